What follows belongs to an exercise in optimizing a design on an open flow for small area; a production flow would make more cautious choices.
In this exercise RTL edits were held to simulation tests only and were not proved equivalent to the original.
Runs are listed by start time; runs that overlapped did not see each other's results, and the first one shown may already differ from the original design.
Some runs may be left out. An edit can pass the tests and still lose a function that they never use.
Power is estimated from default activity; no workload was simulated.

==> flow/design.v <==
`timescale 1ns / 1ps
module Multiply
  #(
    parameter Bit_width = 16  
  ) 
  (
        input [5:0] Enable,  
        input signed [Bit_width-1:0] data_0,
        input signed [Bit_width-1:0] data_1,
        input signed [Bit_width-1:0] data_2,
        input signed [Bit_width-1:0] data_3,
        input signed [Bit_width-1:0] data_4,
        input signed [Bit_width-1:0] weight_0,
        input signed [Bit_width-1:0] weight_1,
        input signed [Bit_width-1:0] weight_2,
        input signed [Bit_width-1:0] weight_3,
        input signed [Bit_width-1:0] weight_4,
        input signed [Bit_width-1:0] weight_5,
        output reg signed [Bit_width*2-1:0] mul_result_0,
        output reg signed [Bit_width*2-1:0] mul_result_1,
        output reg signed [Bit_width*2-1:0] mul_result_2,
        output reg signed [Bit_width*2-1:0] mul_result_3,
        output reg signed [Bit_width*2-1:0] mul_result_4,
        output reg signed [Bit_width*2-1:0] mul_result_5
  );
    always @ (*) begin
        mul_result_0 = Enable[5] ? { {8{weight_0[15]}}, weight_0, 8'h0} : 0;  
        mul_result_1 = Enable[4] ? data_0 * weight_1 : 0;
        mul_result_2 = Enable[3] ? data_1 * weight_2 : 0;
        mul_result_3 = Enable[2] ? data_2 * weight_3 : 0;
        mul_result_4 = Enable[1] ? data_3 * weight_4 : 0;
        mul_result_5 = Enable[0] ? data_4 * weight_5 : 0;
    end
endmodule
`timescale 1ns / 1ps
module Adder
    #(
        parameter Bit_width = 32  
    )(
        input [1:0] Adder_Ctrl,
        input signed [Bit_width-1:0] Mul_result_0,
        input signed [Bit_width-1:0] Mul_result_1,
        input signed [Bit_width-1:0] Mul_result_2,
        input signed [Bit_width-1:0] Mul_result_3,
        input signed [Bit_width-1:0] Mul_result_4,
        input signed [Bit_width-1:0] Mul_result_5,
        input signed [Bit_width-1:0] Additional_input,
        output reg [Bit_width-1:0] Out_sum
    );
    reg [Bit_width-1:0] Sum;
    reg [Bit_width-1:0] Div_sum;
    always @ (*) begin
        Sum = Mul_result_0 + Mul_result_1 + Mul_result_2 + Mul_result_3 + Mul_result_4 + Mul_result_5 + Additional_input;
        Div_sum = (Adder_Ctrl[1]) ? {{8{Sum[31]}}, Sum[31:8]} : Sum;
        Out_sum = (Adder_Ctrl[0]) ? (Div_sum[Bit_width-1]) ? 0 : Div_sum : Div_sum; 
    end 
endmodule
`timescale 1ns / 1ps
module Comparator
    #(
        parameter Bit_width = 32
    )
    (
        input signed [Bit_width - 1 : 0] Input_0,
        input signed [Bit_width - 1 : 0] Input_1,
        input signed [Bit_width - 1 : 0] Input_2,
        input signed [Bit_width - 1 : 0] Input_3,
        input signed [Bit_width - 1 : 0] Input_4,
        output reg signed [Bit_width - 1 : 0] Out_data
    );
    reg signed [Bit_width - 1 : 0] temp_0;
    reg signed [Bit_width - 1 : 0] temp_1;
    reg signed [Bit_width - 1 : 0] temp_2;
    always @ (*) begin
        temp_0 = (Input_0 > Input_1) ? Input_0 : Input_1;
        temp_1 = (Input_2 > Input_3) ? Input_2 : Input_3;
        temp_2 = (temp_0 > temp_1) ? temp_0 : temp_1;
        Out_data = (temp_2 > Input_4) ? temp_2 : Input_4;
    end
endmodule
`timescale 1ns / 1ps
module Comparator_2_into_1#(
    parameter Bit_width = 16
)(
    input Clk,
    input signed [Bit_width - 1 : 0] Data_in_A,
    input signed [Bit_width - 1 : 0] reference_data,
    input [1:0] Latch_reset,
    output signed [Bit_width - 1 : 0] Data_out
);
    wire Latch;
    wire Reset;
    assign Latch = Latch_reset[1];
    assign Reset = Latch_reset[0];
    reg signed [Bit_width - 1 : 0] internal_ref;
    always @ (posedge Clk) begin
        if (Latch) begin
            internal_ref <= reference_data;
        end else if (Reset) begin
            internal_ref <= 0;
        end else begin
            internal_ref <= internal_ref;
        end
    end
    assign Data_out = (Data_in_A > internal_ref) ? Data_in_A : internal_ref;
endmodule
`timescale 1ns / 1ps
module CONV1D_1st_RAM
    #(
        Bit_width = 16,
        RAM_Depth = 8
    )
    (
        input CLK,
        input Enable,
        input [4:0] Depth,
        output reg signed [Bit_width - 1 : 0] data_out_0,
        output reg signed [Bit_width - 1 : 0] data_out_1,
        output reg signed [Bit_width - 1 : 0] data_out_2,
        output reg signed [Bit_width - 1 : 0] data_out_3,
        output reg signed [Bit_width - 1 : 0] data_out_4,
        output reg signed [Bit_width - 1 : 0] data_out_5
    );
    function [15:0] f_RAM_0;
        input [8:0] a;
        begin
            case (a)
                9'd0: f_RAM_0 = 16'd22;
                9'd1: f_RAM_0 = 16'd20;
                9'd2: f_RAM_0 = 16'd80;
                9'd3: f_RAM_0 = 16'd45;
                9'd4: f_RAM_0 = 16'd22;
                9'd5: f_RAM_0 = 16'd13;
                9'd6: f_RAM_0 = -16'd14;
                9'd7: f_RAM_0 = 16'd6;
                default: f_RAM_0 = 16'd0;
            endcase
        end
    endfunction
    function [15:0] f_RAM_1;
        input [8:0] a;
        begin
            case (a)
                9'd0: f_RAM_1 = -16'd31;
                9'd1: f_RAM_1 = 16'd20;
                9'd2: f_RAM_1 = 16'd79;
                9'd3: f_RAM_1 = 16'd12;
                9'd4: f_RAM_1 = -16'd5;
                9'd5: f_RAM_1 = -16'd82;
                9'd6: f_RAM_1 = 16'd114;
                9'd7: f_RAM_1 = -16'd72;
                default: f_RAM_1 = 16'd0;
            endcase
        end
    endfunction
    function [15:0] f_RAM_2;
        input [8:0] a;
        begin
            case (a)
                9'd0: f_RAM_2 = -16'd1;
                9'd1: f_RAM_2 = -16'd10;
                9'd2: f_RAM_2 = 16'd43;
                9'd3: f_RAM_2 = -16'd21;
                9'd4: f_RAM_2 = -16'd40;
                9'd5: f_RAM_2 = 16'd89;
                9'd6: f_RAM_2 = 16'd65;
                9'd7: f_RAM_2 = -16'd44;
                default: f_RAM_2 = 16'd0;
            endcase
        end
    endfunction
    function [15:0] f_RAM_3;
        input [8:0] a;
        begin
            case (a)
                9'd0: f_RAM_3 = 16'd36;
                9'd1: f_RAM_3 = 16'd13;
                9'd2: f_RAM_3 = 16'd38;
                9'd3: f_RAM_3 = -16'd31;
                9'd4: f_RAM_3 = -16'd16;
                9'd5: f_RAM_3 = -16'd2;
                9'd6: f_RAM_3 = -16'd17;
                9'd7: f_RAM_3 = 16'd2;
                default: f_RAM_3 = 16'd0;
            endcase
        end
    endfunction
    function [15:0] f_RAM_4;
        input [8:0] a;
        begin
            case (a)
                9'd0: f_RAM_4 = 16'd62;
                9'd1: f_RAM_4 = -16'd72;
                9'd2: f_RAM_4 = 16'd41;
                9'd3: f_RAM_4 = 16'd40;
                9'd4: f_RAM_4 = -16'd15;
                9'd5: f_RAM_4 = -16'd15;
                9'd6: f_RAM_4 = -16'd86;
                9'd7: f_RAM_4 = 16'd27;
                default: f_RAM_4 = 16'd0;
            endcase
        end
    endfunction
    function [15:0] f_RAM_5;
        input [8:0] a;
        begin
            case (a)
                9'd0: f_RAM_5 = 16'd47;
                9'd1: f_RAM_5 = 16'd70;
                9'd2: f_RAM_5 = -16'd63;
                9'd3: f_RAM_5 = 16'd82;
                9'd4: f_RAM_5 = 16'd97;
                9'd5: f_RAM_5 = 16'd14;
                9'd6: f_RAM_5 = -16'd74;
                9'd7: f_RAM_5 = 16'd32;
                default: f_RAM_5 = 16'd0;
            endcase
        end
    endfunction
    always @ (negedge CLK) begin
        if (Enable) begin
            data_out_0 <= f_RAM_0(Depth);
            data_out_1 <= f_RAM_1(Depth);
            data_out_2 <= f_RAM_2(Depth);
            data_out_3 <= f_RAM_3(Depth);
            data_out_4 <= f_RAM_4(Depth);
            data_out_5 <= f_RAM_5(Depth);
        end else begin
            data_out_0 <= 0;
            data_out_1 <= 0;
            data_out_2 <= 0;
            data_out_3 <= 0;
            data_out_4 <= 0;
            data_out_5 <= 0;
        end
    end
endmodule
`timescale 1ns / 1ps
module CONV1D_2nd_RAM
    #(
        Bit_width = 16,
        RAM_Depth = 128
    )
    (
        input CLK,
        input Enable,
        input [4:0] Depth,
        input [3:0] Width,
        output reg signed [Bit_width - 1 : 0] data_out_0,
        output reg signed [Bit_width - 1 : 0] data_out_1,
        output reg signed [Bit_width - 1 : 0] data_out_2,
        output reg signed [Bit_width - 1 : 0] data_out_3
    );
    wire [6:0] ADDR = (Width << 4) + Depth;
    function [15:0] f_RAM_0;
        input [8:0] a;
        begin
            case (a)
                9'd0: f_RAM_0 = -16'd19;
                9'd1: f_RAM_0 = 16'd48;
                9'd2: f_RAM_0 = 16'd8;
                9'd3: f_RAM_0 = 16'd13;
                9'd4: f_RAM_0 = 16'd2;
                9'd5: f_RAM_0 = 16'd10;
                9'd6: f_RAM_0 = -16'd6;
                9'd7: f_RAM_0 = 16'd2;
                9'd8: f_RAM_0 = -16'd48;
                9'd9: f_RAM_0 = 16'd34;
                9'd10: f_RAM_0 = 16'd5;
                9'd11: f_RAM_0 = 16'd14;
                9'd12: f_RAM_0 = 16'd20;
                9'd13: f_RAM_0 = 16'd20;
                9'd14: f_RAM_0 = 16'd9;
                9'd15: f_RAM_0 = 16'd38;
                9'd16: f_RAM_0 = -16'd19;
                9'd17: f_RAM_0 = 16'd48;
                9'd18: f_RAM_0 = 16'd8;
                9'd19: f_RAM_0 = 16'd13;
                9'd20: f_RAM_0 = 16'd2;
                9'd21: f_RAM_0 = 16'd10;
                9'd22: f_RAM_0 = -16'd6;
                9'd23: f_RAM_0 = 16'd2;
                9'd24: f_RAM_0 = -16'd48;
                9'd25: f_RAM_0 = 16'd34;
                9'd26: f_RAM_0 = 16'd5;
                9'd27: f_RAM_0 = 16'd14;
                9'd28: f_RAM_0 = 16'd20;
                9'd29: f_RAM_0 = 16'd20;
                9'd30: f_RAM_0 = 16'd9;
                9'd31: f_RAM_0 = 16'd38;
                9'd32: f_RAM_0 = -16'd19;
                9'd33: f_RAM_0 = 16'd48;
                9'd34: f_RAM_0 = 16'd8;
                9'd35: f_RAM_0 = 16'd13;
                9'd36: f_RAM_0 = 16'd2;
                9'd37: f_RAM_0 = 16'd10;
                9'd38: f_RAM_0 = -16'd6;
                9'd39: f_RAM_0 = 16'd2;
                9'd40: f_RAM_0 = -16'd48;
                9'd41: f_RAM_0 = 16'd34;
                9'd42: f_RAM_0 = 16'd5;
                9'd43: f_RAM_0 = 16'd14;
                9'd44: f_RAM_0 = 16'd20;
                9'd45: f_RAM_0 = 16'd20;
                9'd46: f_RAM_0 = 16'd9;
                9'd47: f_RAM_0 = 16'd38;
                9'd48: f_RAM_0 = -16'd19;
                9'd49: f_RAM_0 = 16'd48;
                9'd50: f_RAM_0 = 16'd8;
                9'd51: f_RAM_0 = 16'd13;
                9'd52: f_RAM_0 = 16'd2;
                9'd53: f_RAM_0 = 16'd10;
                9'd54: f_RAM_0 = -16'd6;
                9'd55: f_RAM_0 = 16'd2;
                9'd56: f_RAM_0 = -16'd48;
                9'd57: f_RAM_0 = 16'd34;
                9'd58: f_RAM_0 = 16'd5;
                9'd59: f_RAM_0 = 16'd14;
                9'd60: f_RAM_0 = 16'd20;
                9'd61: f_RAM_0 = 16'd20;
                9'd62: f_RAM_0 = 16'd9;
                9'd63: f_RAM_0 = 16'd38;
                9'd64: f_RAM_0 = -16'd19;
                9'd65: f_RAM_0 = 16'd48;
                9'd66: f_RAM_0 = 16'd8;
                9'd67: f_RAM_0 = 16'd13;
                9'd68: f_RAM_0 = 16'd2;
                9'd69: f_RAM_0 = 16'd10;
                9'd70: f_RAM_0 = -16'd6;
                9'd71: f_RAM_0 = 16'd2;
                9'd72: f_RAM_0 = -16'd48;
                9'd73: f_RAM_0 = 16'd34;
                9'd74: f_RAM_0 = 16'd5;
                9'd75: f_RAM_0 = 16'd14;
                9'd76: f_RAM_0 = 16'd20;
                9'd77: f_RAM_0 = 16'd20;
                9'd78: f_RAM_0 = 16'd9;
                9'd79: f_RAM_0 = 16'd38;
                9'd80: f_RAM_0 = -16'd19;
                9'd81: f_RAM_0 = 16'd48;
                9'd82: f_RAM_0 = 16'd8;
                9'd83: f_RAM_0 = 16'd13;
                9'd84: f_RAM_0 = 16'd2;
                9'd85: f_RAM_0 = 16'd10;
                9'd86: f_RAM_0 = -16'd6;
                9'd87: f_RAM_0 = 16'd2;
                9'd88: f_RAM_0 = -16'd48;
                9'd89: f_RAM_0 = 16'd34;
                9'd90: f_RAM_0 = 16'd5;
                9'd91: f_RAM_0 = 16'd14;
                9'd92: f_RAM_0 = 16'd20;
                9'd93: f_RAM_0 = 16'd20;
                9'd94: f_RAM_0 = 16'd9;
                9'd95: f_RAM_0 = 16'd38;
                9'd96: f_RAM_0 = -16'd19;
                9'd97: f_RAM_0 = 16'd48;
                9'd98: f_RAM_0 = 16'd8;
                9'd99: f_RAM_0 = 16'd13;
                9'd100: f_RAM_0 = 16'd2;
                9'd101: f_RAM_0 = 16'd10;
                9'd102: f_RAM_0 = -16'd6;
                9'd103: f_RAM_0 = 16'd2;
                9'd104: f_RAM_0 = -16'd48;
                9'd105: f_RAM_0 = 16'd34;
                9'd106: f_RAM_0 = 16'd5;
                9'd107: f_RAM_0 = 16'd14;
                9'd108: f_RAM_0 = 16'd20;
                9'd109: f_RAM_0 = 16'd20;
                9'd110: f_RAM_0 = 16'd9;
                9'd111: f_RAM_0 = 16'd38;
                9'd112: f_RAM_0 = -16'd19;
                9'd113: f_RAM_0 = 16'd48;
                9'd114: f_RAM_0 = 16'd8;
                9'd115: f_RAM_0 = 16'd13;
                9'd116: f_RAM_0 = 16'd2;
                9'd117: f_RAM_0 = 16'd10;
                9'd118: f_RAM_0 = -16'd6;
                9'd119: f_RAM_0 = 16'd2;
                9'd120: f_RAM_0 = -16'd48;
                9'd121: f_RAM_0 = 16'd34;
                9'd122: f_RAM_0 = 16'd5;
                9'd123: f_RAM_0 = 16'd14;
                9'd124: f_RAM_0 = 16'd20;
                9'd125: f_RAM_0 = 16'd20;
                9'd126: f_RAM_0 = 16'd9;
                9'd127: f_RAM_0 = 16'd38;
                default: f_RAM_0 = 16'd0;
            endcase
        end
    endfunction
    function [15:0] f_RAM_1;
        input [8:0] a;
        begin
            case (a)
                9'd0: f_RAM_1 = 16'd6;
                9'd1: f_RAM_1 = 16'd0;
                9'd2: f_RAM_1 = 16'd10;
                9'd3: f_RAM_1 = -16'd1;
                9'd4: f_RAM_1 = 16'd4;
                9'd5: f_RAM_1 = -16'd11;
                9'd6: f_RAM_1 = -16'd15;
                9'd7: f_RAM_1 = -16'd7;
                9'd8: f_RAM_1 = 16'd4;
                9'd9: f_RAM_1 = 16'd2;
                9'd10: f_RAM_1 = -16'd11;
                9'd11: f_RAM_1 = 16'd18;
                9'd12: f_RAM_1 = -16'd7;
                9'd13: f_RAM_1 = -16'd26;
                9'd14: f_RAM_1 = -16'd7;
                9'd15: f_RAM_1 = -16'd17;
                9'd16: f_RAM_1 = -16'd2;
                9'd17: f_RAM_1 = 16'd9;
                9'd18: f_RAM_1 = -16'd9;
                9'd19: f_RAM_1 = 16'd36;
                9'd20: f_RAM_1 = 16'd11;
                9'd21: f_RAM_1 = 16'd13;
                9'd22: f_RAM_1 = -16'd2;
                9'd23: f_RAM_1 = -16'd4;
                9'd24: f_RAM_1 = -16'd4;
                9'd25: f_RAM_1 = 16'd6;
                9'd26: f_RAM_1 = -16'd2;
                9'd27: f_RAM_1 = -16'd4;
                9'd28: f_RAM_1 = -16'd19;
                9'd29: f_RAM_1 = -16'd35;
                9'd30: f_RAM_1 = -16'd19;
                9'd31: f_RAM_1 = 16'd17;
                9'd32: f_RAM_1 = 16'd26;
                9'd33: f_RAM_1 = 16'd2;
                9'd34: f_RAM_1 = -16'd25;
                9'd35: f_RAM_1 = -16'd45;
                9'd36: f_RAM_1 = 16'd20;
                9'd37: f_RAM_1 = -16'd33;
                9'd38: f_RAM_1 = 16'd43;
                9'd39: f_RAM_1 = 16'd24;
                9'd40: f_RAM_1 = 16'd4;
                9'd41: f_RAM_1 = -16'd4;
                9'd42: f_RAM_1 = 16'd15;
                9'd43: f_RAM_1 = 16'd75;
                9'd44: f_RAM_1 = -16'd2;
                9'd45: f_RAM_1 = 16'd44;
                9'd46: f_RAM_1 = -16'd25;
                9'd47: f_RAM_1 = -16'd45;
                9'd48: f_RAM_1 = 16'd5;
                9'd49: f_RAM_1 = 16'd15;
                9'd50: f_RAM_1 = 16'd27;
                9'd51: f_RAM_1 = 16'd34;
                9'd52: f_RAM_1 = 16'd7;
                9'd53: f_RAM_1 = -16'd20;
                9'd54: f_RAM_1 = -16'd16;
                9'd55: f_RAM_1 = -16'd15;
                9'd56: f_RAM_1 = -16'd2;
                9'd57: f_RAM_1 = 16'd27;
                9'd58: f_RAM_1 = 16'd2;
                9'd59: f_RAM_1 = -16'd7;
                9'd60: f_RAM_1 = -16'd6;
                9'd61: f_RAM_1 = -16'd46;
                9'd62: f_RAM_1 = -16'd26;
                9'd63: f_RAM_1 = -16'd11;
                9'd64: f_RAM_1 = -16'd6;
                9'd65: f_RAM_1 = 16'd19;
                9'd66: f_RAM_1 = 16'd9;
                9'd67: f_RAM_1 = 16'd14;
                9'd68: f_RAM_1 = 16'd5;
                9'd69: f_RAM_1 = -16'd2;
                9'd70: f_RAM_1 = -16'd24;
                9'd71: f_RAM_1 = -16'd20;
                9'd72: f_RAM_1 = -16'd10;
                9'd73: f_RAM_1 = 16'd13;
                9'd74: f_RAM_1 = -16'd4;
                9'd75: f_RAM_1 = -16'd27;
                9'd76: f_RAM_1 = -16'd15;
                9'd77: f_RAM_1 = -16'd59;
                9'd78: f_RAM_1 = -16'd16;
                9'd79: f_RAM_1 = 16'd37;
                9'd80: f_RAM_1 = -16'd9;
                9'd81: f_RAM_1 = 16'd32;
                9'd82: f_RAM_1 = 16'd13;
                9'd83: f_RAM_1 = 16'd54;
                9'd84: f_RAM_1 = 16'd13;
                9'd85: f_RAM_1 = 16'd21;
                9'd86: f_RAM_1 = -16'd15;
                9'd87: f_RAM_1 = -16'd30;
                9'd88: f_RAM_1 = -16'd8;
                9'd89: f_RAM_1 = 16'd28;
                9'd90: f_RAM_1 = -16'd21;
                9'd91: f_RAM_1 = -16'd29;
                9'd92: f_RAM_1 = -16'd17;
                9'd93: f_RAM_1 = -16'd45;
                9'd94: f_RAM_1 = -16'd3;
                9'd95: f_RAM_1 = 16'd1;
                9'd96: f_RAM_1 = 16'd21;
                9'd97: f_RAM_1 = 16'd11;
                9'd98: f_RAM_1 = -16'd4;
                9'd99: f_RAM_1 = -16'd34;
                9'd100: f_RAM_1 = -16'd42;
                9'd101: f_RAM_1 = -16'd6;
                9'd102: f_RAM_1 = -16'd9;
                9'd103: f_RAM_1 = 16'd5;
                9'd104: f_RAM_1 = 16'd8;
                9'd105: f_RAM_1 = 16'd5;
                9'd106: f_RAM_1 = 16'd22;
                9'd107: f_RAM_1 = 16'd83;
                9'd108: f_RAM_1 = 16'd8;
                9'd109: f_RAM_1 = 16'd67;
                9'd110: f_RAM_1 = -16'd1;
                9'd111: f_RAM_1 = -16'd76;
                9'd112: f_RAM_1 = -16'd11;
                9'd113: f_RAM_1 = 16'd16;
                9'd114: f_RAM_1 = 16'd55;
                9'd115: f_RAM_1 = -16'd10;
                9'd116: f_RAM_1 = 16'd5;
                9'd117: f_RAM_1 = -16'd9;
                9'd118: f_RAM_1 = -16'd29;
                9'd119: f_RAM_1 = -16'd16;
                9'd120: f_RAM_1 = -16'd22;
                9'd121: f_RAM_1 = 16'd11;
                9'd122: f_RAM_1 = 16'd6;
                9'd123: f_RAM_1 = -16'd26;
                9'd124: f_RAM_1 = -16'd8;
                9'd125: f_RAM_1 = -16'd30;
                9'd126: f_RAM_1 = 16'd13;
                9'd127: f_RAM_1 = -16'd24;
                default: f_RAM_1 = 16'd0;
            endcase
        end
    endfunction
    function [15:0] f_RAM_2;
        input [8:0] a;
        begin
            case (a)
                9'd0: f_RAM_2 = 16'd13;
                9'd1: f_RAM_2 = 16'd6;
                9'd2: f_RAM_2 = 16'd46;
                9'd3: f_RAM_2 = -16'd8;
                9'd4: f_RAM_2 = 16'd4;
                9'd5: f_RAM_2 = -16'd12;
                9'd6: f_RAM_2 = -16'd17;
                9'd7: f_RAM_2 = -16'd5;
                9'd8: f_RAM_2 = -16'd4;
                9'd9: f_RAM_2 = -16'd10;
                9'd10: f_RAM_2 = 16'd1;
                9'd11: f_RAM_2 = -16'd10;
                9'd12: f_RAM_2 = -16'd7;
                9'd13: f_RAM_2 = 16'd13;
                9'd14: f_RAM_2 = -16'd22;
                9'd15: f_RAM_2 = -16'd40;
                9'd16: f_RAM_2 = -16'd10;
                9'd17: f_RAM_2 = 16'd16;
                9'd18: f_RAM_2 = -16'd27;
                9'd19: f_RAM_2 = 16'd4;
                9'd20: f_RAM_2 = 16'd10;
                9'd21: f_RAM_2 = 16'd2;
                9'd22: f_RAM_2 = 16'd23;
                9'd23: f_RAM_2 = -16'd6;
                9'd24: f_RAM_2 = -16'd15;
                9'd25: f_RAM_2 = 16'd17;
                9'd26: f_RAM_2 = 16'd0;
                9'd27: f_RAM_2 = -16'd25;
                9'd28: f_RAM_2 = -16'd14;
                9'd29: f_RAM_2 = -16'd15;
                9'd30: f_RAM_2 = -16'd7;
                9'd31: f_RAM_2 = 16'd23;
                9'd32: f_RAM_2 = 16'd16;
                9'd33: f_RAM_2 = 16'd41;
                9'd34: f_RAM_2 = 16'd15;
                9'd35: f_RAM_2 = 16'd2;
                9'd36: f_RAM_2 = 16'd30;
                9'd37: f_RAM_2 = -16'd20;
                9'd38: f_RAM_2 = 16'd13;
                9'd39: f_RAM_2 = 16'd6;
                9'd40: f_RAM_2 = -16'd1;
                9'd41: f_RAM_2 = 16'd11;
                9'd42: f_RAM_2 = -16'd3;
                9'd43: f_RAM_2 = 16'd24;
                9'd44: f_RAM_2 = -16'd5;
                9'd45: f_RAM_2 = -16'd6;
                9'd46: f_RAM_2 = -16'd11;
                9'd47: f_RAM_2 = 16'd13;
                9'd48: f_RAM_2 = -16'd1;
                9'd49: f_RAM_2 = 16'd8;
                9'd50: f_RAM_2 = 16'd6;
                9'd51: f_RAM_2 = 16'd9;
                9'd52: f_RAM_2 = 16'd12;
                9'd53: f_RAM_2 = -16'd10;
                9'd54: f_RAM_2 = -16'd17;
                9'd55: f_RAM_2 = -16'd12;
                9'd56: f_RAM_2 = -16'd21;
                9'd57: f_RAM_2 = 16'd31;
                9'd58: f_RAM_2 = 16'd8;
                9'd59: f_RAM_2 = -16'd46;
                9'd60: f_RAM_2 = 16'd2;
                9'd61: f_RAM_2 = -16'd6;
                9'd62: f_RAM_2 = -16'd16;
                9'd63: f_RAM_2 = -16'd2;
                9'd64: f_RAM_2 = -16'd13;
                9'd65: f_RAM_2 = 16'd11;
                9'd66: f_RAM_2 = 16'd14;
                9'd67: f_RAM_2 = 16'd11;
                9'd68: f_RAM_2 = -16'd18;
                9'd69: f_RAM_2 = 16'd5;
                9'd70: f_RAM_2 = 16'd8;
                9'd71: f_RAM_2 = -16'd15;
                9'd72: f_RAM_2 = -16'd27;
                9'd73: f_RAM_2 = 16'd27;
                9'd74: f_RAM_2 = -16'd3;
                9'd75: f_RAM_2 = -16'd60;
                9'd76: f_RAM_2 = -16'd12;
                9'd77: f_RAM_2 = -16'd14;
                9'd78: f_RAM_2 = 16'd5;
                9'd79: f_RAM_2 = -16'd26;
                9'd80: f_RAM_2 = -16'd2;
                9'd81: f_RAM_2 = 16'd20;
                9'd82: f_RAM_2 = 16'd0;
                9'd83: f_RAM_2 = 16'd12;
                9'd84: f_RAM_2 = 16'd12;
                9'd85: f_RAM_2 = 16'd12;
                9'd86: f_RAM_2 = -16'd5;
                9'd87: f_RAM_2 = -16'd11;
                9'd88: f_RAM_2 = -16'd2;
                9'd89: f_RAM_2 = 16'd20;
                9'd90: f_RAM_2 = -16'd11;
                9'd91: f_RAM_2 = 16'd6;
                9'd92: f_RAM_2 = -16'd18;
                9'd93: f_RAM_2 = 16'd2;
                9'd94: f_RAM_2 = -16'd14;
                9'd95: f_RAM_2 = 16'd20;
                9'd96: f_RAM_2 = 16'd4;
                9'd97: f_RAM_2 = 16'd13;
                9'd98: f_RAM_2 = -16'd27;
                9'd99: f_RAM_2 = -16'd9;
                9'd100: f_RAM_2 = 16'd12;
                9'd101: f_RAM_2 = -16'd3;
                9'd102: f_RAM_2 = -16'd20;
                9'd103: f_RAM_2 = 16'd5;
                9'd104: f_RAM_2 = -16'd3;
                9'd105: f_RAM_2 = 16'd0;
                9'd106: f_RAM_2 = 16'd17;
                9'd107: f_RAM_2 = 16'd50;
                9'd108: f_RAM_2 = -16'd28;
                9'd109: f_RAM_2 = -16'd8;
                9'd110: f_RAM_2 = 16'd16;
                9'd111: f_RAM_2 = -16'd32;
                9'd112: f_RAM_2 = 16'd0;
                9'd113: f_RAM_2 = 16'd5;
                9'd114: f_RAM_2 = 16'd16;
                9'd115: f_RAM_2 = 16'd12;
                9'd116: f_RAM_2 = -16'd17;
                9'd117: f_RAM_2 = 16'd6;
                9'd118: f_RAM_2 = -16'd24;
                9'd119: f_RAM_2 = -16'd6;
                9'd120: f_RAM_2 = -16'd7;
                9'd121: f_RAM_2 = 16'd5;
                9'd122: f_RAM_2 = 16'd19;
                9'd123: f_RAM_2 = -16'd33;
                9'd124: f_RAM_2 = -16'd18;
                9'd125: f_RAM_2 = -16'd7;
                9'd126: f_RAM_2 = -16'd7;
                9'd127: f_RAM_2 = 16'd2;
                default: f_RAM_2 = 16'd0;
            endcase
        end
    endfunction
    function [15:0] f_RAM_3;
        input [8:0] a;
        begin
            case (a)
                9'd0: f_RAM_3 = 16'd3;
                9'd1: f_RAM_3 = -16'd22;
                9'd2: f_RAM_3 = 16'd27;
                9'd3: f_RAM_3 = -16'd27;
                9'd4: f_RAM_3 = -16'd23;
                9'd5: f_RAM_3 = -16'd21;
                9'd6: f_RAM_3 = 16'd36;
                9'd7: f_RAM_3 = -16'd7;
                9'd8: f_RAM_3 = 16'd23;
                9'd9: f_RAM_3 = -16'd14;
                9'd10: f_RAM_3 = 16'd18;
                9'd11: f_RAM_3 = -16'd35;
                9'd12: f_RAM_3 = 16'd6;
                9'd13: f_RAM_3 = 16'd5;
                9'd14: f_RAM_3 = 16'd4;
                9'd15: f_RAM_3 = 16'd2;
                9'd16: f_RAM_3 = -16'd15;
                9'd17: f_RAM_3 = 16'd10;
                9'd18: f_RAM_3 = -16'd49;
                9'd19: f_RAM_3 = 16'd22;
                9'd20: f_RAM_3 = 16'd15;
                9'd21: f_RAM_3 = 16'd13;
                9'd22: f_RAM_3 = -16'd19;
                9'd23: f_RAM_3 = -16'd4;
                9'd24: f_RAM_3 = 16'd2;
                9'd25: f_RAM_3 = -16'd19;
                9'd26: f_RAM_3 = -16'd17;
                9'd27: f_RAM_3 = 16'd19;
                9'd28: f_RAM_3 = -16'd16;
                9'd29: f_RAM_3 = -16'd8;
                9'd30: f_RAM_3 = -16'd7;
                9'd31: f_RAM_3 = 16'd53;
                9'd32: f_RAM_3 = 16'd4;
                9'd33: f_RAM_3 = -16'd15;
                9'd34: f_RAM_3 = -16'd54;
                9'd35: f_RAM_3 = 16'd4;
                9'd36: f_RAM_3 = -16'd39;
                9'd37: f_RAM_3 = 16'd21;
                9'd38: f_RAM_3 = 16'd22;
                9'd39: f_RAM_3 = 16'd0;
                9'd40: f_RAM_3 = 16'd7;
                9'd41: f_RAM_3 = 16'd12;
                9'd42: f_RAM_3 = -16'd21;
                9'd43: f_RAM_3 = -16'd31;
                9'd44: f_RAM_3 = -16'd4;
                9'd45: f_RAM_3 = 16'd5;
                9'd46: f_RAM_3 = 16'd4;
                9'd47: f_RAM_3 = 16'd54;
                9'd48: f_RAM_3 = -16'd12;
                9'd49: f_RAM_3 = -16'd39;
                9'd50: f_RAM_3 = 16'd13;
                9'd51: f_RAM_3 = 16'd7;
                9'd52: f_RAM_3 = 16'd22;
                9'd53: f_RAM_3 = -16'd15;
                9'd54: f_RAM_3 = -16'd15;
                9'd55: f_RAM_3 = -16'd9;
                9'd56: f_RAM_3 = 16'd39;
                9'd57: f_RAM_3 = -16'd35;
                9'd58: f_RAM_3 = -16'd21;
                9'd59: f_RAM_3 = -16'd36;
                9'd60: f_RAM_3 = 16'd22;
                9'd61: f_RAM_3 = -16'd7;
                9'd62: f_RAM_3 = 16'd35;
                9'd63: f_RAM_3 = 16'd1;
                9'd64: f_RAM_3 = -16'd18;
                9'd65: f_RAM_3 = -16'd33;
                9'd66: f_RAM_3 = -16'd2;
                9'd67: f_RAM_3 = 16'd6;
                9'd68: f_RAM_3 = 16'd11;
                9'd69: f_RAM_3 = 16'd13;
                9'd70: f_RAM_3 = 16'd1;
                9'd71: f_RAM_3 = -16'd6;
                9'd72: f_RAM_3 = 16'd18;
                9'd73: f_RAM_3 = -16'd39;
                9'd74: f_RAM_3 = -16'd20;
                9'd75: f_RAM_3 = 16'd45;
                9'd76: f_RAM_3 = -16'd7;
                9'd77: f_RAM_3 = 16'd28;
                9'd78: f_RAM_3 = 16'd28;
                9'd79: f_RAM_3 = -16'd9;
                9'd80: f_RAM_3 = -16'd15;
                9'd81: f_RAM_3 = 16'd36;
                9'd82: f_RAM_3 = -16'd25;
                9'd83: f_RAM_3 = 16'd27;
                9'd84: f_RAM_3 = 16'd14;
                9'd85: f_RAM_3 = 16'd7;
                9'd86: f_RAM_3 = 16'd1;
                9'd87: f_RAM_3 = -16'd9;
                9'd88: f_RAM_3 = -16'd1;
                9'd89: f_RAM_3 = 16'd1;
                9'd90: f_RAM_3 = 16'd2;
                9'd91: f_RAM_3 = 16'd6;
                9'd92: f_RAM_3 = -16'd23;
                9'd93: f_RAM_3 = 16'd15;
                9'd94: f_RAM_3 = -16'd15;
                9'd95: f_RAM_3 = -16'd10;
                9'd96: f_RAM_3 = 16'd2;
                9'd97: f_RAM_3 = 16'd9;
                9'd98: f_RAM_3 = -16'd20;
                9'd99: f_RAM_3 = -16'd40;
                9'd100: f_RAM_3 = 16'd4;
                9'd101: f_RAM_3 = 16'd44;
                9'd102: f_RAM_3 = 16'd7;
                9'd103: f_RAM_3 = 16'd21;
                9'd104: f_RAM_3 = 16'd5;
                9'd105: f_RAM_3 = -16'd50;
                9'd106: f_RAM_3 = 16'd31;
                9'd107: f_RAM_3 = 16'd10;
                9'd108: f_RAM_3 = -16'd27;
                9'd109: f_RAM_3 = -16'd3;
                9'd110: f_RAM_3 = 16'd13;
                9'd111: f_RAM_3 = -16'd14;
                9'd112: f_RAM_3 = 16'd0;
                9'd113: f_RAM_3 = -16'd23;
                9'd114: f_RAM_3 = -16'd2;
                9'd115: f_RAM_3 = -16'd15;
                9'd116: f_RAM_3 = -16'd18;
                9'd117: f_RAM_3 = 16'd10;
                9'd118: f_RAM_3 = 16'd13;
                9'd119: f_RAM_3 = 16'd5;
                9'd120: f_RAM_3 = 16'd16;
                9'd121: f_RAM_3 = -16'd7;
                9'd122: f_RAM_3 = 16'd24;
                9'd123: f_RAM_3 = 16'd3;
                9'd124: f_RAM_3 = -16'd1;
                9'd125: f_RAM_3 = -16'd11;
                9'd126: f_RAM_3 = -16'd1;
                9'd127: f_RAM_3 = -16'd28;
                default: f_RAM_3 = 16'd0;
            endcase
        end
    endfunction
    always @ (negedge CLK) begin
        if (Enable) begin
            data_out_0 <= f_RAM_0(ADDR);
            data_out_1 <= f_RAM_1(ADDR);
            data_out_2 <= f_RAM_2(ADDR);
            data_out_3 <= f_RAM_3(ADDR);
        end else begin
            data_out_0 <= 0;
            data_out_1 <= 0;
            data_out_2 <= 0;
            data_out_3 <= 0;
        end
    end
endmodule
`timescale 1ns / 1ps
module CONV1D_3rd_RAM
    #(
        Bit_width = 16,
        RAM_Depth = 512
    )
    (
        input CLK,
        input Enable,
        input [4:0] Depth,
        input [3:0] Width,
        output reg signed [Bit_width - 1 : 0] data_out_0,
        output reg signed [Bit_width - 1 : 0] data_out_1,
        output reg signed [Bit_width - 1 : 0] data_out_2,
        output reg signed [Bit_width - 1 : 0] data_out_3
    );
    wire [8:0] ADDR = (Width << 5) + Depth;
    function [15:0] f_RAM_0;
        input [8:0] a;
        begin
            case (a)
                9'd0: f_RAM_0 = -16'd6;
                9'd1: f_RAM_0 = -16'd1;
                9'd2: f_RAM_0 = -16'd3;
                9'd3: f_RAM_0 = -16'd2;
                9'd4: f_RAM_0 = -16'd6;
                9'd5: f_RAM_0 = -16'd1;
                9'd6: f_RAM_0 = 16'd1;
                9'd7: f_RAM_0 = -16'd3;
                9'd8: f_RAM_0 = -16'd10;
                9'd9: f_RAM_0 = 16'd8;
                9'd10: f_RAM_0 = -16'd9;
                9'd11: f_RAM_0 = 16'd1;
                9'd12: f_RAM_0 = -16'd16;
                9'd13: f_RAM_0 = -16'd19;
                9'd14: f_RAM_0 = -16'd10;
                9'd15: f_RAM_0 = -16'd4;
                9'd16: f_RAM_0 = -16'd29;
                9'd17: f_RAM_0 = 16'd5;
                9'd18: f_RAM_0 = -16'd1;
                9'd19: f_RAM_0 = 16'd0;
                9'd20: f_RAM_0 = 16'd1;
                9'd21: f_RAM_0 = 16'd7;
                9'd22: f_RAM_0 = 16'd4;
                9'd23: f_RAM_0 = -16'd5;
                9'd24: f_RAM_0 = 16'd1;
                9'd25: f_RAM_0 = 16'd8;
                9'd26: f_RAM_0 = 16'd6;
                9'd27: f_RAM_0 = 16'd0;
                9'd28: f_RAM_0 = 16'd2;
                9'd29: f_RAM_0 = -16'd3;
                9'd30: f_RAM_0 = -16'd20;
                9'd31: f_RAM_0 = -16'd11;
                9'd32: f_RAM_0 = -16'd6;
                9'd33: f_RAM_0 = -16'd1;
                9'd34: f_RAM_0 = -16'd3;
                9'd35: f_RAM_0 = -16'd2;
                9'd36: f_RAM_0 = -16'd6;
                9'd37: f_RAM_0 = -16'd1;
                9'd38: f_RAM_0 = 16'd1;
                9'd39: f_RAM_0 = -16'd3;
                9'd40: f_RAM_0 = -16'd10;
                9'd41: f_RAM_0 = 16'd8;
                9'd42: f_RAM_0 = -16'd9;
                9'd43: f_RAM_0 = 16'd1;
                9'd44: f_RAM_0 = -16'd16;
                9'd45: f_RAM_0 = -16'd19;
                9'd46: f_RAM_0 = -16'd10;
                9'd47: f_RAM_0 = -16'd4;
                9'd48: f_RAM_0 = -16'd29;
                9'd49: f_RAM_0 = 16'd5;
                9'd50: f_RAM_0 = -16'd1;
                9'd51: f_RAM_0 = 16'd0;
                9'd52: f_RAM_0 = 16'd1;
                9'd53: f_RAM_0 = 16'd7;
                9'd54: f_RAM_0 = 16'd4;
                9'd55: f_RAM_0 = -16'd5;
                9'd56: f_RAM_0 = 16'd1;
                9'd57: f_RAM_0 = 16'd8;
                9'd58: f_RAM_0 = 16'd6;
                9'd59: f_RAM_0 = 16'd0;
                9'd60: f_RAM_0 = 16'd2;
                9'd61: f_RAM_0 = -16'd3;
                9'd62: f_RAM_0 = -16'd20;
                9'd63: f_RAM_0 = -16'd11;
                9'd64: f_RAM_0 = -16'd6;
                9'd65: f_RAM_0 = -16'd1;
                9'd66: f_RAM_0 = -16'd3;
                9'd67: f_RAM_0 = -16'd2;
                9'd68: f_RAM_0 = -16'd6;
                9'd69: f_RAM_0 = -16'd1;
                9'd70: f_RAM_0 = 16'd1;
                9'd71: f_RAM_0 = -16'd3;
                9'd72: f_RAM_0 = -16'd10;
                9'd73: f_RAM_0 = 16'd8;
                9'd74: f_RAM_0 = -16'd9;
                9'd75: f_RAM_0 = 16'd1;
                9'd76: f_RAM_0 = -16'd16;
                9'd77: f_RAM_0 = -16'd19;
                9'd78: f_RAM_0 = -16'd10;
                9'd79: f_RAM_0 = -16'd4;
                9'd80: f_RAM_0 = -16'd29;
                9'd81: f_RAM_0 = 16'd5;
                9'd82: f_RAM_0 = -16'd1;
                9'd83: f_RAM_0 = 16'd0;
                9'd84: f_RAM_0 = 16'd1;
                9'd85: f_RAM_0 = 16'd7;
                9'd86: f_RAM_0 = 16'd4;
                9'd87: f_RAM_0 = -16'd5;
                9'd88: f_RAM_0 = 16'd1;
                9'd89: f_RAM_0 = 16'd8;
                9'd90: f_RAM_0 = 16'd6;
                9'd91: f_RAM_0 = 16'd0;
                9'd92: f_RAM_0 = 16'd2;
                9'd93: f_RAM_0 = -16'd3;
                9'd94: f_RAM_0 = -16'd20;
                9'd95: f_RAM_0 = -16'd11;
                9'd96: f_RAM_0 = -16'd6;
                9'd97: f_RAM_0 = -16'd1;
                9'd98: f_RAM_0 = -16'd3;
                9'd99: f_RAM_0 = -16'd2;
                9'd100: f_RAM_0 = -16'd6;
                9'd101: f_RAM_0 = -16'd1;
                9'd102: f_RAM_0 = 16'd1;
                9'd103: f_RAM_0 = -16'd3;
                9'd104: f_RAM_0 = -16'd10;
                9'd105: f_RAM_0 = 16'd8;
                9'd106: f_RAM_0 = -16'd9;
                9'd107: f_RAM_0 = 16'd1;
                9'd108: f_RAM_0 = -16'd16;
                9'd109: f_RAM_0 = -16'd19;
                9'd110: f_RAM_0 = -16'd10;
                9'd111: f_RAM_0 = -16'd4;
                9'd112: f_RAM_0 = -16'd29;
                9'd113: f_RAM_0 = 16'd5;
                9'd114: f_RAM_0 = -16'd1;
                9'd115: f_RAM_0 = 16'd0;
                9'd116: f_RAM_0 = 16'd1;
                9'd117: f_RAM_0 = 16'd7;
                9'd118: f_RAM_0 = 16'd4;
                9'd119: f_RAM_0 = -16'd5;
                9'd120: f_RAM_0 = 16'd1;
                9'd121: f_RAM_0 = 16'd8;
                9'd122: f_RAM_0 = 16'd6;
                9'd123: f_RAM_0 = 16'd0;
                9'd124: f_RAM_0 = 16'd2;
                9'd125: f_RAM_0 = -16'd3;
                9'd126: f_RAM_0 = -16'd20;
                9'd127: f_RAM_0 = -16'd11;
                9'd128: f_RAM_0 = -16'd6;
                9'd129: f_RAM_0 = -16'd1;
                9'd130: f_RAM_0 = -16'd3;
                9'd131: f_RAM_0 = -16'd2;
                9'd132: f_RAM_0 = -16'd6;
                9'd133: f_RAM_0 = -16'd1;
                9'd134: f_RAM_0 = 16'd1;
                9'd135: f_RAM_0 = -16'd3;
                9'd136: f_RAM_0 = -16'd10;
                9'd137: f_RAM_0 = 16'd8;
                9'd138: f_RAM_0 = -16'd9;
                9'd139: f_RAM_0 = 16'd1;
                9'd140: f_RAM_0 = -16'd16;
                9'd141: f_RAM_0 = -16'd19;
                9'd142: f_RAM_0 = -16'd10;
                9'd143: f_RAM_0 = -16'd4;
                9'd144: f_RAM_0 = -16'd29;
                9'd145: f_RAM_0 = 16'd5;
                9'd146: f_RAM_0 = -16'd1;
                9'd147: f_RAM_0 = 16'd0;
                9'd148: f_RAM_0 = 16'd1;
                9'd149: f_RAM_0 = 16'd7;
                9'd150: f_RAM_0 = 16'd4;
                9'd151: f_RAM_0 = -16'd5;
                9'd152: f_RAM_0 = 16'd1;
                9'd153: f_RAM_0 = 16'd8;
                9'd154: f_RAM_0 = 16'd6;
                9'd155: f_RAM_0 = 16'd0;
                9'd156: f_RAM_0 = 16'd2;
                9'd157: f_RAM_0 = -16'd3;
                9'd158: f_RAM_0 = -16'd20;
                9'd159: f_RAM_0 = -16'd11;
                9'd160: f_RAM_0 = -16'd6;
                9'd161: f_RAM_0 = -16'd1;
                9'd162: f_RAM_0 = -16'd3;
                9'd163: f_RAM_0 = -16'd2;
                9'd164: f_RAM_0 = -16'd6;
                9'd165: f_RAM_0 = -16'd1;
                9'd166: f_RAM_0 = 16'd1;
                9'd167: f_RAM_0 = -16'd3;
                9'd168: f_RAM_0 = -16'd10;
                9'd169: f_RAM_0 = 16'd8;
                9'd170: f_RAM_0 = -16'd9;
                9'd171: f_RAM_0 = 16'd1;
                9'd172: f_RAM_0 = -16'd16;
                9'd173: f_RAM_0 = -16'd19;
                9'd174: f_RAM_0 = -16'd10;
                9'd175: f_RAM_0 = -16'd4;
                9'd176: f_RAM_0 = -16'd29;
                9'd177: f_RAM_0 = 16'd5;
                9'd178: f_RAM_0 = -16'd1;
                9'd179: f_RAM_0 = 16'd0;
                9'd180: f_RAM_0 = 16'd1;
                9'd181: f_RAM_0 = 16'd7;
                9'd182: f_RAM_0 = 16'd4;
                9'd183: f_RAM_0 = -16'd5;
                9'd184: f_RAM_0 = 16'd1;
                9'd185: f_RAM_0 = 16'd8;
                9'd186: f_RAM_0 = 16'd6;
                9'd187: f_RAM_0 = 16'd0;
                9'd188: f_RAM_0 = 16'd2;
                9'd189: f_RAM_0 = -16'd3;
                9'd190: f_RAM_0 = -16'd20;
                9'd191: f_RAM_0 = -16'd11;
                9'd192: f_RAM_0 = -16'd6;
                9'd193: f_RAM_0 = -16'd1;
                9'd194: f_RAM_0 = -16'd3;
                9'd195: f_RAM_0 = -16'd2;
                9'd196: f_RAM_0 = -16'd6;
                9'd197: f_RAM_0 = -16'd1;
                9'd198: f_RAM_0 = 16'd1;
                9'd199: f_RAM_0 = -16'd3;
                9'd200: f_RAM_0 = -16'd10;
                9'd201: f_RAM_0 = 16'd8;
                9'd202: f_RAM_0 = -16'd9;
                9'd203: f_RAM_0 = 16'd1;
                9'd204: f_RAM_0 = -16'd16;
                9'd205: f_RAM_0 = -16'd19;
                9'd206: f_RAM_0 = -16'd10;
                9'd207: f_RAM_0 = -16'd4;
                9'd208: f_RAM_0 = -16'd29;
                9'd209: f_RAM_0 = 16'd5;
                9'd210: f_RAM_0 = -16'd1;
                9'd211: f_RAM_0 = 16'd0;
                9'd212: f_RAM_0 = 16'd1;
                9'd213: f_RAM_0 = 16'd7;
                9'd214: f_RAM_0 = 16'd4;
                9'd215: f_RAM_0 = -16'd5;
                9'd216: f_RAM_0 = 16'd1;
                9'd217: f_RAM_0 = 16'd8;
                9'd218: f_RAM_0 = 16'd6;
                9'd219: f_RAM_0 = 16'd0;
                9'd220: f_RAM_0 = 16'd2;
                9'd221: f_RAM_0 = -16'd3;
                9'd222: f_RAM_0 = -16'd20;
                9'd223: f_RAM_0 = -16'd11;
                9'd224: f_RAM_0 = -16'd6;
                9'd225: f_RAM_0 = -16'd1;
                9'd226: f_RAM_0 = -16'd3;
                9'd227: f_RAM_0 = -16'd2;
                9'd228: f_RAM_0 = -16'd6;
                9'd229: f_RAM_0 = -16'd1;
                9'd230: f_RAM_0 = 16'd1;
                9'd231: f_RAM_0 = -16'd3;
                9'd232: f_RAM_0 = -16'd10;
                9'd233: f_RAM_0 = 16'd8;
                9'd234: f_RAM_0 = -16'd9;
                9'd235: f_RAM_0 = 16'd1;
                9'd236: f_RAM_0 = -16'd16;
                9'd237: f_RAM_0 = -16'd19;
                9'd238: f_RAM_0 = -16'd10;
                9'd239: f_RAM_0 = -16'd4;
                9'd240: f_RAM_0 = -16'd29;
                9'd241: f_RAM_0 = 16'd5;
                9'd242: f_RAM_0 = -16'd1;
                9'd243: f_RAM_0 = 16'd0;
                9'd244: f_RAM_0 = 16'd1;
                9'd245: f_RAM_0 = 16'd7;
                9'd246: f_RAM_0 = 16'd4;
                9'd247: f_RAM_0 = -16'd5;
                9'd248: f_RAM_0 = 16'd1;
                9'd249: f_RAM_0 = 16'd8;
                9'd250: f_RAM_0 = 16'd6;
                9'd251: f_RAM_0 = 16'd0;
                9'd252: f_RAM_0 = 16'd2;
                9'd253: f_RAM_0 = -16'd3;
                9'd254: f_RAM_0 = -16'd20;
                9'd255: f_RAM_0 = -16'd11;
                9'd256: f_RAM_0 = -16'd6;
                9'd257: f_RAM_0 = -16'd1;
                9'd258: f_RAM_0 = -16'd3;
                9'd259: f_RAM_0 = -16'd2;
                9'd260: f_RAM_0 = -16'd6;
                9'd261: f_RAM_0 = -16'd1;
                9'd262: f_RAM_0 = 16'd1;
                9'd263: f_RAM_0 = -16'd3;
                9'd264: f_RAM_0 = -16'd10;
                9'd265: f_RAM_0 = 16'd8;
                9'd266: f_RAM_0 = -16'd9;
                9'd267: f_RAM_0 = 16'd1;
                9'd268: f_RAM_0 = -16'd16;
                9'd269: f_RAM_0 = -16'd19;
                9'd270: f_RAM_0 = -16'd10;
                9'd271: f_RAM_0 = -16'd4;
                9'd272: f_RAM_0 = -16'd29;
                9'd273: f_RAM_0 = 16'd5;
                9'd274: f_RAM_0 = -16'd1;
                9'd275: f_RAM_0 = 16'd0;
                9'd276: f_RAM_0 = 16'd1;
                9'd277: f_RAM_0 = 16'd7;
                9'd278: f_RAM_0 = 16'd4;
                9'd279: f_RAM_0 = -16'd5;
                9'd280: f_RAM_0 = 16'd1;
                9'd281: f_RAM_0 = 16'd8;
                9'd282: f_RAM_0 = 16'd6;
                9'd283: f_RAM_0 = 16'd0;
                9'd284: f_RAM_0 = 16'd2;
                9'd285: f_RAM_0 = -16'd3;
                9'd286: f_RAM_0 = -16'd20;
                9'd287: f_RAM_0 = -16'd11;
                9'd288: f_RAM_0 = -16'd6;
                9'd289: f_RAM_0 = -16'd1;
                9'd290: f_RAM_0 = -16'd3;
                9'd291: f_RAM_0 = -16'd2;
                9'd292: f_RAM_0 = -16'd6;
                9'd293: f_RAM_0 = -16'd1;
                9'd294: f_RAM_0 = 16'd1;
                9'd295: f_RAM_0 = -16'd3;
                9'd296: f_RAM_0 = -16'd10;
                9'd297: f_RAM_0 = 16'd8;
                9'd298: f_RAM_0 = -16'd9;
                9'd299: f_RAM_0 = 16'd1;
                9'd300: f_RAM_0 = -16'd16;
                9'd301: f_RAM_0 = -16'd19;
                9'd302: f_RAM_0 = -16'd10;
                9'd303: f_RAM_0 = -16'd4;
                9'd304: f_RAM_0 = -16'd29;
                9'd305: f_RAM_0 = 16'd5;
                9'd306: f_RAM_0 = -16'd1;
                9'd307: f_RAM_0 = 16'd0;
                9'd308: f_RAM_0 = 16'd1;
                9'd309: f_RAM_0 = 16'd7;
                9'd310: f_RAM_0 = 16'd4;
                9'd311: f_RAM_0 = -16'd5;
                9'd312: f_RAM_0 = 16'd1;
                9'd313: f_RAM_0 = 16'd8;
                9'd314: f_RAM_0 = 16'd6;
                9'd315: f_RAM_0 = 16'd0;
                9'd316: f_RAM_0 = 16'd2;
                9'd317: f_RAM_0 = -16'd3;
                9'd318: f_RAM_0 = -16'd20;
                9'd319: f_RAM_0 = -16'd11;
                9'd320: f_RAM_0 = -16'd6;
                9'd321: f_RAM_0 = -16'd1;
                9'd322: f_RAM_0 = -16'd3;
                9'd323: f_RAM_0 = -16'd2;
                9'd324: f_RAM_0 = -16'd6;
                9'd325: f_RAM_0 = -16'd1;
                9'd326: f_RAM_0 = 16'd1;
                9'd327: f_RAM_0 = -16'd3;
                9'd328: f_RAM_0 = -16'd10;
                9'd329: f_RAM_0 = 16'd8;
                9'd330: f_RAM_0 = -16'd9;
                9'd331: f_RAM_0 = 16'd1;
                9'd332: f_RAM_0 = -16'd16;
                9'd333: f_RAM_0 = -16'd19;
                9'd334: f_RAM_0 = -16'd10;
                9'd335: f_RAM_0 = -16'd4;
                9'd336: f_RAM_0 = -16'd29;
                9'd337: f_RAM_0 = 16'd5;
                9'd338: f_RAM_0 = -16'd1;
                9'd339: f_RAM_0 = 16'd0;
                9'd340: f_RAM_0 = 16'd1;
                9'd341: f_RAM_0 = 16'd7;
                9'd342: f_RAM_0 = 16'd4;
                9'd343: f_RAM_0 = -16'd5;
                9'd344: f_RAM_0 = 16'd1;
                9'd345: f_RAM_0 = 16'd8;
                9'd346: f_RAM_0 = 16'd6;
                9'd347: f_RAM_0 = 16'd0;
                9'd348: f_RAM_0 = 16'd2;
                9'd349: f_RAM_0 = -16'd3;
                9'd350: f_RAM_0 = -16'd20;
                9'd351: f_RAM_0 = -16'd11;
                9'd352: f_RAM_0 = -16'd6;
                9'd353: f_RAM_0 = -16'd1;
                9'd354: f_RAM_0 = -16'd3;
                9'd355: f_RAM_0 = -16'd2;
                9'd356: f_RAM_0 = -16'd6;
                9'd357: f_RAM_0 = -16'd1;
                9'd358: f_RAM_0 = 16'd1;
                9'd359: f_RAM_0 = -16'd3;
                9'd360: f_RAM_0 = -16'd10;
                9'd361: f_RAM_0 = 16'd8;
                9'd362: f_RAM_0 = -16'd9;
                9'd363: f_RAM_0 = 16'd1;
                9'd364: f_RAM_0 = -16'd16;
                9'd365: f_RAM_0 = -16'd19;
                9'd366: f_RAM_0 = -16'd10;
                9'd367: f_RAM_0 = -16'd4;
                9'd368: f_RAM_0 = -16'd29;
                9'd369: f_RAM_0 = 16'd5;
                9'd370: f_RAM_0 = -16'd1;
                9'd371: f_RAM_0 = 16'd0;
                9'd372: f_RAM_0 = 16'd1;
                9'd373: f_RAM_0 = 16'd7;
                9'd374: f_RAM_0 = 16'd4;
                9'd375: f_RAM_0 = -16'd5;
                9'd376: f_RAM_0 = 16'd1;
                9'd377: f_RAM_0 = 16'd8;
                9'd378: f_RAM_0 = 16'd6;
                9'd379: f_RAM_0 = 16'd0;
                9'd380: f_RAM_0 = 16'd2;
                9'd381: f_RAM_0 = -16'd3;
                9'd382: f_RAM_0 = -16'd20;
                9'd383: f_RAM_0 = -16'd11;
                9'd384: f_RAM_0 = -16'd6;
                9'd385: f_RAM_0 = -16'd1;
                9'd386: f_RAM_0 = -16'd3;
                9'd387: f_RAM_0 = -16'd2;
                9'd388: f_RAM_0 = -16'd6;
                9'd389: f_RAM_0 = -16'd1;
                9'd390: f_RAM_0 = 16'd1;
                9'd391: f_RAM_0 = -16'd3;
                9'd392: f_RAM_0 = -16'd10;
                9'd393: f_RAM_0 = 16'd8;
                9'd394: f_RAM_0 = -16'd9;
                9'd395: f_RAM_0 = 16'd1;
                9'd396: f_RAM_0 = -16'd16;
                9'd397: f_RAM_0 = -16'd19;
                9'd398: f_RAM_0 = -16'd10;
                9'd399: f_RAM_0 = -16'd4;
                9'd400: f_RAM_0 = -16'd29;
                9'd401: f_RAM_0 = 16'd5;
                9'd402: f_RAM_0 = -16'd1;
                9'd403: f_RAM_0 = 16'd0;
                9'd404: f_RAM_0 = 16'd1;
                9'd405: f_RAM_0 = 16'd7;
                9'd406: f_RAM_0 = 16'd4;
                9'd407: f_RAM_0 = -16'd5;
                9'd408: f_RAM_0 = 16'd1;
                9'd409: f_RAM_0 = 16'd8;
                9'd410: f_RAM_0 = 16'd6;
                9'd411: f_RAM_0 = 16'd0;
                9'd412: f_RAM_0 = 16'd2;
                9'd413: f_RAM_0 = -16'd3;
                9'd414: f_RAM_0 = -16'd20;
                9'd415: f_RAM_0 = -16'd11;
                9'd416: f_RAM_0 = -16'd6;
                9'd417: f_RAM_0 = -16'd1;
                9'd418: f_RAM_0 = -16'd3;
                9'd419: f_RAM_0 = -16'd2;
                9'd420: f_RAM_0 = -16'd6;
                9'd421: f_RAM_0 = -16'd1;
                9'd422: f_RAM_0 = 16'd1;
                9'd423: f_RAM_0 = -16'd3;
                9'd424: f_RAM_0 = -16'd10;
                9'd425: f_RAM_0 = 16'd8;
                9'd426: f_RAM_0 = -16'd9;
                9'd427: f_RAM_0 = 16'd1;
                9'd428: f_RAM_0 = -16'd16;
                9'd429: f_RAM_0 = -16'd19;
                9'd430: f_RAM_0 = -16'd10;
                9'd431: f_RAM_0 = -16'd4;
                9'd432: f_RAM_0 = -16'd29;
                9'd433: f_RAM_0 = 16'd5;
                9'd434: f_RAM_0 = -16'd1;
                9'd435: f_RAM_0 = 16'd0;
                9'd436: f_RAM_0 = 16'd1;
                9'd437: f_RAM_0 = 16'd7;
                9'd438: f_RAM_0 = 16'd4;
                9'd439: f_RAM_0 = -16'd5;
                9'd440: f_RAM_0 = 16'd1;
                9'd441: f_RAM_0 = 16'd8;
                9'd442: f_RAM_0 = 16'd6;
                9'd443: f_RAM_0 = 16'd0;
                9'd444: f_RAM_0 = 16'd2;
                9'd445: f_RAM_0 = -16'd3;
                9'd446: f_RAM_0 = -16'd20;
                9'd447: f_RAM_0 = -16'd11;
                9'd448: f_RAM_0 = -16'd6;
                9'd449: f_RAM_0 = -16'd1;
                9'd450: f_RAM_0 = -16'd3;
                9'd451: f_RAM_0 = -16'd2;
                9'd452: f_RAM_0 = -16'd6;
                9'd453: f_RAM_0 = -16'd1;
                9'd454: f_RAM_0 = 16'd1;
                9'd455: f_RAM_0 = -16'd3;
                9'd456: f_RAM_0 = -16'd10;
                9'd457: f_RAM_0 = 16'd8;
                9'd458: f_RAM_0 = -16'd9;
                9'd459: f_RAM_0 = 16'd1;
                9'd460: f_RAM_0 = -16'd16;
                9'd461: f_RAM_0 = -16'd19;
                9'd462: f_RAM_0 = -16'd10;
                9'd463: f_RAM_0 = -16'd4;
                9'd464: f_RAM_0 = -16'd29;
                9'd465: f_RAM_0 = 16'd5;
                9'd466: f_RAM_0 = -16'd1;
                9'd467: f_RAM_0 = 16'd0;
                9'd468: f_RAM_0 = 16'd1;
                9'd469: f_RAM_0 = 16'd7;
                9'd470: f_RAM_0 = 16'd4;
                9'd471: f_RAM_0 = -16'd5;
                9'd472: f_RAM_0 = 16'd1;
                9'd473: f_RAM_0 = 16'd8;
                9'd474: f_RAM_0 = 16'd6;
                9'd475: f_RAM_0 = 16'd0;
                9'd476: f_RAM_0 = 16'd2;
                9'd477: f_RAM_0 = -16'd3;
                9'd478: f_RAM_0 = -16'd20;
                9'd479: f_RAM_0 = -16'd11;
                9'd480: f_RAM_0 = -16'd6;
                9'd481: f_RAM_0 = -16'd1;
                9'd482: f_RAM_0 = -16'd3;
                9'd483: f_RAM_0 = -16'd2;
                9'd484: f_RAM_0 = -16'd6;
                9'd485: f_RAM_0 = -16'd1;
                9'd486: f_RAM_0 = 16'd1;
                9'd487: f_RAM_0 = -16'd3;
                9'd488: f_RAM_0 = -16'd10;
                9'd489: f_RAM_0 = 16'd8;
                9'd490: f_RAM_0 = -16'd9;
                9'd491: f_RAM_0 = 16'd1;
                9'd492: f_RAM_0 = -16'd16;
                9'd493: f_RAM_0 = -16'd19;
                9'd494: f_RAM_0 = -16'd10;
                9'd495: f_RAM_0 = -16'd4;
                9'd496: f_RAM_0 = -16'd29;
                9'd497: f_RAM_0 = 16'd5;
                9'd498: f_RAM_0 = -16'd1;
                9'd499: f_RAM_0 = 16'd0;
                9'd500: f_RAM_0 = 16'd1;
                9'd501: f_RAM_0 = 16'd7;
                9'd502: f_RAM_0 = 16'd4;
                9'd503: f_RAM_0 = -16'd5;
                9'd504: f_RAM_0 = 16'd1;
                9'd505: f_RAM_0 = 16'd8;
                9'd506: f_RAM_0 = 16'd6;
                9'd507: f_RAM_0 = 16'd0;
                9'd508: f_RAM_0 = 16'd2;
                9'd509: f_RAM_0 = -16'd3;
                9'd510: f_RAM_0 = -16'd20;
                9'd511: f_RAM_0 = -16'd11;
                default: f_RAM_0 = 16'd0;
            endcase
        end
    endfunction
    function [15:0] f_RAM_1;
        input [8:0] a;
        begin
            case (a)
                9'd0: f_RAM_1 = -16'd3;
                9'd1: f_RAM_1 = 16'd0;
                9'd2: f_RAM_1 = -16'd1;
                9'd3: f_RAM_1 = 16'd0;
                9'd4: f_RAM_1 = 16'd0;
                9'd5: f_RAM_1 = 16'd3;
                9'd6: f_RAM_1 = -16'd9;
                9'd7: f_RAM_1 = -16'd3;
                9'd8: f_RAM_1 = -16'd15;
                9'd9: f_RAM_1 = -16'd9;
                9'd10: f_RAM_1 = 16'd0;
                9'd11: f_RAM_1 = 16'd0;
                9'd12: f_RAM_1 = 16'd0;
                9'd13: f_RAM_1 = -16'd7;
                9'd14: f_RAM_1 = 16'd0;
                9'd15: f_RAM_1 = 16'd0;
                9'd16: f_RAM_1 = -16'd4;
                9'd17: f_RAM_1 = 16'd2;
                9'd18: f_RAM_1 = 16'd0;
                9'd19: f_RAM_1 = -16'd10;
                9'd20: f_RAM_1 = -16'd18;
                9'd21: f_RAM_1 = -16'd5;
                9'd22: f_RAM_1 = 16'd0;
                9'd23: f_RAM_1 = -16'd6;
                9'd24: f_RAM_1 = -16'd1;
                9'd25: f_RAM_1 = -16'd11;
                9'd26: f_RAM_1 = -16'd19;
                9'd27: f_RAM_1 = -16'd14;
                9'd28: f_RAM_1 = -16'd13;
                9'd29: f_RAM_1 = -16'd4;
                9'd30: f_RAM_1 = 16'd6;
                9'd31: f_RAM_1 = 16'd0;
                9'd32: f_RAM_1 = 16'd0;
                9'd33: f_RAM_1 = -16'd8;
                9'd34: f_RAM_1 = -16'd11;
                9'd35: f_RAM_1 = 16'd2;
                9'd36: f_RAM_1 = 16'd0;
                9'd37: f_RAM_1 = 16'd5;
                9'd38: f_RAM_1 = 16'd13;
                9'd39: f_RAM_1 = -16'd4;
                9'd40: f_RAM_1 = 16'd11;
                9'd41: f_RAM_1 = 16'd1;
                9'd42: f_RAM_1 = 16'd0;
                9'd43: f_RAM_1 = -16'd6;
                9'd44: f_RAM_1 = 16'd0;
                9'd45: f_RAM_1 = -16'd7;
                9'd46: f_RAM_1 = 16'd0;
                9'd47: f_RAM_1 = 16'd0;
                9'd48: f_RAM_1 = -16'd4;
                9'd49: f_RAM_1 = 16'd1;
                9'd50: f_RAM_1 = -16'd1;
                9'd51: f_RAM_1 = -16'd7;
                9'd52: f_RAM_1 = 16'd8;
                9'd53: f_RAM_1 = 16'd5;
                9'd54: f_RAM_1 = 16'd0;
                9'd55: f_RAM_1 = 16'd4;
                9'd56: f_RAM_1 = -16'd5;
                9'd57: f_RAM_1 = 16'd11;
                9'd58: f_RAM_1 = 16'd8;
                9'd59: f_RAM_1 = -16'd10;
                9'd60: f_RAM_1 = 16'd3;
                9'd61: f_RAM_1 = 16'd5;
                9'd62: f_RAM_1 = -16'd14;
                9'd63: f_RAM_1 = 16'd0;
                9'd64: f_RAM_1 = -16'd14;
                9'd65: f_RAM_1 = -16'd19;
                9'd66: f_RAM_1 = -16'd28;
                9'd67: f_RAM_1 = -16'd9;
                9'd68: f_RAM_1 = 16'd0;
                9'd69: f_RAM_1 = 16'd11;
                9'd70: f_RAM_1 = -16'd12;
                9'd71: f_RAM_1 = -16'd28;
                9'd72: f_RAM_1 = 16'd2;
                9'd73: f_RAM_1 = 16'd2;
                9'd74: f_RAM_1 = 16'd0;
                9'd75: f_RAM_1 = -16'd7;
                9'd76: f_RAM_1 = 16'd0;
                9'd77: f_RAM_1 = 16'd4;
                9'd78: f_RAM_1 = 16'd0;
                9'd79: f_RAM_1 = 16'd0;
                9'd80: f_RAM_1 = -16'd4;
                9'd81: f_RAM_1 = -16'd4;
                9'd82: f_RAM_1 = -16'd13;
                9'd83: f_RAM_1 = -16'd4;
                9'd84: f_RAM_1 = -16'd24;
                9'd85: f_RAM_1 = -16'd9;
                9'd86: f_RAM_1 = -16'd29;
                9'd87: f_RAM_1 = 16'd1;
                9'd88: f_RAM_1 = -16'd13;
                9'd89: f_RAM_1 = -16'd6;
                9'd90: f_RAM_1 = -16'd3;
                9'd91: f_RAM_1 = -16'd1;
                9'd92: f_RAM_1 = 16'd16;
                9'd93: f_RAM_1 = -16'd1;
                9'd94: f_RAM_1 = 16'd0;
                9'd95: f_RAM_1 = 16'd0;
                9'd96: f_RAM_1 = 16'd16;
                9'd97: f_RAM_1 = 16'd8;
                9'd98: f_RAM_1 = 16'd11;
                9'd99: f_RAM_1 = 16'd15;
                9'd100: f_RAM_1 = 16'd0;
                9'd101: f_RAM_1 = -16'd13;
                9'd102: f_RAM_1 = 16'd18;
                9'd103: f_RAM_1 = 16'd8;
                9'd104: f_RAM_1 = -16'd19;
                9'd105: f_RAM_1 = -16'd26;
                9'd106: f_RAM_1 = 16'd0;
                9'd107: f_RAM_1 = 16'd16;
                9'd108: f_RAM_1 = 16'd0;
                9'd109: f_RAM_1 = -16'd7;
                9'd110: f_RAM_1 = 16'd0;
                9'd111: f_RAM_1 = 16'd0;
                9'd112: f_RAM_1 = -16'd7;
                9'd113: f_RAM_1 = -16'd21;
                9'd114: f_RAM_1 = 16'd17;
                9'd115: f_RAM_1 = -16'd15;
                9'd116: f_RAM_1 = 16'd2;
                9'd117: f_RAM_1 = -16'd39;
                9'd118: f_RAM_1 = 16'd8;
                9'd119: f_RAM_1 = -16'd29;
                9'd120: f_RAM_1 = 16'd0;
                9'd121: f_RAM_1 = -16'd26;
                9'd122: f_RAM_1 = -16'd31;
                9'd123: f_RAM_1 = -16'd9;
                9'd124: f_RAM_1 = -16'd25;
                9'd125: f_RAM_1 = 16'd10;
                9'd126: f_RAM_1 = 16'd0;
                9'd127: f_RAM_1 = 16'd0;
                9'd128: f_RAM_1 = -16'd5;
                9'd129: f_RAM_1 = -16'd23;
                9'd130: f_RAM_1 = 16'd8;
                9'd131: f_RAM_1 = -16'd20;
                9'd132: f_RAM_1 = 16'd0;
                9'd133: f_RAM_1 = -16'd37;
                9'd134: f_RAM_1 = -16'd2;
                9'd135: f_RAM_1 = 16'd2;
                9'd136: f_RAM_1 = -16'd7;
                9'd137: f_RAM_1 = -16'd6;
                9'd138: f_RAM_1 = 16'd0;
                9'd139: f_RAM_1 = 16'd3;
                9'd140: f_RAM_1 = 16'd0;
                9'd141: f_RAM_1 = 16'd5;
                9'd142: f_RAM_1 = 16'd0;
                9'd143: f_RAM_1 = 16'd0;
                9'd144: f_RAM_1 = 16'd1;
                9'd145: f_RAM_1 = -16'd6;
                9'd146: f_RAM_1 = 16'd2;
                9'd147: f_RAM_1 = -16'd13;
                9'd148: f_RAM_1 = 16'd10;
                9'd149: f_RAM_1 = -16'd6;
                9'd150: f_RAM_1 = -16'd12;
                9'd151: f_RAM_1 = -16'd3;
                9'd152: f_RAM_1 = 16'd4;
                9'd153: f_RAM_1 = -16'd11;
                9'd154: f_RAM_1 = -16'd12;
                9'd155: f_RAM_1 = 16'd1;
                9'd156: f_RAM_1 = -16'd8;
                9'd157: f_RAM_1 = -16'd6;
                9'd158: f_RAM_1 = -16'd6;
                9'd159: f_RAM_1 = 16'd0;
                9'd160: f_RAM_1 = 16'd6;
                9'd161: f_RAM_1 = 16'd12;
                9'd162: f_RAM_1 = -16'd5;
                9'd163: f_RAM_1 = 16'd1;
                9'd164: f_RAM_1 = 16'd0;
                9'd165: f_RAM_1 = -16'd22;
                9'd166: f_RAM_1 = -16'd2;
                9'd167: f_RAM_1 = -16'd6;
                9'd168: f_RAM_1 = -16'd6;
                9'd169: f_RAM_1 = -16'd13;
                9'd170: f_RAM_1 = 16'd0;
                9'd171: f_RAM_1 = -16'd4;
                9'd172: f_RAM_1 = 16'd0;
                9'd173: f_RAM_1 = 16'd0;
                9'd174: f_RAM_1 = 16'd0;
                9'd175: f_RAM_1 = 16'd0;
                9'd176: f_RAM_1 = -16'd3;
                9'd177: f_RAM_1 = -16'd4;
                9'd178: f_RAM_1 = 16'd9;
                9'd179: f_RAM_1 = -16'd2;
                9'd180: f_RAM_1 = -16'd14;
                9'd181: f_RAM_1 = -16'd2;
                9'd182: f_RAM_1 = 16'd14;
                9'd183: f_RAM_1 = 16'd5;
                9'd184: f_RAM_1 = -16'd10;
                9'd185: f_RAM_1 = -16'd21;
                9'd186: f_RAM_1 = -16'd24;
                9'd187: f_RAM_1 = -16'd2;
                9'd188: f_RAM_1 = -16'd10;
                9'd189: f_RAM_1 = 16'd10;
                9'd190: f_RAM_1 = -16'd9;
                9'd191: f_RAM_1 = 16'd0;
                9'd192: f_RAM_1 = 16'd2;
                9'd193: f_RAM_1 = -16'd4;
                9'd194: f_RAM_1 = 16'd6;
                9'd195: f_RAM_1 = -16'd14;
                9'd196: f_RAM_1 = 16'd0;
                9'd197: f_RAM_1 = -16'd2;
                9'd198: f_RAM_1 = -16'd10;
                9'd199: f_RAM_1 = 16'd7;
                9'd200: f_RAM_1 = -16'd16;
                9'd201: f_RAM_1 = -16'd17;
                9'd202: f_RAM_1 = 16'd0;
                9'd203: f_RAM_1 = -16'd4;
                9'd204: f_RAM_1 = 16'd0;
                9'd205: f_RAM_1 = -16'd9;
                9'd206: f_RAM_1 = 16'd0;
                9'd207: f_RAM_1 = 16'd0;
                9'd208: f_RAM_1 = 16'd8;
                9'd209: f_RAM_1 = -16'd7;
                9'd210: f_RAM_1 = -16'd3;
                9'd211: f_RAM_1 = -16'd12;
                9'd212: f_RAM_1 = 16'd1;
                9'd213: f_RAM_1 = -16'd15;
                9'd214: f_RAM_1 = -16'd2;
                9'd215: f_RAM_1 = -16'd5;
                9'd216: f_RAM_1 = 16'd2;
                9'd217: f_RAM_1 = -16'd26;
                9'd218: f_RAM_1 = -16'd22;
                9'd219: f_RAM_1 = -16'd11;
                9'd220: f_RAM_1 = -16'd24;
                9'd221: f_RAM_1 = -16'd6;
                9'd222: f_RAM_1 = 16'd6;
                9'd223: f_RAM_1 = 16'd0;
                9'd224: f_RAM_1 = 16'd1;
                9'd225: f_RAM_1 = 16'd0;
                9'd226: f_RAM_1 = 16'd0;
                9'd227: f_RAM_1 = 16'd0;
                9'd228: f_RAM_1 = 16'd0;
                9'd229: f_RAM_1 = -16'd1;
                9'd230: f_RAM_1 = 16'd0;
                9'd231: f_RAM_1 = 16'd1;
                9'd232: f_RAM_1 = -16'd12;
                9'd233: f_RAM_1 = -16'd16;
                9'd234: f_RAM_1 = 16'd0;
                9'd235: f_RAM_1 = 16'd0;
                9'd236: f_RAM_1 = 16'd0;
                9'd237: f_RAM_1 = -16'd5;
                9'd238: f_RAM_1 = 16'd0;
                9'd239: f_RAM_1 = 16'd0;
                9'd240: f_RAM_1 = -16'd2;
                9'd241: f_RAM_1 = -16'd15;
                9'd242: f_RAM_1 = 16'd0;
                9'd243: f_RAM_1 = -16'd6;
                9'd244: f_RAM_1 = 16'd0;
                9'd245: f_RAM_1 = -16'd27;
                9'd246: f_RAM_1 = 16'd0;
                9'd247: f_RAM_1 = -16'd13;
                9'd248: f_RAM_1 = 16'd0;
                9'd249: f_RAM_1 = -16'd17;
                9'd250: f_RAM_1 = -16'd20;
                9'd251: f_RAM_1 = -16'd8;
                9'd252: f_RAM_1 = -16'd19;
                9'd253: f_RAM_1 = 16'd0;
                9'd254: f_RAM_1 = 16'd12;
                9'd255: f_RAM_1 = 16'd0;
                9'd256: f_RAM_1 = 16'd0;
                9'd257: f_RAM_1 = -16'd2;
                9'd258: f_RAM_1 = -16'd1;
                9'd259: f_RAM_1 = -16'd6;
                9'd260: f_RAM_1 = 16'd0;
                9'd261: f_RAM_1 = 16'd6;
                9'd262: f_RAM_1 = 16'd0;
                9'd263: f_RAM_1 = -16'd1;
                9'd264: f_RAM_1 = -16'd11;
                9'd265: f_RAM_1 = 16'd0;
                9'd266: f_RAM_1 = 16'd0;
                9'd267: f_RAM_1 = 16'd1;
                9'd268: f_RAM_1 = 16'd0;
                9'd269: f_RAM_1 = 16'd11;
                9'd270: f_RAM_1 = 16'd0;
                9'd271: f_RAM_1 = 16'd0;
                9'd272: f_RAM_1 = 16'd14;
                9'd273: f_RAM_1 = 16'd0;
                9'd274: f_RAM_1 = -16'd2;
                9'd275: f_RAM_1 = -16'd5;
                9'd276: f_RAM_1 = -16'd21;
                9'd277: f_RAM_1 = -16'd2;
                9'd278: f_RAM_1 = 16'd0;
                9'd279: f_RAM_1 = -16'd1;
                9'd280: f_RAM_1 = -16'd3;
                9'd281: f_RAM_1 = 16'd0;
                9'd282: f_RAM_1 = 16'd0;
                9'd283: f_RAM_1 = 16'd1;
                9'd284: f_RAM_1 = 16'd0;
                9'd285: f_RAM_1 = -16'd3;
                9'd286: f_RAM_1 = -16'd6;
                9'd287: f_RAM_1 = 16'd0;
                9'd288: f_RAM_1 = 16'd5;
                9'd289: f_RAM_1 = 16'd3;
                9'd290: f_RAM_1 = 16'd15;
                9'd291: f_RAM_1 = 16'd9;
                9'd292: f_RAM_1 = 16'd0;
                9'd293: f_RAM_1 = 16'd16;
                9'd294: f_RAM_1 = 16'd11;
                9'd295: f_RAM_1 = 16'd11;
                9'd296: f_RAM_1 = -16'd1;
                9'd297: f_RAM_1 = 16'd10;
                9'd298: f_RAM_1 = 16'd0;
                9'd299: f_RAM_1 = 16'd9;
                9'd300: f_RAM_1 = 16'd0;
                9'd301: f_RAM_1 = -16'd5;
                9'd302: f_RAM_1 = 16'd0;
                9'd303: f_RAM_1 = 16'd0;
                9'd304: f_RAM_1 = -16'd2;
                9'd305: f_RAM_1 = 16'd5;
                9'd306: f_RAM_1 = 16'd8;
                9'd307: f_RAM_1 = 16'd3;
                9'd308: f_RAM_1 = 16'd6;
                9'd309: f_RAM_1 = 16'd12;
                9'd310: f_RAM_1 = 16'd3;
                9'd311: f_RAM_1 = 16'd4;
                9'd312: f_RAM_1 = 16'd8;
                9'd313: f_RAM_1 = -16'd5;
                9'd314: f_RAM_1 = 16'd7;
                9'd315: f_RAM_1 = -16'd7;
                9'd316: f_RAM_1 = 16'd2;
                9'd317: f_RAM_1 = 16'd7;
                9'd318: f_RAM_1 = -16'd7;
                9'd319: f_RAM_1 = 16'd0;
                9'd320: f_RAM_1 = -16'd3;
                9'd321: f_RAM_1 = -16'd8;
                9'd322: f_RAM_1 = -16'd4;
                9'd323: f_RAM_1 = 16'd5;
                9'd324: f_RAM_1 = 16'd0;
                9'd325: f_RAM_1 = 16'd10;
                9'd326: f_RAM_1 = -16'd2;
                9'd327: f_RAM_1 = -16'd5;
                9'd328: f_RAM_1 = 16'd3;
                9'd329: f_RAM_1 = -16'd1;
                9'd330: f_RAM_1 = 16'd0;
                9'd331: f_RAM_1 = 16'd2;
                9'd332: f_RAM_1 = 16'd0;
                9'd333: f_RAM_1 = 16'd0;
                9'd334: f_RAM_1 = 16'd0;
                9'd335: f_RAM_1 = 16'd0;
                9'd336: f_RAM_1 = -16'd6;
                9'd337: f_RAM_1 = -16'd6;
                9'd338: f_RAM_1 = 16'd1;
                9'd339: f_RAM_1 = -16'd9;
                9'd340: f_RAM_1 = 16'd6;
                9'd341: f_RAM_1 = -16'd9;
                9'd342: f_RAM_1 = -16'd16;
                9'd343: f_RAM_1 = -16'd9;
                9'd344: f_RAM_1 = 16'd0;
                9'd345: f_RAM_1 = -16'd1;
                9'd346: f_RAM_1 = 16'd0;
                9'd347: f_RAM_1 = -16'd22;
                9'd348: f_RAM_1 = 16'd3;
                9'd349: f_RAM_1 = 16'd3;
                9'd350: f_RAM_1 = 16'd19;
                9'd351: f_RAM_1 = 16'd0;
                9'd352: f_RAM_1 = -16'd26;
                9'd353: f_RAM_1 = -16'd37;
                9'd354: f_RAM_1 = -16'd35;
                9'd355: f_RAM_1 = -16'd33;
                9'd356: f_RAM_1 = 16'd0;
                9'd357: f_RAM_1 = 16'd1;
                9'd358: f_RAM_1 = -16'd30;
                9'd359: f_RAM_1 = -16'd35;
                9'd360: f_RAM_1 = 16'd10;
                9'd361: f_RAM_1 = -16'd1;
                9'd362: f_RAM_1 = 16'd0;
                9'd363: f_RAM_1 = -16'd28;
                9'd364: f_RAM_1 = 16'd0;
                9'd365: f_RAM_1 = 16'd11;
                9'd366: f_RAM_1 = 16'd0;
                9'd367: f_RAM_1 = 16'd0;
                9'd368: f_RAM_1 = 16'd2;
                9'd369: f_RAM_1 = 16'd3;
                9'd370: f_RAM_1 = -16'd25;
                9'd371: f_RAM_1 = 16'd6;
                9'd372: f_RAM_1 = -16'd26;
                9'd373: f_RAM_1 = 16'd3;
                9'd374: f_RAM_1 = -16'd31;
                9'd375: f_RAM_1 = 16'd13;
                9'd376: f_RAM_1 = -16'd36;
                9'd377: f_RAM_1 = -16'd3;
                9'd378: f_RAM_1 = -16'd6;
                9'd379: f_RAM_1 = 16'd17;
                9'd380: f_RAM_1 = -16'd4;
                9'd381: f_RAM_1 = -16'd28;
                9'd382: f_RAM_1 = -16'd1;
                9'd383: f_RAM_1 = 16'd0;
                9'd384: f_RAM_1 = -16'd11;
                9'd385: f_RAM_1 = 16'd4;
                9'd386: f_RAM_1 = -16'd3;
                9'd387: f_RAM_1 = -16'd10;
                9'd388: f_RAM_1 = 16'd0;
                9'd389: f_RAM_1 = -16'd1;
                9'd390: f_RAM_1 = -16'd14;
                9'd391: f_RAM_1 = 16'd3;
                9'd392: f_RAM_1 = 16'd3;
                9'd393: f_RAM_1 = 16'd13;
                9'd394: f_RAM_1 = 16'd0;
                9'd395: f_RAM_1 = -16'd11;
                9'd396: f_RAM_1 = 16'd0;
                9'd397: f_RAM_1 = 16'd7;
                9'd398: f_RAM_1 = 16'd0;
                9'd399: f_RAM_1 = 16'd0;
                9'd400: f_RAM_1 = -16'd2;
                9'd401: f_RAM_1 = 16'd9;
                9'd402: f_RAM_1 = -16'd9;
                9'd403: f_RAM_1 = 16'd3;
                9'd404: f_RAM_1 = -16'd11;
                9'd405: f_RAM_1 = 16'd17;
                9'd406: f_RAM_1 = -16'd4;
                9'd407: f_RAM_1 = 16'd3;
                9'd408: f_RAM_1 = -16'd9;
                9'd409: f_RAM_1 = 16'd16;
                9'd410: f_RAM_1 = 16'd18;
                9'd411: f_RAM_1 = 16'd0;
                9'd412: f_RAM_1 = 16'd12;
                9'd413: f_RAM_1 = -16'd9;
                9'd414: f_RAM_1 = 16'd1;
                9'd415: f_RAM_1 = 16'd0;
                9'd416: f_RAM_1 = -16'd29;
                9'd417: f_RAM_1 = -16'd26;
                9'd418: f_RAM_1 = -16'd34;
                9'd419: f_RAM_1 = -16'd24;
                9'd420: f_RAM_1 = 16'd0;
                9'd421: f_RAM_1 = -16'd2;
                9'd422: f_RAM_1 = -16'd38;
                9'd423: f_RAM_1 = -16'd27;
                9'd424: f_RAM_1 = -16'd2;
                9'd425: f_RAM_1 = 16'd5;
                9'd426: f_RAM_1 = 16'd0;
                9'd427: f_RAM_1 = -16'd23;
                9'd428: f_RAM_1 = 16'd0;
                9'd429: f_RAM_1 = 16'd5;
                9'd430: f_RAM_1 = 16'd0;
                9'd431: f_RAM_1 = 16'd0;
                9'd432: f_RAM_1 = 16'd9;
                9'd433: f_RAM_1 = -16'd1;
                9'd434: f_RAM_1 = -16'd23;
                9'd435: f_RAM_1 = 16'd0;
                9'd436: f_RAM_1 = -16'd39;
                9'd437: f_RAM_1 = 16'd1;
                9'd438: f_RAM_1 = -16'd24;
                9'd439: f_RAM_1 = -16'd11;
                9'd440: f_RAM_1 = -16'd14;
                9'd441: f_RAM_1 = 16'd9;
                9'd442: f_RAM_1 = 16'd2;
                9'd443: f_RAM_1 = -16'd1;
                9'd444: f_RAM_1 = 16'd3;
                9'd445: f_RAM_1 = -16'd24;
                9'd446: f_RAM_1 = 16'd21;
                9'd447: f_RAM_1 = 16'd0;
                9'd448: f_RAM_1 = -16'd5;
                9'd449: f_RAM_1 = 16'd4;
                9'd450: f_RAM_1 = 16'd2;
                9'd451: f_RAM_1 = -16'd11;
                9'd452: f_RAM_1 = 16'd0;
                9'd453: f_RAM_1 = -16'd3;
                9'd454: f_RAM_1 = -16'd20;
                9'd455: f_RAM_1 = -16'd2;
                9'd456: f_RAM_1 = -16'd14;
                9'd457: f_RAM_1 = -16'd3;
                9'd458: f_RAM_1 = 16'd0;
                9'd459: f_RAM_1 = 16'd2;
                9'd460: f_RAM_1 = 16'd0;
                9'd461: f_RAM_1 = 16'd9;
                9'd462: f_RAM_1 = 16'd0;
                9'd463: f_RAM_1 = 16'd0;
                9'd464: f_RAM_1 = 16'd17;
                9'd465: f_RAM_1 = -16'd3;
                9'd466: f_RAM_1 = 16'd4;
                9'd467: f_RAM_1 = -16'd8;
                9'd468: f_RAM_1 = -16'd20;
                9'd469: f_RAM_1 = -16'd10;
                9'd470: f_RAM_1 = -16'd9;
                9'd471: f_RAM_1 = -16'd5;
                9'd472: f_RAM_1 = 16'd0;
                9'd473: f_RAM_1 = -16'd13;
                9'd474: f_RAM_1 = -16'd12;
                9'd475: f_RAM_1 = 16'd1;
                9'd476: f_RAM_1 = -16'd4;
                9'd477: f_RAM_1 = -16'd15;
                9'd478: f_RAM_1 = -16'd4;
                9'd479: f_RAM_1 = 16'd0;
                9'd480: f_RAM_1 = 16'd37;
                9'd481: f_RAM_1 = 16'd14;
                9'd482: f_RAM_1 = 16'd18;
                9'd483: f_RAM_1 = 16'd8;
                9'd484: f_RAM_1 = 16'd0;
                9'd485: f_RAM_1 = -16'd25;
                9'd486: f_RAM_1 = 16'd20;
                9'd487: f_RAM_1 = 16'd23;
                9'd488: f_RAM_1 = -16'd14;
                9'd489: f_RAM_1 = -16'd5;
                9'd490: f_RAM_1 = 16'd0;
                9'd491: f_RAM_1 = 16'd14;
                9'd492: f_RAM_1 = 16'd0;
                9'd493: f_RAM_1 = -16'd6;
                9'd494: f_RAM_1 = 16'd0;
                9'd495: f_RAM_1 = 16'd0;
                9'd496: f_RAM_1 = -16'd14;
                9'd497: f_RAM_1 = -16'd8;
                9'd498: f_RAM_1 = 16'd11;
                9'd499: f_RAM_1 = -16'd19;
                9'd500: f_RAM_1 = 16'd7;
                9'd501: f_RAM_1 = -16'd20;
                9'd502: f_RAM_1 = 16'd15;
                9'd503: f_RAM_1 = -16'd34;
                9'd504: f_RAM_1 = 16'd1;
                9'd505: f_RAM_1 = -16'd3;
                9'd506: f_RAM_1 = -16'd7;
                9'd507: f_RAM_1 = -16'd17;
                9'd508: f_RAM_1 = -16'd11;
                9'd509: f_RAM_1 = 16'd21;
                9'd510: f_RAM_1 = 16'd0;
                9'd511: f_RAM_1 = 16'd0;
                default: f_RAM_1 = 16'd0;
            endcase
        end
    endfunction
    function [15:0] f_RAM_2;
        input [8:0] a;
        begin
            case (a)
                9'd0: f_RAM_2 = -16'd2;
                9'd1: f_RAM_2 = 16'd0;
                9'd2: f_RAM_2 = -16'd2;
                9'd3: f_RAM_2 = 16'd0;
                9'd4: f_RAM_2 = 16'd0;
                9'd5: f_RAM_2 = -16'd18;
                9'd6: f_RAM_2 = -16'd2;
                9'd7: f_RAM_2 = -16'd1;
                9'd8: f_RAM_2 = -16'd4;
                9'd9: f_RAM_2 = -16'd5;
                9'd10: f_RAM_2 = 16'd0;
                9'd11: f_RAM_2 = -16'd1;
                9'd12: f_RAM_2 = 16'd0;
                9'd13: f_RAM_2 = -16'd2;
                9'd14: f_RAM_2 = 16'd0;
                9'd15: f_RAM_2 = 16'd0;
                9'd16: f_RAM_2 = -16'd1;
                9'd17: f_RAM_2 = 16'd5;
                9'd18: f_RAM_2 = 16'd0;
                9'd19: f_RAM_2 = -16'd4;
                9'd20: f_RAM_2 = -16'd13;
                9'd21: f_RAM_2 = 16'd2;
                9'd22: f_RAM_2 = 16'd0;
                9'd23: f_RAM_2 = -16'd4;
                9'd24: f_RAM_2 = 16'd1;
                9'd25: f_RAM_2 = -16'd9;
                9'd26: f_RAM_2 = -16'd10;
                9'd27: f_RAM_2 = 16'd0;
                9'd28: f_RAM_2 = -16'd9;
                9'd29: f_RAM_2 = -16'd2;
                9'd30: f_RAM_2 = 16'd4;
                9'd31: f_RAM_2 = 16'd0;
                9'd32: f_RAM_2 = 16'd6;
                9'd33: f_RAM_2 = 16'd6;
                9'd34: f_RAM_2 = 16'd6;
                9'd35: f_RAM_2 = -16'd30;
                9'd36: f_RAM_2 = 16'd0;
                9'd37: f_RAM_2 = 16'd4;
                9'd38: f_RAM_2 = -16'd12;
                9'd39: f_RAM_2 = 16'd0;
                9'd40: f_RAM_2 = -16'd20;
                9'd41: f_RAM_2 = -16'd6;
                9'd42: f_RAM_2 = 16'd0;
                9'd43: f_RAM_2 = -16'd16;
                9'd44: f_RAM_2 = 16'd0;
                9'd45: f_RAM_2 = -16'd5;
                9'd46: f_RAM_2 = 16'd0;
                9'd47: f_RAM_2 = 16'd0;
                9'd48: f_RAM_2 = -16'd4;
                9'd49: f_RAM_2 = -16'd3;
                9'd50: f_RAM_2 = -16'd15;
                9'd51: f_RAM_2 = -16'd21;
                9'd52: f_RAM_2 = 16'd4;
                9'd53: f_RAM_2 = -16'd14;
                9'd54: f_RAM_2 = 16'd10;
                9'd55: f_RAM_2 = -16'd7;
                9'd56: f_RAM_2 = -16'd19;
                9'd57: f_RAM_2 = -16'd7;
                9'd58: f_RAM_2 = -16'd17;
                9'd59: f_RAM_2 = -16'd7;
                9'd60: f_RAM_2 = 16'd0;
                9'd61: f_RAM_2 = -16'd3;
                9'd62: f_RAM_2 = -16'd14;
                9'd63: f_RAM_2 = 16'd0;
                9'd64: f_RAM_2 = -16'd36;
                9'd65: f_RAM_2 = -16'd19;
                9'd66: f_RAM_2 = -16'd18;
                9'd67: f_RAM_2 = 16'd25;
                9'd68: f_RAM_2 = 16'd0;
                9'd69: f_RAM_2 = -16'd15;
                9'd70: f_RAM_2 = -16'd5;
                9'd71: f_RAM_2 = -16'd12;
                9'd72: f_RAM_2 = 16'd4;
                9'd73: f_RAM_2 = -16'd15;
                9'd74: f_RAM_2 = 16'd0;
                9'd75: f_RAM_2 = -16'd8;
                9'd76: f_RAM_2 = 16'd0;
                9'd77: f_RAM_2 = 16'd16;
                9'd78: f_RAM_2 = 16'd0;
                9'd79: f_RAM_2 = 16'd0;
                9'd80: f_RAM_2 = 16'd5;
                9'd81: f_RAM_2 = -16'd11;
                9'd82: f_RAM_2 = 16'd5;
                9'd83: f_RAM_2 = -16'd4;
                9'd84: f_RAM_2 = -16'd35;
                9'd85: f_RAM_2 = -16'd19;
                9'd86: f_RAM_2 = -16'd32;
                9'd87: f_RAM_2 = -16'd8;
                9'd88: f_RAM_2 = 16'd2;
                9'd89: f_RAM_2 = -16'd9;
                9'd90: f_RAM_2 = -16'd19;
                9'd91: f_RAM_2 = 16'd14;
                9'd92: f_RAM_2 = 16'd3;
                9'd93: f_RAM_2 = -16'd5;
                9'd94: f_RAM_2 = 16'd2;
                9'd95: f_RAM_2 = 16'd0;
                9'd96: f_RAM_2 = -16'd8;
                9'd97: f_RAM_2 = -16'd1;
                9'd98: f_RAM_2 = -16'd5;
                9'd99: f_RAM_2 = 16'd5;
                9'd100: f_RAM_2 = 16'd0;
                9'd101: f_RAM_2 = -16'd14;
                9'd102: f_RAM_2 = -16'd10;
                9'd103: f_RAM_2 = 16'd7;
                9'd104: f_RAM_2 = -16'd1;
                9'd105: f_RAM_2 = -16'd11;
                9'd106: f_RAM_2 = 16'd0;
                9'd107: f_RAM_2 = 16'd6;
                9'd108: f_RAM_2 = 16'd0;
                9'd109: f_RAM_2 = -16'd14;
                9'd110: f_RAM_2 = 16'd0;
                9'd111: f_RAM_2 = 16'd0;
                9'd112: f_RAM_2 = 16'd7;
                9'd113: f_RAM_2 = -16'd4;
                9'd114: f_RAM_2 = 16'd10;
                9'd115: f_RAM_2 = 16'd6;
                9'd116: f_RAM_2 = -16'd13;
                9'd117: f_RAM_2 = -16'd10;
                9'd118: f_RAM_2 = -16'd12;
                9'd119: f_RAM_2 = 16'd1;
                9'd120: f_RAM_2 = 16'd5;
                9'd121: f_RAM_2 = -16'd15;
                9'd122: f_RAM_2 = -16'd7;
                9'd123: f_RAM_2 = 16'd4;
                9'd124: f_RAM_2 = -16'd3;
                9'd125: f_RAM_2 = 16'd6;
                9'd126: f_RAM_2 = 16'd2;
                9'd127: f_RAM_2 = 16'd0;
                9'd128: f_RAM_2 = 16'd3;
                9'd129: f_RAM_2 = -16'd26;
                9'd130: f_RAM_2 = -16'd10;
                9'd131: f_RAM_2 = -16'd4;
                9'd132: f_RAM_2 = 16'd0;
                9'd133: f_RAM_2 = 16'd6;
                9'd134: f_RAM_2 = 16'd5;
                9'd135: f_RAM_2 = -16'd15;
                9'd136: f_RAM_2 = -16'd3;
                9'd137: f_RAM_2 = -16'd8;
                9'd138: f_RAM_2 = 16'd0;
                9'd139: f_RAM_2 = 16'd1;
                9'd140: f_RAM_2 = 16'd0;
                9'd141: f_RAM_2 = -16'd8;
                9'd142: f_RAM_2 = 16'd0;
                9'd143: f_RAM_2 = 16'd0;
                9'd144: f_RAM_2 = -16'd1;
                9'd145: f_RAM_2 = -16'd5;
                9'd146: f_RAM_2 = -16'd11;
                9'd147: f_RAM_2 = 16'd1;
                9'd148: f_RAM_2 = -16'd19;
                9'd149: f_RAM_2 = -16'd12;
                9'd150: f_RAM_2 = -16'd12;
                9'd151: f_RAM_2 = 16'd8;
                9'd152: f_RAM_2 = 16'd7;
                9'd153: f_RAM_2 = -16'd18;
                9'd154: f_RAM_2 = -16'd20;
                9'd155: f_RAM_2 = -16'd1;
                9'd156: f_RAM_2 = -16'd3;
                9'd157: f_RAM_2 = 16'd15;
                9'd158: f_RAM_2 = -16'd7;
                9'd159: f_RAM_2 = 16'd0;
                9'd160: f_RAM_2 = -16'd3;
                9'd161: f_RAM_2 = 16'd16;
                9'd162: f_RAM_2 = -16'd5;
                9'd163: f_RAM_2 = 16'd3;
                9'd164: f_RAM_2 = 16'd0;
                9'd165: f_RAM_2 = -16'd2;
                9'd166: f_RAM_2 = -16'd7;
                9'd167: f_RAM_2 = -16'd1;
                9'd168: f_RAM_2 = -16'd1;
                9'd169: f_RAM_2 = -16'd5;
                9'd170: f_RAM_2 = 16'd0;
                9'd171: f_RAM_2 = -16'd5;
                9'd172: f_RAM_2 = 16'd0;
                9'd173: f_RAM_2 = -16'd1;
                9'd174: f_RAM_2 = 16'd0;
                9'd175: f_RAM_2 = 16'd0;
                9'd176: f_RAM_2 = 16'd3;
                9'd177: f_RAM_2 = 16'd4;
                9'd178: f_RAM_2 = 16'd1;
                9'd179: f_RAM_2 = -16'd7;
                9'd180: f_RAM_2 = -16'd27;
                9'd181: f_RAM_2 = -16'd2;
                9'd182: f_RAM_2 = 16'd20;
                9'd183: f_RAM_2 = 16'd4;
                9'd184: f_RAM_2 = -16'd14;
                9'd185: f_RAM_2 = -16'd15;
                9'd186: f_RAM_2 = -16'd11;
                9'd187: f_RAM_2 = -16'd1;
                9'd188: f_RAM_2 = 16'd6;
                9'd189: f_RAM_2 = 16'd1;
                9'd190: f_RAM_2 = -16'd1;
                9'd191: f_RAM_2 = 16'd0;
                9'd192: f_RAM_2 = -16'd6;
                9'd193: f_RAM_2 = -16'd2;
                9'd194: f_RAM_2 = 16'd4;
                9'd195: f_RAM_2 = -16'd14;
                9'd196: f_RAM_2 = 16'd0;
                9'd197: f_RAM_2 = -16'd4;
                9'd198: f_RAM_2 = 16'd0;
                9'd199: f_RAM_2 = 16'd5;
                9'd200: f_RAM_2 = -16'd5;
                9'd201: f_RAM_2 = -16'd5;
                9'd202: f_RAM_2 = 16'd0;
                9'd203: f_RAM_2 = -16'd4;
                9'd204: f_RAM_2 = 16'd0;
                9'd205: f_RAM_2 = 16'd14;
                9'd206: f_RAM_2 = 16'd0;
                9'd207: f_RAM_2 = 16'd0;
                9'd208: f_RAM_2 = 16'd4;
                9'd209: f_RAM_2 = 16'd0;
                9'd210: f_RAM_2 = -16'd9;
                9'd211: f_RAM_2 = -16'd8;
                9'd212: f_RAM_2 = 16'd4;
                9'd213: f_RAM_2 = 16'd5;
                9'd214: f_RAM_2 = -16'd4;
                9'd215: f_RAM_2 = 16'd4;
                9'd216: f_RAM_2 = -16'd7;
                9'd217: f_RAM_2 = -16'd20;
                9'd218: f_RAM_2 = -16'd11;
                9'd219: f_RAM_2 = -16'd2;
                9'd220: f_RAM_2 = -16'd13;
                9'd221: f_RAM_2 = -16'd6;
                9'd222: f_RAM_2 = -16'd2;
                9'd223: f_RAM_2 = 16'd0;
                9'd224: f_RAM_2 = -16'd3;
                9'd225: f_RAM_2 = 16'd1;
                9'd226: f_RAM_2 = -16'd1;
                9'd227: f_RAM_2 = 16'd0;
                9'd228: f_RAM_2 = 16'd0;
                9'd229: f_RAM_2 = -16'd1;
                9'd230: f_RAM_2 = -16'd6;
                9'd231: f_RAM_2 = -16'd2;
                9'd232: f_RAM_2 = -16'd1;
                9'd233: f_RAM_2 = -16'd7;
                9'd234: f_RAM_2 = 16'd0;
                9'd235: f_RAM_2 = -16'd1;
                9'd236: f_RAM_2 = 16'd0;
                9'd237: f_RAM_2 = 16'd0;
                9'd238: f_RAM_2 = 16'd0;
                9'd239: f_RAM_2 = 16'd0;
                9'd240: f_RAM_2 = 16'd0;
                9'd241: f_RAM_2 = -16'd8;
                9'd242: f_RAM_2 = 16'd0;
                9'd243: f_RAM_2 = 16'd1;
                9'd244: f_RAM_2 = 16'd0;
                9'd245: f_RAM_2 = -16'd2;
                9'd246: f_RAM_2 = -16'd2;
                9'd247: f_RAM_2 = -16'd13;
                9'd248: f_RAM_2 = 16'd0;
                9'd249: f_RAM_2 = -16'd6;
                9'd250: f_RAM_2 = -16'd3;
                9'd251: f_RAM_2 = -16'd4;
                9'd252: f_RAM_2 = -16'd6;
                9'd253: f_RAM_2 = -16'd3;
                9'd254: f_RAM_2 = 16'd7;
                9'd255: f_RAM_2 = 16'd0;
                9'd256: f_RAM_2 = -16'd20;
                9'd257: f_RAM_2 = -16'd9;
                9'd258: f_RAM_2 = -16'd2;
                9'd259: f_RAM_2 = 16'd7;
                9'd260: f_RAM_2 = 16'd0;
                9'd261: f_RAM_2 = -16'd2;
                9'd262: f_RAM_2 = -16'd22;
                9'd263: f_RAM_2 = -16'd5;
                9'd264: f_RAM_2 = -16'd2;
                9'd265: f_RAM_2 = 16'd7;
                9'd266: f_RAM_2 = 16'd0;
                9'd267: f_RAM_2 = -16'd26;
                9'd268: f_RAM_2 = 16'd0;
                9'd269: f_RAM_2 = 16'd10;
                9'd270: f_RAM_2 = 16'd0;
                9'd271: f_RAM_2 = 16'd0;
                9'd272: f_RAM_2 = 16'd9;
                9'd273: f_RAM_2 = -16'd11;
                9'd274: f_RAM_2 = -16'd31;
                9'd275: f_RAM_2 = -16'd7;
                9'd276: f_RAM_2 = -16'd16;
                9'd277: f_RAM_2 = 16'd9;
                9'd278: f_RAM_2 = -16'd7;
                9'd279: f_RAM_2 = -16'd6;
                9'd280: f_RAM_2 = -16'd4;
                9'd281: f_RAM_2 = 16'd1;
                9'd282: f_RAM_2 = 16'd8;
                9'd283: f_RAM_2 = -16'd16;
                9'd284: f_RAM_2 = -16'd13;
                9'd285: f_RAM_2 = -16'd21;
                9'd286: f_RAM_2 = -16'd1;
                9'd287: f_RAM_2 = 16'd0;
                9'd288: f_RAM_2 = -16'd19;
                9'd289: f_RAM_2 = -16'd2;
                9'd290: f_RAM_2 = 16'd4;
                9'd291: f_RAM_2 = -16'd10;
                9'd292: f_RAM_2 = 16'd0;
                9'd293: f_RAM_2 = -16'd7;
                9'd294: f_RAM_2 = -16'd29;
                9'd295: f_RAM_2 = 16'd1;
                9'd296: f_RAM_2 = -16'd8;
                9'd297: f_RAM_2 = -16'd8;
                9'd298: f_RAM_2 = 16'd0;
                9'd299: f_RAM_2 = -16'd14;
                9'd300: f_RAM_2 = 16'd0;
                9'd301: f_RAM_2 = 16'd0;
                9'd302: f_RAM_2 = 16'd0;
                9'd303: f_RAM_2 = 16'd0;
                9'd304: f_RAM_2 = 16'd2;
                9'd305: f_RAM_2 = -16'd3;
                9'd306: f_RAM_2 = -16'd11;
                9'd307: f_RAM_2 = -16'd3;
                9'd308: f_RAM_2 = -16'd2;
                9'd309: f_RAM_2 = 16'd3;
                9'd310: f_RAM_2 = -16'd18;
                9'd311: f_RAM_2 = -16'd6;
                9'd312: f_RAM_2 = -16'd7;
                9'd313: f_RAM_2 = -16'd6;
                9'd314: f_RAM_2 = -16'd7;
                9'd315: f_RAM_2 = -16'd4;
                9'd316: f_RAM_2 = -16'd16;
                9'd317: f_RAM_2 = -16'd28;
                9'd318: f_RAM_2 = 16'd1;
                9'd319: f_RAM_2 = 16'd0;
                9'd320: f_RAM_2 = 16'd0;
                9'd321: f_RAM_2 = -16'd6;
                9'd322: f_RAM_2 = -16'd6;
                9'd323: f_RAM_2 = -16'd2;
                9'd324: f_RAM_2 = 16'd0;
                9'd325: f_RAM_2 = -16'd20;
                9'd326: f_RAM_2 = -16'd10;
                9'd327: f_RAM_2 = -16'd6;
                9'd328: f_RAM_2 = -16'd7;
                9'd329: f_RAM_2 = -16'd8;
                9'd330: f_RAM_2 = 16'd0;
                9'd331: f_RAM_2 = -16'd2;
                9'd332: f_RAM_2 = 16'd0;
                9'd333: f_RAM_2 = 16'd0;
                9'd334: f_RAM_2 = 16'd0;
                9'd335: f_RAM_2 = 16'd0;
                9'd336: f_RAM_2 = -16'd5;
                9'd337: f_RAM_2 = -16'd7;
                9'd338: f_RAM_2 = 16'd0;
                9'd339: f_RAM_2 = -16'd10;
                9'd340: f_RAM_2 = -16'd11;
                9'd341: f_RAM_2 = -16'd17;
                9'd342: f_RAM_2 = -16'd13;
                9'd343: f_RAM_2 = -16'd16;
                9'd344: f_RAM_2 = 16'd2;
                9'd345: f_RAM_2 = -16'd2;
                9'd346: f_RAM_2 = -16'd9;
                9'd347: f_RAM_2 = -16'd21;
                9'd348: f_RAM_2 = -16'd5;
                9'd349: f_RAM_2 = -16'd7;
                9'd350: f_RAM_2 = 16'd3;
                9'd351: f_RAM_2 = 16'd0;
                9'd352: f_RAM_2 = -16'd17;
                9'd353: f_RAM_2 = -16'd21;
                9'd354: f_RAM_2 = -16'd28;
                9'd355: f_RAM_2 = -16'd21;
                9'd356: f_RAM_2 = 16'd0;
                9'd357: f_RAM_2 = -16'd9;
                9'd358: f_RAM_2 = -16'd25;
                9'd359: f_RAM_2 = -16'd26;
                9'd360: f_RAM_2 = -16'd3;
                9'd361: f_RAM_2 = 16'd6;
                9'd362: f_RAM_2 = 16'd0;
                9'd363: f_RAM_2 = -16'd28;
                9'd364: f_RAM_2 = 16'd0;
                9'd365: f_RAM_2 = -16'd18;
                9'd366: f_RAM_2 = 16'd0;
                9'd367: f_RAM_2 = 16'd0;
                9'd368: f_RAM_2 = -16'd3;
                9'd369: f_RAM_2 = 16'd2;
                9'd370: f_RAM_2 = -16'd27;
                9'd371: f_RAM_2 = 16'd1;
                9'd372: f_RAM_2 = -16'd36;
                9'd373: f_RAM_2 = -16'd4;
                9'd374: f_RAM_2 = -16'd31;
                9'd375: f_RAM_2 = -16'd3;
                9'd376: f_RAM_2 = -16'd29;
                9'd377: f_RAM_2 = 16'd7;
                9'd378: f_RAM_2 = 16'd12;
                9'd379: f_RAM_2 = -16'd3;
                9'd380: f_RAM_2 = 16'd8;
                9'd381: f_RAM_2 = -16'd21;
                9'd382: f_RAM_2 = 16'd4;
                9'd383: f_RAM_2 = 16'd0;
                9'd384: f_RAM_2 = -16'd10;
                9'd385: f_RAM_2 = -16'd4;
                9'd386: f_RAM_2 = -16'd7;
                9'd387: f_RAM_2 = 16'd14;
                9'd388: f_RAM_2 = 16'd0;
                9'd389: f_RAM_2 = 16'd0;
                9'd390: f_RAM_2 = -16'd16;
                9'd391: f_RAM_2 = -16'd1;
                9'd392: f_RAM_2 = -16'd7;
                9'd393: f_RAM_2 = 16'd7;
                9'd394: f_RAM_2 = 16'd0;
                9'd395: f_RAM_2 = -16'd16;
                9'd396: f_RAM_2 = 16'd0;
                9'd397: f_RAM_2 = -16'd8;
                9'd398: f_RAM_2 = 16'd0;
                9'd399: f_RAM_2 = 16'd0;
                9'd400: f_RAM_2 = 16'd0;
                9'd401: f_RAM_2 = 16'd4;
                9'd402: f_RAM_2 = -16'd8;
                9'd403: f_RAM_2 = -16'd3;
                9'd404: f_RAM_2 = -16'd11;
                9'd405: f_RAM_2 = 16'd5;
                9'd406: f_RAM_2 = -16'd15;
                9'd407: f_RAM_2 = -16'd3;
                9'd408: f_RAM_2 = 16'd6;
                9'd409: f_RAM_2 = 16'd6;
                9'd410: f_RAM_2 = 16'd5;
                9'd411: f_RAM_2 = -16'd2;
                9'd412: f_RAM_2 = 16'd5;
                9'd413: f_RAM_2 = -16'd7;
                9'd414: f_RAM_2 = 16'd10;
                9'd415: f_RAM_2 = 16'd0;
                9'd416: f_RAM_2 = -16'd3;
                9'd417: f_RAM_2 = -16'd14;
                9'd418: f_RAM_2 = -16'd13;
                9'd419: f_RAM_2 = -16'd8;
                9'd420: f_RAM_2 = 16'd0;
                9'd421: f_RAM_2 = -16'd9;
                9'd422: f_RAM_2 = -16'd14;
                9'd423: f_RAM_2 = -16'd14;
                9'd424: f_RAM_2 = -16'd7;
                9'd425: f_RAM_2 = 16'd0;
                9'd426: f_RAM_2 = 16'd0;
                9'd427: f_RAM_2 = -16'd16;
                9'd428: f_RAM_2 = 16'd0;
                9'd429: f_RAM_2 = -16'd9;
                9'd430: f_RAM_2 = 16'd0;
                9'd431: f_RAM_2 = 16'd0;
                9'd432: f_RAM_2 = 16'd3;
                9'd433: f_RAM_2 = -16'd6;
                9'd434: f_RAM_2 = -16'd17;
                9'd435: f_RAM_2 = -16'd11;
                9'd436: f_RAM_2 = -16'd18;
                9'd437: f_RAM_2 = -16'd4;
                9'd438: f_RAM_2 = -16'd25;
                9'd439: f_RAM_2 = -16'd12;
                9'd440: f_RAM_2 = -16'd2;
                9'd441: f_RAM_2 = -16'd3;
                9'd442: f_RAM_2 = 16'd1;
                9'd443: f_RAM_2 = -16'd3;
                9'd444: f_RAM_2 = -16'd2;
                9'd445: f_RAM_2 = -16'd11;
                9'd446: f_RAM_2 = 16'd4;
                9'd447: f_RAM_2 = 16'd0;
                9'd448: f_RAM_2 = -16'd16;
                9'd449: f_RAM_2 = -16'd10;
                9'd450: f_RAM_2 = -16'd11;
                9'd451: f_RAM_2 = -16'd4;
                9'd452: f_RAM_2 = 16'd0;
                9'd453: f_RAM_2 = -16'd8;
                9'd454: f_RAM_2 = -16'd24;
                9'd455: f_RAM_2 = -16'd16;
                9'd456: f_RAM_2 = 16'd28;
                9'd457: f_RAM_2 = -16'd9;
                9'd458: f_RAM_2 = 16'd0;
                9'd459: f_RAM_2 = -16'd18;
                9'd460: f_RAM_2 = 16'd0;
                9'd461: f_RAM_2 = 16'd14;
                9'd462: f_RAM_2 = 16'd0;
                9'd463: f_RAM_2 = 16'd0;
                9'd464: f_RAM_2 = 16'd1;
                9'd465: f_RAM_2 = -16'd13;
                9'd466: f_RAM_2 = -16'd9;
                9'd467: f_RAM_2 = 16'd14;
                9'd468: f_RAM_2 = -16'd32;
                9'd469: f_RAM_2 = -16'd7;
                9'd470: f_RAM_2 = -16'd11;
                9'd471: f_RAM_2 = 16'd4;
                9'd472: f_RAM_2 = 16'd3;
                9'd473: f_RAM_2 = -16'd12;
                9'd474: f_RAM_2 = -16'd8;
                9'd475: f_RAM_2 = 16'd4;
                9'd476: f_RAM_2 = -16'd9;
                9'd477: f_RAM_2 = 16'd1;
                9'd478: f_RAM_2 = -16'd2;
                9'd479: f_RAM_2 = 16'd0;
                9'd480: f_RAM_2 = 16'd22;
                9'd481: f_RAM_2 = 16'd3;
                9'd482: f_RAM_2 = -16'd6;
                9'd483: f_RAM_2 = 16'd7;
                9'd484: f_RAM_2 = 16'd0;
                9'd485: f_RAM_2 = -16'd9;
                9'd486: f_RAM_2 = 16'd7;
                9'd487: f_RAM_2 = -16'd5;
                9'd488: f_RAM_2 = 16'd0;
                9'd489: f_RAM_2 = 16'd0;
                9'd490: f_RAM_2 = 16'd0;
                9'd491: f_RAM_2 = 16'd5;
                9'd492: f_RAM_2 = 16'd0;
                9'd493: f_RAM_2 = -16'd13;
                9'd494: f_RAM_2 = 16'd0;
                9'd495: f_RAM_2 = 16'd0;
                9'd496: f_RAM_2 = 16'd3;
                9'd497: f_RAM_2 = -16'd1;
                9'd498: f_RAM_2 = -16'd3;
                9'd499: f_RAM_2 = -16'd5;
                9'd500: f_RAM_2 = -16'd6;
                9'd501: f_RAM_2 = -16'd8;
                9'd502: f_RAM_2 = -16'd2;
                9'd503: f_RAM_2 = -16'd1;
                9'd504: f_RAM_2 = 16'd3;
                9'd505: f_RAM_2 = -16'd1;
                9'd506: f_RAM_2 = -16'd6;
                9'd507: f_RAM_2 = -16'd5;
                9'd508: f_RAM_2 = -16'd9;
                9'd509: f_RAM_2 = 16'd11;
                9'd510: f_RAM_2 = 16'd6;
                9'd511: f_RAM_2 = 16'd0;
                default: f_RAM_2 = 16'd0;
            endcase
        end
    endfunction
    function [15:0] f_RAM_3;
        input [8:0] a;
        begin
            case (a)
                9'd0: f_RAM_3 = -16'd3;
                9'd1: f_RAM_3 = 16'd0;
                9'd2: f_RAM_3 = 16'd0;
                9'd3: f_RAM_3 = 16'd0;
                9'd4: f_RAM_3 = 16'd0;
                9'd5: f_RAM_3 = -16'd22;
                9'd6: f_RAM_3 = -16'd1;
                9'd7: f_RAM_3 = 16'd2;
                9'd8: f_RAM_3 = -16'd2;
                9'd9: f_RAM_3 = -16'd3;
                9'd10: f_RAM_3 = 16'd0;
                9'd11: f_RAM_3 = 16'd3;
                9'd12: f_RAM_3 = 16'd0;
                9'd13: f_RAM_3 = -16'd3;
                9'd14: f_RAM_3 = 16'd0;
                9'd15: f_RAM_3 = 16'd0;
                9'd16: f_RAM_3 = 16'd1;
                9'd17: f_RAM_3 = -16'd4;
                9'd18: f_RAM_3 = 16'd1;
                9'd19: f_RAM_3 = -16'd4;
                9'd20: f_RAM_3 = 16'd1;
                9'd21: f_RAM_3 = -16'd1;
                9'd22: f_RAM_3 = 16'd0;
                9'd23: f_RAM_3 = -16'd4;
                9'd24: f_RAM_3 = 16'd2;
                9'd25: f_RAM_3 = -16'd4;
                9'd26: f_RAM_3 = -16'd1;
                9'd27: f_RAM_3 = 16'd2;
                9'd28: f_RAM_3 = 16'd0;
                9'd29: f_RAM_3 = -16'd2;
                9'd30: f_RAM_3 = -16'd2;
                9'd31: f_RAM_3 = 16'd0;
                9'd32: f_RAM_3 = -16'd27;
                9'd33: f_RAM_3 = -16'd30;
                9'd34: f_RAM_3 = -16'd31;
                9'd35: f_RAM_3 = 16'd3;
                9'd36: f_RAM_3 = 16'd0;
                9'd37: f_RAM_3 = 16'd8;
                9'd38: f_RAM_3 = -16'd7;
                9'd39: f_RAM_3 = -16'd39;
                9'd40: f_RAM_3 = 16'd6;
                9'd41: f_RAM_3 = -16'd23;
                9'd42: f_RAM_3 = 16'd0;
                9'd43: f_RAM_3 = -16'd24;
                9'd44: f_RAM_3 = 16'd0;
                9'd45: f_RAM_3 = -16'd18;
                9'd46: f_RAM_3 = 16'd0;
                9'd47: f_RAM_3 = 16'd0;
                9'd48: f_RAM_3 = 16'd3;
                9'd49: f_RAM_3 = -16'd22;
                9'd50: f_RAM_3 = -16'd34;
                9'd51: f_RAM_3 = 16'd3;
                9'd52: f_RAM_3 = 16'd1;
                9'd53: f_RAM_3 = -16'd16;
                9'd54: f_RAM_3 = -16'd30;
                9'd55: f_RAM_3 = -16'd10;
                9'd56: f_RAM_3 = -16'd14;
                9'd57: f_RAM_3 = -16'd22;
                9'd58: f_RAM_3 = -16'd18;
                9'd59: f_RAM_3 = 16'd1;
                9'd60: f_RAM_3 = -16'd9;
                9'd61: f_RAM_3 = -16'd8;
                9'd62: f_RAM_3 = -16'd20;
                9'd63: f_RAM_3 = 16'd0;
                9'd64: f_RAM_3 = -16'd18;
                9'd65: f_RAM_3 = -16'd5;
                9'd66: f_RAM_3 = 16'd8;
                9'd67: f_RAM_3 = -16'd15;
                9'd68: f_RAM_3 = 16'd0;
                9'd69: f_RAM_3 = -16'd25;
                9'd70: f_RAM_3 = -16'd9;
                9'd71: f_RAM_3 = -16'd4;
                9'd72: f_RAM_3 = 16'd7;
                9'd73: f_RAM_3 = -16'd8;
                9'd74: f_RAM_3 = 16'd0;
                9'd75: f_RAM_3 = -16'd14;
                9'd76: f_RAM_3 = 16'd0;
                9'd77: f_RAM_3 = 16'd5;
                9'd78: f_RAM_3 = 16'd0;
                9'd79: f_RAM_3 = 16'd0;
                9'd80: f_RAM_3 = 16'd20;
                9'd81: f_RAM_3 = -16'd6;
                9'd82: f_RAM_3 = -16'd5;
                9'd83: f_RAM_3 = 16'd5;
                9'd84: f_RAM_3 = 16'd18;
                9'd85: f_RAM_3 = -16'd6;
                9'd86: f_RAM_3 = -16'd7;
                9'd87: f_RAM_3 = -16'd1;
                9'd88: f_RAM_3 = -16'd16;
                9'd89: f_RAM_3 = -16'd12;
                9'd90: f_RAM_3 = 16'd1;
                9'd91: f_RAM_3 = -16'd5;
                9'd92: f_RAM_3 = -16'd2;
                9'd93: f_RAM_3 = -16'd19;
                9'd94: f_RAM_3 = 16'd5;
                9'd95: f_RAM_3 = 16'd0;
                9'd96: f_RAM_3 = -16'd9;
                9'd97: f_RAM_3 = 16'd7;
                9'd98: f_RAM_3 = 16'd12;
                9'd99: f_RAM_3 = 16'd1;
                9'd100: f_RAM_3 = 16'd0;
                9'd101: f_RAM_3 = -16'd26;
                9'd102: f_RAM_3 = -16'd21;
                9'd103: f_RAM_3 = 16'd7;
                9'd104: f_RAM_3 = -16'd9;
                9'd105: f_RAM_3 = 16'd2;
                9'd106: f_RAM_3 = 16'd0;
                9'd107: f_RAM_3 = -16'd3;
                9'd108: f_RAM_3 = 16'd0;
                9'd109: f_RAM_3 = 16'd6;
                9'd110: f_RAM_3 = 16'd0;
                9'd111: f_RAM_3 = 16'd0;
                9'd112: f_RAM_3 = -16'd11;
                9'd113: f_RAM_3 = -16'd4;
                9'd114: f_RAM_3 = 16'd11;
                9'd115: f_RAM_3 = -16'd4;
                9'd116: f_RAM_3 = -16'd7;
                9'd117: f_RAM_3 = 16'd9;
                9'd118: f_RAM_3 = -16'd1;
                9'd119: f_RAM_3 = -16'd3;
                9'd120: f_RAM_3 = -16'd1;
                9'd121: f_RAM_3 = -16'd1;
                9'd122: f_RAM_3 = -16'd4;
                9'd123: f_RAM_3 = 16'd6;
                9'd124: f_RAM_3 = 16'd1;
                9'd125: f_RAM_3 = -16'd24;
                9'd126: f_RAM_3 = -16'd18;
                9'd127: f_RAM_3 = 16'd0;
                9'd128: f_RAM_3 = -16'd1;
                9'd129: f_RAM_3 = 16'd8;
                9'd130: f_RAM_3 = 16'd25;
                9'd131: f_RAM_3 = -16'd27;
                9'd132: f_RAM_3 = 16'd0;
                9'd133: f_RAM_3 = 16'd0;
                9'd134: f_RAM_3 = -16'd1;
                9'd135: f_RAM_3 = 16'd20;
                9'd136: f_RAM_3 = -16'd2;
                9'd137: f_RAM_3 = 16'd5;
                9'd138: f_RAM_3 = 16'd0;
                9'd139: f_RAM_3 = -16'd13;
                9'd140: f_RAM_3 = 16'd0;
                9'd141: f_RAM_3 = -16'd16;
                9'd142: f_RAM_3 = 16'd0;
                9'd143: f_RAM_3 = 16'd0;
                9'd144: f_RAM_3 = 16'd0;
                9'd145: f_RAM_3 = 16'd2;
                9'd146: f_RAM_3 = -16'd8;
                9'd147: f_RAM_3 = -16'd6;
                9'd148: f_RAM_3 = 16'd14;
                9'd149: f_RAM_3 = 16'd14;
                9'd150: f_RAM_3 = 16'd4;
                9'd151: f_RAM_3 = 16'd15;
                9'd152: f_RAM_3 = -16'd18;
                9'd153: f_RAM_3 = 16'd10;
                9'd154: f_RAM_3 = 16'd18;
                9'd155: f_RAM_3 = 16'd5;
                9'd156: f_RAM_3 = -16'd8;
                9'd157: f_RAM_3 = -16'd16;
                9'd158: f_RAM_3 = -16'd5;
                9'd159: f_RAM_3 = 16'd0;
                9'd160: f_RAM_3 = -16'd19;
                9'd161: f_RAM_3 = 16'd6;
                9'd162: f_RAM_3 = -16'd5;
                9'd163: f_RAM_3 = 16'd12;
                9'd164: f_RAM_3 = 16'd0;
                9'd165: f_RAM_3 = 16'd5;
                9'd166: f_RAM_3 = 16'd12;
                9'd167: f_RAM_3 = 16'd7;
                9'd168: f_RAM_3 = 16'd17;
                9'd169: f_RAM_3 = -16'd4;
                9'd170: f_RAM_3 = 16'd0;
                9'd171: f_RAM_3 = -16'd13;
                9'd172: f_RAM_3 = 16'd0;
                9'd173: f_RAM_3 = 16'd13;
                9'd174: f_RAM_3 = 16'd0;
                9'd175: f_RAM_3 = 16'd0;
                9'd176: f_RAM_3 = 16'd6;
                9'd177: f_RAM_3 = -16'd6;
                9'd178: f_RAM_3 = 16'd6;
                9'd179: f_RAM_3 = 16'd21;
                9'd180: f_RAM_3 = 16'd2;
                9'd181: f_RAM_3 = 16'd6;
                9'd182: f_RAM_3 = -16'd5;
                9'd183: f_RAM_3 = 16'd19;
                9'd184: f_RAM_3 = -16'd20;
                9'd185: f_RAM_3 = -16'd3;
                9'd186: f_RAM_3 = 16'd3;
                9'd187: f_RAM_3 = 16'd11;
                9'd188: f_RAM_3 = -16'd6;
                9'd189: f_RAM_3 = 16'd3;
                9'd190: f_RAM_3 = -16'd6;
                9'd191: f_RAM_3 = 16'd0;
                9'd192: f_RAM_3 = 16'd20;
                9'd193: f_RAM_3 = -16'd16;
                9'd194: f_RAM_3 = -16'd20;
                9'd195: f_RAM_3 = -16'd1;
                9'd196: f_RAM_3 = 16'd0;
                9'd197: f_RAM_3 = -16'd6;
                9'd198: f_RAM_3 = 16'd9;
                9'd199: f_RAM_3 = -16'd9;
                9'd200: f_RAM_3 = 16'd19;
                9'd201: f_RAM_3 = 16'd5;
                9'd202: f_RAM_3 = 16'd0;
                9'd203: f_RAM_3 = 16'd16;
                9'd204: f_RAM_3 = 16'd0;
                9'd205: f_RAM_3 = -16'd3;
                9'd206: f_RAM_3 = 16'd0;
                9'd207: f_RAM_3 = 16'd0;
                9'd208: f_RAM_3 = 16'd0;
                9'd209: f_RAM_3 = 16'd14;
                9'd210: f_RAM_3 = -16'd7;
                9'd211: f_RAM_3 = 16'd11;
                9'd212: f_RAM_3 = -16'd14;
                9'd213: f_RAM_3 = 16'd4;
                9'd214: f_RAM_3 = -16'd7;
                9'd215: f_RAM_3 = 16'd24;
                9'd216: f_RAM_3 = 16'd15;
                9'd217: f_RAM_3 = 16'd11;
                9'd218: f_RAM_3 = 16'd2;
                9'd219: f_RAM_3 = 16'd5;
                9'd220: f_RAM_3 = 16'd2;
                9'd221: f_RAM_3 = 16'd13;
                9'd222: f_RAM_3 = 16'd1;
                9'd223: f_RAM_3 = 16'd0;
                9'd224: f_RAM_3 = -16'd3;
                9'd225: f_RAM_3 = 16'd2;
                9'd226: f_RAM_3 = 16'd0;
                9'd227: f_RAM_3 = 16'd1;
                9'd228: f_RAM_3 = 16'd0;
                9'd229: f_RAM_3 = -16'd5;
                9'd230: f_RAM_3 = 16'd4;
                9'd231: f_RAM_3 = 16'd9;
                9'd232: f_RAM_3 = -16'd2;
                9'd233: f_RAM_3 = -16'd2;
                9'd234: f_RAM_3 = 16'd0;
                9'd235: f_RAM_3 = 16'd4;
                9'd236: f_RAM_3 = 16'd0;
                9'd237: f_RAM_3 = 16'd0;
                9'd238: f_RAM_3 = 16'd0;
                9'd239: f_RAM_3 = 16'd0;
                9'd240: f_RAM_3 = 16'd0;
                9'd241: f_RAM_3 = -16'd2;
                9'd242: f_RAM_3 = 16'd0;
                9'd243: f_RAM_3 = 16'd0;
                9'd244: f_RAM_3 = -16'd5;
                9'd245: f_RAM_3 = -16'd1;
                9'd246: f_RAM_3 = 16'd2;
                9'd247: f_RAM_3 = -16'd5;
                9'd248: f_RAM_3 = -16'd4;
                9'd249: f_RAM_3 = -16'd6;
                9'd250: f_RAM_3 = -16'd2;
                9'd251: f_RAM_3 = 16'd2;
                9'd252: f_RAM_3 = 16'd0;
                9'd253: f_RAM_3 = -16'd10;
                9'd254: f_RAM_3 = 16'd2;
                9'd255: f_RAM_3 = 16'd0;
                9'd256: f_RAM_3 = -16'd10;
                9'd257: f_RAM_3 = -16'd17;
                9'd258: f_RAM_3 = -16'd7;
                9'd259: f_RAM_3 = -16'd20;
                9'd260: f_RAM_3 = 16'd0;
                9'd261: f_RAM_3 = -16'd3;
                9'd262: f_RAM_3 = -16'd4;
                9'd263: f_RAM_3 = -16'd7;
                9'd264: f_RAM_3 = 16'd7;
                9'd265: f_RAM_3 = -16'd6;
                9'd266: f_RAM_3 = 16'd0;
                9'd267: f_RAM_3 = -16'd3;
                9'd268: f_RAM_3 = 16'd0;
                9'd269: f_RAM_3 = -16'd4;
                9'd270: f_RAM_3 = 16'd0;
                9'd271: f_RAM_3 = 16'd0;
                9'd272: f_RAM_3 = 16'd3;
                9'd273: f_RAM_3 = 16'd4;
                9'd274: f_RAM_3 = 16'd0;
                9'd275: f_RAM_3 = 16'd1;
                9'd276: f_RAM_3 = 16'd4;
                9'd277: f_RAM_3 = -16'd6;
                9'd278: f_RAM_3 = -16'd16;
                9'd279: f_RAM_3 = 16'd9;
                9'd280: f_RAM_3 = -16'd2;
                9'd281: f_RAM_3 = -16'd7;
                9'd282: f_RAM_3 = -16'd15;
                9'd283: f_RAM_3 = 16'd13;
                9'd284: f_RAM_3 = -16'd1;
                9'd285: f_RAM_3 = -16'd7;
                9'd286: f_RAM_3 = 16'd1;
                9'd287: f_RAM_3 = 16'd0;
                9'd288: f_RAM_3 = -16'd15;
                9'd289: f_RAM_3 = -16'd31;
                9'd290: f_RAM_3 = -16'd22;
                9'd291: f_RAM_3 = -16'd4;
                9'd292: f_RAM_3 = 16'd0;
                9'd293: f_RAM_3 = -16'd1;
                9'd294: f_RAM_3 = -16'd39;
                9'd295: f_RAM_3 = -16'd24;
                9'd296: f_RAM_3 = -16'd10;
                9'd297: f_RAM_3 = -16'd9;
                9'd298: f_RAM_3 = 16'd0;
                9'd299: f_RAM_3 = -16'd17;
                9'd300: f_RAM_3 = 16'd0;
                9'd301: f_RAM_3 = 16'd15;
                9'd302: f_RAM_3 = 16'd0;
                9'd303: f_RAM_3 = 16'd0;
                9'd304: f_RAM_3 = -16'd14;
                9'd305: f_RAM_3 = -16'd14;
                9'd306: f_RAM_3 = -16'd9;
                9'd307: f_RAM_3 = -16'd18;
                9'd308: f_RAM_3 = -16'd45;
                9'd309: f_RAM_3 = -16'd22;
                9'd310: f_RAM_3 = -16'd23;
                9'd311: f_RAM_3 = -16'd13;
                9'd312: f_RAM_3 = 16'd0;
                9'd313: f_RAM_3 = -16'd17;
                9'd314: f_RAM_3 = -16'd11;
                9'd315: f_RAM_3 = -16'd25;
                9'd316: f_RAM_3 = 16'd1;
                9'd317: f_RAM_3 = -16'd31;
                9'd318: f_RAM_3 = -16'd9;
                9'd319: f_RAM_3 = 16'd0;
                9'd320: f_RAM_3 = 16'd1;
                9'd321: f_RAM_3 = 16'd4;
                9'd322: f_RAM_3 = 16'd0;
                9'd323: f_RAM_3 = -16'd2;
                9'd324: f_RAM_3 = 16'd0;
                9'd325: f_RAM_3 = -16'd26;
                9'd326: f_RAM_3 = 16'd8;
                9'd327: f_RAM_3 = 16'd7;
                9'd328: f_RAM_3 = 16'd0;
                9'd329: f_RAM_3 = -16'd18;
                9'd330: f_RAM_3 = 16'd0;
                9'd331: f_RAM_3 = -16'd3;
                9'd332: f_RAM_3 = 16'd0;
                9'd333: f_RAM_3 = 16'd8;
                9'd334: f_RAM_3 = 16'd0;
                9'd335: f_RAM_3 = 16'd0;
                9'd336: f_RAM_3 = 16'd3;
                9'd337: f_RAM_3 = -16'd9;
                9'd338: f_RAM_3 = -16'd6;
                9'd339: f_RAM_3 = 16'd2;
                9'd340: f_RAM_3 = 16'd6;
                9'd341: f_RAM_3 = -16'd10;
                9'd342: f_RAM_3 = 16'd6;
                9'd343: f_RAM_3 = 16'd0;
                9'd344: f_RAM_3 = -16'd1;
                9'd345: f_RAM_3 = -16'd26;
                9'd346: f_RAM_3 = -16'd30;
                9'd347: f_RAM_3 = 16'd4;
                9'd348: f_RAM_3 = -16'd15;
                9'd349: f_RAM_3 = 16'd1;
                9'd350: f_RAM_3 = 16'd5;
                9'd351: f_RAM_3 = 16'd0;
                9'd352: f_RAM_3 = -16'd11;
                9'd353: f_RAM_3 = -16'd19;
                9'd354: f_RAM_3 = -16'd31;
                9'd355: f_RAM_3 = -16'd3;
                9'd356: f_RAM_3 = 16'd0;
                9'd357: f_RAM_3 = 16'd5;
                9'd358: f_RAM_3 = -16'd7;
                9'd359: f_RAM_3 = -16'd26;
                9'd360: f_RAM_3 = -16'd4;
                9'd361: f_RAM_3 = -16'd5;
                9'd362: f_RAM_3 = 16'd0;
                9'd363: f_RAM_3 = -16'd13;
                9'd364: f_RAM_3 = 16'd0;
                9'd365: f_RAM_3 = 16'd2;
                9'd366: f_RAM_3 = 16'd0;
                9'd367: f_RAM_3 = 16'd0;
                9'd368: f_RAM_3 = 16'd0;
                9'd369: f_RAM_3 = -16'd5;
                9'd370: f_RAM_3 = -16'd10;
                9'd371: f_RAM_3 = 16'd0;
                9'd372: f_RAM_3 = -16'd19;
                9'd373: f_RAM_3 = 16'd1;
                9'd374: f_RAM_3 = -16'd20;
                9'd375: f_RAM_3 = -16'd19;
                9'd376: f_RAM_3 = -16'd4;
                9'd377: f_RAM_3 = 16'd5;
                9'd378: f_RAM_3 = 16'd0;
                9'd379: f_RAM_3 = -16'd9;
                9'd380: f_RAM_3 = -16'd5;
                9'd381: f_RAM_3 = -16'd6;
                9'd382: f_RAM_3 = -16'd10;
                9'd383: f_RAM_3 = 16'd0;
                9'd384: f_RAM_3 = 16'd9;
                9'd385: f_RAM_3 = 16'd1;
                9'd386: f_RAM_3 = 16'd1;
                9'd387: f_RAM_3 = -16'd4;
                9'd388: f_RAM_3 = 16'd0;
                9'd389: f_RAM_3 = -16'd4;
                9'd390: f_RAM_3 = 16'd5;
                9'd391: f_RAM_3 = -16'd2;
                9'd392: f_RAM_3 = -16'd1;
                9'd393: f_RAM_3 = 16'd8;
                9'd394: f_RAM_3 = 16'd0;
                9'd395: f_RAM_3 = 16'd1;
                9'd396: f_RAM_3 = 16'd0;
                9'd397: f_RAM_3 = -16'd1;
                9'd398: f_RAM_3 = 16'd0;
                9'd399: f_RAM_3 = 16'd0;
                9'd400: f_RAM_3 = 16'd0;
                9'd401: f_RAM_3 = 16'd9;
                9'd402: f_RAM_3 = 16'd3;
                9'd403: f_RAM_3 = 16'd4;
                9'd404: f_RAM_3 = 16'd5;
                9'd405: f_RAM_3 = 16'd14;
                9'd406: f_RAM_3 = -16'd5;
                9'd407: f_RAM_3 = 16'd8;
                9'd408: f_RAM_3 = 16'd2;
                9'd409: f_RAM_3 = 16'd11;
                9'd410: f_RAM_3 = 16'd8;
                9'd411: f_RAM_3 = 16'd7;
                9'd412: f_RAM_3 = -16'd1;
                9'd413: f_RAM_3 = -16'd1;
                9'd414: f_RAM_3 = 16'd9;
                9'd415: f_RAM_3 = 16'd0;
                9'd416: f_RAM_3 = 16'd0;
                9'd417: f_RAM_3 = -16'd12;
                9'd418: f_RAM_3 = -16'd10;
                9'd419: f_RAM_3 = -16'd2;
                9'd420: f_RAM_3 = 16'd0;
                9'd421: f_RAM_3 = 16'd10;
                9'd422: f_RAM_3 = 16'd3;
                9'd423: f_RAM_3 = -16'd7;
                9'd424: f_RAM_3 = 16'd1;
                9'd425: f_RAM_3 = 16'd10;
                9'd426: f_RAM_3 = 16'd0;
                9'd427: f_RAM_3 = -16'd20;
                9'd428: f_RAM_3 = 16'd0;
                9'd429: f_RAM_3 = -16'd1;
                9'd430: f_RAM_3 = 16'd0;
                9'd431: f_RAM_3 = 16'd0;
                9'd432: f_RAM_3 = 16'd0;
                9'd433: f_RAM_3 = 16'd9;
                9'd434: f_RAM_3 = -16'd14;
                9'd435: f_RAM_3 = 16'd8;
                9'd436: f_RAM_3 = -16'd8;
                9'd437: f_RAM_3 = 16'd6;
                9'd438: f_RAM_3 = -16'd8;
                9'd439: f_RAM_3 = 16'd2;
                9'd440: f_RAM_3 = -16'd14;
                9'd441: f_RAM_3 = 16'd4;
                9'd442: f_RAM_3 = 16'd3;
                9'd443: f_RAM_3 = -16'd3;
                9'd444: f_RAM_3 = -16'd3;
                9'd445: f_RAM_3 = 16'd1;
                9'd446: f_RAM_3 = -16'd1;
                9'd447: f_RAM_3 = 16'd0;
                9'd448: f_RAM_3 = 16'd6;
                9'd449: f_RAM_3 = 16'd20;
                9'd450: f_RAM_3 = 16'd12;
                9'd451: f_RAM_3 = 16'd5;
                9'd452: f_RAM_3 = 16'd0;
                9'd453: f_RAM_3 = -16'd8;
                9'd454: f_RAM_3 = 16'd4;
                9'd455: f_RAM_3 = 16'd12;
                9'd456: f_RAM_3 = 16'd10;
                9'd457: f_RAM_3 = 16'd1;
                9'd458: f_RAM_3 = 16'd0;
                9'd459: f_RAM_3 = 16'd13;
                9'd460: f_RAM_3 = 16'd0;
                9'd461: f_RAM_3 = 16'd7;
                9'd462: f_RAM_3 = 16'd0;
                9'd463: f_RAM_3 = 16'd0;
                9'd464: f_RAM_3 = -16'd1;
                9'd465: f_RAM_3 = -16'd2;
                9'd466: f_RAM_3 = 16'd19;
                9'd467: f_RAM_3 = 16'd10;
                9'd468: f_RAM_3 = 16'd3;
                9'd469: f_RAM_3 = -16'd6;
                9'd470: f_RAM_3 = 16'd19;
                9'd471: f_RAM_3 = 16'd1;
                9'd472: f_RAM_3 = 16'd7;
                9'd473: f_RAM_3 = 16'd1;
                9'd474: f_RAM_3 = 16'd8;
                9'd475: f_RAM_3 = 16'd12;
                9'd476: f_RAM_3 = 16'd23;
                9'd477: f_RAM_3 = 16'd9;
                9'd478: f_RAM_3 = 16'd1;
                9'd479: f_RAM_3 = 16'd0;
                9'd480: f_RAM_3 = 16'd0;
                9'd481: f_RAM_3 = 16'd10;
                9'd482: f_RAM_3 = 16'd9;
                9'd483: f_RAM_3 = 16'd8;
                9'd484: f_RAM_3 = 16'd0;
                9'd485: f_RAM_3 = -16'd38;
                9'd486: f_RAM_3 = 16'd4;
                9'd487: f_RAM_3 = 16'd20;
                9'd488: f_RAM_3 = -16'd9;
                9'd489: f_RAM_3 = 16'd6;
                9'd490: f_RAM_3 = 16'd0;
                9'd491: f_RAM_3 = 16'd14;
                9'd492: f_RAM_3 = 16'd0;
                9'd493: f_RAM_3 = 16'd15;
                9'd494: f_RAM_3 = 16'd0;
                9'd495: f_RAM_3 = 16'd0;
                9'd496: f_RAM_3 = 16'd3;
                9'd497: f_RAM_3 = 16'd4;
                9'd498: f_RAM_3 = 16'd20;
                9'd499: f_RAM_3 = -16'd9;
                9'd500: f_RAM_3 = 16'd5;
                9'd501: f_RAM_3 = 16'd2;
                9'd502: f_RAM_3 = 16'd2;
                9'd503: f_RAM_3 = -16'd13;
                9'd504: f_RAM_3 = 16'd25;
                9'd505: f_RAM_3 = 16'd2;
                9'd506: f_RAM_3 = 16'd1;
                9'd507: f_RAM_3 = 16'd2;
                9'd508: f_RAM_3 = -16'd13;
                9'd509: f_RAM_3 = 16'd9;
                9'd510: f_RAM_3 = 16'd2;
                9'd511: f_RAM_3 = 16'd0;
                default: f_RAM_3 = 16'd0;
            endcase
        end
    endfunction
    always @ (negedge CLK) begin
        if (Enable) begin
            data_out_0 <= f_RAM_0(ADDR);
            data_out_1 <= f_RAM_1(ADDR);
            data_out_2 <= f_RAM_2(ADDR);
            data_out_3 <= f_RAM_3(ADDR);
        end else begin
            data_out_0 <= 0;
            data_out_1 <= 0;
            data_out_2 <= 0;
            data_out_3 <= 0;
        end
    end
endmodule
`timescale 1ns / 1ps
module FC_1st_RAM
    #(
        Bit_width = 16,
        RAM_Depth = 112
    )
    (
        input CLK,
        input Enable,
        input [4:0] Depth,
        input [3:0] Width,
        output reg [Bit_width - 1 : 0] data_out_0,
        output reg [Bit_width - 1 : 0] data_out_1,
        output reg [Bit_width - 1 : 0] data_out_2,
        output reg [Bit_width - 1 : 0] data_out_3,
        output reg [Bit_width - 1 : 0] data_out_4,
        output reg [Bit_width - 1 : 0] data_out_5
    );
    function [15:0] f_RAM_0;
        input [8:0] a;
        begin
            case (a)
                9'd0: f_RAM_0 = 16'd31;
                9'd1: f_RAM_0 = 16'd19;
                9'd2: f_RAM_0 = 16'd20;
                9'd3: f_RAM_0 = 16'd21;
                9'd4: f_RAM_0 = 16'd28;
                9'd5: f_RAM_0 = 16'd23;
                9'd6: f_RAM_0 = 16'd25;
                9'd7: f_RAM_0 = 16'd33;
                9'd8: f_RAM_0 = 16'd27;
                9'd9: f_RAM_0 = 16'd27;
                9'd10: f_RAM_0 = 16'd31;
                9'd11: f_RAM_0 = 16'd22;
                9'd12: f_RAM_0 = 16'd23;
                9'd13: f_RAM_0 = 16'd19;
                9'd14: f_RAM_0 = 16'd30;
                9'd15: f_RAM_0 = 16'd34;
                default: f_RAM_0 = 16'd0;
            endcase
        end
    endfunction
    function [15:0] f_RAM_1;
        input [8:0] a;
        begin
            case (a)
                9'd0: f_RAM_1 = -16'd297;
                9'd1: f_RAM_1 = -16'd168;
                9'd2: f_RAM_1 = 16'd81;
                9'd3: f_RAM_1 = 16'd29;
                9'd4: f_RAM_1 = -16'd290;
                9'd5: f_RAM_1 = 16'd46;
                9'd6: f_RAM_1 = -16'd44;
                9'd7: f_RAM_1 = 16'd151;
                9'd8: f_RAM_1 = 16'd147;
                9'd9: f_RAM_1 = 16'd72;
                9'd10: f_RAM_1 = -16'd2;
                9'd11: f_RAM_1 = 16'd95;
                9'd12: f_RAM_1 = -16'd150;
                9'd13: f_RAM_1 = -16'd67;
                9'd14: f_RAM_1 = 16'd130;
                9'd15: f_RAM_1 = 16'd153;
                9'd16: f_RAM_1 = -16'd26;
                9'd17: f_RAM_1 = 16'd25;
                9'd18: f_RAM_1 = 16'd196;
                9'd19: f_RAM_1 = -16'd139;
                9'd20: f_RAM_1 = -16'd88;
                9'd21: f_RAM_1 = 16'd47;
                9'd22: f_RAM_1 = 16'd176;
                9'd23: f_RAM_1 = -16'd33;
                9'd24: f_RAM_1 = -16'd27;
                9'd25: f_RAM_1 = 16'd170;
                9'd26: f_RAM_1 = -16'd164;
                9'd27: f_RAM_1 = -16'd65;
                9'd28: f_RAM_1 = -16'd167;
                9'd29: f_RAM_1 = -16'd98;
                9'd30: f_RAM_1 = -16'd39;
                9'd31: f_RAM_1 = 16'd37;
                9'd32: f_RAM_1 = -16'd253;
                9'd33: f_RAM_1 = 16'd153;
                9'd34: f_RAM_1 = 16'd46;
                9'd35: f_RAM_1 = 16'd111;
                9'd36: f_RAM_1 = 16'd86;
                9'd37: f_RAM_1 = -16'd32;
                9'd38: f_RAM_1 = 16'd52;
                9'd39: f_RAM_1 = 16'd202;
                9'd40: f_RAM_1 = -16'd191;
                9'd41: f_RAM_1 = -16'd95;
                9'd42: f_RAM_1 = -16'd211;
                9'd43: f_RAM_1 = -16'd130;
                9'd44: f_RAM_1 = 16'd50;
                9'd45: f_RAM_1 = 16'd45;
                9'd46: f_RAM_1 = -16'd255;
                9'd47: f_RAM_1 = 16'd123;
                9'd48: f_RAM_1 = 16'd6;
                9'd49: f_RAM_1 = -16'd205;
                9'd50: f_RAM_1 = -16'd208;
                9'd51: f_RAM_1 = 16'd25;
                9'd52: f_RAM_1 = 16'd42;
                9'd53: f_RAM_1 = -16'd288;
                9'd54: f_RAM_1 = 16'd2;
                9'd55: f_RAM_1 = 16'd17;
                9'd56: f_RAM_1 = 16'd130;
                9'd57: f_RAM_1 = 16'd89;
                9'd58: f_RAM_1 = 16'd14;
                9'd59: f_RAM_1 = -16'd9;
                9'd60: f_RAM_1 = 16'd142;
                9'd61: f_RAM_1 = -16'd187;
                9'd62: f_RAM_1 = -16'd106;
                9'd63: f_RAM_1 = -16'd191;
                9'd64: f_RAM_1 = -16'd96;
                9'd65: f_RAM_1 = 16'd87;
                9'd66: f_RAM_1 = 16'd46;
                9'd67: f_RAM_1 = -16'd197;
                9'd68: f_RAM_1 = 16'd124;
                9'd69: f_RAM_1 = 16'd51;
                9'd70: f_RAM_1 = -16'd233;
                9'd71: f_RAM_1 = -16'd179;
                9'd72: f_RAM_1 = -16'd58;
                9'd73: f_RAM_1 = 16'd51;
                9'd74: f_RAM_1 = -16'd211;
                9'd75: f_RAM_1 = 16'd90;
                9'd76: f_RAM_1 = 16'd28;
                9'd77: f_RAM_1 = 16'd161;
                9'd78: f_RAM_1 = 16'd102;
                9'd79: f_RAM_1 = 16'd58;
                9'd80: f_RAM_1 = 16'd42;
                9'd81: f_RAM_1 = 16'd196;
                9'd82: f_RAM_1 = -16'd165;
                9'd83: f_RAM_1 = -16'd115;
                9'd84: f_RAM_1 = 16'd184;
                9'd85: f_RAM_1 = 16'd159;
                9'd86: f_RAM_1 = 16'd9;
                9'd87: f_RAM_1 = -16'd2;
                9'd88: f_RAM_1 = 16'd199;
                9'd89: f_RAM_1 = -16'd166;
                9'd90: f_RAM_1 = -16'd75;
                9'd91: f_RAM_1 = 16'd165;
                9'd92: f_RAM_1 = 16'd107;
                9'd93: f_RAM_1 = 16'd16;
                9'd94: f_RAM_1 = 16'd2;
                9'd95: f_RAM_1 = 16'd153;
                9'd96: f_RAM_1 = -16'd182;
                9'd97: f_RAM_1 = -16'd102;
                9'd98: f_RAM_1 = -16'd242;
                9'd99: f_RAM_1 = -16'd191;
                9'd100: f_RAM_1 = 16'd86;
                9'd101: f_RAM_1 = -16'd16;
                9'd102: f_RAM_1 = -16'd206;
                9'd103: f_RAM_1 = 16'd164;
                9'd104: f_RAM_1 = -16'd30;
                9'd105: f_RAM_1 = -16'd249;
                9'd106: f_RAM_1 = -16'd159;
                9'd107: f_RAM_1 = 16'd54;
                9'd108: f_RAM_1 = -16'd28;
                9'd109: f_RAM_1 = -16'd278;
                9'd110: f_RAM_1 = 16'd96;
                9'd111: f_RAM_1 = 16'd39;
                default: f_RAM_1 = 16'd0;
            endcase
        end
    endfunction
    function [15:0] f_RAM_2;
        input [8:0] a;
        begin
            case (a)
                9'd0: f_RAM_2 = -16'd300;
                9'd1: f_RAM_2 = -16'd220;
                9'd2: f_RAM_2 = -16'd296;
                9'd3: f_RAM_2 = -16'd13;
                9'd4: f_RAM_2 = 16'd167;
                9'd5: f_RAM_2 = 16'd154;
                9'd6: f_RAM_2 = -16'd23;
                9'd7: f_RAM_2 = 16'd91;
                9'd8: f_RAM_2 = 16'd99;
                9'd9: f_RAM_2 = 16'd46;
                9'd10: f_RAM_2 = -16'd99;
                9'd11: f_RAM_2 = -16'd93;
                9'd12: f_RAM_2 = -16'd191;
                9'd13: f_RAM_2 = 16'd11;
                9'd14: f_RAM_2 = 16'd159;
                9'd15: f_RAM_2 = 16'd6;
                9'd16: f_RAM_2 = 16'd143;
                9'd17: f_RAM_2 = -16'd44;
                9'd18: f_RAM_2 = -16'd86;
                9'd19: f_RAM_2 = -16'd150;
                9'd20: f_RAM_2 = 16'd28;
                9'd21: f_RAM_2 = 16'd168;
                9'd22: f_RAM_2 = 16'd155;
                9'd23: f_RAM_2 = 16'd237;
                9'd24: f_RAM_2 = -16'd119;
                9'd25: f_RAM_2 = -16'd71;
                9'd26: f_RAM_2 = -16'd147;
                9'd27: f_RAM_2 = -16'd3;
                9'd28: f_RAM_2 = -16'd313;
                9'd29: f_RAM_2 = -16'd193;
                9'd30: f_RAM_2 = -16'd165;
                9'd31: f_RAM_2 = -16'd30;
                9'd32: f_RAM_2 = 16'd24;
                9'd33: f_RAM_2 = 16'd43;
                9'd34: f_RAM_2 = 16'd86;
                9'd35: f_RAM_2 = 16'd29;
                9'd36: f_RAM_2 = -16'd15;
                9'd37: f_RAM_2 = 16'd103;
                9'd38: f_RAM_2 = -16'd44;
                9'd39: f_RAM_2 = -16'd136;
                9'd40: f_RAM_2 = -16'd186;
                9'd41: f_RAM_2 = -16'd59;
                9'd42: f_RAM_2 = -16'd188;
                9'd43: f_RAM_2 = -16'd182;
                9'd44: f_RAM_2 = -16'd265;
                9'd45: f_RAM_2 = 16'd58;
                9'd46: f_RAM_2 = 16'd104;
                9'd47: f_RAM_2 = 16'd135;
                9'd48: f_RAM_2 = 16'd30;
                9'd49: f_RAM_2 = -16'd298;
                9'd50: f_RAM_2 = -16'd275;
                9'd51: f_RAM_2 = -16'd262;
                9'd52: f_RAM_2 = -16'd15;
                9'd53: f_RAM_2 = 16'd127;
                9'd54: f_RAM_2 = 16'd127;
                9'd55: f_RAM_2 = -16'd41;
                9'd56: f_RAM_2 = 16'd186;
                9'd57: f_RAM_2 = 16'd104;
                9'd58: f_RAM_2 = 16'd69;
                9'd59: f_RAM_2 = -16'd104;
                9'd60: f_RAM_2 = -16'd127;
                9'd61: f_RAM_2 = -16'd247;
                9'd62: f_RAM_2 = -16'd73;
                9'd63: f_RAM_2 = -16'd197;
                9'd64: f_RAM_2 = -16'd255;
                9'd65: f_RAM_2 = -16'd255;
                9'd66: f_RAM_2 = 16'd54;
                9'd67: f_RAM_2 = 16'd97;
                9'd68: f_RAM_2 = 16'd49;
                9'd69: f_RAM_2 = -16'd46;
                9'd70: f_RAM_2 = -16'd245;
                9'd71: f_RAM_2 = -16'd220;
                9'd72: f_RAM_2 = -16'd186;
                9'd73: f_RAM_2 = 16'd1;
                9'd74: f_RAM_2 = 16'd104;
                9'd75: f_RAM_2 = 16'd144;
                9'd76: f_RAM_2 = 16'd55;
                9'd77: f_RAM_2 = 16'd91;
                9'd78: f_RAM_2 = 16'd103;
                9'd79: f_RAM_2 = 16'd80;
                9'd80: f_RAM_2 = -16'd123;
                9'd81: f_RAM_2 = -16'd119;
                9'd82: f_RAM_2 = -16'd156;
                9'd83: f_RAM_2 = -16'd36;
                9'd84: f_RAM_2 = 16'd182;
                9'd85: f_RAM_2 = 16'd135;
                9'd86: f_RAM_2 = 16'd76;
                9'd87: f_RAM_2 = -16'd109;
                9'd88: f_RAM_2 = -16'd135;
                9'd89: f_RAM_2 = -16'd176;
                9'd90: f_RAM_2 = -16'd67;
                9'd91: f_RAM_2 = 16'd164;
                9'd92: f_RAM_2 = 16'd88;
                9'd93: f_RAM_2 = 16'd105;
                9'd94: f_RAM_2 = -16'd103;
                9'd95: f_RAM_2 = -16'd124;
                9'd96: f_RAM_2 = -16'd135;
                9'd97: f_RAM_2 = -16'd49;
                9'd98: f_RAM_2 = -16'd261;
                9'd99: f_RAM_2 = -16'd258;
                9'd100: f_RAM_2 = -16'd198;
                9'd101: f_RAM_2 = 16'd44;
                9'd102: f_RAM_2 = 16'd125;
                9'd103: f_RAM_2 = 16'd137;
                9'd104: f_RAM_2 = 16'd7;
                9'd105: f_RAM_2 = -16'd406;
                9'd106: f_RAM_2 = -16'd216;
                9'd107: f_RAM_2 = -16'd273;
                9'd108: f_RAM_2 = 16'd23;
                9'd109: f_RAM_2 = 16'd161;
                9'd110: f_RAM_2 = 16'd120;
                9'd111: f_RAM_2 = -16'd7;
                default: f_RAM_2 = 16'd0;
            endcase
        end
    endfunction
    function [15:0] f_RAM_3;
        input [8:0] a;
        begin
            case (a)
                9'd0: f_RAM_3 = -16'd276;
                9'd1: f_RAM_3 = -16'd294;
                9'd2: f_RAM_3 = 16'd24;
                9'd3: f_RAM_3 = 16'd88;
                9'd4: f_RAM_3 = -16'd218;
                9'd5: f_RAM_3 = 16'd115;
                9'd6: f_RAM_3 = 16'd0;
                9'd7: f_RAM_3 = 16'd110;
                9'd8: f_RAM_3 = 16'd143;
                9'd9: f_RAM_3 = -16'd81;
                9'd10: f_RAM_3 = -16'd21;
                9'd11: f_RAM_3 = 16'd158;
                9'd12: f_RAM_3 = -16'd68;
                9'd13: f_RAM_3 = 16'd0;
                9'd14: f_RAM_3 = 16'd142;
                9'd15: f_RAM_3 = 16'd13;
                9'd16: f_RAM_3 = -16'd25;
                9'd17: f_RAM_3 = -16'd43;
                9'd18: f_RAM_3 = 16'd131;
                9'd19: f_RAM_3 = -16'd82;
                9'd20: f_RAM_3 = 16'd0;
                9'd21: f_RAM_3 = 16'd199;
                9'd22: f_RAM_3 = 16'd66;
                9'd23: f_RAM_3 = -16'd14;
                9'd24: f_RAM_3 = -16'd79;
                9'd25: f_RAM_3 = 16'd101;
                9'd26: f_RAM_3 = -16'd62;
                9'd27: f_RAM_3 = 16'd0;
                9'd28: f_RAM_3 = -16'd260;
                9'd29: f_RAM_3 = -16'd223;
                9'd30: f_RAM_3 = 16'd27;
                9'd31: f_RAM_3 = 16'd76;
                9'd32: f_RAM_3 = -16'd228;
                9'd33: f_RAM_3 = 16'd33;
                9'd34: f_RAM_3 = 16'd0;
                9'd35: f_RAM_3 = 16'd106;
                9'd36: f_RAM_3 = -16'd20;
                9'd37: f_RAM_3 = -16'd69;
                9'd38: f_RAM_3 = -16'd18;
                9'd39: f_RAM_3 = 16'd173;
                9'd40: f_RAM_3 = -16'd132;
                9'd41: f_RAM_3 = 16'd0;
                9'd42: f_RAM_3 = -16'd194;
                9'd43: f_RAM_3 = -16'd256;
                9'd44: f_RAM_3 = -16'd73;
                9'd45: f_RAM_3 = 16'd60;
                9'd46: f_RAM_3 = -16'd183;
                9'd47: f_RAM_3 = 16'd38;
                9'd48: f_RAM_3 = 16'd0;
                9'd49: f_RAM_3 = -16'd269;
                9'd50: f_RAM_3 = -16'd314;
                9'd51: f_RAM_3 = -16'd3;
                9'd52: f_RAM_3 = 16'd97;
                9'd53: f_RAM_3 = -16'd244;
                9'd54: f_RAM_3 = 16'd66;
                9'd55: f_RAM_3 = 16'd0;
                9'd56: f_RAM_3 = 16'd126;
                9'd57: f_RAM_3 = 16'd165;
                9'd58: f_RAM_3 = -16'd77;
                9'd59: f_RAM_3 = -16'd53;
                9'd60: f_RAM_3 = 16'd153;
                9'd61: f_RAM_3 = -16'd91;
                9'd62: f_RAM_3 = 16'd0;
                9'd63: f_RAM_3 = -16'd211;
                9'd64: f_RAM_3 = -16'd200;
                9'd65: f_RAM_3 = -16'd43;
                9'd66: f_RAM_3 = 16'd36;
                9'd67: f_RAM_3 = -16'd207;
                9'd68: f_RAM_3 = 16'd20;
                9'd69: f_RAM_3 = 16'd0;
                9'd70: f_RAM_3 = -16'd242;
                9'd71: f_RAM_3 = -16'd266;
                9'd72: f_RAM_3 = -16'd62;
                9'd73: f_RAM_3 = 16'd51;
                9'd74: f_RAM_3 = -16'd256;
                9'd75: f_RAM_3 = 16'd72;
                9'd76: f_RAM_3 = 16'd0;
                9'd77: f_RAM_3 = 16'd39;
                9'd78: f_RAM_3 = 16'd109;
                9'd79: f_RAM_3 = -16'd21;
                9'd80: f_RAM_3 = -16'd76;
                9'd81: f_RAM_3 = 16'd124;
                9'd82: f_RAM_3 = -16'd121;
                9'd83: f_RAM_3 = 16'd0;
                9'd84: f_RAM_3 = 16'd97;
                9'd85: f_RAM_3 = 16'd145;
                9'd86: f_RAM_3 = -16'd85;
                9'd87: f_RAM_3 = -16'd83;
                9'd88: f_RAM_3 = 16'd187;
                9'd89: f_RAM_3 = -16'd113;
                9'd90: f_RAM_3 = 16'd0;
                9'd91: f_RAM_3 = 16'd35;
                9'd92: f_RAM_3 = 16'd119;
                9'd93: f_RAM_3 = 16'd9;
                9'd94: f_RAM_3 = -16'd13;
                9'd95: f_RAM_3 = 16'd167;
                9'd96: f_RAM_3 = -16'd56;
                9'd97: f_RAM_3 = 16'd0;
                9'd98: f_RAM_3 = -16'd206;
                9'd99: f_RAM_3 = -16'd294;
                9'd100: f_RAM_3 = 16'd37;
                9'd101: f_RAM_3 = 16'd57;
                9'd102: f_RAM_3 = -16'd206;
                9'd103: f_RAM_3 = 16'd46;
                9'd104: f_RAM_3 = 16'd0;
                9'd105: f_RAM_3 = -16'd351;
                9'd106: f_RAM_3 = -16'd303;
                9'd107: f_RAM_3 = -16'd71;
                9'd108: f_RAM_3 = 16'd114;
                9'd109: f_RAM_3 = -16'd357;
                9'd110: f_RAM_3 = 16'd88;
                9'd111: f_RAM_3 = 16'd0;
                default: f_RAM_3 = 16'd0;
            endcase
        end
    endfunction
    function [15:0] f_RAM_4;
        input [8:0] a;
        begin
            case (a)
                9'd0: f_RAM_4 = -16'd245;
                9'd1: f_RAM_4 = 16'd26;
                9'd2: f_RAM_4 = 16'd14;
                9'd3: f_RAM_4 = -16'd272;
                9'd4: f_RAM_4 = 16'd63;
                9'd5: f_RAM_4 = 16'd123;
                9'd6: f_RAM_4 = 16'd0;
                9'd7: f_RAM_4 = 16'd69;
                9'd8: f_RAM_4 = -16'd91;
                9'd9: f_RAM_4 = -16'd36;
                9'd10: f_RAM_4 = 16'd26;
                9'd11: f_RAM_4 = -16'd112;
                9'd12: f_RAM_4 = -16'd127;
                9'd13: f_RAM_4 = 16'd0;
                9'd14: f_RAM_4 = 16'd57;
                9'd15: f_RAM_4 = -16'd97;
                9'd16: f_RAM_4 = -16'd94;
                9'd17: f_RAM_4 = 16'd24;
                9'd18: f_RAM_4 = -16'd109;
                9'd19: f_RAM_4 = -16'd94;
                9'd20: f_RAM_4 = 16'd0;
                9'd21: f_RAM_4 = 16'd85;
                9'd22: f_RAM_4 = -16'd106;
                9'd23: f_RAM_4 = -16'd117;
                9'd24: f_RAM_4 = 16'd54;
                9'd25: f_RAM_4 = -16'd76;
                9'd26: f_RAM_4 = -16'd105;
                9'd27: f_RAM_4 = 16'd0;
                9'd28: f_RAM_4 = -16'd173;
                9'd29: f_RAM_4 = 16'd50;
                9'd30: f_RAM_4 = 16'd68;
                9'd31: f_RAM_4 = -16'd224;
                9'd32: f_RAM_4 = 16'd39;
                9'd33: f_RAM_4 = 16'd64;
                9'd34: f_RAM_4 = 16'd0;
                9'd35: f_RAM_4 = 16'd59;
                9'd36: f_RAM_4 = -16'd120;
                9'd37: f_RAM_4 = -16'd157;
                9'd38: f_RAM_4 = 16'd75;
                9'd39: f_RAM_4 = -16'd147;
                9'd40: f_RAM_4 = -16'd129;
                9'd41: f_RAM_4 = 16'd0;
                9'd42: f_RAM_4 = -16'd162;
                9'd43: f_RAM_4 = 16'd73;
                9'd44: f_RAM_4 = 16'd35;
                9'd45: f_RAM_4 = -16'd232;
                9'd46: f_RAM_4 = 16'd80;
                9'd47: f_RAM_4 = 16'd39;
                9'd48: f_RAM_4 = 16'd0;
                9'd49: f_RAM_4 = -16'd175;
                9'd50: f_RAM_4 = -16'd18;
                9'd51: f_RAM_4 = 16'd17;
                9'd52: f_RAM_4 = -16'd217;
                9'd53: f_RAM_4 = 16'd28;
                9'd54: f_RAM_4 = 16'd119;
                9'd55: f_RAM_4 = 16'd0;
                9'd56: f_RAM_4 = 16'd115;
                9'd57: f_RAM_4 = -16'd159;
                9'd58: f_RAM_4 = -16'd156;
                9'd59: f_RAM_4 = 16'd148;
                9'd60: f_RAM_4 = -16'd149;
                9'd61: f_RAM_4 = -16'd183;
                9'd62: f_RAM_4 = 16'd0;
                9'd63: f_RAM_4 = -16'd136;
                9'd64: f_RAM_4 = 16'd38;
                9'd65: f_RAM_4 = 16'd13;
                9'd66: f_RAM_4 = -16'd229;
                9'd67: f_RAM_4 = 16'd65;
                9'd68: f_RAM_4 = 16'd25;
                9'd69: f_RAM_4 = 16'd0;
                9'd70: f_RAM_4 = -16'd169;
                9'd71: f_RAM_4 = 16'd67;
                9'd72: f_RAM_4 = -16'd14;
                9'd73: f_RAM_4 = -16'd228;
                9'd74: f_RAM_4 = 16'd104;
                9'd75: f_RAM_4 = 16'd83;
                9'd76: f_RAM_4 = 16'd0;
                9'd77: f_RAM_4 = 16'd134;
                9'd78: f_RAM_4 = -16'd109;
                9'd79: f_RAM_4 = -16'd99;
                9'd80: f_RAM_4 = 16'd128;
                9'd81: f_RAM_4 = -16'd113;
                9'd82: f_RAM_4 = -16'd114;
                9'd83: f_RAM_4 = 16'd0;
                9'd84: f_RAM_4 = 16'd148;
                9'd85: f_RAM_4 = -16'd124;
                9'd86: f_RAM_4 = -16'd69;
                9'd87: f_RAM_4 = 16'd157;
                9'd88: f_RAM_4 = -16'd102;
                9'd89: f_RAM_4 = -16'd124;
                9'd90: f_RAM_4 = 16'd0;
                9'd91: f_RAM_4 = 16'd162;
                9'd92: f_RAM_4 = -16'd67;
                9'd93: f_RAM_4 = -16'd61;
                9'd94: f_RAM_4 = 16'd14;
                9'd95: f_RAM_4 = -16'd105;
                9'd96: f_RAM_4 = -16'd141;
                9'd97: f_RAM_4 = 16'd0;
                9'd98: f_RAM_4 = -16'd133;
                9'd99: f_RAM_4 = 16'd108;
                9'd100: f_RAM_4 = 16'd16;
                9'd101: f_RAM_4 = -16'd196;
                9'd102: f_RAM_4 = 16'd37;
                9'd103: f_RAM_4 = 16'd48;
                9'd104: f_RAM_4 = 16'd0;
                9'd105: f_RAM_4 = -16'd137;
                9'd106: f_RAM_4 = 16'd48;
                9'd107: f_RAM_4 = 16'd46;
                9'd108: f_RAM_4 = -16'd263;
                9'd109: f_RAM_4 = 16'd107;
                9'd110: f_RAM_4 = 16'd73;
                9'd111: f_RAM_4 = 16'd0;
                default: f_RAM_4 = 16'd0;
            endcase
        end
    endfunction
    function [15:0] f_RAM_5;
        input [8:0] a;
        begin
            case (a)
                9'd0: f_RAM_5 = -16'd13;
                9'd1: f_RAM_5 = 16'd134;
                9'd2: f_RAM_5 = -16'd1;
                9'd3: f_RAM_5 = 16'd104;
                9'd4: f_RAM_5 = -16'd124;
                9'd5: f_RAM_5 = -16'd151;
                9'd6: f_RAM_5 = 16'd0;
                9'd7: f_RAM_5 = 16'd16;
                9'd8: f_RAM_5 = -16'd67;
                9'd9: f_RAM_5 = 16'd13;
                9'd10: f_RAM_5 = -16'd55;
                9'd11: f_RAM_5 = 16'd111;
                9'd12: f_RAM_5 = 16'd59;
                9'd13: f_RAM_5 = 16'd0;
                9'd14: f_RAM_5 = -16'd74;
                9'd15: f_RAM_5 = -16'd100;
                9'd16: f_RAM_5 = 16'd31;
                9'd17: f_RAM_5 = -16'd66;
                9'd18: f_RAM_5 = 16'd168;
                9'd19: f_RAM_5 = 16'd88;
                9'd20: f_RAM_5 = 16'd0;
                9'd21: f_RAM_5 = 16'd51;
                9'd22: f_RAM_5 = -16'd32;
                9'd23: f_RAM_5 = 16'd48;
                9'd24: f_RAM_5 = -16'd89;
                9'd25: f_RAM_5 = 16'd91;
                9'd26: f_RAM_5 = 16'd180;
                9'd27: f_RAM_5 = 16'd0;
                9'd28: f_RAM_5 = -16'd4;
                9'd29: f_RAM_5 = 16'd112;
                9'd30: f_RAM_5 = 16'd53;
                9'd31: f_RAM_5 = 16'd107;
                9'd32: f_RAM_5 = -16'd126;
                9'd33: f_RAM_5 = -16'd207;
                9'd34: f_RAM_5 = 16'd0;
                9'd35: f_RAM_5 = 16'd64;
                9'd36: f_RAM_5 = -16'd32;
                9'd37: f_RAM_5 = -16'd79;
                9'd38: f_RAM_5 = -16'd64;
                9'd39: f_RAM_5 = 16'd120;
                9'd40: f_RAM_5 = 16'd109;
                9'd41: f_RAM_5 = 16'd0;
                9'd42: f_RAM_5 = -16'd25;
                9'd43: f_RAM_5 = 16'd56;
                9'd44: f_RAM_5 = 16'd41;
                9'd45: f_RAM_5 = 16'd28;
                9'd46: f_RAM_5 = -16'd126;
                9'd47: f_RAM_5 = -16'd179;
                9'd48: f_RAM_5 = 16'd0;
                9'd49: f_RAM_5 = 16'd35;
                9'd50: f_RAM_5 = 16'd74;
                9'd51: f_RAM_5 = -16'd70;
                9'd52: f_RAM_5 = 16'd92;
                9'd53: f_RAM_5 = -16'd126;
                9'd54: f_RAM_5 = -16'd153;
                9'd55: f_RAM_5 = 16'd0;
                9'd56: f_RAM_5 = 16'd83;
                9'd57: f_RAM_5 = -16'd53;
                9'd58: f_RAM_5 = -16'd11;
                9'd59: f_RAM_5 = -16'd51;
                9'd60: f_RAM_5 = 16'd157;
                9'd61: f_RAM_5 = -16'd10;
                9'd62: f_RAM_5 = 16'd0;
                9'd63: f_RAM_5 = 16'd12;
                9'd64: f_RAM_5 = 16'd47;
                9'd65: f_RAM_5 = -16'd34;
                9'd66: f_RAM_5 = 16'd101;
                9'd67: f_RAM_5 = -16'd170;
                9'd68: f_RAM_5 = -16'd210;
                9'd69: f_RAM_5 = 16'd0;
                9'd70: f_RAM_5 = 16'd80;
                9'd71: f_RAM_5 = 16'd75;
                9'd72: f_RAM_5 = -16'd15;
                9'd73: f_RAM_5 = 16'd76;
                9'd74: f_RAM_5 = -16'd93;
                9'd75: f_RAM_5 = -16'd209;
                9'd76: f_RAM_5 = 16'd0;
                9'd77: f_RAM_5 = 16'd69;
                9'd78: f_RAM_5 = -16'd94;
                9'd79: f_RAM_5 = 16'd81;
                9'd80: f_RAM_5 = -16'd52;
                9'd81: f_RAM_5 = 16'd135;
                9'd82: f_RAM_5 = 16'd129;
                9'd83: f_RAM_5 = 16'd0;
                9'd84: f_RAM_5 = -16'd58;
                9'd85: f_RAM_5 = -16'd61;
                9'd86: f_RAM_5 = 16'd22;
                9'd87: f_RAM_5 = -16'd51;
                9'd88: f_RAM_5 = 16'd87;
                9'd89: f_RAM_5 = 16'd72;
                9'd90: f_RAM_5 = 16'd0;
                9'd91: f_RAM_5 = -16'd57;
                9'd92: f_RAM_5 = -16'd117;
                9'd93: f_RAM_5 = -16'd52;
                9'd94: f_RAM_5 = -16'd72;
                9'd95: f_RAM_5 = 16'd98;
                9'd96: f_RAM_5 = -16'd1;
                9'd97: f_RAM_5 = 16'd0;
                9'd98: f_RAM_5 = 16'd79;
                9'd99: f_RAM_5 = 16'd57;
                9'd100: f_RAM_5 = -16'd84;
                9'd101: f_RAM_5 = -16'd2;
                9'd102: f_RAM_5 = -16'd119;
                9'd103: f_RAM_5 = -16'd199;
                9'd104: f_RAM_5 = 16'd0;
                9'd105: f_RAM_5 = -16'd23;
                9'd106: f_RAM_5 = 16'd123;
                9'd107: f_RAM_5 = 16'd65;
                9'd108: f_RAM_5 = 16'd34;
                9'd109: f_RAM_5 = -16'd151;
                9'd110: f_RAM_5 = -16'd187;
                9'd111: f_RAM_5 = 16'd0;
                default: f_RAM_5 = 16'd0;
            endcase
        end
    endfunction
    always @ (negedge CLK) begin  
        if (Enable) begin
            data_out_0 <= f_RAM_0(Depth);
            data_out_1 <= f_RAM_1(Depth * 7 + Width);
            data_out_2 <= f_RAM_2(Depth * 7 + Width);
            data_out_3 <= f_RAM_3(Depth * 7 + Width);
            data_out_4 <= f_RAM_4(Depth * 7 + Width);
            data_out_5 <= f_RAM_5(Depth * 7 + Width);
        end else begin
            data_out_0 <= 0;
            data_out_1 <= 0;
            data_out_2 <= 0;
            data_out_3 <= 0;
            data_out_4 <= 0;
            data_out_5 <= 0;
        end
    end
endmodule
`timescale 1ns / 1ps
module FC_2nd_RAM
    #(
        Bit_width = 16,
        RAM_Depth = 10
    )
    (
        input CLK,
        input Enable,
        input [3:0] Width,
        output reg [Bit_width - 1 : 0] data_out_0,
        output reg [Bit_width - 1 : 0] data_out_1,
        output reg [Bit_width - 1 : 0] data_out_2,
        output reg [Bit_width - 1 : 0] data_out_3,
        output reg [Bit_width - 1 : 0] data_out_4,
        output reg [Bit_width - 1 : 0] data_out_5
    );
    function [15:0] f_RAM_1;
        input [8:0] a;
        begin
            case (a)
                9'd0: f_RAM_1 = -16'd316;
                9'd1: f_RAM_1 = 16'd267;
                9'd2: f_RAM_1 = -16'd359;
                9'd3: f_RAM_1 = -16'd297;
                default: f_RAM_1 = 16'd0;
            endcase
        end
    endfunction
    function [15:0] f_RAM_2;
        input [8:0] a;
        begin
            case (a)
                9'd0: f_RAM_2 = 16'd267;
                9'd1: f_RAM_2 = -16'd380;
                9'd2: f_RAM_2 = 16'd217;
                9'd3: f_RAM_2 = 16'd0;
                default: f_RAM_2 = 16'd0;
            endcase
        end
    endfunction
    function [15:0] f_RAM_3;
        input [8:0] a;
        begin
            case (a)
                9'd0: f_RAM_3 = 16'd259;
                9'd1: f_RAM_3 = -16'd364;
                9'd2: f_RAM_3 = 16'd195;
                9'd3: f_RAM_3 = 16'd0;
                default: f_RAM_3 = 16'd0;
            endcase
        end
    endfunction
    function [15:0] f_RAM_4;
        input [8:0] a;
        begin
            case (a)
                9'd0: f_RAM_4 = 16'd176;
                9'd1: f_RAM_4 = 16'd190;
                9'd2: f_RAM_4 = 16'd266;
                9'd3: f_RAM_4 = 16'd0;
                default: f_RAM_4 = 16'd0;
            endcase
        end
    endfunction
    function [15:0] f_RAM_5;
        input [8:0] a;
        begin
            case (a)
                9'd0: f_RAM_5 = -16'd372;
                9'd1: f_RAM_5 = -16'd396;
                9'd2: f_RAM_5 = -16'd351;
                9'd3: f_RAM_5 = 16'd0;
                default: f_RAM_5 = 16'd0;
            endcase
        end
    endfunction
    always @ (negedge CLK) begin  
        if (Enable) begin
            data_out_0 = 16'sd29;  
            data_out_1 = f_RAM_1(Width);
            data_out_2 = f_RAM_2(Width);
            data_out_3 = f_RAM_3(Width);
            data_out_4 = f_RAM_4(Width);
            data_out_5 = f_RAM_5(Width);
        end else begin
            data_out_0 <= 0;
            data_out_1 <= 0;
            data_out_2 <= 0;
            data_out_3 <= 0;
            data_out_4 <= 0;
            data_out_5 <= 0;
        end
    end
endmodule
`timescale 1ns / 1ps
module Weights_RAM
    #(Bit_width = 16)
    (
        input Clk,
        input [14:0] uCode,
        output reg [Bit_width - 1 : 0] Read_data_out_0,
        output reg [Bit_width - 1 : 0] Read_data_out_1,
        output reg [Bit_width - 1 : 0] Read_data_out_2,
        output reg [Bit_width - 1 : 0] Read_data_out_3,
        output reg [Bit_width - 1 : 0] Read_data_out_4,
        output reg [Bit_width - 1 : 0] Read_data_out_5
    );
    wire Enable;
    wire [4:0] Mode;
    wire [4:0] Depth;
    wire [3:0] Width;  
    assign Width = uCode[14:11];
    assign Depth = uCode[10:6];
    assign Mode = uCode[5:1];
    assign Enable = uCode[0];
    localparam CONV1D_1st = 5'b1_0000;
    localparam CONV1D_2nd = 5'b0_1000;
    localparam CONV1D_3rd = 5'b0_0100;
    localparam FC_1st = 5'b0_0010;
    localparam FC_2nd = 5'b0_0001;
    wire [Bit_width - 1 : 0] Data_out_CONV_1D_1st_0;
    wire [Bit_width - 1 : 0] Data_out_CONV_1D_1st_1;
    wire [Bit_width - 1 : 0] Data_out_CONV_1D_1st_2;
    wire [Bit_width - 1 : 0] Data_out_CONV_1D_1st_3;
    wire [Bit_width - 1 : 0] Data_out_CONV_1D_1st_4;
    wire [Bit_width - 1 : 0] Data_out_CONV_1D_1st_5;
    wire [Bit_width - 1 : 0] Data_out_CONV_1D_2nd_0;
    wire [Bit_width - 1 : 0] Data_out_CONV_1D_2nd_1;
    wire [Bit_width - 1 : 0] Data_out_CONV_1D_2nd_2;
    wire [Bit_width - 1 : 0] Data_out_CONV_1D_2nd_3;
    wire [Bit_width - 1 : 0] Data_out_CONV_1D_3rd_0;
    wire [Bit_width - 1 : 0] Data_out_CONV_1D_3rd_1;
    wire [Bit_width - 1 : 0] Data_out_CONV_1D_3rd_2;
    wire [Bit_width - 1 : 0] Data_out_CONV_1D_3rd_3;
    wire [Bit_width - 1 : 0] Data_out_FC_1st_0;
    wire [Bit_width - 1 : 0] Data_out_FC_1st_1;
    wire [Bit_width - 1 : 0] Data_out_FC_1st_2;
    wire [Bit_width - 1 : 0] Data_out_FC_1st_3;
    wire [Bit_width - 1 : 0] Data_out_FC_1st_4;
    wire [Bit_width - 1 : 0] Data_out_FC_1st_5;
    wire [Bit_width - 1 : 0] Data_out_FC_2nd_0;
    wire [Bit_width - 1 : 0] Data_out_FC_2nd_1;
    wire [Bit_width - 1 : 0] Data_out_FC_2nd_2;
    wire [Bit_width - 1 : 0] Data_out_FC_2nd_3;
    wire [Bit_width - 1 : 0] Data_out_FC_2nd_4;
    wire [Bit_width - 1 : 0] Data_out_FC_2nd_5;
    always @ (*) begin
        if (Enable) begin
            case (Mode)
                CONV1D_1st:
                    begin
                        Read_data_out_0 = Data_out_CONV_1D_1st_0;
                        Read_data_out_1 = Data_out_CONV_1D_1st_1;
                        Read_data_out_2 = Data_out_CONV_1D_1st_2;
                        Read_data_out_3 = Data_out_CONV_1D_1st_3;
                        Read_data_out_4 = Data_out_CONV_1D_1st_4;
                        Read_data_out_5 = Data_out_CONV_1D_1st_5;
                    end
                CONV1D_2nd:
                    begin
                        Read_data_out_0 = Data_out_CONV_1D_2nd_0;
                        Read_data_out_1 = Data_out_CONV_1D_2nd_1;
                        Read_data_out_2 = Data_out_CONV_1D_2nd_2;
                        Read_data_out_3 = Data_out_CONV_1D_2nd_3;
                        Read_data_out_4 = 0;
                        Read_data_out_5 = 0;
                    end
                CONV1D_3rd:
                    begin
                        Read_data_out_0 = Data_out_CONV_1D_3rd_0;
                        Read_data_out_1 = Data_out_CONV_1D_3rd_1;
                        Read_data_out_2 = Data_out_CONV_1D_3rd_2;
                        Read_data_out_3 = Data_out_CONV_1D_3rd_3;
                        Read_data_out_4 = 0;
                        Read_data_out_5 = 0;
                    end
                FC_1st:
                    begin
                        Read_data_out_0 = Data_out_FC_1st_0;
                        Read_data_out_1 = Data_out_FC_1st_1;
                        Read_data_out_2 = Data_out_FC_1st_2;
                        Read_data_out_3 = Data_out_FC_1st_3;
                        Read_data_out_4 = Data_out_FC_1st_4;
                        Read_data_out_5 = Data_out_FC_1st_5;
                    end
                FC_2nd:
                    begin
                        Read_data_out_0 = Data_out_FC_2nd_0;
                        Read_data_out_1 = Data_out_FC_2nd_1;
                        Read_data_out_2 = Data_out_FC_2nd_2;
                        Read_data_out_3 = Data_out_FC_2nd_3;
                        Read_data_out_4 = Data_out_FC_2nd_4;
                        Read_data_out_5 = Data_out_FC_2nd_5;
                    end
                default:
                    begin
                        Read_data_out_0 = 0;
                        Read_data_out_1 = 0;
                        Read_data_out_2 = 0;
                        Read_data_out_3 = 0;
                        Read_data_out_4 = 0;
                        Read_data_out_5 = 0;
                    end
            endcase
        end else begin
            Read_data_out_0 = 0;
            Read_data_out_1 = 0;
            Read_data_out_2 = 0;
            Read_data_out_3 = 0;
            Read_data_out_4 = 0;
            Read_data_out_5 = 0;
        end
    end
    CONV1D_1st_RAM CONV1D_1st_RAM (
        .CLK(Clk),
        .Enable(Mode[4]),
        .Depth(Depth),
        .data_out_0(Data_out_CONV_1D_1st_0),
        .data_out_1(Data_out_CONV_1D_1st_1),
        .data_out_2(Data_out_CONV_1D_1st_2),
        .data_out_3(Data_out_CONV_1D_1st_3),
        .data_out_4(Data_out_CONV_1D_1st_4),
        .data_out_5(Data_out_CONV_1D_1st_5)
    );
    CONV1D_2nd_RAM CONV1D_2nd_RAM (
        .CLK(Clk),
        .Enable(Mode[3]),
        .Depth(Depth),
        .Width(Width),
        .data_out_0(Data_out_CONV_1D_2nd_0),
        .data_out_1(Data_out_CONV_1D_2nd_1),
        .data_out_2(Data_out_CONV_1D_2nd_2),
        .data_out_3(Data_out_CONV_1D_2nd_3)
    );
    CONV1D_3rd_RAM CONV1D_3rd_RAM (
        .CLK(Clk),
        .Enable(Mode[2]),
        .Depth(Depth),
        .Width(Width),
        .data_out_0(Data_out_CONV_1D_3rd_0),
        .data_out_1(Data_out_CONV_1D_3rd_1),
        .data_out_2(Data_out_CONV_1D_3rd_2),
        .data_out_3(Data_out_CONV_1D_3rd_3)
    );
    FC_1st_RAM FC_1st_RAM (
        .CLK(Clk),
        .Enable(Mode[1]),
        .Depth(Depth),
        .Width(Width),
        .data_out_0(Data_out_FC_1st_0),
        .data_out_1(Data_out_FC_1st_1),
        .data_out_2(Data_out_FC_1st_2),
        .data_out_3(Data_out_FC_1st_3),
        .data_out_4(Data_out_FC_1st_4),
        .data_out_5(Data_out_FC_1st_5)
    );
    FC_2nd_RAM FC_2nd_RAM (
        .CLK(Clk),
        .Enable(Mode[0]),
        .Width(Width),
        .data_out_0(Data_out_FC_2nd_0),
        .data_out_1(Data_out_FC_2nd_1),
        .data_out_2(Data_out_FC_2nd_2),
        .data_out_3(Data_out_FC_2nd_3),
        .data_out_4(Data_out_FC_2nd_4),
        .data_out_5(Data_out_FC_2nd_5)
    );
endmodule
`timescale 1ns / 1ps
module uCode
    (
        input Clk,
        input [8:0] Compute_stage,
        input [3:0] Height, 
        input [4:0] Depth,
        input [8:0] Width,
        output reg [15:0] pipeline_uCode,
        output reg [23:0] Data_Read_uCode,
        output reg [23:0] Data_Write_uCode,
        output reg [14:0] Weight_Read_uCode
    );
    localparam CONV1D_1st = 9'b0010_0000_0;
    localparam MaxPool = 9'b0001_0000_0; 
    localparam CONV1D_2nd = 9'b0000_1000_0; 
    localparam CONV1D_3rd = 9'b0000_0100_0; 
    localparam Global_MaxPool = 9'b0000_0010_0; 
    localparam FC_1st = 9'b0000_0001_0; 
    localparam FC_2nd = 9'b0000_0000_1; 
    always @ (posedge Clk) begin
        Data_Read_uCode[9:1] <= Compute_stage;
        Data_Write_uCode[9:1] <= Compute_stage;
        case (Compute_stage)
            CONV1D_1st:
                begin
                    pipeline_uCode[15:14] <= 2'b01;
                    pipeline_uCode[13] <= 0;
                    pipeline_uCode[12] <= 0;
                    pipeline_uCode[11:10] <= 2'b11;
                    pipeline_uCode[9:4] <= 6'b111111;
                    pipeline_uCode[3] <= 0;
                    pipeline_uCode[2] <= 0;
                    pipeline_uCode[1] <= 0;
                    pipeline_uCode[0] <= 0;
                    Weight_Read_uCode[14:11] <= 0;
                    Weight_Read_uCode[10:6] <= Depth;
                    Weight_Read_uCode[5:1] <= 5'b10000;
                    Weight_Read_uCode[0] <= 1;
                    Data_Read_uCode[23:15] <= Width;
                    Data_Read_uCode[14:10] <= 0;
                    Data_Read_uCode[0] <= 1;
                    Data_Write_uCode[23:15] <= Width;
                    Data_Write_uCode[14:10] <= Depth;
                    Data_Write_uCode[0] <= 1;
                end
            MaxPool:
                begin
                    pipeline_uCode[15:14] <= 2'b01;
                    pipeline_uCode[13] <= 0;
                    pipeline_uCode[12] <= 0;
                    pipeline_uCode[11:10] <= 2'b0;
                    pipeline_uCode[9:4] <= 6'b0;
                    pipeline_uCode[3] <= 1;
                    pipeline_uCode[2] <= 1;
                    pipeline_uCode[1] <= 1;
                    pipeline_uCode[0] <= 0;
                    Weight_Read_uCode <= 0;
                    Data_Read_uCode[23:15] <= Width << 1;  
                    Data_Read_uCode[14:10] <= Depth;
                    Data_Read_uCode[0] <= 1;
                    Data_Write_uCode[23:15] <= Width;
                    Data_Write_uCode[14:10] <= Depth;
                    Data_Write_uCode[0] <= 1;
                end
            CONV1D_2nd:
                begin
                    pipeline_uCode[15:14] <= 2'b01;
                    pipeline_uCode[13] <= 0;
                    pipeline_uCode[12] <= (Height == 0) ? 0 : 1;
                    pipeline_uCode[11:10] <= (Height == 7) ? 2'b11: 2'b0;
                    pipeline_uCode[9:4] <= (Height == 0) ? 6'b111100 : 6'b011100;
                    pipeline_uCode[3] <= 0;
                    pipeline_uCode[2] <= 0;
                    pipeline_uCode[1] <= 0;
                    pipeline_uCode[0] <= 0;
                    Weight_Read_uCode[14:11] <= Height;
                    Weight_Read_uCode[10:6] <= Depth;
                    Weight_Read_uCode[5:1] <= 5'b01000;
                    Weight_Read_uCode[0] <= 1;
                    Data_Read_uCode[23:15] <= Width;
                    Data_Read_uCode[14:10] <= {{1'b0}, Height};  
                    Data_Read_uCode[0] <= 1;
                    Data_Write_uCode[23:15] <= Width;
                    Data_Write_uCode[14:10] <= Depth;
                    Data_Write_uCode[0] <= 1;
                end
            CONV1D_3rd:
                begin
                    pipeline_uCode[15] <= (Height == 0);
                    pipeline_uCode[14] <= (Width == 0);
                    pipeline_uCode[13] <= (Height == 15);
                    pipeline_uCode[12] <= (Height == 0) ? 0 : 1;
                    pipeline_uCode[11:10] <= (Height == 15) ? 2'b11: 2'b0;
                    pipeline_uCode[9:4] <= (Height == 0) ? 6'b111100 : 6'b011100;
                    pipeline_uCode[3] <= 0;
                    pipeline_uCode[2] <= 0;
                    pipeline_uCode[1] <= 0;
                    pipeline_uCode[0] <= 0;
                    Weight_Read_uCode[14:11] <= Height;
                    Weight_Read_uCode[10:6] <= Depth;
                    Weight_Read_uCode[5:1] <= 5'b00100;
                    Weight_Read_uCode[0] <= 1;
                    Data_Read_uCode[23:15] <= Width;
                    Data_Read_uCode[14:10] <= {{1'b0}, Height};  
                    Data_Read_uCode[0] <= 1;
                    Data_Write_uCode[23:15] <= 0;
                    Data_Write_uCode[14:10] <= Depth;
                    Data_Write_uCode[0] <= (Height == 15);
                end
            FC_1st:
                begin
                    pipeline_uCode[15:14] <= 2'b01;
                    pipeline_uCode[13] <= 0;
                    pipeline_uCode[12] <= (Width != 0);
                    pipeline_uCode[11:10] <= (Width == 6) ? 2'b11 : 2'b00;  
                    pipeline_uCode[9:4] <= (Width == 0) ? 6'b111111 : 6'b011111;
                    pipeline_uCode[3] <= 0;
                    pipeline_uCode[2] <= 0;
                    pipeline_uCode[1] <= 0;
                    pipeline_uCode[0] <= 0;
                    Weight_Read_uCode[14:11] <= Width[3:0];
                    Weight_Read_uCode[10:6] <= Depth;
                    Weight_Read_uCode[5:1] <= 5'b00010;
                    Weight_Read_uCode[0] <= 1;
                    Data_Read_uCode[23:15] <= Width * 5;
                    Data_Read_uCode[14:10] <= 0;
                    Data_Read_uCode[0] <= 1;
                    Data_Write_uCode[23:15] <= { {4'b0}, Depth};
                    Data_Write_uCode[14:10] <= 0;
                    Data_Write_uCode[0] <= 1;
                end
            FC_2nd:
                begin
                    pipeline_uCode[15:14] <= 2'b01;
                    pipeline_uCode[13] <= 0;
                    pipeline_uCode[12] <= (Width != 0);
                    pipeline_uCode[11:10] <= (Width == 3) ? 2'b11 : 2'b00;  
                    pipeline_uCode[9:4] <= (Width == 0) ? 6'b111111 : 6'b011111;
                    pipeline_uCode[3] <= 0;
                    pipeline_uCode[2] <= 0;
                    pipeline_uCode[1] <= 0;
                    pipeline_uCode[0] <= (Width == 3) ? 1 : 0;  
                    Weight_Read_uCode[14:11] <= Width[3:0];
                    Weight_Read_uCode[10:6] <= 0;
                    Weight_Read_uCode[5:1] <= 5'b00001;
                    Weight_Read_uCode[0] <= 1;
                    Data_Read_uCode[23:15] <= Width * 5;
                    Data_Read_uCode[14:10] <= 0;
                    Data_Read_uCode[0] <= 1;
                end
            default:  
                begin
                    pipeline_uCode <= 0;
                    Data_Read_uCode <= 0;
                    Data_Write_uCode <= 0;
                    Weight_Read_uCode <= 0;
                end
        endcase
    end
endmodule
`timescale 1ns / 1ps
module Compute_Processor
    #(
        parameter Bit_width = 16
    )
    (
    input Clk,
    input Enable,
    input [Bit_width - 1 : 0] Data_read_out_0,
    input [Bit_width - 1 : 0] Data_read_out_1,
    input [Bit_width - 1 : 0] Data_read_out_2,
    input [Bit_width - 1 : 0] Data_read_out_3,
    input [Bit_width - 1 : 0] Data_read_out_4,
    output reg [23:0] Data_Read_Control,  
    output reg [23:0] Data_Write_Control,  
    output reg [Bit_width - 1 : 0] Data_Write,  
    output reg Compute_Done
    );
    localparam Pipelining_Control_uCode_bit_width = 16;
    localparam CONV1D_1st = 9'b0010_0000_0; localparam CONV1D_1st_depth_num = 5'd7; localparam CONV1D_1st_width_num = 9'd511;
    localparam MaxPool = 9'b0001_0000_0; localparam MaxPool_depth_num = 5'd7; localparam MaxPool_width_num = 9'd255;
    localparam CONV1D_2nd = 9'b0000_1000_0; localparam CONV1D_2nd_height_num = 4'd7; localparam CONV1D_2nd_depth_num = 5'd15; localparam CONV1D_2nd_width_num = 9'd255;
    localparam CONV1D_3rd = 9'b0000_0100_0; localparam CONV1D_3rd_height_num = 4'd15; localparam CONV1D_3rd_depth_num = 5'd31; localparam CONV1D_3rd_width_num = 9'd255;
    localparam Global_MaxPool = 9'b0000_0010_0; localparam Global_MaxPool_depth_num = 5'd31; localparam Global_MaxPool_width_num_0 = 9'd51; localparam Global_MaxPool_width_num_1 = 9'd10; localparam Global_MaxPool_width_num_2 = 9'd2; 
    localparam FC_1st = 9'b0000_0001_0; localparam FC_1st_depth_num = 5'd15; localparam FC_1st_width_num = 9'd6;
    localparam FC_2nd = 9'b0000_0000_1; localparam FC_2nd_width_num = 9'd3; 
    reg [8:0] Compute_stage;
    reg [3:0] Height;  
    reg [4:0] Depth;
    reg [8:0] Width;
    reg delay_by_1_cycle;
    always @ (posedge Clk) begin
        if (Enable) begin
            case (Compute_stage)
                CONV1D_1st:
                    begin
                        if (delay_by_1_cycle) begin
                            if (Depth == CONV1D_1st_depth_num && Width == CONV1D_1st_width_num) begin  
                                Compute_stage <= MaxPool;
                                Depth <= 0; Width <= 0; Height <= 0;
                                delay_by_1_cycle <= 0;
                            end else begin  
                                Width <= Width + 1;  
                                Depth <= (Width == CONV1D_1st_width_num) ? Depth + 1 : Depth;
                            end
                        end else begin
                            Compute_stage <= CONV1D_1st;
                            Depth <= 0; Width <= 0; Height <= 0;
                            delay_by_1_cycle <= 1;  
                        end
                    end
                MaxPool:
                    begin
                        if (delay_by_1_cycle) begin
                            if (Depth == MaxPool_depth_num && Width == MaxPool_width_num) begin  
                                Compute_stage <= CONV1D_2nd;
                                Depth <= 0; Width <= 0; Height <= 0;
                                delay_by_1_cycle <= 0;
                            end else begin  
                                Width <= (Width == MaxPool_width_num) ? 0 : Width + 1;
                                Depth <= (Width == MaxPool_width_num) ? Depth + 1 : Depth;
                            end
                        end else begin
                            Compute_stage <= MaxPool;
                            Depth <= 0; Width <= 0; Height <= 0;
                            delay_by_1_cycle <= 1;  
                        end
                    end
                CONV1D_2nd:
                    begin
                        if (delay_by_1_cycle) begin
                            if (Depth == CONV1D_2nd_depth_num && Width == CONV1D_2nd_width_num && Height == CONV1D_2nd_height_num) begin  
                                Compute_stage <= CONV1D_3rd;
                                Depth <= 0; Width <= 0; Height <= 0;
                                delay_by_1_cycle <= 0;
                            end else begin  
                                Height <= (Height == CONV1D_2nd_height_num) ? 0 : Height + 1;
                                Width <= (Height == CONV1D_2nd_height_num) ? (Width == CONV1D_2nd_width_num) ? 0 : Width + 1 : Width;
                                Depth <= (Height == CONV1D_2nd_height_num && Width == CONV1D_2nd_width_num) ? Depth + 1 : Depth;
                            end
                        end else begin
                            Compute_stage <= CONV1D_2nd;
                            Depth <= 0; Width <= 0; Height <= 0;
                            delay_by_1_cycle <= 1;  
                        end
                    end
                CONV1D_3rd:
                    begin
                        if (delay_by_1_cycle) begin
                            if (Depth == CONV1D_3rd_depth_num && Width == CONV1D_3rd_width_num && Height == CONV1D_3rd_height_num) begin  
                                Compute_stage <= FC_1st;  
                                Depth <= 0; Width <= 0; Height <= 0;
                                delay_by_1_cycle <= 0;
                            end else begin  
                                Height <= (Height == CONV1D_3rd_height_num) ? 0 : Height + 1;
                                Width <= (Height == CONV1D_3rd_height_num) ? (Width == CONV1D_3rd_width_num) ? 0 : Width + 1 : Width;
                                Depth <= (Height == CONV1D_3rd_height_num && Width == CONV1D_3rd_width_num) ? Depth + 1 : Depth;
                            end
                        end else begin
                            Compute_stage <= CONV1D_3rd;
                            Depth <= 0; Width <= 0; Height <= 0;
                            delay_by_1_cycle <= 1;  
                        end
                    end
                FC_1st:
                    begin
                        if (delay_by_1_cycle) begin
                            if (Depth == FC_1st_depth_num && Width == FC_1st_width_num) begin  
                                Compute_stage <= FC_2nd;
                                Depth <= 0; Width <= 0; Height <= 0;
                                delay_by_1_cycle <= 0;
                            end else begin  
                                Width <= (Width == FC_1st_width_num) ? 0 : Width + 1;
                                Depth <= (Width == FC_1st_width_num) ? Depth + 1 : Depth;
                            end
                        end else begin
                            Compute_stage <= FC_1st;
                            Depth <= 0; Width <= 0; Height <= 0;
                            delay_by_1_cycle <= 1;  
                        end
                    end
                FC_2nd:
                    begin                        
                        if (delay_by_1_cycle) begin
                            if (Width == FC_2nd_width_num) begin  
                                Compute_stage <= CONV1D_1st;
                                Depth <= 0; Width <= 0; Height <= 0;
                                delay_by_1_cycle <= 0;
                            end else begin  
                                Width <= Width + 1;
                            end
                        end else begin
                            Compute_stage <= FC_2nd;
                            Depth <= 0; Width <= 0; Height <= 0;
                            delay_by_1_cycle <= 1;  
                        end
                    end
                default:
                    begin
                        Compute_stage <= CONV1D_1st;
                        Height <= 0; Depth <= 0; Width <= 0;
                        delay_by_1_cycle <= 0;
                    end
            endcase
        end else begin
            Compute_stage <= CONV1D_1st;
            Height <= 0; Depth <= 0; Width <= 0;
            delay_by_1_cycle <= 0;
        end
    end
    wire [Pipelining_Control_uCode_bit_width - 1 : 0] uCode;
    wire [23 : 0] Data_Read_Addr_Ctrl;
    wire [23 : 0] Data_Write_Addr_Ctrl;
    wire [14 : 0] Weight_Read_Addr_Ctrl;
    reg [23 : 0] Data_Write_Control_Reg;
    reg Adder_Input_Reg;
    reg [1:0] Adder_Ctrl_Reg;
    reg [5:0] Mul_Path_Enable_Reg;
    reg Compute_Done_Reg;
    reg Mul_Mux_Control_reg;
    reg Mul_Mux_Sel_Reg;
    reg ALU_Mux_Reg;
    reg Data_Write_Mux_Reg;
    reg [1:0] Comparator_Ctrl_Reg;
    reg [14:0] Weight_Read_Control;  
    wire [Bit_width - 1 : 0] Weight_read_out_0;
    wire [Bit_width - 1 : 0] Weight_read_out_1;
    wire [Bit_width - 1 : 0] Weight_read_out_2;
    wire [Bit_width - 1 : 0] Weight_read_out_3;
    wire [Bit_width - 1 : 0] Weight_read_out_4;
    wire [Bit_width - 1 : 0] Weight_read_out_5;
    reg Adder_Input_MUL;
    reg [1:0] Adder_Ctrl_MUL;
    reg Compute_Done_MUL;
    reg MUL_Mux_Control;
    reg [23:0] Data_Write_Control_MUL;
    reg MUL_Mux_Sel;
    reg ALU_Mux_MUL;
    reg [5:0] Mul_Path_Enable;
    wire Final_Mul_Mux_Control;  
    wire [23:0] Data_Write_Control_MUL_Muxed;
    reg Data_Write_Mux_MUL;
    reg [1:0] Comparator_Ctrl_MUL;
    reg [Bit_width - 1 : 0] Mul_input_data_0;
    reg [Bit_width - 1 : 0] Mul_input_data_1;
    reg [Bit_width - 1 : 0] Mul_input_data_2;
    reg [Bit_width - 1 : 0] Mul_input_data_3;
    reg [Bit_width - 1 : 0] Mul_input_data_4;
    reg [Bit_width - 1 : 0] Mul_input_weight_0;  
    reg [Bit_width - 1 : 0] Mul_input_weight_1;
    reg [Bit_width - 1 : 0] Mul_input_weight_2;
    reg [Bit_width - 1 : 0] Mul_input_weight_3;
    reg [Bit_width - 1 : 0] Mul_input_weight_4;
    reg [Bit_width - 1 : 0] Mul_input_weight_5;
    wire [2 * Bit_width - 1 : 0] Mul_output_mul_data_0;
    wire [2 * Bit_width - 1 : 0] Mul_output_mul_data_1;
    wire [2 * Bit_width - 1 : 0] Mul_output_mul_data_2;
    wire [2 * Bit_width - 1 : 0] Mul_output_mul_data_3;
    wire [2 * Bit_width - 1 : 0] Mul_output_mul_data_4;
    wire [2 * Bit_width - 1 : 0] Mul_output_mul_data_5;
    wire [2 * Bit_width - 1 : 0] Mul_Mux_data_out_0;
    wire [2 * Bit_width - 1 : 0] Mul_Mux_data_out_1;
    wire [2 * Bit_width - 1 : 0] Mul_Mux_data_out_2;
    wire [2 * Bit_width - 1 : 0] Mul_Mux_data_out_3;
    wire [2 * Bit_width - 1 : 0] Mul_Mux_data_out_4;
    wire [2 * Bit_width - 1 : 0] Mul_Mux_data_out_5;
    assign Final_Mul_Mux_Control = MUL_Mux_Sel ? Mul_Mux_Control_reg : MUL_Mux_Control;  
    assign Mul_Mux_data_out_0 = Final_Mul_Mux_Control ? { {16{Data_read_out_0[Bit_width-1]}}, Data_read_out_0} : Mul_output_mul_data_0;
    assign Mul_Mux_data_out_1 = Final_Mul_Mux_Control ? { {16{Data_read_out_1[Bit_width-1]}}, Data_read_out_1} : Mul_output_mul_data_1;
    assign Mul_Mux_data_out_2 = Final_Mul_Mux_Control ? { {16{Data_read_out_2[Bit_width-1]}}, Data_read_out_2} : Mul_output_mul_data_2;
    assign Mul_Mux_data_out_3 = Final_Mul_Mux_Control ? { {16{Data_read_out_3[Bit_width-1]}}, Data_read_out_3} : Mul_output_mul_data_3;
    assign Mul_Mux_data_out_4 = Final_Mul_Mux_Control ? { {16{Data_read_out_4[Bit_width-1]}}, Data_read_out_4} : Mul_output_mul_data_4;
    assign Mul_Mux_data_out_5 = Final_Mul_Mux_Control ? 0 : Mul_output_mul_data_5;
    reg Adder_Input_Mux;
    reg Compute_Done_ALU;
    reg [1:0] Adder_Ctrl;
    reg ALU_Mux_Ctrl;
    reg [23:0] Data_Write_Control_ALU;
    wire [2 * Bit_width - 1 : 0] Additional_input;
    reg [2 * Bit_width - 1 : 0] Mul_output_mul_data_ALU_0;
    reg [2 * Bit_width - 1 : 0] Mul_output_mul_data_ALU_1;
    reg [2 * Bit_width - 1 : 0] Mul_output_mul_data_ALU_2;
    reg [2 * Bit_width - 1 : 0] Mul_output_mul_data_ALU_3;
    reg [2 * Bit_width - 1 : 0] Mul_output_mul_data_ALU_4;
    reg [2 * Bit_width - 1 : 0] Mul_output_mul_data_ALU_5;
    wire [2 * Bit_width - 1 : 0] Adder_output;
    wire [2 * Bit_width - 1 : 0] Comparator_output;
    wire [2 * Bit_width - 1 : 0] ALU_output;
    assign ALU_output = (ALU_Mux_Ctrl) ? Comparator_output : Adder_output;
    reg [1:0] Comparator_Ctrl;
    reg Data_Write_Mux_ALU;
    wire signed [Bit_width - 1 : 0] CMP_2_to_1_output;
    reg [2 * Bit_width - 1 : 0] Data_Write_32_bit;
    assign Additional_input = (Adder_Input_Mux) ? Data_Write_32_bit : 0;
    assign Data_Write_Control_MUL_Muxed = (MUL_Mux_Sel) ? Data_Write_Control_Reg : Data_Write_Control_MUL;
    always @ (posedge Clk) begin
        if (Enable) begin
            Comparator_Ctrl_Reg <= uCode[15:14];
            Data_Write_Mux_Reg <= uCode[13];
            Adder_Input_Reg <= uCode[12];
            Adder_Ctrl_Reg <= uCode[11:10];
            Mul_Path_Enable_Reg <= uCode[9:4];
            Mul_Mux_Control_reg <= uCode[3];
            Mul_Mux_Sel_Reg <= uCode[2];
            ALU_Mux_Reg <= uCode[1];
            Compute_Done_Reg <= uCode[0];
            Data_Write_Control_Reg <= Data_Write_Addr_Ctrl;
            Data_Read_Control <= Data_Read_Addr_Ctrl;
            Weight_Read_Control <= Weight_Read_Addr_Ctrl;
        end else begin
            Comparator_Ctrl_Reg <= 2'b01;  
            Data_Write_Mux_Reg <= 0;
            Adder_Input_Reg <= 0;
            Adder_Ctrl_Reg <= 0;
            Mul_Path_Enable_Reg <= 0;
            Mul_Mux_Control_reg <= 0;
            Mul_Mux_Sel_Reg <= 0;
            ALU_Mux_Reg <= 0;
            Compute_Done_Reg <= 0;
        end
        Adder_Input_MUL <= Adder_Input_Reg;
        Adder_Ctrl_MUL <= Adder_Ctrl_Reg;
        Mul_Path_Enable <= Mul_Path_Enable_Reg;
        MUL_Mux_Control <= Mul_Mux_Control_reg;
        MUL_Mux_Sel <= Mul_Mux_Sel_Reg;
        ALU_Mux_MUL <= ALU_Mux_Reg;
        Compute_Done_MUL <= Compute_Done_Reg;
        Data_Write_Mux_MUL <= Data_Write_Mux_Reg;
        Comparator_Ctrl_MUL <= Comparator_Ctrl_Reg;
        Data_Write_Control_MUL <= Data_Write_Control_Reg;
        Mul_input_data_0 <= Data_read_out_0;
        Mul_input_data_1 <= Data_read_out_1;
        Mul_input_data_2 <= Data_read_out_2;
        Mul_input_data_3 <= Data_read_out_3;
        Mul_input_data_4 <= Data_read_out_4;
        Mul_input_weight_0 <= Weight_read_out_0;
        Mul_input_weight_1 <= Weight_read_out_1;
        Mul_input_weight_2 <= Weight_read_out_2;
        Mul_input_weight_3 <= Weight_read_out_3;
        Mul_input_weight_4 <= Weight_read_out_4;
        Mul_input_weight_5 <= Weight_read_out_5;
        Adder_Input_Mux <= Adder_Input_MUL;
        Adder_Ctrl <= Adder_Ctrl_MUL;
        ALU_Mux_Ctrl <= ALU_Mux_MUL;
        Compute_Done_ALU <= Compute_Done_MUL;
        Data_Write_Mux_ALU <= Data_Write_Mux_MUL;
        Comparator_Ctrl <= Comparator_Ctrl_MUL;
        Data_Write_Control_ALU <= Data_Write_Control_MUL_Muxed;
        Mul_output_mul_data_ALU_0 <= Mul_Mux_data_out_0;
        Mul_output_mul_data_ALU_1 <= Mul_Mux_data_out_1;
        Mul_output_mul_data_ALU_2 <= Mul_Mux_data_out_2;
        Mul_output_mul_data_ALU_3 <= Mul_Mux_data_out_3;
        Mul_output_mul_data_ALU_4 <= Mul_Mux_data_out_4;
        Mul_output_mul_data_ALU_5 <= Mul_Mux_data_out_5;
        Compute_Done <= Compute_Done_ALU;
        Data_Write_Control <= Data_Write_Control_ALU;
        Data_Write <= Data_Write_Mux_ALU ? CMP_2_to_1_output : ALU_output[15:0];  
        Data_Write_32_bit <= ALU_output;  
    end
    uCode uCode_gen (
        .Clk(Clk),
        .Compute_stage(Compute_stage),
        .Height(Height),
        .Depth(Depth),
        .Width(Width),
        .pipeline_uCode(uCode),
        .Data_Read_uCode(Data_Read_Addr_Ctrl),
        .Data_Write_uCode(Data_Write_Addr_Ctrl),
        .Weight_Read_uCode(Weight_Read_Addr_Ctrl)
    );
    Weights_RAM Weights_RAM (
        .Clk(Clk),
        .uCode(Weight_Read_Control),
        .Read_data_out_0(Weight_read_out_0),
        .Read_data_out_1(Weight_read_out_1),
        .Read_data_out_2(Weight_read_out_2),
        .Read_data_out_3(Weight_read_out_3),
        .Read_data_out_4(Weight_read_out_4),
        .Read_data_out_5(Weight_read_out_5)
    );
    Multiply Multiply_unit_parallel(
        .Enable(Mul_Path_Enable),
        .data_0(Mul_input_data_0),
        .data_1(Mul_input_data_1),
        .data_2(Mul_input_data_2),
        .data_3(Mul_input_data_3),
        .data_4(Mul_input_data_4),
        .weight_0(Mul_input_weight_0),
        .weight_1(Mul_input_weight_1),
        .weight_2(Mul_input_weight_2),
        .weight_3(Mul_input_weight_3),
        .weight_4(Mul_input_weight_4),
        .weight_5(Mul_input_weight_5),
        .mul_result_0(Mul_output_mul_data_0),
        .mul_result_1(Mul_output_mul_data_1),
        .mul_result_2(Mul_output_mul_data_2),
        .mul_result_3(Mul_output_mul_data_3),
        .mul_result_4(Mul_output_mul_data_4),
        .mul_result_5(Mul_output_mul_data_5)
    );
    Adder Adder_unit(
        .Adder_Ctrl(Adder_Ctrl),
        .Mul_result_0(Mul_output_mul_data_ALU_0),
        .Mul_result_1(Mul_output_mul_data_ALU_1),
        .Mul_result_2(Mul_output_mul_data_ALU_2),
        .Mul_result_3(Mul_output_mul_data_ALU_3),
        .Mul_result_4(Mul_output_mul_data_ALU_4),
        .Mul_result_5(Mul_output_mul_data_ALU_5),
        .Additional_input(Additional_input),
        .Out_sum(Adder_output)
    );
    Comparator Comparator(
        .Input_0(Mul_output_mul_data_ALU_0),
        .Input_1(Mul_output_mul_data_ALU_1),
        .Input_2(Mul_output_mul_data_ALU_2),
        .Input_3(Mul_output_mul_data_ALU_3),
        .Input_4(Mul_output_mul_data_ALU_4),
        .Out_data(Comparator_output)
    );
    Comparator_2_into_1 Comparator_2_into_1(
        .Clk(Clk),
        .Data_in_A(ALU_output[15:0]),
        .reference_data(Data_Write),
        .Latch_reset(Comparator_Ctrl),
        .Data_out(CMP_2_to_1_output)
    );
endmodule
==> flow/run.sh <==
#!/bin/bash
# synth_recipe.tcl (not shown) runs the flow's synth.tcl, then flattens the netlist and writes it again
# the make line also repeats each setting of config.mk as NAME=value (left out here)
make -C /OpenROAD-flow-scripts/flow DESIGN_CONFIG=/design/flow/config.mk WORK_HOME=/design/flow/orfs CLKGATE_MAP_FILE= SYNTH_SCRIPT=/design/flow/synth_recipe.tcl finish
==> flow/config.mk <==
export PLATFORM = sky130hd
export DESIGN_NAME = Compute_Processor
export DESIGN_NICKNAME = Compute_Processor
export VERILOG_FILES = /design/flow/design.v
export SDC_FILE = /design/flow/constraint.sdc
export NUM_CORES = 4
export LEC_CHECK = 0
export CAP_MARGIN = 20
export CORE_MARGIN = 2
export CORE_UTILIZATION = 40
export SLEW_MARGIN = 20
export SYNTH_MEMORY_MAX_BITS = 65536
==> flow/constraint.sdc <==
create_clock -name core_clock -period 12.0 [get_ports {Clk}]
set_input_delay 2.4000 -clock core_clock [delete_from_list [all_inputs] [get_ports {Clk}]]
set_output_delay 2.4000 -clock core_clock [all_outputs]
set_load 0.01 [all_outputs]
==> impl_metrics.toml, run 1 <==
[cts]
clockRootBuffer = "sky130_fd_sc_hd__clkbuf_16"
cts_inserted_buffers = 97
htree_levels = 3
cts_tree = "built"
post_cts.resized_instances = 0
clock_insertion_delay_worst_skew_ps = 800
clkSlewWorstSetupHoldPaths_ps = 60
ctsLongestPathBuffers = 3
cts.sinks = 771
hold_buffers = 0
post_cts_buffers = 0

[logic_synthesis]
post_synth_design_cell_area_sq_mm = 0.0972
top_reg_cell_synth = "sky130_fd_sc_hd__dfxtp_1"
synth.yosys.warnings = 12
postSynthCellCount = 11400
synth-edff-count = 82
syn-mean-instance-area_sq_um = 8.54
yosys.cell_types.count = 97
ys_seq_elements = 771
synth.yosys.seq_area_share = 0.167
share_of_synthesized_registers_carrying_an_async_set_or_reset = 0

[sta]
worst_slack_ps = 76.6
hold_viol = 0
timing_worst_slew_pin_value_ps = 1300
setup_viols_final = 0
slew_viol_final = 0
timing.setup.tns_ps = 0
relSlewSlack = 0.132
timing.clock.skew_ps = 60.2
setup_repair_after_global_routing_missed_its_margin = "no"

[drt]
totalWireLength_mm = 515
drc = 0
wire_per_inst_microns = 34.4
detail-route-antenna-nets = 0
vias_per_cell = 6.13
drt-pass1-iter-count = 8
initial_drt_markers = 11400
dr_total_vias = 91700

[setup_path]
r2r_slack_ps = 80
crit_path_max_incr_delay_ps = 950
arrival_ps = 6590
timing.critical_path.cells = "inv_1 -> fa_1 -> inv_1 -> ha_1 -> ha_1 -> a21oi_1 -> xnor2_2 -> buf_12 -> buf_12 -> nor2_1 -> a211oi_1 -> o21ai_0 -> a2111oi_0 -> nor3_1 -> a211oi_1"
crit_path_top_delay_cell = "sky130_fd_sc_hd__a2111oi_0"
cp.buffers_inverters = 4
cp_top_family = "compound AO/OA/AOI/OAI gates"
worstReg2RegStart = "Weight_Read_Control[6]"
reg2reg_depth = 15
worstSetupPathType = "reg2reg"
critical_path.reg2reg.endpoint = "Weights_RAM.FC_1st_RAM.data_out_2[1]"
worstSetupStartpointType = "flop"
cp-end-kind = "flop"
worstPathMaxFanout = 62
timing.critical_path.required_ps = 6670

[pwr]
power.ir.vdd_worst_mv = 0.348
clock_network_fraction_of_design_power = 0.203
static-leakage-power_nw = 48.1
powerDensity_mw_per_mm2 = 156
power_switching_w = 0.00908
switching_share = 0.535
power_frac_seq = 0.201
internal_power_of_the_cells_w = 0.00788
power_frac_comb = 0.596

[die]
floorplan.die.height_microns = 497
dieArea_sq_mm = 0.247
num_rows = 180
floorplan.core_area_sq_mm = 0.241
die_width_microns = 497
io-pin-count = 147
initial_utilization = 0.403

[placed_design]
dp_worst_setup_slack_ps = 421
dp_hpwl_mm = 404
gp_congestion = 1.14
place.port_buffers = 140

[job]
drv_cap = 0

[global_routing]
grt_use_met2 = 0.601
antenna_found_initial = 82
globalRoute.totalOverflow = 0
grt_pass1_vias = 91700
grt_busiest_layer = "met2"
global_route.usage.met3 = 0.134
grt.total_usage = 0.411
groute.layer.met1.usage = 0.517
grt_max_degree = 140
grt_pass1_wl_mm = 720

[cells_and_area]
final_core_util = 0.452
layout-drive-gt1-share = 0.0765
nNetsFinal = 13800
relative_area_change_from_synthesis_to_final_layout_pct = 12.1

[hold_path]
hold_path_class = "reg2reg"
worstHoldPathCells = 0
holdPathEnd = "Data_Write_Control[11]"
startpoint_of_the_lowest_slack_hold_path = "Data_Write_Control_ALU[11]"

[run_status]
status = "finished clean"
worst max path at each step:
stage	startpoint	end	slack (ps)	cells past startpoint
final	Weight_Read_Control[6]	Weights_RAM.FC_1st_RAM.data_out_2[1]	80	15
after CTS	Weight_Read_Control[6]	Weights_RAM.FC_1st_RAM.data_out_2[1]	340	15
after global placement	Weight_Read_Control[6]	Weights_RAM.FC_1st_RAM.data_out_2[1]	320	15
after floorplan	Weight_Read_Control[8]	Weights_RAM.FC_1st_RAM.data_out_3[0]	1	21
after detailed placement	Weight_Read_Control[6]	Weights_RAM.FC_1st_RAM.data_out_2[1]	420	15
after global routing	Weight_Read_Control[6]	Weights_RAM.FC_1st_RAM.data_out_2[1]	40	15
metrics by stage:
stage               power [W]  cells  hold WS (ps)  cell area, sq um
global route           0.0174  14900           333            109000
floorplan             0.00853  11400           310             97200
CTS                    0.0164  14900           327            109000
global placement       0.0132  14600           311            105000
finish                 0.0170  15000           326            109000
detailed placement     0.0130  14600           312            105000
synthesized netlist by cell type (43+ instances only):
| library cell | n | area share |
|---|---|---|
| sky130_fd_sc_hd__nor2_1 | 603 | 0.023 |
| sky130_fd_sc_hd__a21o_1 | 125 | 0.0097 |
| sky130_fd_sc_hd__o311ai_0 | 43 | 0.0039 |
| sky130_fd_sc_hd__o21ai_0 | 575 | 0.030 |
| sky130_fd_sc_hd__clkbuf_1 | 571 | 0.022 |
| sky130_fd_sc_hd__mux2_2 | 43 | 0.0050 |
| sky130_fd_sc_hd__a31oi_1 | 149 | 0.0096 |
| sky130_fd_sc_hd__inv_1 | 1907 | 0.074 |
| sky130_fd_sc_hd__and3_1 | 73 | 0.0047 |
| sky130_fd_sc_hd__edfxtp_1 | 82 | 0.025 |
| sky130_fd_sc_hd__nand2b_1 | 125 | 0.0080 |
| sky130_fd_sc_hd__a311oi_1 | 81 | 0.0073 |
| sky130_fd_sc_hd__a211oi_1 | 117 | 0.0090 |
| sky130_fd_sc_hd__and2_1 | 486 | 0.031 |
| sky130_fd_sc_hd__nor3_1 | 187 | 0.0096 |
| sky130_fd_sc_hd__fa_1 | 1434 | 0.30 |
| sky130_fd_sc_hd__dfxtp_1 | 689 | 0.14 |
| sky130_fd_sc_hd__nand4_1 | 61 | 0.0039 |
| sky130_fd_sc_hd__buf_1 | 72 | 0.0028 |
| sky130_fd_sc_hd__o211ai_1 | 83 | 0.0064 |
| sky130_fd_sc_hd__o221ai_1 | 70 | 0.0063 |
| sky130_fd_sc_hd__nand2_1 | 1104 | 0.043 |
| sky130_fd_sc_hd__nor2b_1 | 56 | 0.0036 |
| sky130_fd_sc_hd__ha_1 | 672 | 0.086 |
| sky130_fd_sc_hd__a221oi_1 | 65 | 0.0059 |
| sky130_fd_sc_hd__a21oi_1 | 715 | 0.037 |
| sky130_fd_sc_hd__xor2_1 | 92 | 0.0083 |
| sky130_fd_sc_hd__a22oi_1 | 71 | 0.0055 |
| sky130_fd_sc_hd__nand3_1 | 211 | 0.011 |
| sky130_fd_sc_hd__xnor2_1 | 144 | 0.013 |
| sky130_fd_sc_hd__mux2i_1 | 67 | 0.0069 |
cells by family after synthesis:
kind of cell | count (synthesis) | share of synthesized area
fa+ha+maj | 2106 | 0.382
xor+xnor | 237 | 0.0215
buf+inv | 2595 | 0.101
flops | 771 | 0.167
compound gates | 2516 | 0.167
other cells | 1 | 0.0000386
simple gates | 3036 | 0.147
mux | 118 | 0.0135
placed cells by master, fill, tap and decap left out, types with 51 or more instances in the layout:
cell type	Yosys	layout
sky130_fd_sc_hd__a21oi_1	715	709
sky130_fd_sc_hd__nor2_1	603	586
sky130_fd_sc_hd__fa_1	1434	1434
sky130_fd_sc_hd__and3_1	73	73
sky130_fd_sc_hd__nand2_1	1104	1101
sky130_fd_sc_hd__buf_4	15	517
sky130_fd_sc_hd__o221ai_1	70	70
sky130_fd_sc_hd__inv_1	1907	2070
sky130_fd_sc_hd__xor2_1	92	87
sky130_fd_sc_hd__a22oi_1	71	71
sky130_fd_sc_hd__a31oi_1	149	146
sky130_fd_sc_hd__xnor2_1	144	139
sky130_fd_sc_hd__and2_1	486	484
sky130_fd_sc_hd__nor3_1	187	185
sky130_fd_sc_hd__o21ai_0	575	566
sky130_fd_sc_hd__ha_1	672	666
sky130_fd_sc_hd__nand4_1	61	61
sky130_fd_sc_hd__nand3_1	211	211
sky130_fd_sc_hd__a221oi_1	65	65
sky130_fd_sc_hd__a311oi_1	81	81
sky130_fd_sc_hd__edfxtp_1	82	82
sky130_fd_sc_hd__clkbuf_16	0	100
sky130_fd_sc_hd__clkdlybuf4s50_1	0	139
sky130_fd_sc_hd__a211oi_1	117	117
sky130_fd_sc_hd__nor2b_1	56	51
sky130_fd_sc_hd__o211ai_1	83	83
sky130_fd_sc_hd__mux2i_1	67	67
sky130_fd_sc_hd__a21o_1	125	125
sky130_fd_sc_hd__nand2b_1	125	123
sky130_fd_sc_hd__dfxtp_1	689	687
final cells by class:
type,instances,area (sq um)
antenna,49,123
clock buffer,117,2660
clock inverter,232,1450
fill,23800,132000
inverter,1915,7190
multi-input combinational,8019,71500
sequential,771,16300
tap,3185,3990
timing repair buffer,686,5830
layer usage:
layer / routed length (microns) / vias up
li1: - / 38100
met1: 202000 / 46400
met2: 216000 / 5541
met3: 54600 / 1645
met4: 42500 / 56
met5: 362 / -
power by group through the flow:
stage          sequential, W  clock (W)  combinational (W)
6_report             0.00340    0.00344             0.0101
5_1_grt              0.00342    0.00363             0.0104
4_1_cts              0.00339    0.00348            0.00954
3_5_place_dp         0.00344  0.0000835            0.00950
3_3_place_gp         0.00344  0.0000835            0.00967
2_1_floorplan        0.00309  0.0000835            0.00536
==> run 2: too many edits to list; what changed since run 1 <==
flow/design.v: 4380 -> 4570 lines; modules unchanged: 0
  Multiply: edited, 33 -> 1419 lines, shown in part
  Adder: edited, 22 -> 14 lines
  Comparator: edited, 22 -> 14 lines
  Comparator_2_into_1: edited, 25 -> 15 lines
  CONV1D_1st_RAM: edited, 130 -> 108 lines
  CONV1D_2nd_RAM: edited, 574 -> 443 lines, not shown
  CONV1D_3rd_RAM: edited, 2110 -> 1611 lines, not shown
  FC_1st_RAM: edited, 659 -> 637 lines, not shown
  FC_2nd_RAM: edited, 94 -> 72 lines
  Weights_RAM: edited, 173 -> 47 lines
  Compute_Processor: edited, 366 -> 178 lines
  removed: uCode
==> module Multiply, changes in run 2, first 44 of 1452 lines <==
@@ -1,33 +1,1419 @@
-module Multiply
-  #(
-    parameter Bit_width = 16  
-  ) 
-  (
-        input [5:0] Enable,  
-        input signed [Bit_width-1:0] data_0,
-        input signed [Bit_width-1:0] data_1,
-        input signed [Bit_width-1:0] data_2,
-        input signed [Bit_width-1:0] data_3,
-        input signed [Bit_width-1:0] data_4,
-        input signed [Bit_width-1:0] weight_0,
-        input signed [Bit_width-1:0] weight_1,
-        input signed [Bit_width-1:0] weight_2,
-        input signed [Bit_width-1:0] weight_3,
-        input signed [Bit_width-1:0] weight_4,
-        input signed [Bit_width-1:0] weight_5,
-        output reg signed [Bit_width*2-1:0] mul_result_0,
-        output reg signed [Bit_width*2-1:0] mul_result_1,
-        output reg signed [Bit_width*2-1:0] mul_result_2,
-        output reg signed [Bit_width*2-1:0] mul_result_3,
-        output reg signed [Bit_width*2-1:0] mul_result_4,
-        output reg signed [Bit_width*2-1:0] mul_result_5
-  );
-    always @ (*) begin
-        mul_result_0 = Enable[5] ? { {8{weight_0[15]}}, weight_0, 8'h0} : 0;  
-        mul_result_1 = Enable[4] ? data_0 * weight_1 : 0;
-        mul_result_2 = Enable[3] ? data_1 * weight_2 : 0;
-        mul_result_3 = Enable[2] ? data_2 * weight_3 : 0;
-        mul_result_4 = Enable[1] ? data_3 * weight_4 : 0;
-        mul_result_5 = Enable[0] ? data_4 * weight_5 : 0;
-    end
+module Multiply (
+    input [15:0] d0, input [15:0] d1, input [15:0] d2, input [15:0] d3, input [15:0] d4,
+    input [9:0] w1, input [9:0] w2, input [9:0] w3, input [9:0] w4, input [9:0] w5,
+    input [7:0] b,
+    output [28:0] ra,
+    output [28:0] rb
+);
+    wire [16:0] x1 = {d0[15], d0};
+    wire [17:0] xs1 = {x1, 1'b0};
+    wire ng1_0 = w1[1];
+    wire on1_0 = w1[0] ^ 1'b0;
==> module Adder as of run 2 <==
module Adder
    #(
        parameter Bit_width = 29
    )(
        input Div_relu,
        input [Bit_width-1:0] Sa,
        input [Bit_width-1:0] Sb,
        input [Bit_width-1:0] Addend,
        output [Bit_width-1:0] Out_sum
    );
    wire [Bit_width-1:0] Sum = Sa + Sb + Addend;
    wire [Bit_width-1:0] Div_sum = Div_relu ? {{8{Sum[Bit_width-1]}}, Sum[Bit_width-1:8]} : Sum;
    assign Out_sum = (Div_relu & Sum[Bit_width-1]) ? {Bit_width{1'b0}} : Div_sum;
endmodule
==> module Comparator as of run 2 <==
module Comparator
    (
        input signed [15:0] Input_0,
        input signed [15:0] Input_1,
        input signed [15:0] Input_2,
        input signed [15:0] Input_3,
        input signed [15:0] Input_4,
        output signed [15:0] Out_data
    );
    wire signed [15:0] temp_0 = (Input_0 > Input_1) ? Input_0 : Input_1;
    wire signed [15:0] temp_1 = (Input_2 > Input_3) ? Input_2 : Input_3;
    wire signed [15:0] temp_2 = (temp_0 > temp_1) ? temp_0 : temp_1;
    assign Out_data = (temp_2 > Input_4) ? temp_2 : Input_4;
endmodule
==> module Comparator_2_into_1 as of run 2 <==
module Comparator_2_into_1 (
    input Clk,
    input signed [15:0] Data_in_A,
    input signed [15:0] reference_data,
    input Latch,
    input Reset,
    output signed [15:0] Data_out
);
    reg signed [15:0] internal_ref;
    always @ (posedge Clk) begin
        if (Latch) internal_ref <= reference_data;
        else if (Reset) internal_ref <= 0;
    end
    assign Data_out = (Data_in_A > internal_ref) ? Data_in_A : internal_ref;
endmodule
==> module CONV1D_1st_RAM as of run 2 <==
module CONV1D_1st_RAM (
    input [2:0] Depth,
    output [7:0] bias,
    output [9:0] w1, output [9:0] w2, output [9:0] w3, output [9:0] w4, output [9:0] w5
);
    function [7:0] f_b;
        input [2:0] a;
        begin
            case (a)
                3'd0: f_b = 8'd22;
                3'd1: f_b = 8'd20;
                3'd2: f_b = 8'd80;
                3'd3: f_b = 8'd45;
                3'd4: f_b = 8'd22;
                3'd5: f_b = 8'd13;
                3'd6: f_b = 8'd141;
                3'd7: f_b = 8'd6;
                default: f_b = 8'd0;
            endcase
        end
    endfunction
    function [9:0] f_w1;
        input [2:0] a;
        begin
            case (a)
                3'd0: f_w1 = 10'd542;
                3'd1: f_w1 = 10'd20;
                3'd2: f_w1 = 10'd79;
                3'd3: f_w1 = 10'd12;
                3'd4: f_w1 = 10'd516;
                3'd5: f_w1 = 10'd593;
                3'd6: f_w1 = 10'd114;
                3'd7: f_w1 = 10'd583;
                default: f_w1 = 10'd0;
            endcase
        end
    endfunction
    function [9:0] f_w2;
        input [2:0] a;
        begin
            case (a)
                3'd0: f_w2 = 10'd512;
                3'd1: f_w2 = 10'd521;
                3'd2: f_w2 = 10'd43;
                3'd3: f_w2 = 10'd532;
                3'd4: f_w2 = 10'd551;
                3'd5: f_w2 = 10'd89;
                3'd6: f_w2 = 10'd65;
                3'd7: f_w2 = 10'd555;
                default: f_w2 = 10'd0;
            endcase
        end
    endfunction
    function [9:0] f_w3;
        input [2:0] a;
        begin
            case (a)
                3'd0: f_w3 = 10'd36;
                3'd1: f_w3 = 10'd13;
                3'd2: f_w3 = 10'd38;
                3'd3: f_w3 = 10'd542;
                3'd4: f_w3 = 10'd527;
                3'd5: f_w3 = 10'd513;
                3'd6: f_w3 = 10'd528;
                3'd7: f_w3 = 10'd2;
                default: f_w3 = 10'd0;
            endcase
        end
    endfunction
    function [9:0] f_w4;
        input [2:0] a;
        begin
            case (a)
                3'd0: f_w4 = 10'd62;
                3'd1: f_w4 = 10'd583;
                3'd2: f_w4 = 10'd41;
                3'd3: f_w4 = 10'd40;
                3'd4: f_w4 = 10'd526;
                3'd5: f_w4 = 10'd526;
                3'd6: f_w4 = 10'd597;
                3'd7: f_w4 = 10'd27;
                default: f_w4 = 10'd0;
            endcase
        end
    endfunction
    function [9:0] f_w5;
        input [2:0] a;
        begin
            case (a)
                3'd0: f_w5 = 10'd47;
                3'd1: f_w5 = 10'd70;
                3'd2: f_w5 = 10'd574;
                3'd3: f_w5 = 10'd82;
                3'd4: f_w5 = 10'd97;
                3'd5: f_w5 = 10'd14;
                3'd6: f_w5 = 10'd585;
                3'd7: f_w5 = 10'd32;
                default: f_w5 = 10'd0;
            endcase
        end
    endfunction
    assign bias = f_b(Depth);
    assign w1 = f_w1(Depth);
    assign w2 = f_w2(Depth);
    assign w3 = f_w3(Depth);
    assign w4 = f_w4(Depth);
    assign w5 = f_w5(Depth);
endmodule
==> module FC_2nd_RAM as of run 2 <==
module FC_2nd_RAM (
    input [1:0] Width,
    output [7:0] bias,
    output [9:0] w1, output [9:0] w2, output [9:0] w3, output [9:0] w4, output [9:0] w5
);
    function [9:0] f_w1;
        input [1:0] a;
        begin
            case (a)
                2'd0: f_w1 = 10'd827;
                2'd1: f_w1 = 10'd267;
                2'd2: f_w1 = 10'd870;
                2'd3: f_w1 = 10'd808;
                default: f_w1 = 10'd0;
            endcase
        end
    endfunction
    function [9:0] f_w2;
        input [1:0] a;
        begin
            case (a)
                2'd0: f_w2 = 10'd267;
                2'd1: f_w2 = 10'd891;
                2'd2: f_w2 = 10'd217;
                2'd3: f_w2 = 10'd0;
                default: f_w2 = 10'd0;
            endcase
        end
    endfunction
    function [9:0] f_w3;
        input [1:0] a;
        begin
            case (a)
                2'd0: f_w3 = 10'd259;
                2'd1: f_w3 = 10'd875;
                2'd2: f_w3 = 10'd195;
                2'd3: f_w3 = 10'd0;
                default: f_w3 = 10'd0;
            endcase
        end
    endfunction
    function [9:0] f_w4;
        input [1:0] a;
        begin
            case (a)
                2'd0: f_w4 = 10'd176;
                2'd1: f_w4 = 10'd190;
                2'd2: f_w4 = 10'd266;
                2'd3: f_w4 = 10'd0;
                default: f_w4 = 10'd0;
            endcase
        end
    endfunction
    function [9:0] f_w5;
        input [1:0] a;
        begin
            case (a)
                2'd0: f_w5 = 10'd883;
                2'd1: f_w5 = 10'd907;
                2'd2: f_w5 = 10'd862;
                2'd3: f_w5 = 10'd0;
                default: f_w5 = 10'd0;
            endcase
        end
    endfunction
    assign bias = 8'd29;
    assign w1 = f_w1(Width);
    assign w2 = f_w2(Width);
    assign w3 = f_w3(Width);
    assign w4 = f_w4(Width);
    assign w5 = f_w5(Width);
endmodule
==> module Weights_RAM as of run 2 <==
module Weights_RAM (
    input valid,
    input s_c1, input s_c2, input s_c3, input s_f1, input s_f2,
    input [3:0] Height,
    input [4:0] Depth,
    input [8:0] Width,
    output [7:0] bias,
    output [9:0] w1, output [9:0] w2, output [9:0] w3, output [9:0] w4, output [9:0] w5
);
    wire [7:0] eb;
    wire [9:0] e1, e2, e3, e4, e5;
    assign bias = {eb[7], eb[6:0] ^ {7{eb[7]}}};
    assign w1 = {e1[9], e1[8:0] ^ {9{e1[9]}}};
    assign w2 = {e2[9], e2[8:0] ^ {9{e2[9]}}};
    assign w3 = {e3[9], e3[8:0] ^ {9{e3[9]}}};
    assign w4 = {e4[9], e4[8:0] ^ {9{e4[9]}}};
    assign w5 = {e5[9], e5[8:0] ^ {9{e5[9]}}};
    wire [7:0] c1_b, c2_b, c3_b, f1_b, f2_b;
    wire [9:0] c1_1, c1_2, c1_3, c1_4, c1_5;
    wire [9:0] c2_1, c2_2, c2_3;
    wire [9:0] c3_1, c3_2, c3_3;
    wire [9:0] f1_1, f1_2, f1_3, f1_4, f1_5;
    wire [9:0] f2_1, f2_2, f2_3, f2_4, f2_5;
    wire any = s_c1 | s_c2 | s_c3 | s_f1 | s_f2;
    wire [3:0] H = Height & {4{any}};
    wire [4:0] D = Depth & {5{any}};
    wire [2:0] W = Width[2:0] & {3{any}};
    CONV1D_1st_RAM r_c1 (.Depth(D[2:0]), .bias(c1_b), .w1(c1_1), .w2(c1_2), .w3(c1_3), .w4(c1_4), .w5(c1_5));
    CONV1D_2nd_RAM r_c2 (.Height(H[2:0]), .Depth(D[3:0]), .bias(c2_b), .w1(c2_1), .w2(c2_2), .w3(c2_3));
    CONV1D_3rd_RAM r_c3 (.Height(H), .Depth(D), .bias(c3_b), .w1(c3_1), .w2(c3_2), .w3(c3_3));
    FC_1st_RAM r_f1 (.Depth(D[3:0]), .Width(W), .bias(f1_b), .w1(f1_1), .w2(f1_2), .w3(f1_3), .w4(f1_4), .w5(f1_5));
    FC_2nd_RAM r_f2 (.Width(W[1:0]), .bias(f2_b), .w1(f2_1), .w2(f2_2), .w3(f2_3), .w4(f2_4), .w5(f2_5));
    wire h0 = (Height == 4'd0);
    wire wd0 = (Width == 9'd0);
    wire e_c1 = valid & s_c1;
    wire e_c2 = valid & s_c2;
    wire e_c3 = valid & s_c3;
    wire e_f1 = valid & s_f1;
    wire e_f2 = valid & s_f2;
    assign eb = ({8{e_c1}} & c1_b) | ({8{e_c2 & h0}} & c2_b) | ({8{e_c3 & h0}} & c3_b)
                | ({8{e_f1 & wd0}} & f1_b) | ({8{e_f2 & wd0}} & f2_b);
    assign e1 = ({10{e_c1}} & c1_1) | ({10{e_c2}} & c2_1) | ({10{e_c3}} & c3_1) | ({10{e_f1}} & f1_1) | ({10{e_f2}} & f2_1);
    assign e2 = ({10{e_c1}} & c1_2) | ({10{e_c2}} & c2_2) | ({10{e_c3}} & c3_2) | ({10{e_f1}} & f1_2) | ({10{e_f2}} & f2_2);
    assign e3 = ({10{e_c1}} & c1_3) | ({10{e_c2}} & c2_3) | ({10{e_c3}} & c3_3) | ({10{e_f1}} & f1_3) | ({10{e_f2}} & f2_3);
    assign e4 = ({10{e_c1}} & c1_4) | ({10{e_f1}} & f1_4) | ({10{e_f2}} & f2_4);
    assign e5 = ({10{e_c1}} & c1_5) | ({10{e_f1}} & f1_5) | ({10{e_f2}} & f2_5);
endmodule
==> module Compute_Processor as of run 2 <==
module Compute_Processor
    #(
        parameter Bit_width = 16
    )
    (
    input Clk,
    input Enable,
    input [Bit_width - 1 : 0] Data_read_out_0,
    input [Bit_width - 1 : 0] Data_read_out_1,
    input [Bit_width - 1 : 0] Data_read_out_2,
    input [Bit_width - 1 : 0] Data_read_out_3,
    input [Bit_width - 1 : 0] Data_read_out_4,
    output [23:0] Data_Read_Control,
    output reg [23:0] Data_Write_Control,
    output [Bit_width - 1 : 0] Data_Write,
    output reg Compute_Done
    );
    localparam KS = 29;    
    localparam KA = 29;    
    reg en_d;                        
    reg [5:0] stg;                   
    reg [3:0] Height;
    reg [4:0] Depth;
    reg [8:0] Width;
    reg delay_by_1_cycle;
    localparam ST_C1 = 6'b100000, ST_MP = 6'b010000, ST_C2 = 6'b001000,
               ST_C3 = 6'b000100, ST_F1 = 6'b000010, ST_F2 = 6'b000001;
    always @ (posedge Clk) begin
        en_d <= Enable;
    end
    always @ (posedge Clk) begin
        if (!en_d || !delay_by_1_cycle || !(stg == ST_C1 || stg == ST_MP || stg == ST_C2 ||
                                           stg == ST_C3 || stg == ST_F1 || stg == ST_F2)) begin
            if (!en_d || !(stg == ST_C1 || stg == ST_MP || stg == ST_C2 ||
                           stg == ST_C3 || stg == ST_F1 || stg == ST_F2)) begin
                stg <= ST_C1;
                delay_by_1_cycle <= 0;
            end else begin
                delay_by_1_cycle <= 1;
            end
            Height <= 0; Depth <= 0; Width <= 0;
        end else begin
            case (stg)
                ST_C1:
                    if (Depth == 5'd7 && Width == 9'd511) begin
                        stg <= ST_MP; Depth <= 0; Width <= 0; Height <= 0; delay_by_1_cycle <= 0;
                    end else begin
                        Width <= Width + 1;
                        Depth <= (Width == 9'd511) ? Depth + 1 : Depth;
                    end
                ST_MP:
                    if (Depth == 5'd7 && Width == 9'd255) begin
                        stg <= ST_C2; Depth <= 0; Width <= 0; Height <= 0; delay_by_1_cycle <= 0;
                    end else begin
                        Width <= (Width == 9'd255) ? 0 : Width + 1;
                        Depth <= (Width == 9'd255) ? Depth + 1 : Depth;
                    end
                ST_C2:
                    if (Depth == 5'd15 && Width == 9'd255 && Height == 4'd7) begin
                        stg <= ST_C3; Depth <= 0; Width <= 0; Height <= 0; delay_by_1_cycle <= 0;
                    end else begin
                        Height <= (Height == 4'd7) ? 0 : Height + 1;
                        Width <= (Height == 4'd7) ? ((Width == 9'd255) ? 0 : Width + 1) : Width;
                        Depth <= (Height == 4'd7 && Width == 9'd255) ? Depth + 1 : Depth;
                    end
                ST_C3:
                    if (Depth == 5'd31 && Width == 9'd255 && Height == 4'd15) begin
                        stg <= ST_F1; Depth <= 0; Width <= 0; Height <= 0; delay_by_1_cycle <= 0;
                    end else begin
                        Height <= (Height == 4'd15) ? 0 : Height + 1;
                        Width <= (Height == 4'd15) ? ((Width == 9'd255) ? 0 : Width + 1) : Width;
                        Depth <= (Height == 4'd15 && Width == 9'd255) ? Depth + 1 : Depth;
                    end
                ST_F1:
                    if (Depth == 5'd15 && Width == 9'd6) begin
                        stg <= ST_F2; Depth <= 0; Width <= 0; Height <= 0; delay_by_1_cycle <= 0;
                    end else begin
                        Width <= (Width == 9'd6) ? 0 : Width + 1;
                        Depth <= (Width == 9'd6) ? Depth + 1 : Depth;
                    end
                default:  
                    if (Width == 9'd3) begin
                        stg <= ST_C1; Depth <= 0; Width <= 0; Height <= 0; delay_by_1_cycle <= 0;
                    end else begin
                        Width <= Width + 1;
                    end
            endcase
        end
    end
    reg [5:0] q_stg;
    reg [3:0] q_H;
    reg [4:0] q_D;
    reg [8:0] q_W;
    always @ (posedge Clk) begin
        if (Enable) begin
            q_stg <= stg; q_H <= Height; q_D <= Depth; q_W <= Width;
        end
    end
    wire c1 = q_stg[5], mp = q_stg[4], c2 = q_stg[3], c3 = q_stg[2], f1 = q_stg[1], f2 = q_stg[0];
    wire [8:0] rd_w = ({9{c1 | c2 | c3}} & q_W) | ({9{mp}} & {q_W[7:0], 1'b0})
                    | ({9{f1 | f2}} & ({6'd0, q_W[2:0]} + {4'd0, q_W[2:0], 2'b00}));
    wire [4:0] rd_d = ({5{mp}} & q_D) | ({5{c2 | c3}} & {1'b0, q_H});
    assign Data_Read_Control = {rd_w, rd_d, 2'b00, c1, mp, c2, c3, 1'b0, f1, f2, |q_stg};
    wire h15 = (q_H == 4'd15);
    wire [8:0] wr_w = ({9{c1 | mp | c2}} & q_W) | ({9{f1}} & {4'd0, q_D}) | ({9{f2}} & 9'd15);
    wire [4:0] wr_d = {5{c1 | mp | c2 | c3}} & q_D;
    wire [23:0] wc_dec = {wr_w, wr_d, 2'b00, c1, mp, c2, c3, 1'b0, f1, f2, (c1 | mp | c2 | f1 | f2 | (c3 & h15))};
    wire hz = (q_H == 4'd0);
    wire wz = (q_W == 9'd0);
    wire x_dec   = en_d & mp;                                            
    wire ai_dec  = en_d & (((c2 | c3) & ~hz) | ((f1 | f2) & ~wz));       
    wire ac_dec  = en_d & (c1 | (c2 & q_H == 4'd7) | (c3 & h15) | (f1 & q_W == 9'd6) | (f2 & q_W == 9'd3));  
    wire dn_dec  = en_d & f2 & (q_W == 9'd3);
    wire dwm_dec = en_d & c3 & h15;                                      
    wire cl_dec  = en_d & c3 & hz;                                       
    wire cr_dec  = ~(en_d & c3) | wz;                                    
    wire [7:0] bias;
    wire [9:0] w1, w2, w3, w4, w5;
    Weights_RAM Weights_RAM (
        .valid(en_d), .s_c1(c1), .s_c2(c2), .s_c3(c3), .s_f1(f1), .s_f2(f2),
        .Height(q_H), .Depth(q_D), .Width(q_W),
        .bias(bias), .w1(w1), .w2(w2), .w3(w3), .w4(w4), .w5(w5)
    );
    wire [KS-1:0] ra, rb;
    Multiply Multiply_unit_parallel (
        .d0(Data_read_out_0), .d1(Data_read_out_1), .d2(Data_read_out_2),
        .d3(Data_read_out_3), .d4(Data_read_out_4),
        .w1(w1), .w2(w2), .w3(w3), .w4(w4), .w5(w5), .b(bias),
        .ra(ra), .rb(rb)
    );
    reg [KS-1:0] Sa, Sb;             
    reg x_m, ai_m, ac_m, dn_m, dwm_m, cl_m, cr_m;
    reg [23:0] wc_m;
    always @ (posedge Clk) begin
        Sa <= ra; Sb <= rb;
        x_m <= x_dec; ai_m <= ai_dec; ac_m <= ac_dec; dn_m <= dn_dec;
        dwm_m <= dwm_dec; cl_m <= cl_dec; cr_m <= cr_dec;
        wc_m <= wc_dec;
    end
    wire [15:0] mx;
    Comparator Comparator (
        .Input_0(Data_read_out_0), .Input_1(Data_read_out_1), .Input_2(Data_read_out_2),
        .Input_3(Data_read_out_3), .Input_4(Data_read_out_4),
        .Out_data(mx)
    );
    wire [15:0] mx_g = {16{x_dec}} & mx;
    reg [KA-1:0] Acc;                
    wire [KA-1:0] addend = ai_m ? Acc : {KA{1'b0}};
    wire [KA-1:0] alu;
    Adder Adder_unit (
        .Div_relu(ac_m),
        .Sa(Sa),
        .Sb(Sb),
        .Addend(addend),
        .Out_sum(alu)
    );
    wire [15:0] gmp;
    Comparator_2_into_1 Comparator_2_into_1 (
        .Clk(Clk),
        .Data_in_A(alu[15:0]),
        .reference_data(Acc[15:0]),
        .Latch(cl_m),
        .Reset(cr_m),
        .Data_out(gmp)
    );
    reg dn_a;
    reg [23:0] wc_a;
    reg [15:0] DW;
    always @ (posedge Clk) begin
        Acc <= x_m ? {{(KA-16){mx_g[15]}}, mx_g} : {alu[KA-1:16], dwm_m ? gmp : alu[15:0]};
        DW <= Acc[15:0];
        dn_a <= dn_m;
        wc_a <= x_m ? wc_dec : wc_m;
        Data_Write_Control <= wc_a;
        Compute_Done <= dn_a;
    end
    assign Data_Write = DW;
endmodule
removed: flow/run.sh
==> flow/flow/run.sh (new file) <==
#!/bin/bash
# Layout flow: the standard synthesis, then a stronger re-mapping of the
# combinational logic (registers, full and half adders kept as they are),
# then the standard layout from floorplan on. Each tool writes its own
# log in this folder.
set -euo pipefail
W=$PWD
F=$W/flow
P=${FLOW_PLATFORM:-sky130hd}
R=$W/orfs/results/$P/Compute_Processor/base
L=$W/orfs/logs/$P/Compute_Processor/base
YOSYS=$FLOW_HOME/../tools/install/yosys/bin/yosys
[ -x "$YOSYS" ] || YOSYS=yosys
LIB=$FLOW_HOME/platforms/$P/lib/sky130_fd_sc_hd__tt_025C_1v80.lib

# 1. standard synthesis (yosys netlist only)
bash standard.sh $R/1_2_yosys.v > $W/log_1_synth.log 2>&1
cp $R/1_2_yosys.v $W/net_std.v

# 2. re-map the combinational logic
DU=$(grep -o -- "-dont_use [^ ]*" $L/1_2_yosys.log | sort -u | tr '\n' ' ')
python3 $F/libmodels.py $LIB '(__fa_|__ha_|__dfxtp|__edfxtp|__conb|__probe|lpflow|__fah|__dlx|__sdf|__df|__ebuf|__einv|__tap|__fill|__decap|__diode|macro)' > $W/models.v
cat >> $W/models.v <<'EOM'
module sky130_fd_sc_hd__ha_1 (A, B, COUT, SUM);
  input A;
  input B;
  output COUT;
  output SUM;
  assign COUT = A & B;
  assign SUM = A ^ B;
endmodule
EOM
python3 $F/faflip.py $W/net_std.v $W/net_flip.v > $W/log_2_faflip.log 2>&1
python3 $F/bbmodels.py $LIB $W/net_flip.v $W/models.v > $W/models_bb.v
cat > $W/resyn.ys <<EOS
read_verilog -lib $W/models_bb.v
read_verilog $W/models.v
read_verilog $W/net_flip.v
hierarchy -top $FLOW_TOP
flatten
techmap
opt -fast
abc -D 11000 -script $F/abc_area.script -liberty $LIB $DU
opt_clean -purge
setundef -zero
splitnets
opt_clean -purge
hilomap -singleton -hicell sky130_fd_sc_hd__conb_1 HI -locell sky130_fd_sc_hd__conb_1 LO
insbuf -buf sky130_fd_sc_hd__buf_4 A X
check
tee -o $W/resyn_stat.txt stat -liberty $LIB
write_verilog -noattr -nohex -nodec $W/net_resyn.v
EOS
$YOSYS -s $W/resyn.ys > $W/log_3_resyn.log 2>&1
cp $W/net_resyn.v $R/1_2_yosys.v

# 3. standard layout from floorplan on
bash standard.sh finish > $W/log_4_layout.log 2>&1
==> flow/flow/abc_area.script (new file) <==
strash
&get -n
&deepsyn -T 150
&put
dch -f
map -a
strash
dch -f
map -a
strash
&get -n
&dch -f
&nf -R 20
&put
topo
stime -c
buffer -c
upsize -c
dnsize -c
==> flow/flow/bbmodels.py (new file) <==
#!/usr/bin/env python3
# bbmodels.py LIB NETLIST MODELS > blackboxes.v
# Empty modules (pins only) for the cells the netlist uses that have no logic
# model in MODELS: flip-flops, adder cells, tie cells.
import re, sys
lib = open(sys.argv[1]).read()
net = open(sys.argv[2]).read()
have = set(re.findall(r'module (\w+)', open(sys.argv[3]).read()))
used = set(re.findall(r'(sky130_fd_sc_hd__\w+)\s+\S+\s*\(', net))
for c in sorted(used - have):
    m = re.search(r'\n\s*cell\s*\(\s*"?' + c + r'"?\s*\)\s*\{', lib)
    i = m.end(); d = 1
    while d:
        ch = lib[i]; d += (ch == '{') - (ch == '}'); i += 1
    body = lib[m.end():i]
    pins = re.findall(r'\n\s*pin\s*\(\s*"?(\w+)"?\s*\)\s*\{\s*[^}]*?direction\s*:\s*"?(\w+)"?', body)
    sys.stdout.write(f"module {c}({', '.join(p for p, _ in pins)});\n" +
                     "".join(f"  {dd} {p};\n" for p, dd in pins) + "endmodule\n")
==> flow/flow/faflip.py (new file) <==
#!/usr/bin/env python3
# faflip.py IN.v OUT.v
# Full adders are self-dual: FA(~a,~b,~c) = ~FA(a,b,c). Chooses which fa
# cells of a mapped netlist to complement (all inputs and both outputs) so
# that fewer inversions sit between full adders, and writes the netlist with
# the chosen cells wrapped in inverters (a later logic optimisation removes
# the inverter pairs this creates).
import re, sys, random
src = open(sys.argv[1]).read()
inst_re = re.compile(r'^(\s*)(sky130_fd_sc_hd__\w+)\s+(\S+)\s*\((.*?)\);', re.S | re.M)
pin_re = re.compile(r'\.(\w+)\(\s*(.*?)\s*\)\s*(?:,|$)', re.S)
insts = []
for m in inst_re.finditer(src):
    typ, name, body = m.group(2), m.group(3), m.group(4)
    pins = {p: n.strip() for p, n in pin_re.findall(body)}
    insts.append((m.start(), m.end(), typ, name, pins))
def esc(n): return n + ' ' if n.startswith('\\') else n
OUTP = {'X', 'Y', 'Q', 'SUM', 'COUT', 'HI', 'LO', 'Q_N'}
drv = {}
for idx, (_, _, typ, name, pins) in enumerate(insts):
    for p, n in pins.items():
        if p in OUTP:
            drv[n] = (idx, p)
def is_inv(t): return re.search(r'__(clk)?inv_\d+$', t) is not None
def is_buf(t): return re.search(r'__(clk)?buf_\d+$', t) is not None
def trace(net):
    par = 0
    seen = 0
    while net in drv and seen < 50:
        idx, p = drv[net]
        t = insts[idx][2]
        if is_inv(t):
            par ^= 1; net = insts[idx][4]['A']; seen += 1
        elif is_buf(t):
            net = insts[idx][4]['A']; seen += 1
        else:
            return idx, par
    return None, par
fas = [i for i, x in enumerate(insts) if re.search(r'__fa_\d+$', x[2])]
fidx = {i: k for k, i in enumerate(fas)}
edges = []   # (driver fa k or None, load fa k, parity, weight)
for i in fas:
    for p in ('A', 'B', 'CIN'):
        d, par = trace(insts[i][4][p])
        if d is not None and d in fidx:
            edges.append((fidx[d], fidx[i], par, 1.0))
        else:
            edges.append((None, fidx[i], par, 0.3))
loads_nonfa = {}
N = len(fas)
adj = [[] for _ in range(N)]
for e in edges:
    d, l, par, w = e
    adj[l].append(e)
    if d is not None:
        adj[d].append(e)
x = [0] * N
def ecost(e):
    d, l, par, w = e
    return w * (par ^ (x[d] if d is not None else 0) ^ x[l])
def cost(): return sum(ecost(e) for e in edges)
c0 = cost()
improved = True
it = 0
while improved and it < 100:
    improved = False; it += 1
    for k in range(N):
        before = sum(ecost(e) for e in adj[k])
        x[k] ^= 1
        after = sum(ecost(e) for e in adj[k])
        if after < before - 1e-9:
            improved = True
        else:
            x[k] ^= 1
print(f"fa cells {N}, cost {c0:.1f} -> {cost():.1f}, flipped {sum(x)}", file=sys.stderr)
# rewrite
out = []; pos = 0; extra = []; wires = []; cnt = 0
for i in fas:
    k = fidx[i]
    if not x[k]:
        continue
    s, e, typ, name, pins = insts[i]
    out.append(src[pos:s]); pos = e
    newp = {}
    for p in ('A', 'B', 'CIN'):
        w = f"_faflip_{cnt}_"; cnt += 1; wires.append(w)
        extra.append(f"  sky130_fd_sc_hd__inv_1 _faflipi_{cnt}_ (.A({esc(pins[p])}), .Y({w}));")
        newp[p] = w
    for p in ('SUM', 'COUT'):
        if p in pins and pins[p] != '':
            w = f"_faflip_{cnt}_"; cnt += 1; wires.append(w)
            extra.append(f"  sky130_fd_sc_hd__inv_1 _faflipo_{cnt}_ (.A({w}), .Y({esc(pins[p])}));")
            newp[p] = w
    conn = ",\n".join(f"    .{p}({newp.get(p, esc(pins[p]))})" for p in pins)
    out.append(f"  {typ} {name} (\n{conn}\n  );")
out.append(src[pos:])
txt = "".join(out)
txt = txt.replace("endmodule", "".join(f"  wire {w};\n" for w in wires) + "\n".join(extra) + "\nendmodule", 1)
open(sys.argv[2], 'w').write(txt)
==> flow/flow/libmodels.py (new file) <==
#!/usr/bin/env python3
# Writes Verilog models (continuous assigns) for the combinational single-output
# cells of a liberty file, so yosys can flatten a mapped netlist into gates.
import re, sys
lib = open(sys.argv[1]).read()
skip = re.compile(sys.argv[2]) if len(sys.argv) > 2 else None
out = []
for m in re.finditer(r'\n\s*cell\s*\(\s*"?([\w]+)"?\s*\)\s*\{', lib):
    name = m.group(1)
    start = m.end()
    # find matching brace
    depth = 1; i = start
    while depth:
        c = lib[i]
        if c == '{': depth += 1
        elif c == '}': depth -= 1
        i += 1
    body = lib[start:i]
    if skip and skip.search(name):
        continue
    if re.search(r'\b(ff|latch|statetable)\s*\(', body):
        continue
    pins = []
    for pm in re.finditer(r'\n\s*pin\s*\(\s*"?(\w+)"?\s*\)\s*\{', body):
        pstart = pm.end(); depth = 1; j = pstart
        while depth:
            c = body[j]
            if c == '{': depth += 1
            elif c == '}': depth -= 1
            j += 1
        pb = body[pstart:j]
        d = re.search(r'direction\s*:\s*"?(\w+)"?', pb)
        f = re.search(r'\bfunction\s*:\s*"([^"]*)"', pb)
        pins.append((pm.group(1), d.group(1) if d else None, f.group(1) if f else None))
    outs = [p for p in pins if p[1] == 'output']
    ins = [p for p in pins if p[1] == 'input']
    if len(outs) != 1 or outs[0][2] is None or not ins:
        continue
    fn = outs[0][2]
    e = fn.replace('!', '~').replace('+', '|').replace('*', '&')
    # implicit AND by whitespace between operands
    e = re.sub(r'(\w|\))\s+(?=[\w(~])', r'\1 & ', e)
    out.append(f"module {name} ({', '.join(p[0] for p in ins + outs)});\n" +
               "".join(f"  input {p[0]};\n" for p in ins) + f"  output {outs[0][0]};\n" +
               f"  assign {outs[0][0]} = {e};\nendmodule\n")
sys.stdout.write("".join(out))
==> flow/standard.sh (new file) <==
#!/bin/bash
# synth_recipe.tcl (not shown) runs the flow's synth.tcl, then flattens the netlist and writes it again
# the make line also repeats each setting of config.mk as NAME=value (left out here)
make -C /OpenROAD-flow-scripts/flow DESIGN_CONFIG=/design/flow/config.mk WORK_HOME=/design/flow/orfs CLKGATE_MAP_FILE= SYNTH_SCRIPT=/design/flow/synth_recipe.tcl "${@:-finish}"
--- a/flow/config.mk
+++ b/flow/config.mk
@@ -5,8 +5,12 @@
 export SDC_FILE = /design/flow/constraint.sdc
 export NUM_CORES = 4
 export LEC_CHECK = 0
-export CAP_MARGIN = 20
+export ABC_AREA = 1
+export CAP_MARGIN = 30
 export CORE_MARGIN = 2
-export CORE_UTILIZATION = 40
-export SLEW_MARGIN = 20
+export CORE_UTILIZATION = 30
+export GPL_TIMING_DRIVEN = 0
+export PLACE_DENSITY = 0.6
+export SETUP_SLACK_MARGIN = 0.9
+export SLEW_MARGIN = 30
 export SYNTH_MEMORY_MAX_BITS = 65536
==> run 2 against run 1 <==
  * Still clean
  * Die area down 42%
  * Non-clock buffer count down 52
  * Register-to-register slack better by 70 ps
  * Core utilization down 8.9 points
  * Via count down 35%
  * Cell area down 54%
  * Critical endpoint is now Sb[10]
  * Highest routed layer unchanged
==> impl_metrics.toml, run 2 <==
[global_routing]
antenna_found_initial = 92
grt_pass1_vias = 53500
grt_max_degree = 43
globalRoute.totalOverflow = 0
grt_pass1_wl_mm = 552
grt.total_usage = 0.591

[setup_path]
critical_path.reg2reg.endpoint = "Sb[10]"
worstSetupPathType = "reg2reg"
timing.critical_path.required_ps = 12480
arrival_ps = 12340
crit_path_max_incr_delay_ps = 1120
crit_path_top_delay_cell = "sky130_fd_sc_hd__a21oi_2"
worstPathMaxFanout = 10
r2r_slack_ps = 140
cp-end-kind = "flop"
worstSetupStartpointType = "flop"
worstReg2RegStart = "q_stg[3]"
cpMostUsedCell = "sky130_fd_sc_hd__fa_1"
reg2reg_depth = 32

[cts]
hold_buffers = 0
cts_tree = "built"
htree_levels = 1
clockRootBuffer = "sky130_fd_sc_hd__clkbuf_16"
cts_inserted_buffers = 24
cts.sinks = 237
clkSlewWorstSetupHoldPaths_ps = 70
clock_insertion_delay_worst_skew_ps = 610
ctsLongestPathBuffers = 3

[sta]
hold_viol = 0
timing.clock.skew_ps = 61.6
finalCritPeriodShare = 0.988
final.min_clock_period_ps = 11860
relSlewSlack = 0.00509
setup_repair_after_global_routing_missed_its_margin = "yes"
fmax_mhz = 84.3
timing_worst_slew_pin_value_ps = 1490
fin_worst_hold_slack_ps = 323
slew_viol_final = 0
setup_viols_final = 0

[logic_synthesis]
synth.yosys.warnings = 7
post_synth_design_cell_area_sq_mm = 0.0418
syn-mean-instance-area_sq_um = 7.57
postSynthCellCount = 5525

[die]
dieArea_sq_mm = 0.142
io-pin-count = 147
num_rows = 136
floorplan.die.height_microns = 377
initial_utilization = 0.303
die_width_microns = 377
floorplan.core_area_sq_mm = 0.138

[cells_and_area]
leading_cell_type_in_the_layout_fill_and_taps_excluded = "sky130_fd_sc_hd__nand2_1"
layout.filler_cells = 14500
reg_top3 = "Acc x29, Sa x27, Sb x27"
most-common-layout-cells = "615 x sky130_fd_sc_hd__nand2_1, 536 x sky130_fd_sc_hd__a21oi_1, 443 x sky130_fd_sc_hd__o21ai_0"
layout-drive-gt1-share = 0.146
relative_area_change_from_synthesis_to_final_layout_pct = 19.7
largest_register = "Acc"
nNetsFinal = 6320
largest_reg_flops = 29

[drt]
drt-pass1-iter-count = 14
totalWireLength_mm = 425
drc = 0
wire_per_inst_microns = 54.9
vias_per_cell = 7.77
dr_total_vias = 60100
detail-route-antenna-nets = 0
initial_drt_markers = 12100

[job]
drv_cap = 0

[run_status]
status = "finished clean"

[hold_path]
hold_path_class = "reg2reg"
startpoint_of_the_lowest_slack_hold_path = "wc_a[2]"
holdPathEnd = "Data_Write_Control[2]"
worstHoldPathCells = 0

[placed_design]
gp_congestion = 1.23
place.port_buffers = 140
dp_hpwl_mm = 321
run 2: cell types whose count changed in the layout (fill, tap and decap cells not counted), moves of 228 or more:
cell / change
sky130_fd_sc_hd__and2_1: -443
sky130_fd_sc_hd__buf_4: -436
sky130_fd_sc_hd__dfxtp_1: -500
sky130_fd_sc_hd__fa_1: -1016
sky130_fd_sc_hd__ha_1: -666
sky130_fd_sc_hd__inv_1: -1909
sky130_fd_sc_hd__nand2_1: -486
sky130_fd_sc_hd__nor2_1: -228
run 2: per-layer routing:
layer  wire length [microns]  track usage
met3                   66400        0.387
met4                   54000        0.562
met2                  160000        0.765
met5                    1210       0.0937
met1                  144000        0.627
run 2: critical path: cells and delay by family (launching register included):
kind | cells | cell delay, ps
flip-flops | 1 | 460
buffers and inverters | 7 | 1190
XOR/XNOR | 1 | 150
AO/OA/AOI/OAI | 8 | 2860
AND/OR/NAND/NOR | 8 | 2750
adder cells (fa/ha/maj) | 8 | 4320
run 2: final cells by class:
class	instances	area, sq um	area share
diodes	105	263	0.00525
plain buffers	370	2110	0.0421
clock buffers	31	658	0.0132
clock inverters	13	131	0.00263
inverters	168	631	0.0126
multi-input cells	4755	35800	0.715
flip-flops and latches	237	5220	0.104
well taps	1794	2240	0.0449
repair buffers	264	3010	0.0601
run 2: how the worst max path moves through the flow:
| stage | slack, ps | depth (start not counted) | from | endpoint |
|---|---|---|---|---|
| 2_1_floorplan | 3430 | 33 | q_stg[3] | Sb[9] |
| 3_3_place_gp | -3020 | 25 | q_D[4] | Sb[9] |
| 3_5_place_dp | -1210 | 31 | q_stg[3] | Sb[9] |
| 4_1_cts | 900 | 33 | q_stg[3] | Sb[9] |
| 5_1_grt | 490 | 32 | q_stg[3] | Sb[9] |
| 6_report | 140 | 32 | q_stg[3] | Sb[10] |
run 2: stage by stage:
stage	setup TNS, ps	instance area [sq um]	setup WS (ps)	util	instances
after floorplan	0	41800	3430	-	5530
after global placement	-116920	45500	-3020	0.330	7464
after detailed placement	-25280	47300	-1210	0.343	7536
after CTS	0	48600	898	0.352	7595
after global routing	0	49800	488	0.362	7659
final	0	50000	142	0.363	7737
run 2: what timing repair did:
action | in CTS | in global routing
gates resized for setup | 109 | 212
setup endpoints to repair | 49 | 40
pin swaps | 9 | 23
setup buffers | 15 | 29
Power of run 2 is left out: the tool's default activity adds up to more than one toggle a clock period on the data nets, which glitch-free logic cannot reach.
==> inputs of run 3 (changes only) <==
--- a/flow/config.mk
+++ b/flow/config.mk
@@ -11,6 +11,6 @@
 export CORE_UTILIZATION = 30
 export GPL_TIMING_DRIVEN = 0
 export PLACE_DENSITY = 0.6
-export SETUP_SLACK_MARGIN = 0.9
+export SETUP_SLACK_MARGIN = 1.4
 export SLEW_MARGIN = 30
 export SYNTH_MEMORY_MAX_BITS = 65536
==> run 3 against run 2 <==
  * Register-to-register slack better by 830 ps
  * Area after synthesis unchanged
  * Synthesized cell count unchanged
  * Worst setup slack better by 830 ps
  * Critical path depth unchanged
  * Die area unchanged
  * Worst hold slack better by 1.4 ps
  * Sequential cell count unchanged
  * Fmax up 7.5%
  * Count of clock-buffer cells in the layout unchanged
  * Critical endpoint is now Sb[8]
==> impl_metrics.toml, run 3 <==
[run_status]
status = "finished clean"

[drt]
dr_total_vias = 60400
wire_per_inst_microns = 54.7
drt-pass1-iter-count = 13
totalWireLength_mm = 426
detail-route-antenna-nets = 0
drc = 0
initial_drt_markers = 12300
vias_per_cell = 7.76

[sta]
setup_repair_after_global_routing_missed_its_margin = "yes"
timing.setup.tns_ps = 0
fmax_mhz = 90.7
final.min_clock_period_ps = 11030
finalCritPeriodShare = 0.919
slew_viol_final = 0
worst_slack_ps = 971
setup_viols_final = 0
hold_viol = 0
timing_worst_slew_pin_value_ps = 1240
relSlewSlack = 0.168
timing.clock.skew_ps = 62.5

[cells_and_area]
multi_input_logic_area_sq_mm = 0.0366
layout-drive-gt1-share = 0.175
nNetsFinal = 6376
layout.filler_cells = 14400
most-common-layout-cells = "584 x sky130_fd_sc_hd__nand2_1, 525 x sky130_fd_sc_hd__a21oi_1, 436 x sky130_fd_sc_hd__o21ai_0"
largest_register = "Acc"
finish.instance_area_sq_mm = 0.0516
reg_top3 = "Acc x29, Sa x27, Sb x27"
largest_reg_flops = 29
layout.area.seq_sq_mm = 0.00522
leading_cell_type_in_the_layout_fill_and_taps_excluded = "sky130_fd_sc_hd__nand2_1"
relative_area_change_from_synthesis_to_final_layout_pct = 23.4

[placed_design]
dp_worst_setup_slack_ps = -1210
gp_congestion = 1.23
placedInstanceArea_sq_mm = 0.0473
dp_hpwl_mm = 321
place.port_buffers = 140

[die]
die_width_microns = 377
io-pin-count = 147
num_rows = 136
floorplan.core_area_sq_mm = 0.138
dieArea_sq_mm = 0.142
initial_utilization = 0.303
floorplan.die.height_microns = 377

[cts]
clkSlewWorstSetupHoldPaths_ps = 70
hold_buffers = 0
cts_inserted_buffers = 24
htree_levels = 1
cts_tree = "built"
clock_insertion_delay_worst_skew_ps = 610
ctsLongestPathBuffers = 3
cts.sinks = 237
clockRootBuffer = "sky130_fd_sc_hd__clkbuf_16"

[setup_path]
worstSetupStartpointType = "flop"
cp-end-kind = "flop"
crit_path_max_incr_delay_ps = 690
worstPathMaxFanout = 10
critical_path.reg2reg.endpoint = "Sb[8]"
worstSetupPathType = "reg2reg"
r2r_slack_ps = 970
worstReg2RegStart = "q_stg[2]"
arrival_ps = 11520
crit_path_top_delay_cell = "sky130_fd_sc_hd__fa_1"
cpMostUsedCell = "sky130_fd_sc_hd__fa_1"
timing.critical_path.required_ps = 12490
reg2reg_depth = 32

[global_routing]
antenna_found_initial = 87
grt.total_usage = 0.592
grt_pass1_vias = 53700
grt_max_degree = 43
globalRoute.totalOverflow = 0
grt_use_met2 = 0.767
global_route.usage.met3 = 0.387
grt_pass1_wl_mm = 554
grt_busiest_layer = "met2"
groute.layer.met1.usage = 0.630

[hold_path]
worstHoldPathCells = 0
holdPathEnd = "Data_Write_Control[23]"
startpoint_of_the_lowest_slack_hold_path = "wc_a[23]"
hold_path_class = "reg2reg"

[logic_synthesis]
postSynthCellCount = 5525
synth.yosys.warnings = 7
post_synth_design_cell_area_sq_mm = 0.0418
syn-mean-instance-area_sq_um = 7.57

[job]
drv_cap = 0
-- run 3: cell types whose count changed in the layout (fill, tap and decap cells not counted), sizes merged --
cell,previous run,this run
diode,105,101
clkbuf,224,232
clkinvlp,0,1
buf,297,347
clkdlybuf4s15,5,3
inv,172,171
-- run 3: per-stage QoR --
step,cells,util,hold slack [ps]
finish,7789,0.374,325
global route,7714,0.373,332
CTS,7604,0.357,326
detailed placement,7536,0.343,312
global placement,7464,0.330,311
floorplan,5530,-,310
-- run 3: how the worst max path moves through the flow --
stage                   from    end  slack [ps]  cells after the start
CTS                 q_stg[3]  Sb[9]        1400                     35
detailed placement  q_stg[3]  Sb[9]       -1210                     31
finish              q_stg[2]  Sb[8]         970                     32
floorplan           q_stg[3]  Sb[9]        3430                     33
global placement      q_D[4]  Sb[9]       -3020                     25
global route        q_stg[3]  Sb[9]        1280                     33
-- run 3: timing repair --
action                     4_1_cts  5_1_grt
pin swaps                       19       50
setup buffers                   24       74
gates resized for setup        263      355
setup endpoints to repair       52       40
gates cloned                     0        0
-- run 3: critical path, delay by kind of cell (launching register included) --
kind	cells	cell delay, ps
compound gates	7	1830
xor+xnor	1	360
fa+ha+maj	7	3710
buf+inv	9	1580
flops	1	430
simple gates	8	3010
-- run 3: final cells by class --
type / count / area share
Sequential cell: 237 / 0.101
Timing Repair Buffer: 320 / 0.0683
Multi-Input combinational cell: 4755 / 0.709
Clock buffer: 31 / 0.0128
Antenna cell: 101 / 0.00490
Tap cell: 1794 / 0.0435
Inverter: 168 / 0.0123
Buffer: 370 / 0.0451
Clock inverter: 13 / 0.00255
-- run 3: layer usage --
layer	routed length [microns]	up-vias
met1	144000	29400
met5	1480	-
met2	160000	7133
met4	55000	56
li1	-	21000
met3	66500	2800
Power of run 3 is left out for the same reason.
==> inputs of run 4 (changes only) <==
==> flow/run.sh (new file) <==
#!/bin/bash
# synth_recipe.tcl (not shown) runs the flow's synth.tcl, then flattens the netlist and writes it again
# the make line also repeats each setting of config.mk as NAME=value (left out here)
make -C /OpenROAD-flow-scripts/flow DESIGN_CONFIG=/design/flow/config.mk WORK_HOME=/design/flow/orfs CLKGATE_MAP_FILE= SYNTH_SCRIPT=/design/flow/synth_recipe.tcl finish
--- a/flow/config.mk
+++ b/flow/config.mk
@@ -11,6 +11,6 @@
 export CORE_UTILIZATION = 30
 export GPL_TIMING_DRIVEN = 0
 export PLACE_DENSITY = 0.6
-export SETUP_SLACK_MARGIN = 1.4
+export SETUP_SLACK_MARGIN = 0.9
 export SLEW_MARGIN = 30
 export SYNTH_MEMORY_MAX_BITS = 65536
removed: flow/flow/run.sh
removed: flow/flow/abc_area.script
removed: flow/flow/bbmodels.py
removed: flow/flow/faflip.py
removed: flow/flow/libmodels.py
removed: flow/standard.sh
==> run 4 against run 3 <==
  * Core utilization fell by 3.6 points
  * Count of clock-buffer cells in the layout fell by 3
  * Sequential share of layout area fell by 0.68 points
  * Non-clock buffer count fell by 58
  * Sequential cell count did not move
  * Area after synthesis rose by 18%
  * Cell count rose by 34%
  * Worst hold slack got worse by 27 ps
  * Die area rose by 18%
  * Register-to-register slack got worse by 410 ps
  * Worst setup slack got worse by 410 ps
  * Wire length rose by 10%
==> impl_metrics.toml, run 4 <==
[cts]
cts.sinks = 237
htree_levels = 1
hold_buffers = 0
cts_inserted_buffers = 21
clkSlewWorstSetupHoldPaths_ps = 110
cts_tree = "built"
ctsLongestPathBuffers = 3
clock_insertion_delay_worst_skew_ps = 580
clockRootBuffer = "sky130_fd_sc_hd__clkbuf_16"

[cells_and_area]
final_core_util = 0.339
most-common-layout-cells = "2421 x sky130_fd_sc_hd__nand2_1, 892 x sky130_fd_sc_hd__inv_1, 842 x sky130_fd_sc_hd__nand3_1"
largest_reg_flops = 29
layout.filler_cells = 18300
nNetsFinal = 8818
leading_cell_type_in_the_layout_fill_and_taps_excluded = "sky130_fd_sc_hd__nand2_1"
relative_area_change_from_synthesis_to_final_layout_pct = 11.8
largest_register = "Acc"
reg_top3 = "Acc x29, Sa x27, Sb x27"
layout-drive-gt1-share = 0.0822

[setup_path]
timing.critical_path.required_ps = 12390
worstSetupPathType = "reg2reg"
crit_path_top_delay_cell = "sky130_fd_sc_hd__buf_1"
arrival_ps = 11830
cp.buffers_inverters = 10
crit_path_max_incr_delay_ps = 900
cp_top_family = "adder cells"
cpMostUsedCell = "sky130_fd_sc_hd__fa_1"
cp-end-kind = "flop"
timing.critical_path.depth = 31
worstSetupStartpointType = "flop"
reg2reg_depth = 31
worstPathMaxFanout = 10

[placed_design]
gp_congestion = 1.23
dp_hpwl_mm = 367
place.port_buffers = 124
dp_worst_setup_slack_ps = -1140

[drt]
wire_per_inst_microns = 45.1
drt-pass1-iter-count = 10
totalWireLength_mm = 471
detail-route-antenna-nets = 0
dr_total_vias = 69200
drc = 0
vias_per_cell = 6.64
initial_drt_markers = 13000

[global_routing]
globalRoute.totalOverflow = 0
antenna_found_initial = 92
grt_pass1_vias = 62600
grt_pass1_wl_mm = 607
grt_max_degree = 26
grt.total_usage = 0.543

[logic_synthesis]
syn-mean-instance-area_sq_um = 6.21
post_synth_design_cell_area_sq_mm = 0.0494
top_reg_cell_synth = "sky130_fd_sc_hd__dfxtp_1"
post_synth_most_frequent_cells = "2448 x sky130_fd_sc_hd__nand2_1, 901 x sky130_fd_sc_hd__inv_1, 846 x sky130_fd_sc_hd__nand3_1"
synth.most_common_cell = "sky130_fd_sc_hd__nand2_1"
portion_of_synthesized_cell_area_occupied_by_the_leading_cell_type = 0.186
yosys.cell_types.count = 70
share_of_synthesized_registers_carrying_an_async_set_or_reset = 0
synth-edff-count = 47
ys_seq_elements = 237
synth.yosys.seq_area_share = 0.106
synth.yosys.warnings = 7
synth_area_leader_cell = "sky130_fd_sc_hd__nand2_1"
synth_top_cells_by_area = "sky130_fd_sc_hd__nand2_1 19%, sky130_fd_sc_hd__fa_1 17%, sky130_fd_sc_hd__nand3_1 8.6%, sky130_fd_sc_hd__dfxtp_1 7.7%, sky130_fd_sc_hd__inv_1 6.8%"
postSynthCellCount = 7956

[sta]
timing_worst_slew_pin_value_ps = 1160
setup_viols_final = 0
timing.setup.tns_ps = 0
setup_repair_after_global_routing_missed_its_margin = "yes"
hold_viol = 0
relSlewSlack = 0.224
slew_viol_final = 0
worst_slack_ps = 558
final.min_clock_period_ps = 11440
finalCritPeriodShare = 0.954
fmax_mhz = 87.4
timing.clock.skew_ps = 43.0

[job]
drv_cap = 0

[run_status]
status = "finished clean"

[hold_path]
worstHoldPathCells = 0
hold_path_class = "reg2reg"

[die]
dieArea_sq_mm = 0.168
floorplan.die.height_microns = 410
die_width_microns = 410
floorplan.core_area_sq_mm = 0.163
io-pin-count = 147
initial_utilization = 0.303
num_rows = 148
==> run 4: final cells by class <==
class,count,area [sq um],area share
clock buffer,28,624,0.0113
buffer,476,2480,0.0449
tap,2175,2720,0.0493
timing repair buffer,156,1610,0.0292
inverter,973,3700,0.0670
sequential,237,5220,0.0944
multi-input combinational,6275,38500,0.698
clock inverter,8,92.6,0.00168
antenna,97,243,0.00440
==> run 4: per-stage QoR <==
stage	hold slack [ps]	cell area, sq um	std cells
after floorplan	310	49400	7961
after global placement	311	53400	10300
after detailed placement	312	53800	10300
after CTS	311	54600	10300
after global routing	307	55000	10400
final	298	55200	10400
==> run 4: routing by layer <==
layer  share of wire  up-vias  wire [microns]  GRT usage
met5          0.0019        -             891     0.0218
met4            0.13       46           60100      0.537
met1            0.34    33300          161000      0.590
met3            0.14     2493           65300      0.267
li1                -    26500               -          -
met2            0.39     6839          184000      0.750
==> run 4: timing repair <==
action / CTS / global route
buffers inserted: 1 / 11
resized for setup: 18 / 63
pin swaps: 1 / 3
cloned: 0 / 0
endpoints found under the setup margin: 43 / 64
==> run 4: kinds of logic (layout without fill, tap and decap cells) <==
logic type / after synthesis / count (layout) / synth area share
other: 1 / 103 / 0.0000759
AOI/OAI and AO/OA: 1539 / 1539 / 0.180
and+or+nand+nor: 3904 / 3904 / 0.333
DFF: 237 / 237 / 0.106
buffers and inverters: 1449 / 1641 / 0.123
xor gates and xnor gates: 230 / 230 / 0.0429
adders and majority gates: 596 / 596 / 0.215
==> run 4: path summary, 6_finish.rpt <==
kind | startpoint | to | slack [ps]
max | q_stg[5] | Sb[16] | 560
min | wc_a[16] | Data_Write_Control[16] | 300
max reg2reg | q_stg[5] | Sb[16] | 560
min reg2reg | wc_a[16] | Data_Write_Control[16] | 300
==> run 4: worst register-to-register path: cells and delay by family (launching register included) <==
kind	cells	cell delay, ps
adder cells (fa/ha/maj)	7	3610
buffers and inverters	10	3220
AND/OR/NAND/NOR	11	2420
AO/OA/AOI/OAI	2	1010
flip-flops	1	580
XOR/XNOR	1	420
Power of run 4 is left out for the same reason.

afterwards: timing with drivers on the ports:
The results above use ideal ports. As a check the final layouts listed here were re-extracted and re-timed, cells and wires unchanged.
Step 1, drivers: a clkbuf_16 drives Clk and a buf_2 each remaining input, both assumed.
Step 2, shift: input delay + t, output delay - t, t = (earliest + latest rising clock arrival at the registers) / 2. This alone moves slack from input paths to output paths.
Slacks: ideal ports / drivers / drivers and shift; pairs: ideal ports / drivers.
run	t, ns	slack for setup (ns)	hold slack, ns
run 2	0.649	0.142 / 0.142 / 0.142	0.323 / 0.323 / 0.323
run 3	0.650	0.971 / 0.971 / 0.971	0.325 / 0.325 / 0.325
run 4	0.631	0.558 / 0.558 / 0.492	0.298 / 0.298 / 0.298
After both steps every run listed still meets setup and hold. For run 4, which loses most, drivers alone change the setup slack by 0.000 ns; drivers and shift together by -0.066 ns.
